Source: an optimization exercise on an open RTL-to-GDS flow (aim: small area). Production flows keep margins and buffers that such runs may drop. Where RTL was checked, it was by simulation tests only, not by an equivalence proof against the original. Runs are listed by start time; runs that overlapped did not see each other's results, and the first one shown may already differ from the original design. Not every run is shown, and edits may drop behaviour that the tests do not exercise. The RTL of runs 4 and 5 was laid out without a check of its function. Power and IR drop assume default switching activity.

## run.sh

```bash
#!/bin/bash
# synth_recipe.tcl (not shown) runs the flow's synth.tcl, then flattens the netlist and writes it again
# the make line also repeats each setting of config.mk as NAME=value (left out here)
make -C /OpenROAD-flow-scripts/flow DESIGN_CONFIG=/design/flow/config.mk WORK_HOME=/design/flow/orfs CLKGATE_MAP_FILE= SYNTH_SCRIPT=/design/flow/synth_recipe.tcl finish
```

## config.mk

```make
export PLATFORM = sky130hd
export DESIGN_NAME = koto_evt_ctrl
export DESIGN_NICKNAME = koto_evt_ctrl
export VERILOG_FILES = /design/flow/design.v
export SDC_FILE = /design/flow/constraint.sdc
export NUM_CORES = 4
export LEC_CHECK = 0
export CAP_MARGIN = 20
export CORE_MARGIN = 2
export CORE_UTILIZATION = 40
export SLEW_MARGIN = 20
```

## constraint.sdc

```tcl
create_clock -name core_clock -period 10.0 [get_ports {clk}]
set_input_delay 2.0000 -clock core_clock [delete_from_list [all_inputs] [get_ports {clk}]]
set_output_delay 2.0000 -clock core_clock [all_outputs]
set_load 0.01 [all_outputs]
```

## design.v

```verilog
module new_receive_manager(din,clk,reset,evt_tx,need_read,     
evt_rx_00, evt_rx_01, evt_rx_02, evt_rx_03,
evt_rx_04, evt_rx_05, evt_rx_06, evt_rx_07,
evt_rx_08, evt_rx_09, evt_rx_10, evt_rx_11,
evt_rx_12, evt_rx_13, evt_rx_14, evt_rx_15,
need_check);
input wire clk;
input wire[15:0] din;      
input wire reset;
input wire[15:0] evt_tx;            
output reg need_read;      
output reg[15:0] evt_rx_00;
output reg[15:0] evt_rx_01;
output reg[15:0] evt_rx_02;
output reg[15:0] evt_rx_03;
output reg[15:0] evt_rx_04;
output reg[15:0] evt_rx_05;
output reg[15:0] evt_rx_06;
output reg[15:0] evt_rx_07;
output reg[15:0] evt_rx_08;
output reg[15:0] evt_rx_09;
output reg[15:0] evt_rx_10;
output reg[15:0] evt_rx_11;
output reg[15:0] evt_rx_12;
output reg[15:0] evt_rx_13;
output reg[15:0] evt_rx_14;
output reg[15:0] evt_rx_15;
output reg need_check;
reg lock;
reg[15:0] evt_tx_pipe;
reg[15:0] evt_rx_00_v;    
reg[15:0] evt_rx_01_v;    
reg[15:0] evt_rx_02_v;    
reg[15:0] evt_rx_03_v;    
reg[15:0] evt_rx_04_v;    
reg[15:0] evt_rx_05_v;    
reg[15:0] evt_rx_06_v;    
reg[15:0] evt_rx_07_v;    
reg[15:0] evt_rx_08_v;    
reg[15:0] evt_rx_09_v;    
reg[15:0] evt_rx_10_v;    
reg[15:0] evt_rx_11_v;    
reg[15:0] evt_rx_12_v;    
reg[15:0] evt_rx_13_v;    
reg[15:0] evt_rx_14_v;    
reg[15:0] evt_rx_15_v;    
reg need_read_v;    
reg need_check_v;    
reg lock_v;    
reg[15:0] evt_tx_pipe_v;    
always @(posedge clk)
begin
  evt_rx_00_v = evt_rx_00;
  evt_rx_01_v = evt_rx_01;
  evt_rx_02_v = evt_rx_02;
  evt_rx_03_v = evt_rx_03;
  evt_rx_04_v = evt_rx_04;
  evt_rx_05_v = evt_rx_05;
  evt_rx_06_v = evt_rx_06;
  evt_rx_07_v = evt_rx_07;
  evt_rx_08_v = evt_rx_08;
  evt_rx_09_v = evt_rx_09;
  evt_rx_10_v = evt_rx_10;
  evt_rx_11_v = evt_rx_11;
  evt_rx_12_v = evt_rx_12;
  evt_rx_13_v = evt_rx_13;
  evt_rx_14_v = evt_rx_14;
  evt_rx_15_v = evt_rx_15;
  need_read_v = need_read;
  need_check_v = need_check;
  lock_v = lock;
  evt_tx_pipe_v = evt_tx_pipe;
  if(reset)
  begin
  evt_rx_00_v   = 16'b0;
  evt_rx_01_v   = 16'b0;
  evt_rx_02_v   = 16'b0;
  evt_rx_03_v   = 16'b0;  
  evt_rx_04_v   = 16'b0;
  evt_rx_05_v   = 16'b0;
  evt_rx_06_v   = 16'b0;
  evt_rx_07_v   = 16'b0;
  evt_rx_08_v   = 16'b0;
  evt_rx_09_v   = 16'b0;
  evt_rx_10_v   = 16'b0;
  evt_rx_11_v   = 16'b0; 
  evt_rx_12_v   = 16'b0;
  evt_rx_13_v   = 16'b0;
  evt_rx_14_v   = 16'b0;
  evt_rx_15_v   = 16'b0;   
  need_read_v   = 1'b0;
  need_check_v  = 1'b0;
  lock_v        = 1'b0;
  evt_tx_pipe_v = 16'b0;
  end  
  else
  begin    
  evt_rx_00_v  = din[0]   ? evt_rx_00_v  + 1'b1 : evt_rx_00_v;
  evt_rx_01_v  = din[1]   ? evt_rx_01_v  + 1'b1 : evt_rx_01_v;
  evt_rx_02_v  = din[2]   ? evt_rx_02_v  + 1'b1 : evt_rx_02_v;
  evt_rx_03_v  = din[3]   ? evt_rx_03_v  + 1'b1 : evt_rx_03_v;
  evt_rx_04_v  = din[4]   ? evt_rx_04_v  + 1'b1 : evt_rx_04_v;
  evt_rx_05_v  = din[5]   ? evt_rx_05_v  + 1'b1 : evt_rx_05_v;
  evt_rx_06_v  = din[6]   ? evt_rx_06_v  + 1'b1 : evt_rx_06_v;
  evt_rx_07_v  = din[7]   ? evt_rx_07_v  + 1'b1 : evt_rx_07_v;
  evt_rx_08_v  = din[8]   ? evt_rx_08_v  + 1'b1 : evt_rx_08_v;
  evt_rx_09_v  = din[9]   ? evt_rx_09_v  + 1'b1 : evt_rx_09_v;
  evt_rx_10_v  = din[10]  ? evt_rx_10_v  + 1'b1 : evt_rx_10_v;
  evt_rx_11_v  = din[11]  ? evt_rx_11_v  + 1'b1 : evt_rx_11_v;  
  evt_rx_12_v  = din[12]  ? evt_rx_12_v  + 1'b1 : evt_rx_12_v;
  evt_rx_13_v  = din[13]  ? evt_rx_13_v  + 1'b1 : evt_rx_13_v;
  evt_rx_14_v  = din[14]  ? evt_rx_14_v  + 1'b1 : evt_rx_14_v;
  evt_rx_15_v  = din[15]  ? evt_rx_15_v  + 1'b1 : evt_rx_15_v;  
  need_read_v = 1'b1;	 
  need_read_v = (evt_rx_00_v <= evt_tx) ? 1'b0 : need_read_v;      
  need_read_v = (evt_rx_01_v <= evt_tx) ? 1'b0 : need_read_v;
  need_read_v = (evt_rx_02_v <= evt_tx) ? 1'b0 : need_read_v;      
  need_read_v = (evt_rx_03_v <= evt_tx) ? 1'b0 : need_read_v;  
  need_read_v = (evt_rx_04_v <= evt_tx) ? 1'b0 : need_read_v;      
  need_read_v = (evt_rx_05_v <= evt_tx) ? 1'b0 : need_read_v;
  need_read_v = (evt_rx_06_v <= evt_tx) ? 1'b0 : need_read_v;      
  need_read_v = (evt_rx_07_v <= evt_tx) ? 1'b0 : need_read_v;  
  need_read_v = (evt_rx_08_v <= evt_tx) ? 1'b0 : need_read_v;      
  need_read_v = (evt_rx_09_v <= evt_tx) ? 1'b0 : need_read_v;
  need_read_v = (evt_rx_10_v <= evt_tx) ? 1'b0 : need_read_v;      
  need_read_v = (evt_rx_11_v <= evt_tx) ? 1'b0 : need_read_v;  
  need_read_v = (evt_rx_12_v <= evt_tx) ? 1'b0 : need_read_v;      
  need_read_v = (evt_rx_13_v <= evt_tx) ? 1'b0 : need_read_v;
  need_read_v = (evt_rx_14_v <= evt_tx) ? 1'b0 : need_read_v;      
  need_read_v = (evt_rx_15_v <= evt_tx) ? 1'b0 : need_read_v;  
  if((evt_tx-evt_tx_pipe_v)==1'b1)
  begin
    if(need_read_v)
    begin
      need_check_v = 1'b1;
      lock_v       = 1'b1;
    end
    else
    begin
      need_check_v = 1'b0;
      lock_v       = 1'b0;	 
    end
  end
  else
  begin
    if(need_read_v)
    begin
      if(lock_v==1'b0)
      begin
        need_check_v = 1'b1;
        lock_v       = 1'b1;
      end  
      else
      begin
        need_check_v = 1'b0;
        lock_v       = lock_v;
      end
    end	 
    else
    begin
      need_check_v = 1'b0;
      lock_v       = 1'b0;
    end	 
  end
  evt_tx_pipe_v = evt_tx;  
  end
  evt_rx_00 <= evt_rx_00_v;
  evt_rx_01 <= evt_rx_01_v;
  evt_rx_02 <= evt_rx_02_v;
  evt_rx_03 <= evt_rx_03_v;
  evt_rx_04 <= evt_rx_04_v;
  evt_rx_05 <= evt_rx_05_v;
  evt_rx_06 <= evt_rx_06_v;
  evt_rx_07 <= evt_rx_07_v;
  evt_rx_08 <= evt_rx_08_v;
  evt_rx_09 <= evt_rx_09_v;
  evt_rx_10 <= evt_rx_10_v;
  evt_rx_11 <= evt_rx_11_v;
  evt_rx_12 <= evt_rx_12_v;
  evt_rx_13 <= evt_rx_13_v;
  evt_rx_14 <= evt_rx_14_v;
  evt_rx_15 <= evt_rx_15_v;
  need_read <= need_read_v;
  need_check <= need_check_v;
  lock <= lock_v;
  evt_tx_pipe <= evt_tx_pipe_v;
end
endmodule
module L1A_checker_part1(reset,need_check,clk,one_adc_finish_check,start_check,error,check_in_progress);
input wire reset;
input wire need_check;
input wire clk;
input wire one_adc_finish_check;
output reg[15:0] start_check;
output reg[1:0] error;
output reg check_in_progress;
reg[15:0] start_check_v;    
reg[1:0] error_v;    
reg check_in_progress_v;    
always @(posedge clk)
begin
  start_check_v = start_check;
  error_v = error;
  check_in_progress_v = check_in_progress;
  if(reset)
  begin
    error_v             = 2'b0;
    start_check_v       = 16'b0;
    check_in_progress_v = 1'b0;
  end
  else
  begin    
  if(need_check)
  begin
    if(start_check_v==16'b0)
      start_check_v = start_check_v + 1'b1;
    else  
      error_v[0] = 1'b1;                      
  end
  if(one_adc_finish_check)
    start_check_v = start_check_v << 1'b1;
  check_in_progress_v = start_check_v==16'b0 ? 1'b0 : 1'b1;	 
  end
  start_check <= start_check_v;
  error <= error_v;
  check_in_progress <= check_in_progress_v;
end
endmodule
module L1A_checker_part3(L1A_00,L1A_01,L1A_02,L1A_03,
L1A_04,L1A_05,L1A_06,L1A_07,
L1A_08,L1A_09,L1A_10,L1A_11,
L1A_12,L1A_13,L1A_14,L1A_15,
clk,reset,check_in_progress,start_check,L1A_align,error,one_adc_finish_check,trig_in);
input wire[13:0] L1A_00;
input wire[13:0] L1A_01;
input wire[13:0] L1A_02;
input wire[13:0] L1A_03;
input wire[13:0] L1A_04;
input wire[13:0] L1A_05;
input wire[13:0] L1A_06;
input wire[13:0] L1A_07;
input wire[13:0] L1A_08;
input wire[13:0] L1A_09;
input wire[13:0] L1A_10;
input wire[13:0] L1A_11;
input wire[13:0] L1A_12;
input wire[13:0] L1A_13;
input wire[13:0] L1A_14;
input wire[13:0] L1A_15;
input wire[15:0] start_check;           
input wire clk;
input wire reset;
input wire check_in_progress;
input wire[15:0] trig_in;
output reg L1A_align;
output reg[15:0] error;
output reg one_adc_finish_check; 
reg[3:0] mode;
reg[3:0] mode_v;    
reg L1A_align_v;    
reg[15:0] error_v;    
reg one_adc_finish_check_v;    
always @(posedge clk)
begin
  mode_v = mode;
  L1A_align_v = L1A_align;
  error_v = error;
  one_adc_finish_check_v = one_adc_finish_check;
  if(reset)
  begin
    mode_v                   = 4'b0;
    L1A_align_v              = 1'b0;
    error_v                  = 16'b0;
    one_adc_finish_check_v   = 1'b0;
  end
  else
  begin    
  one_adc_finish_check_v = 1'b0;
  L1A_align_v = 1'b0;
  case(mode_v)
  2'b00:  
  begin
    if(trig_in[0] && start_check[0])  
      begin
        if(check_in_progress)
        begin
          mode_v = mode_v +1'b1;
          error_v[0] = 1'b0;
          one_adc_finish_check_v = 1'b1;
        end	
        else
        begin
          mode_v = mode_v;
          error_v[0] = 1'b1;
        end
      end	
    else
        one_adc_finish_check_v = 1'b0;
  end
  2'b01:  
  begin
    if(trig_in[1] && start_check[1]) 
      begin
        if(L1A_01==L1A_00)  
        begin
          error_v[1] = 1'b0;
          mode_v = mode_v + 1'b1;
          one_adc_finish_check_v = 1'b1;
        end
        else
        begin
          error_v[1] = 1'b1;
          mode_v = mode_v;
        end
      end	
    else
      one_adc_finish_check_v = 1'b0;
  end
  2'b10:  
  begin
    if(trig_in[2] && start_check[2]) 
      begin
        if(L1A_02==L1A_01)      
        begin
          error_v[2] = 1'b0;
          mode_v = mode_v + 1'b1;
          one_adc_finish_check_v = 1'b1;
        end
        else
        begin
          error_v[2] = 1'b1;
          mode_v = mode_v;
        end
      end
    else
      one_adc_finish_check_v = 1'b0;
  end
  2'b11:  
  begin
    if(trig_in[3] && start_check[3])
      begin
        if(L1A_03==L1A_02)      
        begin
          error_v[3] = 1'b0;
          mode_v = mode_v + 1'b1;
          one_adc_finish_check_v = 1'b1;
        end
        else
        begin
          error_v[3] = 1'b1;
          mode_v = mode_v;
        end
      end
    else
      one_adc_finish_check_v = 1'b0;
  end
  3'b100:  
  begin
    if(trig_in[4] && start_check[4])
      begin
        if(L1A_04==L1A_03)      
        begin
          error_v[4] = 1'b0;
          mode_v = mode_v + 1'b1;
          one_adc_finish_check_v = 1'b1;
        end
        else
        begin
          error_v[4] = 1'b1;
          mode_v = mode_v;
        end
      end
    else
      one_adc_finish_check_v = 1'b0;
  end
  3'b101:  
  begin
    if(trig_in[5] && start_check[5])
      begin
        if(L1A_05==L1A_04)      
        begin
          error_v[5] = 1'b0;
          mode_v = mode_v + 1'b1;
          one_adc_finish_check_v = 1'b1;
        end
        else
        begin
          error_v[5] = 1'b1;
          mode_v = mode_v;
        end
      end
    else
      one_adc_finish_check_v = 1'b0;
  end
  3'b110:  
  begin
    if(trig_in[6] && start_check[6])
      begin
        if(L1A_06==L1A_05)      
        begin
          error_v[6] = 1'b0;
          mode_v = mode_v + 1'b1;
          one_adc_finish_check_v = 1'b1;
        end
        else
        begin
          error_v[6] = 1'b1;
          mode_v = mode_v;
        end
      end
    else
      one_adc_finish_check_v = 1'b0;
  end
  3'b111:  
  begin
    if(trig_in[7] && start_check[7])
      begin
        if(L1A_07==L1A_06)      
        begin
          error_v[7] = 1'b0;
          mode_v = mode_v + 1'b1;
          one_adc_finish_check_v = 1'b1;
        end
        else
        begin
          error_v[7] = 1'b1;
          mode_v = mode_v;
        end
      end
    else
      one_adc_finish_check_v = 1'b0;
  end
  4'b1000:  
  begin
    if(trig_in[8] && start_check[8])
      begin
        if(L1A_08==L1A_07)      
        begin
          error_v[8] = 1'b0;
          mode_v = mode_v + 1'b1;
          one_adc_finish_check_v = 1'b1;
        end
        else
        begin
          error_v[8] = 1'b1;
          mode_v = mode_v;
        end
      end
    else
      one_adc_finish_check_v = 1'b0;
  end
  4'b1001:  
  begin
    if(trig_in[9] && start_check[9])
      begin
        if(L1A_09==L1A_08)      
        begin
          error_v[9] = 1'b0;
          mode_v = mode_v + 1'b1;
          one_adc_finish_check_v = 1'b1;
        end
        else
        begin
          error_v[9] = 1'b1;
          mode_v = mode_v;
        end
      end
    else
      one_adc_finish_check_v = 1'b0;
  end
  4'b1010:  
  begin
    if(trig_in[10] && start_check[10])
      begin
        if(L1A_10==L1A_09)      
        begin
          error_v[10] = 1'b0;
          mode_v = mode_v + 1'b1;
          one_adc_finish_check_v = 1'b1;
        end
        else
        begin
          error_v[10] = 1'b1;
          mode_v = mode_v;
        end
      end
    else
      one_adc_finish_check_v = 1'b0;
  end
  4'b1011:  
  begin
    if(trig_in[11] && start_check[11])
      begin
        if(L1A_11==L1A_10)      
        begin
          error_v[11] = 1'b0;
          mode_v = mode_v + 1'b1;
          one_adc_finish_check_v = 1'b1;
        end
        else
        begin
          error_v[11] = 1'b1;
          mode_v = mode_v;
        end
      end
    else
      one_adc_finish_check_v = 1'b0;
  end
  4'b1100:  
  begin
    if(trig_in[12] && start_check[12])
      begin
        if(L1A_12==L1A_11)      
        begin
          error_v[12] = 1'b0;
          mode_v = mode_v + 1'b1;
          one_adc_finish_check_v = 1'b1;
        end
        else
        begin
          error_v[12] = 1'b1;
          mode_v = mode_v;
        end
      end
    else
      one_adc_finish_check_v = 1'b0;
  end
  4'b1101:  
  begin
    if(trig_in[13] && start_check[13])
      begin
        if(L1A_13==L1A_12)      
        begin
          error_v[13] = 1'b0;
          mode_v = mode_v + 1'b1;
          one_adc_finish_check_v = 1'b1;
        end
        else
        begin
          error_v[13] = 1'b1;
          mode_v = mode_v;
        end
      end
    else
      one_adc_finish_check_v = 1'b0;
  end
  4'b1110:  
  begin
    if(trig_in[14] && start_check[14])
      begin
        if(L1A_14==L1A_13)      
        begin
          error_v[14] = 1'b0;
          mode_v = mode_v + 1'b1;
          one_adc_finish_check_v = 1'b1;
        end
        else
        begin
          error_v[14] = 1'b1;
          mode_v = mode_v;
        end
      end
    else
      one_adc_finish_check_v = 1'b0;
  end
  4'b1111:  
  begin
    if(trig_in[15] && start_check[15])
      begin
        if(L1A_15==L1A_14)      
        begin
          error_v[15] = 1'b0;
          mode_v = mode_v + 1'b1;
          one_adc_finish_check_v = 1'b1;
          L1A_align_v = error_v==16'b0 ? 1'b1:1'b0;
        end
        else
        begin
          error_v[15] = 1'b1;
          mode_v = mode_v;
        end
      end
    else
    begin
      one_adc_finish_check_v = 1'b0;
      L1A_align_v = 1'b0;	
    end	
  end  
  endcase
  end
  mode <= mode_v;
  L1A_align <= L1A_align_v;
  error <= error_v;
  one_adc_finish_check <= one_adc_finish_check_v;
end
endmodule
module tx_manager(clk,reset,L1A_Align,need_read,one_adc_finish_read,start_read,error,evt_tx);
input wire clk;
input wire reset;
input wire L1A_Align;
input wire need_read;
input wire one_adc_finish_read;
output reg[15:0] start_read;
output reg[1:0] error;     
output reg[15:0] evt_tx;
reg[15:0] start_read_v;    
reg[1:0] error_v;    
reg[15:0] evt_tx_v;    
always @(posedge clk)
begin
  start_read_v = start_read;
  error_v = error;
  evt_tx_v = evt_tx;
  if(reset)
  begin
    start_read_v = 16'b0;
	 error_v = 2'b0;
	 evt_tx_v = 16'b0;  
  end
  else
  begin    
  if(L1A_Align)     
  begin
    if(start_read_v==16'b0)
	 begin
	   if(need_read)
	     start_read_v = start_read_v + 1'b1;
		else
		  error_v[0] = 1'b1;  
    end
	 else
	   error_v[1] = 1'b1;     
  end
  if(one_adc_finish_read)
  begin
    if(start_read_v[15]==1'b1)
	   evt_tx_v = evt_tx_v + 1'b1;
    start_read_v = start_read_v << 1'b1;
  end
  end
  start_read <= start_read_v;
  error <= error_v;
  evt_tx <= evt_tx_v;
end
endmodule
module koto_evt_ctrl(
  input  wire        clk,
  input  wire        reset,
  input  wire [15:0] din,
  input  wire [15:0] trig_in,
  input  wire [13:0] L1A_00, L1A_01, L1A_02, L1A_03,
  input  wire [13:0] L1A_04, L1A_05, L1A_06, L1A_07,
  input  wire [13:0] L1A_08, L1A_09, L1A_10, L1A_11,
  input  wire [13:0] L1A_12, L1A_13, L1A_14, L1A_15,
  input  wire        one_adc_finish_read,
  output wire [15:0] evt_rx_00, evt_rx_01, evt_rx_02, evt_rx_03,
  output wire [15:0] evt_rx_04, evt_rx_05, evt_rx_06, evt_rx_07,
  output wire [15:0] evt_rx_08, evt_rx_09, evt_rx_10, evt_rx_11,
  output wire [15:0] evt_rx_12, evt_rx_13, evt_rx_14, evt_rx_15,
  output wire        need_read,
  output wire        need_check,
  output wire [15:0] start_check,
  output wire        check_in_progress,
  output wire [1:0]  check_error,
  output wire [15:0] L1A_error,
  output wire        L1A_align,
  output wire        one_adc_finish_check,
  output wire [15:0] start_read,
  output wire [1:0]  tx_error,
  output wire [15:0] evt_tx
);
new_receive_manager u_rx(
  .din(din), .clk(clk), .reset(reset), .evt_tx(evt_tx), .need_read(need_read),
  .evt_rx_00(evt_rx_00), .evt_rx_01(evt_rx_01), .evt_rx_02(evt_rx_02), .evt_rx_03(evt_rx_03),
  .evt_rx_04(evt_rx_04), .evt_rx_05(evt_rx_05), .evt_rx_06(evt_rx_06), .evt_rx_07(evt_rx_07),
  .evt_rx_08(evt_rx_08), .evt_rx_09(evt_rx_09), .evt_rx_10(evt_rx_10), .evt_rx_11(evt_rx_11),
  .evt_rx_12(evt_rx_12), .evt_rx_13(evt_rx_13), .evt_rx_14(evt_rx_14), .evt_rx_15(evt_rx_15),
  .need_check(need_check));
L1A_checker_part1 u_chk1(
  .reset(reset), .need_check(need_check), .clk(clk),
  .one_adc_finish_check(one_adc_finish_check), .start_check(start_check),
  .error(check_error), .check_in_progress(check_in_progress));
L1A_checker_part3 u_chk3(
  .L1A_00(L1A_00), .L1A_01(L1A_01), .L1A_02(L1A_02), .L1A_03(L1A_03),
  .L1A_04(L1A_04), .L1A_05(L1A_05), .L1A_06(L1A_06), .L1A_07(L1A_07),
  .L1A_08(L1A_08), .L1A_09(L1A_09), .L1A_10(L1A_10), .L1A_11(L1A_11),
  .L1A_12(L1A_12), .L1A_13(L1A_13), .L1A_14(L1A_14), .L1A_15(L1A_15),
  .clk(clk), .reset(reset), .check_in_progress(check_in_progress),
  .start_check(start_check), .L1A_align(L1A_align), .error(L1A_error),
  .one_adc_finish_check(one_adc_finish_check), .trig_in(trig_in));
tx_manager u_tx(
  .clk(clk), .reset(reset), .L1A_Align(L1A_align), .need_read(need_read),
  .one_adc_finish_read(one_adc_finish_read), .start_read(start_read),
  .error(tx_error), .evt_tx(evt_tx));
endmodule
```

==> results.json, run 1 <==
{
  "status": "no timing/DRC/antenna violations",
  "synth_edf_count": 0,
  "path_cells": "clkdlybuf4s50_1 -> and3_1 -> and3_1 -> nand4_1 -> or3_1 -> nor3_1 -> xor2_1 -> ha_1 -> nand4_1 -> nor4_1 -> a31oi_1 -> o41ai_1 -> or3_1 -> nor4_1 -> and4_1 -> a21boi_1",
  "synth-xor-area-share_pct": 17.50,
  "multi_input_area_sq_um": 16150,
  "drive_gt1_share_pct": 3.346,
  "dr.pass1.iters": 5,
  "ys_ff_latch": 348,
  "tightest_slew_ps": 1007,
  "rows": 89,
  "die-area_sq_um": 61030,
  "p_comb_share_pct": 16.7,
  "clk_latency_ps": 580,
  "period_share_pct": 58.47,
  "power_density_nw_per_um2": 116.4,
  "slew_headroom_pct": 32.87,
  "pwr-share-clk_pct": 43.7,
  "hpwlAfterDp_um": 71700,
  "grt_max_degree": 208,
  "yosys_warnings": 4,
  "grt_pass1_vias": 22030,
  "avgSynthCellArea_sq_um": 8.777,
  "p_leak_nw": 12.93,
  "ys.flop_type": "dfxtp_1",
  "grt_pass1_wl_um": 135400,
  "antenna_found_initial": 2,
  "cts_sinks": 348,
  "clk_pin_slew_worst_paths_ps": 60,
  "report.final.slew_viol_count": 0,
  "seq_power_share_pct": 39.6,
  "die_w_um": 247.0,
  "io_pins": 588,
  "final-setup-viol-count": 0,
  "maxCapViolCount": 0,
  "final_common_cell": "clkdlybuf4s50_1",
  "drt_iter0_drc": 1346,
  "crit_path_start_kind": "input port",
  "synth-compound-area-share_pct": 7.816,
  "slowest_stage": "clkdlybuf4s50_1",
  "synth_fa_ha_area_share_pct": 15.76,
  "peakVddDrop_mv": 0.1064,
  "core_sq_um": 58690,
  "post_cts_buffers": 0,
  "muxShareOfSynthArea_pct": 2.627,
  "synth-simple-area-share_pct": 24.66,
  "start_util_pct": 40.26,
  "crit_type": "input port to flop",
  "gr-usage-all-layers_pct": 29.17,
  "ctsHtreeMaxLevel": 2,
  "cts_max_path_buffers": 3,
  "final_antenna_net_count": 0,
  "slowest_delay_ps": 570,
  "cts_tree": "built",
  "overflow": 0,
  "post-place-ws_ps": 3681,
  "end_kind": "flop",
  "final_cell_mix": "clkdlybuf4s50_1, dfxtp_1, ha_1, nor2b_1, xor2_1",
  "place.gp.congestion": 1.049,
  "switching_share_pct": 27.15,
  "hold_class": "flop to flop",
  "seq_area_frac_synth_pct": 29.49,
  "syn_inst": 2692,
  "synth_top_family_by_area": "simple AND/OR/NAND/NOR gates",
  "rsz0062_at_grt": "no",
  "setup_ws_ps": 4153,
  "num-nets-final": 3842,
  "total_power_mw": 3.704,
  "intPower_mw": 2.698,
  "wirelength_um": 91210,
  "cts_hold_buf": 0,
  "power_switching_mw": 1.006,
  "areaGrowthSynthToFinish_pct": 34.66,
  "synth_area_sq_um": 23630,
  "layout_min_cycle_time_ps": 5847,
  "final.setup.tns_ps": 0,
  "hold_viol": 0,
  "synth_cell_type_count": 59,
  "cts_buffers": 42,
  "numPortBuffers": 586,
  "via_per_inst": 5.392,
  "max_freq_mhz": 171.0,
  "critical_path.max_fanout": 5,
  "seq_area_sq_um": 6968,
  "async_flop_share_pct": 0,
  "cp_data_required_time_ps": 10500,
  "routedWlPerCell_um": 22.29,
  "clock-root-buffer": "clkbuf_16",
  "clock_skew_ps": 14.14,
  "cts-resized-gates": 0,
  "fill_cells": 5375,
  "drc": 0,
  "dieHeight_um": 247.0,
  "num_vias": 22060,
  "worstPathArrival_ps": 6350
}
-- area by class of cell --
cell class              count  area share (%)
multi-input cells        2219           50.77
flip-flops and latches    348           21.90
repair buffers            604           18.92
clock buffers              56           3.756
well taps                 773           3.040
inverters                  71          0.8376
clock inverters            19          0.7629
diodes                      2         0.01573
-- power by group through the flow --
stage | logic, mW | registers, mW | clock network (mW)
2_1_floorplan | 0.282 | 1.50 | 0
3_3_place_gp | 0.604 | 1.50 | 0
3_5_place_dp | 0.611 | 1.50 | 0
4_1_cts | 0.615 | 1.47 | 1.65
5_1_grt | 0.663 | 1.47 | 1.71
6_report | 0.617 | 1.47 | 1.62
-- layer usage --
| metal | global-route usage [%] | wire, um | share of wire [%] |
|---|---|---|---|
| met2 | 46.33 | 40780 | 45 |
| met5 | 0 | 0 | 0 |
| met4 | 7.406 | 1984 | 2.2 |
| met3 | 5.654 | 6162 | 6.8 |
| met1 | 40.32 | 42280 | 46 |
-- cells in the mapped netlist (3+ instances only) --
cell / count / share of area (%)
and4_1: 17 / 0.63
a211oi_1: 24 / 0.76
or3_1: 15 / 0.40
nor2_1: 220 / 3.5
clkbuf_8: 3 / 0.17
inv_1: 71 / 1.1
o21a_1: 7 / 0.22
a21o_1: 31 / 0.98
ha_1: 296 / 16
nand2b_1: 8 / 0.21
mux2i_1: 44 / 1.9
nand2_1: 145 / 2.3
nand4_1: 135 / 3.6
nand3_1: 89 / 1.9
a221oi_1: 4 / 0.15
o21bai_1: 3 / 0.095
o21ai_0: 49 / 1.0
a31oi_1: 4 / 0.11
o31ai_1: 6 / 0.19
a2111oi_0: 14 / 0.52
clkbuf_1: 46 / 0.73
a21oi_1: 112 / 2.4
or4_1: 5 / 0.16
xnor2_1: 218 / 8.1
nor4_1: 63 / 1.7
o22ai_1: 3 / 0.079
nor2b_1: 268 / 7.1
nor3_1: 54 / 1.1
and3_1: 61 / 1.6
mux2_2: 16 / 0.76
and2_1: 11 / 0.29
xor2_1: 254 / 9.4
buf_1: 3 / 0.048
o211ai_1: 14 / 0.44
dfxtp_1: 348 / 29
-- stage by stage --
stage / hold WS [ps] / cells / utilization, % / cell area, sq um
floorplan: 486.3 / 2692 / - / 23630
global placement: 450.6 / 4015 / 51.76 / 30370
detailed placement: 463.8 / 4015 / 51.76 / 30370
CTS: 479.9 / 4090 / 54.21 / 31810
global route: 500.2 / 4092 / 54.22 / 31820
finish: 479.1 / 4092 / 54.22 / 31820
-- critical path: cells and delay by family --
kind | cells | cell delay (ps)
buffers and inverters | 1 | 570
AOI/OAI and AO/OA | 3 | 790
and+or+nand+nor | 10 | 2480
xor gates and xnor gates | 1 | 220
adders and majority gates | 1 | 280
-- worst paths after layout --
path	end	from	slack (ps)	depth (start not counted)
setup / recovery	u_rx.need_check	din[12]	4150	16
hold / removal	u_tx.error[1]	u_tx.error[1]	480	2
hold reg to reg	u_tx.error[1]	u_tx.error[1]	480	2
setup reg to reg	u_rx.need_check	u_rx.evt_rx_12[3]	5760	15
-- kinds of logic (layout without fill, tap and decap cells) --
logic type	Yosys count	in the layout
DFF	348	348
adders and majority gates	297	297
other	1	3
buffers and inverters	125	750
and+or+nand+nor	1097	1097
muxes	60	60
AOI/OAI and AO/OA	292	292
xor gates and xnor gates	472	472
==> run 2, diff against run 1 <==
==> design.v (replaced) <==
module koto_evt_ctrl(
  input  wire        clk,
  input  wire        reset,
  input  wire [15:0] din,
  input  wire [15:0] trig_in,
  input  wire [13:0] L1A_00, L1A_01, L1A_02, L1A_03,
  input  wire [13:0] L1A_04, L1A_05, L1A_06, L1A_07,
  input  wire [13:0] L1A_08, L1A_09, L1A_10, L1A_11,
  input  wire [13:0] L1A_12, L1A_13, L1A_14, L1A_15,
  input  wire        one_adc_finish_read,
  output wire [15:0] evt_rx_00, evt_rx_01, evt_rx_02, evt_rx_03,
  output wire [15:0] evt_rx_04, evt_rx_05, evt_rx_06, evt_rx_07,
  output wire [15:0] evt_rx_08, evt_rx_09, evt_rx_10, evt_rx_11,
  output wire [15:0] evt_rx_12, evt_rx_13, evt_rx_14, evt_rx_15,
  output wire        need_read,
  output wire        need_check,
  output wire [15:0] start_check,
  output wire        check_in_progress,
  output wire [1:0]  check_error,
  output wire [15:0] L1A_error,
  output wire        L1A_align,
  output wire        one_adc_finish_check,
  output wire [15:0] start_read,
  output wire [1:0]  tx_error,
  output wire [15:0] evt_tx
);
reg [15:0] rx [0:15];
reg        nr_q;           
reg        nc_q;           
reg        tx_up_q;        
reg        rd_act_q;       
reg [3:0]  rd_idx_q;       
reg [15:0] tx_q;           
reg [1:0]  tx_err_q;
reg        ck_act_q;       
reg [3:0]  ck_idx_q;       
reg        ofc_q;          
reg        ck_err_q;       
reg        align_q;        
reg        chk_err_q;      
wire [15:0] gt;
genvar gi, gb;
generate
  for (gi = 0; gi < 16; gi = gi + 1) begin : g_rx
    wire [16:0] cc;        
    wire [16:0] ic;        
    assign cc[0] = din[gi];
    assign ic[0] = din[gi];
    for (gb = 0; gb < 16; gb = gb + 1) begin : g_b
      assign cc[gb+1] = (rx[gi][gb] & ~tx_q[gb]) | ((rx[gi][gb] | ~tx_q[gb]) & cc[gb]);
      assign ic[gb+1] = rx[gi][gb] & ic[gb];
    end
    assign gt[gi] = cc[16] & ~ic[16];
    always @(posedge clk)
      if (reset) rx[gi] <= 16'd0;
      else       rx[gi] <= rx[gi] ^ ic[15:0];
  end
endgenerate
wire nr_d = &gt;
always @(posedge clk)
  if (reset) begin
    nr_q <= 1'b0;
    nc_q <= 1'b0;
  end else begin
    nr_q <= nr_d;
    nc_q <= nr_d & (tx_up_q | ~nr_q);
  end
wire rd_start = align_q & ~rd_act_q & nr_q;
wire rd_on    = rd_act_q | rd_start;
wire rd_adv   = one_adc_finish_read & rd_on;
wire rd_wrap  = rd_adv & (&rd_idx_q);
always @(posedge clk)
  if (reset) begin
    rd_act_q <= 1'b0;
    rd_idx_q <= 4'd0;
    tx_q     <= 16'd0;
    tx_err_q <= 2'b00;
    tx_up_q  <= 1'b0;
  end else begin
    rd_act_q <= rd_on & ~rd_wrap;
    rd_idx_q <= rd_idx_q + rd_adv;
    tx_q     <= tx_q + rd_wrap;
    tx_err_q <= tx_err_q | {align_q & rd_act_q, align_q & ~rd_act_q & ~nr_q};
    tx_up_q  <= rd_wrap;
  end
wire [13:0] l1a [0:15];
assign l1a[0]  = L1A_00; assign l1a[1]  = L1A_01; assign l1a[2]  = L1A_02; assign l1a[3]  = L1A_03;
assign l1a[4]  = L1A_04; assign l1a[5]  = L1A_05; assign l1a[6]  = L1A_06; assign l1a[7]  = L1A_07;
assign l1a[8]  = L1A_08; assign l1a[9]  = L1A_09; assign l1a[10] = L1A_10; assign l1a[11] = L1A_11;
assign l1a[12] = L1A_12; assign l1a[13] = L1A_13; assign l1a[14] = L1A_14; assign l1a[15] = L1A_15;
wire [2:0]  ev_sel = ck_idx_q[3:1];                       
wire [2:0]  od_sel = ck_idx_q[3:1] - {2'b00, ~ck_idx_q[0]};  
wire [13:0] ev_l1a = l1a[{ev_sel, 1'b0}];
wire [13:0] od_l1a = l1a[{od_sel, 1'b1}];
wire        l1a_ok = (ev_l1a == od_l1a) | (ck_idx_q == 4'd0);
wire        ck_try = ck_act_q & ~ofc_q & trig_in[ck_idx_q];
wire        ck_pass = ck_try & l1a_ok;
wire        ck_fail = ck_try & ~l1a_ok;
always @(posedge clk)
  if (reset) begin
    ck_act_q  <= 1'b0;
    ck_idx_q  <= 4'd0;
    ofc_q     <= 1'b0;
    ck_err_q  <= 1'b0;
    align_q   <= 1'b0;
    chk_err_q <= 1'b0;
  end else begin
    ck_act_q  <= ck_act_q ? ~(ofc_q & (&ck_idx_q)) : nc_q;
    ck_idx_q  <= ck_idx_q + ofc_q;
    ofc_q     <= ck_pass;
    ck_err_q  <= ck_fail | (ck_err_q & ~ck_pass);
    align_q   <= ck_pass & (&ck_idx_q);
    chk_err_q <= chk_err_q | (nc_q & ck_act_q);
  end
wire [15:0] ck_dec = 16'd1 << ck_idx_q;
wire [15:0] rd_dec = 16'd1 << rd_idx_q;
assign evt_rx_00 = rx[0];  assign evt_rx_01 = rx[1];  assign evt_rx_02 = rx[2];  assign evt_rx_03 = rx[3];
assign evt_rx_04 = rx[4];  assign evt_rx_05 = rx[5];  assign evt_rx_06 = rx[6];  assign evt_rx_07 = rx[7];
assign evt_rx_08 = rx[8];  assign evt_rx_09 = rx[9];  assign evt_rx_10 = rx[10]; assign evt_rx_11 = rx[11];
assign evt_rx_12 = rx[12]; assign evt_rx_13 = rx[13]; assign evt_rx_14 = rx[14]; assign evt_rx_15 = rx[15];
assign need_read            = nr_q;
assign need_check           = nc_q;
assign start_check          = {ck_dec[15:1], ck_dec[0] & ck_act_q};
assign check_in_progress    = ck_act_q;
assign check_error          = {1'b0, chk_err_q};
assign L1A_error            = {ck_dec[15:1] & {15{ck_err_q}}, 1'b0};
assign L1A_align            = align_q;
assign one_adc_finish_check = ofc_q;
assign start_read           = {rd_dec[15:1], rd_dec[0] & rd_act_q};
assign tx_error             = tx_err_q;
assign evt_tx               = tx_q;
endmodule
--- a/config.mk
+++ b/config.mk
@@ -7,5 +7,6 @@
 export LEC_CHECK = 0
 export CAP_MARGIN = 20
 export CORE_MARGIN = 2
-export CORE_UTILIZATION = 40
+export CORE_UTILIZATION = 60
+export CTS_BUF_LIST = sky130_fd_sc_hd__clkbuf_4
 export SLEW_MARGIN = 20
==> results.json, run 2 <==
{
  "status": "no timing/DRC/antenna violations",
  "avgSynthCellArea_sq_um": 9.598,
  "synth_commonest_cells": "nor2b_1, dfxtp_1, ha_1",
  "dieHeight_um": 178.9,
  "grt_max_degree": 123,
  "clock-root-buffer": "clkbuf_4",
  "p_leak_nw": 10.95,
  "whs_ps": 473.9,
  "hold_path.startpoint": "tx_err_q[0]",
  "largest_reg_flops": 256,
  "core_sq_um": 30350,
  "numPortBuffers": 585,
  "netlist.top_cell.by_area": "dfxtp_1",
  "p_comb_share_pct": 10.7,
  "maxCapViolCount": 0,
  "synth_area_sq_um": 18350,
  "pwr-share-clk_pct": 42.9,
  "synth_cell_type_count": 86,
  "final_common_cell": "clkdlybuf4s50_1",
  "die_w_um": 178.9,
  "via_per_inst": 6.143,
  "rsz0062_at_grt": "no",
  "report.final.slew_viol_count": 0,
  "gr-usage-all-layers_pct": 45.09,
  "syn_inst": 1912,
  "peakVddDrop_mv": 0.1040,
  "areaGrowthSynthToFinish_pct": 38.11,
  "min_to": "tx_err_q[0]",
  "final.setup.tns_ps": 0,
  "max_freq_mhz": 135.3,
  "yosys_warnings": 2,
  "slew_headroom_pct": 33.47,
  "cts_sinks": 291,
  "cts_tree": "built",
  "num-nets-final": 3017,
  "post-place-ws_ps": 1970,
  "ctsHtreeMaxLevel": 3,
  "top_register": "rx",
  "synth_area_leaders": "dfxtp_1, ha_1, nor2b_1, mux4_2, maj3_1",
  "clk_latency_ps": 730,
  "final_antenna_net_count": 0,
  "power_density_nw_per_um2": 101.0,
  "power_switching_mw": 0.6451,
  "post_cts_buffers": 0,
  "hold_viol": 0,
  "synth.top_cell.area_share_pct": 31.74,
  "rows": 64,
  "drt_iter0_drc": 1785,
  "top_regs": "rx x256, tx_q x16",
  "setup_ws_ps": 2611,
  "clock_skew_ps": 70.99,
  "intPower_mw": 1.914,
  "cts_hold_buf": 0,
  "routedWlPerCell_um": 25.37,
  "fill_cells": 1897,
  "slowest_delay_ps": 520,
  "cts_max_path_buffers": 3,
  "rr_worst_depth": 25,
  "yosysMostFrequentCell": "nor2b_1",
  "overflow": 0,
  "switching_share_pct": 25.21,
  "worstHoldPathCells": 2,
  "rrSetupSlack_ps": 4030,
  "period_share_pct": 73.89,
  "critical_path.max_fanout": 3,
  "r2r-end": "nr_q",
  "cpMostUsedCell": "ha_1",
  "grt_pass1_vias": 17690,
  "wirelength_um": 74900,
  "crit_type": "input port to flop",
  "place.gp.congestion": 0.9738,
  "die-area_sq_um": 32000,
  "final_cell_mix": "clkdlybuf4s50_1, nor2b_1, dfxtp_1, ha_1, clkbuf_4",
  "seq_power_share_pct": 46.4,
  "drive_gt1_share_pct": 9.227,
  "worstPathArrival_ps": 8000,
  "ys.flop_type": "dfxtp_1",
  "clk_pin_slew_worst_paths_ps": 70,
  "cp_data_required_time_ps": 10610,
  "reg2reg_from": "rx[12][0]",
  "io_pins": 588,
  "total_power_mw": 2.559,
  "cts_buffers": 77,
  "slowest_stage": "nor4_1",
  "layout_min_cycle_time_ps": 7389,
  "dr.pass1.iters": 6,
  "synth_edf_count": 0,
  "hold_class": "flop to flop",
  "seq_area_frac_synth_pct": 31.74,
  "cts-resized-gates": 0,
  "hpwlAfterDp_um": 56770,
  "end_kind": "flop",
  "start_util_pct": 60.47,
  "num_vias": 18130,
  "ys_ff_latch": 291,
  "drc": 0,
  "async_flop_share_pct": 0,
  "grt_pass1_wl_um": 106900,
  "antenna_found_initial": 19,
  "tightest_slew_ps": 972.8,
  "crit_path_start_kind": "input port",
  "final-setup-viol-count": 0
}
==> run 2: changes by cell type in the layout (fill, tap and decap cells not counted), sizes merged, moves of 68 or more <==
cell | before | now
xor2 | 254 | 12
nand2 | 146 | 61
nand4 | 135 | 8
nor2 | 220 | 70
nand2b | 8 | 76
xnor2 | 218 | 19
==> run 2: cell families after synthesis <==
family | after synthesis | synth area share [%]
compound gates | 318 | 12.91
xor+xnor | 31 | 1.520
fa+ha+maj | 334 | 21.99
buf+inv | 187 | 4.718
flops | 291 | 31.74
mux | 63 | 5.352
other cells | 1 | 0.02043
simple gates | 687 | 21.74
==> run 2: how the worst max path moves through the flow <==
| stage | start | to | slack, ps | depth (start not counted) |
|---|---|---|---|---|
| after floorplan | din[7] | nc_q | 3390 | 25 |
| after global placement | din[12] | nc_q | 2240 | 26 |
| after detailed placement | din[12] | nr_q | 1970 | 26 |
| after CTS | din[12] | nr_q | 2670 | 26 |
| after global routing | din[12] | nr_q | 2400 | 26 |
| final | din[12] | nr_q | 2610 | 26 |
==> run 2: metal layers <==
layer,global-route usage (%),share of wire (%)
met5,0,0.20
met4,33.94,8.4
met3,19.08,13
met2,66.41,42
met1,51.83,36
==> run 2: per-stage QoR <==
step / utilization, % / cell area [sq um] / std cells
floorplan: - / 18360 / 1913
global placement: 80.13 / 24320 / 2806
detailed placement: 80.13 / 24320 / 2806
CTS: 83.44 / 25320 / 2943
global route: 83.48 / 25330 / 2948
finish: 83.51 / 25340 / 2952
==> run 2: final cells by class <==
type | count | area, sq um | area share [%]
Antenna cell | 9 | 22.52 | 0.08886
Clock buffer | 114 | 855.8 | 3.377
Clock inverter | 23 | 147.6 | 0.5825
Inverter | 76 | 289.0 | 1.140
Multi-Input combinational cell | 1435 | 11670 | 46.06
Sequential cell | 291 | 5828 | 23.00
Tap cell | 396 | 495.5 | 1.955
Timing Repair Buffer | 608 | 6032 | 23.80
==> run 2: worst max-delay path: cells and delay by family <==
kind	cells	cell delay [ps]
buf+inv	1	450
simple gates	5	1530
compound gates	4	900
fa+ha+maj	16	3100
==> run 2: power groups by stage <==
stage	combinational, mW	clock [mW]	sequential, mW
floorplan	0.0970	0	1.22
global placement	0.261	0	1.21
detailed placement	0.267	0	1.21
CTS	0.270	1.10	1.19
global route	0.292	1.16	1.19
finish	0.275	1.10	1.19
==> run 3, diff against run 2 <==
==> flow/run.sh (new file) <==
#!/bin/bash
# Standard layout, with the port buffers made from the smallest buffer cell.
set -o pipefail
export BUFFER_PORTS_ARGS="-buffer_cell sky130_fd_sc_hd__buf_1"
bash standard.sh > standard.log 2>&1
==> standard.sh (new file) <==
#!/bin/bash
# synth_recipe.tcl (not shown) runs the flow's synth.tcl, then flattens the netlist and writes it again
# the make line also repeats each setting of config.mk as NAME=value (left out here)
make -C /OpenROAD-flow-scripts/flow DESIGN_CONFIG=/design/flow/config.mk WORK_HOME=/design/flow/orfs CLKGATE_MAP_FILE= SYNTH_SCRIPT=/design/flow/synth_recipe.tcl "${@:-finish}"
removed: run.sh
==> results.json, run 3 <==
{
  "critical_path.max_fanout": 3,
  "drt_iter0_drc": 1719,
  "overflow": 0,
  "synth-simple-area-share_pct": 21.74,
  "syn_inst": 1912,
  "cts_hold_buf": 0,
  "num_vias": 17710,
  "multi_input_area_sq_um": 11670,
  "hold_path.startpoint": "tx_err_q[1]",
  "rr_worst_depth": 25,
  "total_power_mw": 2.500,
  "cts_buffers": 81,
  "hpwlAfterDp_um": 54220,
  "cts-resized-gates": 0,
  "die-area_sq_um": 32000,
  "min_to": "tx_err_q[1]",
  "tightest_slew_ps": 1171,
  "end_kind": "flop",
  "muxShareOfSynthArea_pct": 5.352,
  "cts_sinks": 291,
  "period_share_pct": 68.68,
  "yosys_warnings": 2,
  "crit_type": "input port to flop",
  "via_per_inst": 5.994,
  "io_pins": 588,
  "cp_data_required_time_ps": 10640,
  "areaGrowthSynthToFinish_pct": 18.28,
  "worstPathArrival_ps": 7510,
  "die_w_um": 178.9,
  "final_antenna_net_count": 0,
  "synth_area_sq_um": 18350,
  "numPortBuffers": 585,
  "rsz0062_at_grt": "no",
  "report.final.slew_viol_count": 0,
  "netlist.top_cell.by_area": "dfxtp_1",
  "ys.flop_type": "dfxtp_1",
  "post-place-ws_ps": 2464,
  "r2r-end": "nr_q",
  "crit_path_start_kind": "input port",
  "antenna_found_initial": 18,
  "ctsHtreeMaxLevel": 3,
  "async_flop_share_pct": 0,
  "core_sq_um": 30350,
  "synth-xor-area-share_pct": 1.520,
  "final-setup-viol-count": 0,
  "maxCapViolCount": 0,
  "peakVddDrop_mv": 0.1110,
  "grt_max_degree": 90,
  "rows": 64,
  "status": "no timing/DRC/antenna violations",
  "synth_area_leaders": "dfxtp_1, ha_1, nor2b_1, mux4_2, maj3_1",
  "dieHeight_um": 178.9,
  "hold_class": "flop to flop",
  "ys_ff_latch": 291,
  "whs_ps": 483.5,
  "max_freq_mhz": 145.6,
  "final_common_cell": "buf_1",
  "top_register": "rx",
  "dr.pass1.iters": 8,
  "synth_top_family_by_area": "adder cells",
  "start_util_pct": 60.47,
  "grt_pass1_vias": 16300,
  "seq_area_sq_um": 5828,
  "clk_latency_ps": 750,
  "wirelength_um": 70950,
  "p_leak_nw": 9.533,
  "synth_fa_ha_area_share_pct": 21.99,
  "stdcell_area_sq_um": 21710,
  "reg2reg_from": "rx[11][0]",
  "drive_gt1_share_pct": 9.384,
  "synth_edf_count": 0,
  "clock_skew_ps": 65.88,
  "top_regs": "rx x256, tx_q x16",
  "synth_cell_type_count": 86,
  "cts_max_path_buffers": 3,
  "hold_viol": 0,
  "avgSynthCellArea_sq_um": 9.598,
  "place.gp.congestion": 0.9701,
  "post_cts_buffers": 0,
  "cts_tree": "built",
  "final.setup.tns_ps": 0,
  "gr-usage-all-layers_pct": 42.71,
  "seq_area_frac_synth_pct": 31.74,
  "place_area_sq_um": 20660,
  "fill_cells": 2545,
  "final_cell_mix": "buf_1, nor2b_1, dfxtp_1, ha_1, clkbuf_4",
  "setup_ws_ps": 3132,
  "largest_reg_flops": 256,
  "synth-compound-area-share_pct": 12.91,
  "routedWlPerCell_um": 24.02,
  "power_density_nw_per_um2": 115.2,
  "rrSetupSlack_ps": 4190,
  "worstHoldPathCells": 2,
  "synth.top_cell.area_share_pct": 31.74,
  "clock-root-buffer": "clkbuf_4",
  "num-nets-final": 3021,
  "synth_commonest_cells": "nor2b_1, dfxtp_1, ha_1",
  "yosysMostFrequentCell": "nor2b_1",
  "grt_pass1_wl_um": 100600,
  "slew_headroom_pct": 19.94,
  "clk_pin_slew_worst_paths_ps": 60,
  "drc": 0,
  "layout_min_cycle_time_ps": 6868
}
run 3: cell count changes in the layout (fill, tap and decap cells not counted):
cell	change
clkbuf_4	+4
clkbuf_8	-1
clkdlybuf4s50_1	-584
clkinv_4	+1
buf_1	+584
clkinv_1	-4
diode_2	+2
run 3: layout make-up:
type,instances,area share [%]
multi-input combinational,1435,53.78
inverter,76,1.332
antenna,11,0.1268
sequential,291,26.85
clock inverter,20,0.6514
tap,396,2.283
timing repair buffer,608,10.93
clock buffer,117,4.047
run 3: worst max path at each step:
stage	end	slack (ps)	start	cells after the start
finish	nr_q	3130	din[11]	26
floorplan	nc_q	3390	din[7]	25
global placement	nc_q	2530	din[12]	26
global route	nc_q	2870	din[12]	26
CTS	nr_q	3170	din[11]	26
detailed placement	nc_q	2460	din[11]	26
run 3: layer usage:
layer	global-route usage [%]	vias up	part of all wire, %
met2	61.68	1017	42
met4	29.71	12	7.1
met3	16.67	249	12
met5	2.404	-	0.12
li1	-	8112	-
met1	51.74	8316	39
run 3: cells by family after synthesis:
| group | Yosys count |
|---|---|
| AOI/OAI and AO/OA | 318 |
| xor gates and xnor gates | 31 |
| adders and majority gates | 334 |
| buffers and inverters | 187 |
| DFF | 291 |
| muxes | 63 |
| other | 1 |
| and+or+nand+nor | 687 |
run 3: through the flow:
stage	instances	utilization, %
final	2954	71.52
after global routing	2953	71.51
after CTS	2943	71.43
after detailed placement	2806	68.07
after global placement	2806	68.07
after floorplan	1913	-
run 3: critical path, cell delays in order:
cell	delay [ps]
buf_1	110
ha_1	210
ha_1	180
ha_1	180
ha_1	190
ha_1	180
ha_1	180
ha_1	180
ha_1	180
ha_1	200
ha_1	250
ha_1	200
ha_1	170
ha_1	180
ha_1	180
ha_1	190
ha_1	180
nor4_1	440
o2111ai_1	170
nand4b_1	220
a2111oi_2	250
nand4_1	160
a2111oi_2	290
o2111ai_1	160
nor4_1	430
and4_1	250
run 3: where the power goes:
group | switching (mW) | internal, mW
clock network | 0.533 | 0.586
registers | 0.0140 | 1.17
logic | 0.107 | 0.0862
total | 0.654 | 1.85
==> run 4, diff against run 3 <==
--- a/design.v
+++ b/design.v
@@ -45,11 +45,15 @@
     wire [16:0] cc;        
     wire [16:0] ic;        
     assign cc[0] = din[gi];
-    assign ic[0] = din[gi];
     for (gb = 0; gb < 16; gb = gb + 1) begin : g_b
       assign cc[gb+1] = (rx[gi][gb] & ~tx_q[gb]) | ((rx[gi][gb] | ~tx_q[gb]) & cc[gb]);
-      assign ic[gb+1] = rx[gi][gb] & ic[gb];
+      if (gb == 0) begin : g_c0
+        assign ic[gb] = din[gi];
+      end else begin : g_cn
+        assign ic[gb] = din[gi] & (&rx[gi][gb-1:0]);
+      end
     end
+    assign ic[16] = din[gi] & (&rx[gi]);
     assign gt[gi] = cc[16] & ~ic[16];
     always @(posedge clk)
       if (reset) rx[gi] <= 16'd0;
==> flow/run.sh (replaced) <==
#!/bin/bash
# Standard ORFS layout (standard.sh) with two changes:
#  * synthesis maps the logic with an area-oriented ABC script (flow/area.abc),
#    through flow/synth_area.tcl, which otherwise runs synth_recipe.tcl as is;
#  * the port buffers use the smallest buffer cell.
# Each tool's output goes to standard.log; ORFS's own logs stay under orfs/logs.
set -euo pipefail
W=$(pwd)
export AREA_ABC_SCRIPT=$W/flow/area.abc
export FLOW_SYNTH_TCL=$W/synth_recipe.tcl
export BUFFER_PORTS_ARGS="-buffer_cell sky130_fd_sc_hd__buf_1"
sed "s|SYNTH_SCRIPT=[^ ]*|SYNTH_SCRIPT=$W/flow/synth_area.tcl|" standard.sh > standard_area.sh
grep -q "SYNTH_SCRIPT=$W/flow/synth_area.tcl" standard_area.sh
bash standard_area.sh > standard.log 2>&1
==> flow/area.abc (new file) <==
strash
&get -n
&fraig -x
&put
dc2
strash
&get -n
&dch -f
&nf -R 1000
&st
&syn2
&dch -f
&nf -R 1000
&st
&dch -f
&nf -R 1000
&put
==> flow/synth_area.tcl (new file) <==
# The standard flow's synthesis (synth_recipe.tcl, unchanged) with one difference: the
# combinational logic is mapped by ABC with an area-oriented script
# (area.abc) in place of ORFS's speed script. Registers are not touched.
set ::area_abc_script $::env(AREA_ABC_SCRIPT)
proc abc {args} {
  set i [lsearch -exact $args -script]
  if { $i >= 0 } {
    lset args [expr { $i + 1 }] $::area_abc_script
  }
  yosys abc {*}$args
}
source $::env(FLOW_SYNTH_TCL)
==> results.json, run 4 <==
{
  "ys_ff_latch": 291,
  "synth_cell_type_count": 46,
  "yosysMostFrequentCell": "dfxtp_1",
  "netlist.top_cell.by_area": "dfxtp_1",
  "rows": 57,
  "synth_commonest_cells": "dfxtp_1, a21oi_1, nor3_1",
  "yosys_warnings": 2,
  "seq_area_frac_synth_pct": 39.50,
  "start_util_pct": 60.82,
  "synth_edf_count": 0,
  "ys.flop_type": "dfxtp_1",
  "error": "[ERROR PPL-0024] Number of IO pins (588) exceeds maximum number of available positions (574). Increase the die perimeter from 643.12um to 799.68um.",
  "haltStage": "I/O pin placement (3_2_place_iop)",
  "avgSynthCellArea_sq_um": 8.399,
  "synth_area_sq_um": 14750,
  "synth.top_cell.area_share_pct": 39.50,
  "dieHeight_um": 160.8,
  "synth_area_leaders": "dfxtp_1, a21oi_1, nor3_1, o21a_1, a22oi_1",
  "async_flop_share_pct": 0,
  "die_w_um": 160.8,
  "syn_inst": 1756,
  "status": "stopped before the end"
}
==> run 4: cell types whose count changed after synthesis, sizes merged, moves of 55 or more <==
cell and change:
o22ai +55, buf -62, a21oi +191, nor2b -302, o21a +91, ha -240
nand2b -65, maj3 -63, inv -75, a22oi +78, and3 +80, nor3 +149
==> run 4: kinds of logic after synthesis <==
family	synth area share, %
buffers and inverters	1.273
and+or+nand+nor	21.83
DFF	39.50
adders and majority gates	2.596
AOI/OAI and AO/OA	32.88
xor gates and xnor gates	1.900
other	0.02543
==> run 5, diff against run 4 <==
--- a/config.mk
+++ b/config.mk
@@ -6,7 +6,7 @@
 export NUM_CORES = 4
 export LEC_CHECK = 0
 export CAP_MARGIN = 20
-export CORE_MARGIN = 2
-export CORE_UTILIZATION = 60
+export CORE_AREA = 4 4 198 198
 export CTS_BUF_LIST = sky130_fd_sc_hd__clkbuf_4
+export DIE_AREA = 0 0 202 202
 export SLEW_MARGIN = 20
==> results.json, run 5 <==
{
  "grt_util_met1_pct": 40.22,
  "worstHoldPathCells": 2,
  "ys.flop_type": "dfxtp_1",
  "io_pins": 588,
  "cts_sinks": 291,
  "die_w_um": 202,
  "clock-root-buffer": "clkbuf_4",
  "via_per_inst": 5.832,
  "maxCapViolCount": 0,
  "critical_path.max_fanout": 5,
  "stdcell_area_sq_um": 18740,
  "clk_pin_slew_worst_paths_ps": 60,
  "areaGrowthSynthToFinish_pct": 27.08,
  "max_freq_mhz": 188.1,
  "rsz0062_at_grt": "no",
  "final_antenna_net_count": 0,
  "antenna_found_initial": 3,
  "final-setup-viol-count": 0,
  "grt_max_degree": 94,
  "top_regs": "rx x256, tx_q x16",
  "numPortBuffers": 585,
  "cts_max_path_buffers": 3,
  "worstPathArrival_ps": 5920,
  "clock_skew_ps": 36.49,
  "peakVddDrop_mv": 0.09357,
  "hold_viol": 0,
  "synth_area_sq_um": 14750,
  "dieHeight_um": 202,
  "synth.top_cell.area_share_pct": 39.50,
  "place_area_sq_um": 17800,
  "drc": 0,
  "cts_hold_buf": 0,
  "rr_worst_depth": 15,
  "num-nets-final": 2738,
  "grt_pass1_wl_um": 97540,
  "total_power_mw": 2.438,
  "core_sq_um": 36870,
  "grt_util_met3_pct": 12.85,
  "post_cts_buffers": 0,
  "met2_usage_pct": 45.63,
  "synth_area_leaders": "dfxtp_1, a21oi_1, nor3_1, o21a_1, a22oi_1",
  "top_usage_layer": "met2",
  "rows": 70,
  "grt_pass1_vias": 15890,
  "end_kind": "flop",
  "cts-resized-gates": 0,
  "final_cell_mix": "buf_1, dfxtp_1, a21oi_1, nor3_1, clkbuf_4",
  "power_density_nw_per_um2": 130.1,
  "synth_cell_type_count": 46,
  "start_util_pct": 40.00,
  "drt_iter0_drc": 1516,
  "status": "no timing/DRC/antenna violations",
  "report.final.slew_viol_count": 0,
  "hold_class": "flop to flop",
  "seq_area_frac_synth_pct": 39.50,
  "setup_ws_ps": 4685,
  "crit_path_start_kind": "input port",
  "layout_min_cycle_time_ps": 5315,
  "top_register": "rx",
  "cpMostUsedCell": "and3_1",
  "ctsHtreeMaxLevel": 3,
  "overflow": 0,
  "clk_latency_ps": 710,
  "synth_edf_count": 0,
  "place.gp.congestion": 0.9666,
  "slowest_stage": "a2111oi_0",
  "yosys_warnings": 2,
  "largest_reg_flops": 256,
  "die-area_sq_um": 40800,
  "cts_tree": "built",
  "slew_headroom_pct": 30.25,
  "crit_type": "input port to flop",
  "final_common_cell": "buf_1",
  "wirelength_um": 66770,
  "num_vias": 17540,
  "dp_cells": 2875,
  "period_share_pct": 53.15,
  "gr-usage-all-layers_pct": 30.43,
  "fin_cells": 3008,
  "post-place-ws_ps": 3948,
  "async_flop_share_pct": 0,
  "yosysMostFrequentCell": "dfxtp_1",
  "avgSynthCellArea_sq_um": 8.399,
  "final.setup.tns_ps": 0,
  "synth_commonest_cells": "dfxtp_1, a21oi_1, nor3_1",
  "hpwlAfterDp_um": 52080,
  "drive_gt1_share_pct": 6.073,
  "syn_inst": 1756,
  "cts_buffers": 77,
  "cp_data_required_time_ps": 10600,
  "ys_ff_latch": 291,
  "path_cells": "buf_1 -> and4_1 -> and3_1 -> and3_1 -> and2_0 -> and3_1 -> and2_0 -> and3_1 -> and3_1 -> and2_0 -> a2111oi_0 -> nand4_1 -> a211oi_1 -> o2111ai_1 -> nor3_1 -> a21boi_0",
  "netlist.top_cell.by_area": "dfxtp_1",
  "slowest_delay_ps": 630,
  "p_leak_nw": 6.739,
  "tightest_slew_ps": 1046,
  "dr.pass1.iters": 8,
  "routedWlPerCell_um": 22.20
}
-- run 5: cell counts after synthesis --
Identical to the previous run, type by type.
-- run 5: path summary, 6_finish.rpt --
kind,from,end,slack (ps)
max,din[15],nc_q,4680
min,tx_up_q,nc_q,450
max reg2reg,ck_idx_q[1],align_q,5530
min reg2reg,tx_up_q,nc_q,450
-- run 5: kinds of logic (layout without fill, tap and decap cells) --
| family | after synthesis | after routing | synth area share [%] |
|---|---|---|---|
| xor gates and xnor gates | 32 | 32 | 1.900 |
| and+or+nand+nor | 621 | 621 | 21.83 |
| DFF | 291 | 291 | 39.50 |
| other | 1 | 3 | 0.02543 |
| AOI/OAI and AO/OA | 733 | 733 | 32.88 |
| buffers and inverters | 47 | 793 | 1.273 |
| adders and majority gates | 31 | 31 | 2.596 |
-- run 5: per-layer routing --
layer,share of wire [%],wire length (um),vias to the layer above
met1,42,28080,8269
met3,12,8136,109
met5,0.019,13,-
met4,2.8,1847,2
li1,-,-,8389
met2,43,28690,775
-- run 5: worst max-delay path, delay by kind of cell --
family	cells	cell delay, ps
buf+inv	1	120
compound gates	4	1240
simple gates	11	2550
-- run 5: final cells by class --
type,instances,area (sq um)
antenna,1,2.502
inverter,44,165.2
clock buffer,118,885.9
clock inverter,14,53.80
multi-input combinational,1419,8738
timing repair buffer,617,2440
sequential,291,5826
tap,504,630.6
fill,3815,18130
-- run 5: power by group --
group | internal, mW | switching (mW)
clock network | 0.533 | 0.498
registers | 1.17 | 0.0199
logic | 0.0969 | 0.117
-- run 5: per-stage QoR --
stage	util, %	hold slack (ps)
floorplan	-	420.3
global placement	48.27	431.7
detailed placement	48.27	449.1
CTS	50.82	459.4
global route	50.83	472.6
finish	50.83	454.2
==> run 6, diff against run 5 <==
--- a/design.v
+++ b/design.v
@@ -73,6 +73,16 @@
 wire rd_on    = rd_act_q | rd_start;
 wire rd_adv   = one_adc_finish_read & rd_on;
 wire rd_wrap  = rd_adv & (&rd_idx_q);
+wire [15:0] tx_inc;
+generate
+  for (gb = 0; gb < 16; gb = gb + 1) begin : g_tx
+    if (gb == 0) begin : g_c0
+      assign tx_inc[gb] = rd_wrap;
+    end else begin : g_cn
+      assign tx_inc[gb] = rd_wrap & (&tx_q[gb-1:0]);
+    end
+  end
+endgenerate
 always @(posedge clk)
   if (reset) begin
     rd_act_q <= 1'b0;
@@ -83,7 +93,7 @@
   end else begin
     rd_act_q <= rd_on & ~rd_wrap;
     rd_idx_q <= rd_idx_q + rd_adv;
-    tx_q     <= tx_q + rd_wrap;
+    tx_q     <= tx_q ^ tx_inc;
     tx_err_q <= tx_err_q | {align_q & rd_act_q, align_q & ~rd_act_q & ~nr_q};
     tx_up_q  <= rd_wrap;
   end
--- a/flow/run.sh
+++ b/flow/run.sh
@@ -9,6 +9,7 @@
 export AREA_ABC_SCRIPT=$W/flow/area.abc
 export FLOW_SYNTH_TCL=$W/synth_recipe.tcl
 export BUFFER_PORTS_ARGS="-buffer_cell sky130_fd_sc_hd__buf_1"
+export CTS_ARGS="-sink_clustering_enable -repair_clock_nets -dont_use_dummy_load -buf_list sky130_fd_sc_hd__clkbuf_4 -sink_clustering_size 10 -sink_clustering_max_diameter 50"
 sed "s|SYNTH_SCRIPT=[^ ]*|SYNTH_SCRIPT=$W/flow/synth_area.tcl|" standard.sh > standard_area.sh
 grep -q "SYNTH_SCRIPT=$W/flow/synth_area.tcl" standard_area.sh
 bash standard_area.sh > standard.log 2>&1
==> results.json, run 6 <==
{
  "dr.pass1.iters": 8,
  "layout_min_cycle_time_ps": 5143,
  "period_share_pct": 51.43,
  "die-area_sq_um": 40800,
  "clock_skew_ps": 47.14,
  "maxCapViolCount": 0,
  "cts_sinks": 291,
  "grt_util_met1_pct": 34.27,
  "worstPathArrival_ps": 5720,
  "synth_area_leaders": "dfxtp_1, a21oi_1, nor3_1, and3_1, o21a_1",
  "synth_edf_count": 0,
  "synth_cell_type_count": 48,
  "post_cts_buffers": 0,
  "final_antenna_net_count": 0,
  "gr-usage-all-layers_pct": 31.63,
  "synth.top_cell.area_share_pct": 39.41,
  "numPortBuffers": 585,
  "peakVddDrop_mv": 0.09744,
  "power_density_nw_per_um2": 109.3,
  "cts_hold_buf": 0,
  "num_vias": 17410,
  "hpwlAfterDp_um": 54770,
  "max_freq_mhz": 194.4,
  "top_regs": "rx x256, tx_q x16",
  "grt_max_degree": 94,
  "hold_class": "flop to flop",
  "cts-resized-gates": 0,
  "num-nets-final": 2695,
  "tightest_slew_ps": 1012,
  "rsz0062_at_grt": "no",
  "status": "no timing/DRC/antenna violations",
  "clk_pin_slew_worst_paths_ps": 120,
  "crit_type": "input port to flop",
  "ys.flop_type": "dfxtp_1",
  "drt_iter0_drc": 1569,
  "ctsHtreeMaxLevel": 2,
  "grt_pass1_wl_um": 100600,
  "cts_buffers": 38,
  "areaGrowthSynthToFinish_pct": 22.64,
  "crit_path_start_kind": "input port",
  "dieHeight_um": 202,
  "drc": 0,
  "synth_area_sq_um": 14780,
  "yosys_warnings": 2,
  "rows": 70,
  "top_usage_layer": "met2",
  "avgSynthCellArea_sq_um": 8.409,
  "die_w_um": 202,
  "cts_tree": "built",
  "place.gp.congestion": 0.9820,
  "via_per_inst": 5.961,
  "synth_commonest_cells": "dfxtp_1, a21oi_1, nor3_1",
  "critical_path.max_fanout": 5,
  "seq_area_frac_synth_pct": 39.41,
  "syn_inst": 1758,
  "hold_viol": 0,
  "end_kind": "flop",
  "async_flop_share_pct": 0,
  "final_common_cell": "buf_1",
  "ys_ff_latch": 291,
  "met2_usage_pct": 58.41,
  "io_pins": 588,
  "report.final.slew_viol_count": 0,
  "overflow": 0,
  "yosysMostFrequentCell": "dfxtp_1",
  "p_leak_nw": 6.436,
  "clk_latency_ps": 670,
  "final_cell_mix": "buf_1, dfxtp_1, a21oi_1, nor3_1, nor2_1",
  "wirelength_um": 69920,
  "post-place-ws_ps": 4209,
  "grt_util_met3_pct": 7.845,
  "antenna_found_initial": 19,
  "core_sq_um": 36870,
  "clock-root-buffer": "clkbuf_4",
  "fill_cells": 3801,
  "netlist.top_cell.by_area": "dfxtp_1",
  "cts_max_path_buffers": 3,
  "slew_headroom_pct": 32.11,
  "largest_reg_flops": 256,
  "final-setup-viol-count": 0,
  "routedWlPerCell_um": 23.94,
  "grt_pass1_vias": 16120,
  "setup_ws_ps": 4857,
  "final.setup.tns_ps": 0,
  "start_util_pct": 40.09,
  "top_register": "rx",
  "cp_data_required_time_ps": 10570,
  "drive_gt1_share_pct": 2.743
}
run 6: power breakdown:
group          internal, mW  switching, mW  total [mW]
registers              1.17         0.0203        1.19
logic                0.0971          0.120       0.217
clock network         0.176          0.396       0.572
total                  1.44          0.537        1.98
run 6: logic make-up after synthesis:
| logic type | count (synthesis) | synth area share, % |
|---|---|---|
| buffers and inverters | 43 | 1.168 |
| and+or+nand+nor | 624 | 21.86 |
| other | 1 | 0.02537 |
| DFF | 291 | 39.41 |
| adders and majority gates | 28 | 2.370 |
| xor gates and xnor gates | 25 | 1.481 |
| AOI/OAI and AO/OA | 746 | 33.69 |
run 6: final timing paths:
kind / startpoint / slack, ps / depth (start not counted) / endpoint
min: tx_err_q[0] / 490 / 2 / tx_err_q[0]
max reg2reg: ck_idx_q[1] / 5360 / 16 / align_q
min reg2reg: tx_err_q[0] / 490 / 2 / tx_err_q[0]
max: din[7] / 4860 / 16 / nc_q
run 6: metrics by stage:
stage	cells	total power [mW]	instance area (sq um)	hold slack (ps)	utilization, %
2_1_floorplan	1759	1.326	14790	420.3	-
3_3_place_gp	2871	1.432	17790	451.5	48.25
3_5_place_dp	2871	1.435	17790	459.4	48.25
4_1_cts	2909	1.995	18070	486.8	49.02
5_1_grt	2918	2.068	18120	520.1	49.15
6_report	2921	1.981	18130	492.1	49.17
run 6: final cells by class:
type | count | area (sq um) | area share (%)
Antenna cell | 11 | 27.53 | 0.1518
Clock buffer | 38 | 285.3 | 1.574
Inverter | 40 | 150.1 | 0.8282
Multi-Input combinational cell | 1425 | 8788 | 48.47
Sequential cell | 291 | 5826 | 32.13
Tap cell | 504 | 630.6 | 3.478
Timing Repair Buffer | 612 | 2422 | 13.36
run 6: layer usage:
| layer | vias to the layer above | part of all wire, % |
|---|---|---|
| li1 | 8267 | - |
| met1 | 8336 | 36 |
| met2 | 673 | 51 |
| met3 | 133 | 8.0 |
| met4 | 4 | 4.8 |
| met5 | - | 0.047 |
run 6: worst max-delay path: stages:
cell and delay (ps):
buf_1 120, and4_1 210, and3_1 240, and3_1 210, and2_0 240, and3_1 240
and2_0 220, and3_1 230, and2_0 220, and3_1 230, a2111oi_0 390, nand4_1 150
nor4_1 260, nor4b_1 360, and3_1 230, a21boi_0 160
==> run 7, diff against run 6 <==
--- a/flow/run.sh
+++ b/flow/run.sh
@@ -9,7 +9,7 @@
 export AREA_ABC_SCRIPT=$W/flow/area.abc
 export FLOW_SYNTH_TCL=$W/synth_recipe.tcl
 export BUFFER_PORTS_ARGS="-buffer_cell sky130_fd_sc_hd__buf_1"
-export CTS_ARGS="-sink_clustering_enable -repair_clock_nets -dont_use_dummy_load -buf_list sky130_fd_sc_hd__clkbuf_4 -sink_clustering_size 10 -sink_clustering_max_diameter 50"
+export CTS_ARGS="-sink_clustering_enable -repair_clock_nets -dont_use_dummy_load -buf_list sky130_fd_sc_hd__clkbuf_8 -sink_clustering_size 20 -sink_clustering_max_diameter 60"
 sed "s|SYNTH_SCRIPT=[^ ]*|SYNTH_SCRIPT=$W/flow/synth_area.tcl|" standard.sh > standard_area.sh
 grep -q "SYNTH_SCRIPT=$W/flow/synth_area.tcl" standard_area.sh
 bash standard_area.sh > standard.log 2>&1
==> results.json, run 7 <==
{
  "cts_max_path_buffers": 3,
  "report.final.slew_viol_count": 0,
  "r2r-end": "align_q",
  "hpwlAfterDp_um": 54770,
  "place_area_sq_um": 17790,
  "top_regs": "rx x256, tx_q x16",
  "areaGrowthSynthToFinish_pct": 23.25,
  "seq_area_sq_um": 5826,
  "period_share_pct": 52.50,
  "reg2reg_from": "ck_idx_q[1]",
  "cpMostUsedCell": "and3_1",
  "power_density_nw_per_um2": 112.2,
  "intPower_mw": 1.517,
  "cts-resized-gates": 0,
  "maxCapViolCount": 0,
  "path_cells": "buf_1 -> and4_1 -> and3_1 -> and3_1 -> and2_0 -> and3_1 -> and2_0 -> and3_1 -> and2_0 -> and3_1 -> a2111oi_0 -> nand4_1 -> nor4_1 -> nor4b_1 -> and3_1 -> a21boi_0",
  "antenna_found_initial": 17,
  "synth_fa_ha_area_share_pct": 2.370,
  "syn_inst": 1758,
  "synth-simple-area-share_pct": 21.86,
  "die-area_sq_um": 40800,
  "core_sq_um": 36870,
  "min_to": "tx_err_q[0]",
  "end_kind": "flop",
  "netlist.top_cell.by_area": "dfxtp_1",
  "final.setup.tns_ps": 0,
  "slowest_delay_ps": 390,
  "top_register": "rx",
  "io_pins": 588,
  "rows": 70,
  "switching_share_pct": 25.78,
  "overflow": 0,
  "stdcell_area_sq_um": 18220,
  "p_leak_nw": 6.462,
  "max_freq_mhz": 190.5,
  "crit_start": "din[7]",
  "synth_area_leaders": "dfxtp_1, a21oi_1, nor3_1, and3_1, o21a_1",
  "numPortBuffers": 585,
  "grt_pass1_vias": 16000,
  "peakVddDrop_mv": 0.1220,
  "crit_type": "input port to flop",
  "wirelength_um": 69310,
  "clock_skew_ps": 83.16,
  "ys.flop_type": "dfxtp_1",
  "clock-root-buffer": "clkbuf_8",
  "largest_reg_flops": 256,
  "rsz0062_at_grt": "no",
  "tightest_slew_ps": 1004,
  "clk_pin_slew_worst_paths_ps": 110,
  "synth_edf_count": 0,
  "dr.pass1.iters": 7,
  "start_util_pct": 40.09,
  "num_vias": 17320,
  "synth_area_sq_um": 14780,
  "dieHeight_um": 202,
  "async_flop_share_pct": 0,
  "die_w_um": 202,
  "pwr-share-clk_pct": 31.1,
  "rr_worst_depth": 16,
  "rrSetupSlack_ps": 5420,
  "cts_buffers": 28,
  "synth_cell_type_count": 48,
  "hold_viol": 0,
  "seq_power_share_pct": 58.3,
  "place.gp.congestion": 0.9820,
  "yosys_warnings": 2,
  "slowest_stage": "a2111oi_0",
  "final_common_cell": "buf_1",
  "crit_path_start_kind": "input port",
  "grt_max_degree": 94,
  "worstPathArrival_ps": 5710,
  "synth_top_family_by_area": "compound AO/OA/AOI/OAI gates",
  "drc": 0,
  "cts_tree": "built",
  "avgSynthCellArea_sq_um": 8.409,
  "critPathTopFamily": "simple AND/OR/NAND/NOR gates",
  "p_comb_share_pct": 10.6,
  "power_switching_mw": 0.5271,
  "fill_cells": 3780,
  "worstHoldPathCells": 2,
  "grt_pass1_wl_um": 99660,
  "routedWlPerCell_um": 23.84,
  "path_buf_inv": 1,
  "ys_ff_latch": 291,
  "cts_hold_buf": 0,
  "slew_headroom_pct": 32.62,
  "seq_area_frac_synth_pct": 39.41,
  "synth-xor-area-share_pct": 1.481,
  "final-setup-viol-count": 0,
  "hold_path.startpoint": "tx_err_q[0]",
  "status": "no timing/DRC/antenna violations",
  "cts_sinks": 291,
  "yosysMostFrequentCell": "dfxtp_1",
  "gr-usage-all-layers_pct": 31.37,
  "ctsHtreeMaxLevel": 1,
  "layout_min_cycle_time_ps": 5250,
  "synth_commonest_cells": "dfxtp_1, a21oi_1, nor3_1",
  "multi_input_area_sq_um": 8788,
  "synth-compound-area-share_pct": 33.69,
  "cp_data_required_time_ps": 10460,
  "num-nets-final": 2685,
  "final_antenna_net_count": 0,
  "synth.top_cell.area_share_pct": 39.41,
  "final_cell_mix": "buf_1, dfxtp_1, a21oi_1, nor3_1, nor2_1",
  "critical_path.max_fanout": 5,
  "drt_iter0_drc": 1452,
  "clk_latency_ps": 620,
  "muxShareOfSynthArea_pct": 0,
  "drive_gt1_share_pct": 2.337,
  "post_cts_buffers": 0,
  "via_per_inst": 5.957,
  "hold_class": "flop to flop"
}
run 7: changes by cell type in the layout (fill, tap and decap cells not counted), sizes merged:
cell and delta:
clkbuf -10, diode -4
run 7: worst min-delay path, cell delays in order, from the launching register on:
cell and delay [ps]:
dfxtp_1 350, a21oi_1 40, nor2_1 70
run 7: area by class of cell:
| type | count | area share, % |
|---|---|---|
| timing repair buffer | 612 | 13.29 |
| antenna | 7 | 0.09614 |
| sequential | 291 | 31.97 |
| clock buffer | 28 | 2.115 |
| multi-input combinational | 1425 | 48.24 |
| tap | 504 | 3.461 |
| inverter | 40 | 0.8241 |
run 7: logic make-up (layout without fill, tap and decap cells):
group           after synthesis  in the layout
buf+inv                      43            680
fa+ha+maj                    28             28
other cells                   1              9
simple gates                624            624
xor+xnor                     25             25
compound gates              746            746
flops                       291            291
run 7: power groups by stage:
stage               Sequential [mW]  Combinational [mW]  Clock [mW]
floorplan                      1.22               0.105           0
global placement               1.22               0.215           0
detailed placement             1.22               0.216           0
CTS                            1.19               0.218       0.655
global route                   1.20               0.240       0.696
finish                         1.19               0.217       0.636
run 7: how the worst max path moves through the flow:
stage | depth (start not counted) | to | slack (ps)
final | 16 | nc_q | 4750
after global routing | 16 | nc_q | 4440
after CTS | 16 | nc_q | 4770
after detailed placement | 16 | nc_q | 4210
after global placement | 16 | nc_q | 4230
after floorplan | 15 | nc_q | 4880
run 7: per-stage QoR:
step / util [%] / setup slack [ps] / power, mW / cells / hold WS [ps]
after floorplan: - / 4880 / 1.326 / 1759 / 420.3
after global placement: 48.25 / 4231 / 1.432 / 2871 / 451.5
after detailed placement: 48.25 / 4209 / 1.435 / 2871 / 459.4
after CTS: 49.29 / 4773 / 2.065 / 2899 / 485.3
after global routing: 49.41 / 4438 / 2.131 / 2906 / 517.0
final: 49.41 / 4750 / 2.045 / 2907 / 487.7
run 7: routing by layer:
metal	wire length [um]	vias to the layer above	GRT usage, %	part of all wire (%)
met5	76	-	0	0.11
met4	4374	10	17.19	6.3
met3	5852	149	8.070	8.4
met2	34250	692	56.08	49
met1	24750	8226	33.78	36
li1	-	8239	-	-
==> run 8, diff against run 7 <==
--- a/design.v
+++ b/design.v
@@ -25,8 +25,8 @@
   output wire [15:0] evt_tx
 );
 reg [15:0] rx [0:15];
-reg        nr_q;           
-reg        nc_q;           
+reg        nr_prev_q;      
+reg        up_prev_q;      
 reg        tx_up_q;        
 reg        rd_act_q;       
 reg [3:0]  rd_idx_q;       
@@ -36,15 +36,14 @@
 reg [3:0]  ck_idx_q;       
 reg        ofc_q;          
 reg        ck_err_q;       
-reg        align_q;        
 reg        chk_err_q;      
 wire [15:0] gt;
 genvar gi, gb;
 generate
   for (gi = 0; gi < 16; gi = gi + 1) begin : g_rx
     wire [16:0] cc;        
-    wire [16:0] ic;        
-    assign cc[0] = din[gi];
+    wire [15:0] ic;        
+    assign cc[0] = tx_up_q;
     for (gb = 0; gb < 16; gb = gb + 1) begin : g_b
       assign cc[gb+1] = (rx[gi][gb] & ~tx_q[gb]) | ((rx[gi][gb] | ~tx_q[gb]) & cc[gb]);
       if (gb == 0) begin : g_c0
@@ -53,22 +52,23 @@
         assign ic[gb] = din[gi] & (&rx[gi][gb-1:0]);
       end
     end
-    assign ic[16] = din[gi] & (&rx[gi]);
-    assign gt[gi] = cc[16] & ~ic[16];
+    assign gt[gi] = cc[16];
     always @(posedge clk)
       if (reset) rx[gi] <= 16'd0;
       else       rx[gi] <= rx[gi] ^ ic[15:0];
   end
 endgenerate
-wire nr_d = &gt;
+wire nr_q = (&gt) & ~(tx_up_q & ~(|tx_q));
+wire nc_q = nr_q & (up_prev_q | ~nr_prev_q);
 always @(posedge clk)
   if (reset) begin
-    nr_q <= 1'b0;
-    nc_q <= 1'b0;
+    nr_prev_q <= 1'b0;
+    up_prev_q <= 1'b0;
   end else begin
-    nr_q <= nr_d;
-    nc_q <= nr_d & (tx_up_q | ~nr_q);
+    nr_prev_q <= nr_q;
+    up_prev_q <= tx_up_q;
   end
+wire align_q = ofc_q & (&ck_idx_q);
 wire rd_start = align_q & ~rd_act_q & nr_q;
 wire rd_on    = rd_act_q | rd_start;
 wire rd_adv   = one_adc_finish_read & rd_on;
@@ -116,14 +116,12 @@
     ck_idx_q  <= 4'd0;
     ofc_q     <= 1'b0;
     ck_err_q  <= 1'b0;
-    align_q   <= 1'b0;
     chk_err_q <= 1'b0;
   end else begin
     ck_act_q  <= ck_act_q ? ~(ofc_q & (&ck_idx_q)) : nc_q;
     ck_idx_q  <= ck_idx_q + ofc_q;
     ofc_q     <= ck_pass;
-    ck_err_q  <= ck_fail | (ck_err_q & ~ck_pass);
-    align_q   <= ck_pass & (&ck_idx_q);
+    ck_err_q  <= ck_try ? ~l1a_ok : ck_err_q;
     chk_err_q <= chk_err_q | (nc_q & ck_act_q);
   end
 wire [15:0] ck_dec = 16'd1 << ck_idx_q;
==> flow/run.sh (replaced) <==
#!/bin/bash
# Standard ORFS layout (standard.sh) with three changes:
#  * synthesis maps the logic with an area-oriented ABC script (flow/area.abc),
#    through flow/synth_area.tcl, which otherwise runs synth_recipe.tcl as is;
#  * the port buffers use the smallest buffer cell;
#  * clock tree: clkbuf_8 buffers over clusters of up to 14 flip-flops,
#    without dummy loads.
# Each tool's output goes to standard.log; ORFS's own logs stay under orfs/logs.
set -euo pipefail
W=$(pwd)
export AREA_ABC_SCRIPT=$W/flow/area.abc
export FLOW_SYNTH_TCL=$W/synth_recipe.tcl
export BUFFER_PORTS_ARGS="-buffer_cell sky130_fd_sc_hd__buf_1"
export CTS_ARGS="-sink_clustering_enable -repair_clock_nets -dont_use_dummy_load -buf_list sky130_fd_sc_hd__clkbuf_8 -sink_clustering_size 14 -sink_clustering_max_diameter 45"
sed "s|SYNTH_SCRIPT=[^ ]*|SYNTH_SCRIPT=$W/flow/synth_area.tcl|" standard.sh > standard_area.sh
grep -q "SYNTH_SCRIPT=$W/flow/synth_area.tcl" standard_area.sh
bash standard_area.sh > standard.log 2>&1
--- a/flow/area.abc
+++ b/flow/area.abc
@@ -13,5 +13,5 @@
 &nf -R 1000
 &st
 &dch -f
-&nf -R 1000
+&nf -R 1000 -C 32
 &put
==> config.mk (replaced) <==
export PLATFORM = sky130hd
export DESIGN_NAME = koto_evt_ctrl
export DESIGN_NICKNAME = koto_evt_ctrl
export VERILOG_FILES = /design/flow/design.v
export SDC_FILE = /design/flow/constraint.sdc
export NUM_CORES = 4
export LEC_CHECK = 0
export CAP_MARGIN = 0
export CORE_AREA = 4 4 198 198
export DIE_AREA = 0 0 202 202
export GPL_TIMING_DRIVEN = 0
export SLEW_MARGIN = 0
==> results.json, run 8 <==
{
  "status": "no timing/DRC/antenna violations",
  "fin_cells": 2843,
  "async_flop_share_pct": 0,
  "dr.pass1.iters": 9,
  "final.setup.tns_ps": 0,
  "yosys_warnings": 2,
  "hold_class": "flop to flop",
  "whs_ps": 467.4,
  "ys.flop_type": "dfxtp_1",
  "slew_headroom_pct": 9.610,
  "final_cell_mix": "buf_1, dfxtp_1, a21oi_1, nor3_1, nor2_1",
  "grt_util_met1_pct": 41.10,
  "cts_sinks": 290,
  "grt_util_met3_pct": 10.91,
  "synth_area_leaders": "dfxtp_1, a21oi_1, nor3_1, a22oi_1, o21a_1",
  "die-area_sq_um": 40800,
  "clock_skew_ps": 58.90,
  "min_to": "tx_err_q[1]",
  "max_freq_mhz": 125.6,
  "fill_cells": 3772,
  "antenna_found_initial": 6,
  "clk_pin_slew_worst_paths_ps": 80,
  "wirelength_um": 68590,
  "maxCapViolCount": 0,
  "report.final.slew_viol_count": 0,
  "peakVddDrop_mv": 0.1038,
  "start_util_pct": 39.44,
  "critical_path.max_fanout": 16,
  "dp_cells": 2801,
  "drive_gt1_share_pct": 2.740,
  "power_density_nw_per_um2": 118.0,
  "via_per_inst": 5.943,
  "rr_worst_depth": 32,
  "cts_max_path_buffers": 3,
  "cts-resized-gates": 0,
  "final_antenna_net_count": 0,
  "synth_area_sq_um": 14540,
  "netlist.top_cell.by_area": "dfxtp_1",
  "end_kind": "flop",
  "place_area_sq_um": 17620,
  "post_cts_buffers": 0,
  "tightest_slew_ps": 1351,
  "hpwlAfterDp_um": 53020,
  "final-setup-viol-count": 0,
  "synth.top_cell.area_share_pct": 39.92,
  "crit_path_start_kind": "flop",
  "top_register": "rx",
  "num_vias": 16900,
  "p_leak_nw": 6.430,
  "reg2reg_from": "tx_up_q",
  "core_sq_um": 36870,
  "hold_path.startpoint": "tx_err_q[1]",
  "rsz0062_at_grt": "no",
  "top_regs": "rx x256, tx_q x16",
  "post-place-ws_ps": 2223,
  "hold_viol": 0,
  "cts_buffers": 35,
  "clock-root-buffer": "clkbuf_8",
  "critPathTopFamily": "simple AND/OR/NAND/NOR gates",
  "seq_area_frac_synth_pct": 39.92,
  "cts_hold_buf": 0,
  "overflow": 0,
  "path_buf_inv": 0,
  "synth_cell_type_count": 42,
  "worstPathArrival_ps": 8410,
  "grt_pass1_wl_um": 99840,
  "clk_latency_ps": 570,
  "stdcell_area_sq_um": 18200,
  "io_pins": 588,
  "numPortBuffers": 585,
  "total_power_mw": 2.149,
  "worstHoldPathCells": 2,
  "final_common_cell": "buf_1",
  "rrSetupSlack_ps": 2040,
  "fin_util_pct": 49.37,
  "num-nets-final": 2625,
  "areaGrowthSynthToFinish_pct": 25.17,
  "drc": 0,
  "avgSynthCellArea_sq_um": 8.565,
  "slowest_stage": "nand2b_1",
  "met2_usage_pct": 49.43,
  "dieHeight_um": 202,
  "rows": 70,
  "die_w_um": 202,
  "synth_commonest_cells": "dfxtp_1, a21oi_1, nor3_1",
  "largest_reg_flops": 256,
  "crit_type": "flop to flop",
  "syn_inst": 1698,
  "gr-usage-all-layers_pct": 31.59,
  "ctsHtreeMaxLevel": 2,
  "drt_iter0_drc": 1461,
  "r2r-end": "tx_q[15]",
  "period_share_pct": 79.63,
  "top_usage_layer": "met2",
  "place.gp.congestion": 0.9743,
  "yosysMostFrequentCell": "dfxtp_1",
  "slowest_delay_ps": 960,
  "cts_tree": "built",
  "grt_max_degree": 52,
  "cp_data_required_time_ps": 10440,
  "layout_min_cycle_time_ps": 7963,
  "routedWlPerCell_um": 24.12,
  "synth_edf_count": 0,
  "grt_pass1_vias": 15340,
  "setup_ws_ps": 2037,
  "ys_ff_latch": 290
}
==> run 8: changes by cell type in the layout (fill, tap and decap cells not counted), sizes merged, moves of 15 or more <==
cell    delta
a22oi     +17
o22ai     -24
a221oi    -15
nand2     -33
a22o      -21
a21oi     -21
==> run 8: kinds of logic after synthesis <==
| logic type | Yosys count | share of synthesized area [%] |
|---|---|---|
| compound gates | 705 | 32.63 |
| xor+xnor | 36 | 2.168 |
| fa+ha+maj | 31 | 2.616 |
| buf+inv | 38 | 1.058 |
| flops | 290 | 39.92 |
| other cells | 1 | 0.02579 |
| simple gates | 597 | 21.59 |
==> run 8: worst reg2reg max path: cells and delay by family (launching register included) <==
kind,cells,cell delay (ps)
and+or+nand+nor,16,4830
AOI/OAI and AO/OA,13,2060
adders and majority gates,2,440
DFF,1,340
xor gates and xnor gates,1,170
==> run 8: cell type report <==
type	instances	area, sq um	share of cell area [%]
repair buffers	602	2502	13.75
plain buffers	3	22.52	0.1237
inverters	35	131.4	0.7217
well taps	504	630.6	3.464
flip-flops and latches	290	5806	31.89
diodes	3	7.507	0.04124
multi-input cells	1371	8622	47.36
clock buffers	35	481.7	2.646
==> run 8: power breakdown <==
group	internal, mW	leakage, nW	switching, mW	total (mW)
sequential	1.17	2.34	0.0198	1.19
clock	0.312	0.252	0.410	0.722
combinational	0.113	3.84	0.126	0.239
total	1.59	6.43	0.556	2.15
==> run 8: per-layer routing <==
metal	part of all wire, %	vias to the layer above
met5	0.015	-
met4	3.7	2
met3	10	113
met2	44	704
met1	42	8044
li1	-	8033
==> run 8: worst max-delay path by stage <==
stage	endpoint	slack [ps]	startpoint	cells after the start
CTS	tx_q[15]	2150	tx_up_q	31
detailed placement	tx_q[15]	2220	tx_up_q	31
finish	tx_q[15]	2040	tx_up_q	32
global placement	tx_up_q	-2340	reset	2
floorplan	tx_q[15]	4000	tx_q[0]	31
global route	tx_q[15]	1300	tx_up_q	32
==> run 9, diff against run 8 <==
--- a/flow/run.sh
+++ b/flow/run.sh
@@ -11,7 +11,7 @@
 export AREA_ABC_SCRIPT=$W/flow/area.abc
 export FLOW_SYNTH_TCL=$W/synth_recipe.tcl
 export BUFFER_PORTS_ARGS="-buffer_cell sky130_fd_sc_hd__buf_1"
-export CTS_ARGS="-sink_clustering_enable -repair_clock_nets -dont_use_dummy_load -buf_list sky130_fd_sc_hd__clkbuf_8 -sink_clustering_size 14 -sink_clustering_max_diameter 45"
+export CTS_ARGS="-sink_clustering_enable -repair_clock_nets -dont_use_dummy_load -buf_list sky130_fd_sc_hd__clkbuf_4 -sink_clustering_size 10 -sink_clustering_max_diameter 35"
 sed "s|SYNTH_SCRIPT=[^ ]*|SYNTH_SCRIPT=$W/flow/synth_area.tcl|" standard.sh > standard_area.sh
 grep -q "SYNTH_SCRIPT=$W/flow/synth_area.tcl" standard_area.sh
 bash standard_area.sh > standard.log 2>&1
==> results.json, run 9 <==
{
  "place_area_sq_um": 17620,
  "clock-root-buffer": "clkbuf_4",
  "num_vias": 16930,
  "wl_met3_um": 7433,
  "ys_ff_latch": 290,
  "hold_viol": 0,
  "dieHeight_um": 202,
  "switching_share_pct": 26.88,
  "drc": 0,
  "p_leak_nw": 6.423,
  "drive_gt1_share_pct": 3.524,
  "max_freq_mhz": 122.3,
  "seq_area_frac_synth_pct": 39.92,
  "rsz0062_at_grt": "no",
  "clock_skew_ps": 89.13,
  "synth_area_sq_um": 14540,
  "yosysMostFrequentCell": "dfxtp_1",
  "layout_min_cycle_time_ps": 8178,
  "tightest_slew_ps": 1356,
  "final-setup-viol-count": 0,
  "num-nets-final": 2644,
  "peakVddDrop_mv": 0.08202,
  "top_register": "rx",
  "period_share_pct": 81.78,
  "numPortBuffers": 585,
  "cts_sinks": 290,
  "cts-resized-gates": 0,
  "final_common_cell": "buf_1",
  "worstPathArrival_ps": 6180,
  "power_density_nw_per_um2": 115.2,
  "via_per_inst": 5.916,
  "crit_path_start_kind": "flop",
  "place.gp.congestion": 0.9743,
  "rr_worst_depth": 32,
  "cts_tree": "built",
  "slew_headroom_pct": 9.248,
  "synth_commonest_cells": "dfxtp_1, a21oi_1, nor3_1",
  "ctsHtreeMaxLevel": 2,
  "cp_data_required_time_ps": 8000,
  "rows": 70,
  "synth_cell_type_count": 42,
  "drt_iter0_drc": 1368,
  "status": "no timing/DRC/antenna violations",
  "synth_area_leaders": "dfxtp_1, a21oi_1, nor3_1, a22oi_1, o21a_1",
  "yosys_warnings": 2,
  "gr-usage-all-layers_pct": 31.61,
  "final_antenna_net_count": 0,
  "routedWlPerCell_um": 24.00,
  "maxCapViolCount": 0,
  "wl_met1_um": 28620,
  "syn_inst": 1698,
  "synth_edf_count": 0,
  "cts_max_path_buffers": 3,
  "overflow": 0,
  "areaGrowthSynthToFinish_pct": 24.60,
  "cts_hold_buf": 0,
  "report.final.slew_viol_count": 0,
  "largest_reg_flops": 256,
  "post-place-ws_ps": 2223,
  "wirelength_um": 68680,
  "io_pins": 588,
  "crit_type": "flop to primary output",
  "p_comb_share_pct": 11.4,
  "power_switching_mw": 0.5610,
  "end_kind": "primary output",
  "hpwlAfterDp_um": 53020,
  "worstHoldPathCells": 2,
  "top_regs": "rx x256, tx_q x16",
  "wl_met2_um": 30030,
  "post_cts_buffers": 0,
  "grt_pass1_vias": 15440,
  "grt_max_degree": 52,
  "critical_path.max_fanout": 16,
  "final_cell_mix": "buf_1, dfxtp_1, a21oi_1, nor3_1, nor2_1",
  "antenna_found_initial": 7,
  "seq_power_share_pct": 56.9,
  "clk_pin_slew_worst_paths_ps": 80,
  "stdcell_area_sq_um": 18120,
  "setup_ws_ps": 1822,
  "avgSynthCellArea_sq_um": 8.565,
  "grt_pass1_wl_um": 99870,
  "dr.pass1.iters": 7,
  "pwr-share-clk_pct": 31.6,
  "hold_class": "flop to flop",
  "total_power_mw": 2.087,
  "intPower_mw": 1.526,
  "netlist.top_cell.by_area": "dfxtp_1",
  "ys.flop_type": "dfxtp_1",
  "async_flop_share_pct": 0,
  "synth.top_cell.area_share_pct": 39.92,
  "cts_buffers": 54,
  "topRoutingLayerUsed": "met5",
  "die-area_sq_um": 40800,
  "die_w_um": 202,
  "start_util_pct": 39.44,
  "core_sq_um": 36870,
  "clk_latency_ps": 750,
  "final.setup.tns_ps": 0
}
run 9: power by group through the flow:
stage          registers, mW  clock network [mW]  logic, mW
6_report                1.19               0.660      0.239
5_1_grt                 1.19               0.725      0.265
4_1_cts                 1.19               0.679      0.237
3_5_place_dp            1.21                   0      0.235
3_3_place_gp            1.21                   0      0.242
2_1_floorplan           1.22                   0      0.120
run 9: layout make-up:
| type | count | area, sq um |
|---|---|---|
| buffer | 3 | 22.52 |
| fill | 3787 | 18750 |
| sequential | 290 | 5806 |
| clock buffer | 54 | 405.4 |
| tap | 504 | 630.6 |
| multi-input combinational | 1371 | 8622 |
| inverter | 35 | 131.4 |
| timing repair buffer | 602 | 2495 |
| antenna | 3 | 7.507 |
run 9: logic make-up (layout without fill, tap and decap cells):
logic type / after synthesis / after routing / synth area share [%]
adder cells (fa/ha/maj): 31 / 31 / 2.616
buffers and inverters: 38 / 694 / 1.058
AO/OA/AOI/OAI: 705 / 705 / 32.63
flip-flops: 290 / 290 / 39.92
AND/OR/NAND/NOR: 597 / 597 / 21.59
XOR/XNOR: 36 / 36 / 2.168
other: 1 / 5 / 0.02579
run 9: routing by layer:
layer,GRT usage [%],up-vias
li1,-,8089
met1,40.80,8000
met2,49.12,726
met3,11.49,114
met4,10.69,2
met5,0,-
run 9: path summary, 6_finish.rpt:
path	slack [ps]	from	endpoint
max	1820	tx_up_q	need_check
min	470	tx_err_q[1]	tx_err_q[1]
max reg2reg	1970	tx_up_q	tx_q[15]
min reg2reg	470	tx_err_q[1]	tx_err_q[1]
run 9: per-stage QoR:
step	instances	util (%)	hold slack, ps
final	2862	49.14	468.2
after global routing	2862	49.14	497.7
after CTS	2855	48.89	472.9
after detailed placement	2801	47.79	460.2
after global placement	2788	47.12	455.5
after floorplan	1699	-	438.0
run 9: critical path: stages (launching register included):
cell and delay, ps:
dfxtp_1 340, nand2b_1 1020, a221oi_1 190, o21ai_0 250
o21a_1 150, maj3_1 250, o21ai_0 110, a2bb2oi_1 260
maj3_1 210, o21ai_0 70, o2bb2ai_1 180, a21oi_1 190
a221oi_1 60, o2bb2ai_1 190, o21ai_0 100, nand2_1 190
o2111ai_1 160, nor4b_1 530, nand4_1 370, a21oi_1 360
buf_1 280
==> run 10, diff against run 9 <==
--- a/flow/run.sh
+++ b/flow/run.sh
@@ -11,7 +11,7 @@
 export AREA_ABC_SCRIPT=$W/flow/area.abc
 export FLOW_SYNTH_TCL=$W/synth_recipe.tcl
 export BUFFER_PORTS_ARGS="-buffer_cell sky130_fd_sc_hd__buf_1"
-export CTS_ARGS="-sink_clustering_enable -repair_clock_nets -dont_use_dummy_load -buf_list sky130_fd_sc_hd__clkbuf_4 -sink_clustering_size 10 -sink_clustering_max_diameter 35"
+export CTS_ARGS='-sink_clustering_enable -repair_clock_nets -dont_use_dummy_load -buf_list {sky130_fd_sc_hd__clkbuf_4 sky130_fd_sc_hd__clkbuf_8} -sink_clustering_size 10 -sink_clustering_max_diameter 40'
 sed "s|SYNTH_SCRIPT=[^ ]*|SYNTH_SCRIPT=$W/flow/synth_area.tcl|" standard.sh > standard_area.sh
 grep -q "SYNTH_SCRIPT=$W/flow/synth_area.tcl" standard_area.sh
 bash standard_area.sh > standard.log 2>&1
==> results.json, run 10 <==
{
  "clk_latency_ps": 580,
  "pwr-share-clk_pct": 36.1,
  "async_flop_share_pct": 0,
  "p_leak_nw": 6.487,
  "cts_tree": "built",
  "num_vias": 16760,
  "synth_area_leaders": "dfxtp_1, a21oi_1, nor3_1, a22oi_1, o21a_1",
  "report.final.slew_viol_count": 0,
  "dieHeight_um": 202,
  "hpwlAfterDp_um": 53020,
  "num-nets-final": 2633,
  "cp_data_required_time_ps": 10460,
  "wirelength_um": 68630,
  "cts-resized-gates": 0,
  "final_antenna_net_count": 0,
  "cts_max_path_buffers": 3,
  "final_cell_mix": "buf_1, dfxtp_1, a21oi_1, nor3_1, nor2_1",
  "cp.depth": 32,
  "period_share_pct": 79.67,
  "fin_cells": 2851,
  "avgSynthCellArea_sq_um": 8.565,
  "maxCapViolCount": 0,
  "core_sq_um": 36870,
  "power_density_nw_per_um2": 122.1,
  "io_pins": 588,
  "gr-usage-all-layers_pct": 31.58,
  "setup_ws_ps": 2033,
  "top_register": "rx",
  "slowest_delay_ps": 970,
  "critical_path.max_fanout": 16,
  "peakVddDrop_mv": 0.09281,
  "start_util_pct": 39.44,
  "seq_area_sq_um": 5806,
  "netlist.top_cell.by_area": "dfxtp_1",
  "layout_min_cycle_time_ps": 7967,
  "tightest_slew_ps": 1372,
  "final.setup.tns_ps": 0,
  "final_common_cell": "buf_1",
  "critPathTopFamily": "simple AND/OR/NAND/NOR gates",
  "yosys_warnings": 2,
  "seq_power_share_pct": 53.2,
  "overflow": 0,
  "status": "no timing/DRC/antenna violations",
  "yosysMostFrequentCell": "dfxtp_1",
  "multi_input_area_sq_um": 8622,
  "grt_max_degree": 52,
  "ys_ff_latch": 290,
  "ctsHtreeMaxLevel": 2,
  "numPortBuffers": 585,
  "worstPathArrival_ps": 8430,
  "slew_headroom_pct": 8.227,
  "post-place-ws_ps": 2223,
  "worstHoldPathCells": 2,
  "end_kind": "flop",
  "syn_inst": 1698,
  "cts_sinks": 290,
  "intPower_mw": 1.662,
  "dr.pass1.iters": 9,
  "rsz0062_at_grt": "no",
  "hold_class": "flop to flop",
  "place_area_sq_um": 17620,
  "clock_skew_ps": 67.85,
  "hold_viol": 0,
  "antenna_found_initial": 6,
  "path_buf_inv": 0,
  "cts_hold_buf": 0,
  "synth.top_cell.area_share_pct": 39.92,
  "final-setup-viol-count": 0,
  "top_regs": "rx x256, tx_q x16",
  "p_comb_share_pct": 10.7,
  "post_cts_buffers": 0,
  "cts_buffers": 43,
  "crit_type": "flop to flop",
  "rows": 70,
  "switching_share_pct": 25.65,
  "rr_worst_depth": 32,
  "max_freq_mhz": 125.5,
  "areaGrowthSynthToFinish_pct": 25.93,
  "power_switching_mw": 0.5735,
  "drt_iter0_drc": 1522,
  "seq_area_frac_synth_pct": 39.92,
  "synth_area_sq_um": 14540,
  "dp_cells": 2801,
  "slowest_stage": "nand2b_1",
  "synth_cell_type_count": 42,
  "drc": 0,
  "fill_cells": 3757,
  "stdcell_area_sq_um": 18310,
  "ys.flop_type": "dfxtp_1",
  "clock-root-buffer": "clkbuf_8",
  "routedWlPerCell_um": 24.07,
  "clk_pin_slew_worst_paths_ps": 70,
  "largest_reg_flops": 256,
  "grt_pass1_vias": 15380,
  "die_w_um": 202,
  "synth_commonest_cells": "dfxtp_1, a21oi_1, nor3_1",
  "crit_path_start_kind": "flop",
  "place.gp.congestion": 0.9743,
  "die-area_sq_um": 40800,
  "grt_pass1_wl_um": 99810,
  "via_per_inst": 5.880,
  "synth_edf_count": 0,
  "drive_gt1_share_pct": 3.072
}
## run 10: cell counts after synthesis
Identical to the previous run, type by type.
## run 10: cell type report
type / count / share of cell area, %
Inverter: 35 / 0.7174
Clock buffer: 43 / 3.232
Buffer: 3 / 0.1230
Antenna cell: 3 / 0.04099
Sequential cell: 290 / 31.70
Timing Repair Buffer: 602 / 13.66
Tap cell: 504 / 3.443
Multi-Input combinational cell: 1371 / 47.08
## run 10: routing by layer
metal  up-vias  part of all wire [%]  global-route usage (%)
met5         -                     0                       0
met4         0                   3.6                   10.08
li1       8035                     -                       -
met2       660                    44                   49.03
met3       108                    11                   11.20
met1      7960                    42                   41.19
## run 10: cell families (layout without fill, tap and decap cells)
logic type | after synthesis | in the layout | share of synthesized area [%]
and+or+nand+nor | 597 | 597 | 21.59
adders and majority gates | 31 | 31 | 2.616
buffers and inverters | 38 | 683 | 1.058
AOI/OAI and AO/OA | 705 | 705 | 32.63
other | 1 | 5 | 0.02579
xor gates and xnor gates | 36 | 36 | 2.168
DFF | 290 | 290 | 39.92
## run 10: final timing paths
path                       to  slack (ps)         from
hold reg to reg   tx_err_q[1]         470  tx_err_q[1]
setup / recovery     tx_q[15]        2030      tx_up_q
hold / removal    tx_err_q[1]         470  tx_err_q[1]
setup reg to reg     tx_q[15]        2030      tx_up_q
## run 10: power by group through the flow
stage	logic, mW	clock network, mW	registers (mW)
2_1_floorplan	0.120	0	1.22
3_3_place_gp	0.242	0	1.21
3_5_place_dp	0.235	0	1.21
4_1_cts	0.237	0.831	1.19
5_1_grt	0.265	0.873	1.19
6_report	0.239	0.807	1.19
## run 10: per-stage QoR
step / power [mW] / util, % / hold WS, ps
4_1_cts: 2.257 / 49.40 / 470.0
2_1_floorplan: 1.336 / - / 438.0
3_5_place_dp: 1.449 / 47.79 / 460.2
3_3_place_gp: 1.455 / 47.12 / 455.5
6_report: 2.235 / 49.67 / 467.1
5_1_grt: 2.329 / 49.67 / 494.8
## run 10: tightest hold or removal path, stage by stage (launching register included)
cell and delay [ps]:
dfxtp_1 320, a21oi_1 40, nor2_1 70
==> run 11, diff against run 10 <==
--- a/flow/run.sh
+++ b/flow/run.sh
@@ -11,7 +11,8 @@
 export AREA_ABC_SCRIPT=$W/flow/area.abc
 export FLOW_SYNTH_TCL=$W/synth_recipe.tcl
 export BUFFER_PORTS_ARGS="-buffer_cell sky130_fd_sc_hd__buf_1"
-export CTS_ARGS='-sink_clustering_enable -repair_clock_nets -dont_use_dummy_load -buf_list {sky130_fd_sc_hd__clkbuf_4 sky130_fd_sc_hd__clkbuf_8} -sink_clustering_size 10 -sink_clustering_max_diameter 40'
+export DONT_USE_CELLS="sky130_fd_sc_hd__buf_6 sky130_fd_sc_hd__buf_8 sky130_fd_sc_hd__buf_12 sky130_fd_sc_hd__buf_16 sky130_fd_sc_hd__bufbuf_8 sky130_fd_sc_hd__bufbuf_16"
+export CTS_ARGS="-sink_clustering_enable -repair_clock_nets -dont_use_dummy_load -buf_list sky130_fd_sc_hd__clkbuf_8 -sink_clustering_size 14 -sink_clustering_max_diameter 45"
 sed "s|SYNTH_SCRIPT=[^ ]*|SYNTH_SCRIPT=$W/flow/synth_area.tcl|" standard.sh > standard_area.sh
 grep -q "SYNTH_SCRIPT=$W/flow/synth_area.tcl" standard_area.sh
 bash standard_area.sh > standard.log 2>&1
==> results.json, run 11 <==
{
  "pwr-share-clk_pct": 33.6,
  "grt_pass1_wl_um": 99840,
  "top_register": "rx",
  "clk_pin_slew_worst_paths_ps": 80,
  "cts_hold_buf": 0,
  "numPortBuffers": 585,
  "num-nets-final": 2625,
  "end_kind": "flop",
  "yosysMostFrequentCell": "dfxtp_1",
  "p_comb_share_pct": 11.1,
  "via_per_inst": 5.943,
  "crit_path_start_kind": "flop",
  "max_freq_mhz": 125.6,
  "cts-resized-gates": 0,
  "routedWlPerCell_um": 24.12,
  "clk_latency_ps": 570,
  "grt_pass1_vias": 15340,
  "seq_power_share_pct": 55.3,
  "drive_gt1_share_pct": 2.740,
  "rows": 70,
  "io_pins": 588,
  "avgSynthCellArea_sq_um": 8.565,
  "synth_commonest_cells": "dfxtp_1, a21oi_1, nor3_1",
  "largest_reg_flops": 256,
  "place.gp.congestion": 0.9743,
  "drc": 0,
  "hold_class": "flop to flop",
  "synth_cell_type_count": 42,
  "final_cell_mix": "buf_1, dfxtp_1, a21oi_1, nor3_1, nor2_1",
  "critical_path.max_fanout": 16,
  "power_density_nw_per_um2": 118.0,
  "final_common_cell": "buf_1",
  "power_switching_mw": 0.5555,
  "post-place-ws_ps": 2223,
  "dr.pass1.iters": 9,
  "rsz0062_at_grt": "no",
  "maxCapViolCount": 0,
  "top_regs": "rx x256, tx_q x16",
  "netlist.top_cell.by_area": "dfxtp_1",
  "ctsHtreeMaxLevel": 2,
  "final-setup-viol-count": 0,
  "gr-usage-all-layers_pct": 31.59,
  "cts_tree": "built",
  "synth_edf_count": 0,
  "die_w_um": 202,
  "clock_skew_ps": 58.90,
  "cts_max_path_buffers": 3,
  "areaGrowthSynthToFinish_pct": 25.17,
  "dieHeight_um": 202,
  "wirelength_um": 68590,
  "die-area_sq_um": 40800,
  "antenna_found_initial": 6,
  "async_flop_share_pct": 0,
  "ys_ff_latch": 290,
  "switching_share_pct": 25.85,
  "slew_headroom_pct": 9.610,
  "drt_iter0_drc": 1461,
  "hold_viol": 0,
  "core_sq_um": 36870,
  "clock-root-buffer": "clkbuf_8",
  "synth.top_cell.area_share_pct": 39.92,
  "overflow": 0,
  "peakVddDrop_mv": 0.1038,
  "status": "no timing/DRC/antenna violations",
  "ys.flop_type": "dfxtp_1",
  "crit_type": "flop to flop",
  "grt_max_degree": 52,
  "slowest_stage": "nand2b_1",
  "cts_buffers": 35,
  "cp_data_required_time_ps": 10440,
  "syn_inst": 1698,
  "synth_area_sq_um": 14540,
  "num_vias": 16900,
  "worstPathArrival_ps": 8410,
  "hpwlAfterDp_um": 53020,
  "cts_sinks": 290,
  "report.final.slew_viol_count": 0,
  "total_power_mw": 2.149,
  "synth_area_leaders": "dfxtp_1, a21oi_1, nor3_1, a22oi_1, o21a_1",
  "post_cts_buffers": 0,
  "layout_min_cycle_time_ps": 7963,
  "tightest_slew_ps": 1351,
  "period_share_pct": 79.63,
  "p_leak_nw": 6.430,
  "slowest_delay_ps": 960,
  "seq_area_frac_synth_pct": 39.92,
  "setup_ws_ps": 2037,
  "final_antenna_net_count": 0,
  "yosys_warnings": 2,
  "intPower_mw": 1.593,
  "start_util_pct": 39.44
}
run 11: cell types whose count changed in the layout (fill, tap and decap cells not counted), sizes merged:
| cell | before | now |
|---|---|---|
| clkbuf | 43 | 35 |
run 11: area by class of cell:
| cell class | instances | area (sq um) |
|---|---|---|
| Inverter | 35 | 131.4 |
| Clock buffer | 35 | 481.7 |
| Sequential cell | 290 | 5806 |
| Timing Repair Buffer | 602 | 2502 |
| Tap cell | 504 | 630.6 |
| Antenna cell | 3 | 7.507 |
| Buffer | 3 | 22.52 |
| Fill cell | 3772 | 18670 |
| Multi-Input combinational cell | 1371 | 8622 |
run 11: kinds of logic after synthesis:
group	after synthesis	share of synthesized area (%)
AOI/OAI and AO/OA	705	32.63
DFF	290	39.92
other	1	0.02579
xor gates and xnor gates	36	2.168
and+or+nand+nor	597	21.59
adders and majority gates	31	2.616
buffers and inverters	38	1.058
run 11: through the flow:
step	hold slack [ps]	cells	area [sq um]	setup TNS (ps)	utilization [%]
after floorplan	438.0	1699	14550	0	-
after global placement	455.5	2788	17370	-497600	47.12
after detailed placement	460.2	2801	17620	0	47.79
after CTS	473.4	2836	18100	0	49.10
after global routing	498.7	2842	18200	0	49.36
final	467.4	2843	18200	0	49.37
run 11: power groups by stage:
stage	sequential, mW	clock, mW	combinational [mW]
floorplan	1.22	0	0.120
global placement	1.21	0	0.242
detailed placement	1.21	0	0.235
CTS	1.19	0.741	0.237
global route	1.19	0.783	0.265
finish	1.19	0.722	0.239
run 11: per-layer routing:
metal	wire (um)	track usage, %	vias up
met4	2559	10.03	2
met5	10	0	-
li1	-	-	8033
met2	30060	49.43	704
met3	7101	10.91	113
met1	28850	41.10	8044
run 11: path summary, 6_finish.rpt:
kind | cells after the start | slack (ps) | endpoint | start
worst min-delay path | 2 | 470 | tx_err_q[1] | tx_err_q[1]
worst max register to register | 32 | 2040 | tx_q[15] | tx_up_q
worst max-delay path | 32 | 2040 | tx_q[15] | tx_up_q
worst min register to register | 2 | 470 | tx_err_q[1] | tx_err_q[1]
run 11: worst max-delay path: cells and delay by family (launching register included):
kind | cells | cell delay, ps
AND/OR/NAND/NOR | 16 | 4820
adder cells (fa/ha/maj) | 2 | 440
XOR/XNOR | 1 | 170
AO/OA/AOI/OAI | 13 | 2030
flip-flops | 1 | 340
==> run 12, diff against run 11 <==
--- a/design.v
+++ b/design.v
@@ -53,9 +53,9 @@
       end
     end
     assign gt[gi] = cc[16];
+    wire [16:0] icx = {din[gi] & (&rx[gi]), ic};
     always @(posedge clk)
-      if (reset) rx[gi] <= 16'd0;
-      else       rx[gi] <= rx[gi] ^ ic[15:0];
+      rx[gi] <= (rx[gi] | icx[15:0]) & ~({16{reset}} | icx[16:1]);
   end
 endgenerate
 wire nr_q = (&gt) & ~(tx_up_q & ~(|tx_q));
@@ -73,7 +73,7 @@
 wire rd_on    = rd_act_q | rd_start;
 wire rd_adv   = one_adc_finish_read & rd_on;
 wire rd_wrap  = rd_adv & (&rd_idx_q);
-wire [15:0] tx_inc;
+wire [16:0] tx_inc;
 generate
   for (gb = 0; gb < 16; gb = gb + 1) begin : g_tx
     if (gb == 0) begin : g_c0
@@ -83,17 +83,18 @@
     end
   end
 endgenerate
+assign tx_inc[16] = rd_wrap & (&tx_q);
+always @(posedge clk)
+  tx_q <= (tx_q | tx_inc[15:0]) & ~({16{reset}} | tx_inc[16:1]);
 always @(posedge clk)
   if (reset) begin
     rd_act_q <= 1'b0;
     rd_idx_q <= 4'd0;
-    tx_q     <= 16'd0;
     tx_err_q <= 2'b00;
     tx_up_q  <= 1'b0;
   end else begin
     rd_act_q <= rd_on & ~rd_wrap;
     rd_idx_q <= rd_idx_q + rd_adv;
-    tx_q     <= tx_q ^ tx_inc;
     tx_err_q <= tx_err_q | {align_q & rd_act_q, align_q & ~rd_act_q & ~nr_q};
     tx_up_q  <= rd_wrap;
   end
==> flow/run.sh (replaced) <==
#!/bin/bash
# Standard ORFS layout (standard.sh) with these changes:
#  * synthesis maps the logic with an area-oriented ABC script (flow/area.abc)
#    and without ha/fa extraction, through flow/synth_area.tcl, which otherwise
#    runs synth_recipe.tcl as is;
#  * the port buffers use the smallest buffer cell;
#  * the large buffers (buf_6 and up) are added to the platform's don't-use
#    list, so high-fanout nets get trees of small buffers;
#  * clock tree: clkbuf_8 buffers over clusters of up to 14 flip-flops,
#    without dummy loads.
# Each tool's output goes to standard.log; ORFS's own logs stay under orfs/logs.
set -euo pipefail
W=$(pwd)
export AREA_ABC_SCRIPT=$W/flow/area.abc
export FLOW_SYNTH_TCL=$W/synth_recipe.tcl
export BUFFER_PORTS_ARGS="-buffer_cell sky130_fd_sc_hd__buf_1"
export CTS_ARGS="-sink_clustering_enable -repair_clock_nets -dont_use_dummy_load -buf_list sky130_fd_sc_hd__clkbuf_8 -sink_clustering_size 14 -sink_clustering_max_diameter 45"
# the platform's don't-use cells, then the large buffers
DU="sky130_fd_sc_hd__probe_p_8 sky130_fd_sc_hd__probec_p_8 sky130_fd_sc_hd__lpflow_bleeder_1 sky130_fd_sc_hd__lpflow_clkbufkapwr_1 sky130_fd_sc_hd__lpflow_clkbufkapwr_16 sky130_fd_sc_hd__lpflow_clkbufkapwr_2 sky130_fd_sc_hd__lpflow_clkbufkapwr_4 sky130_fd_sc_hd__lpflow_clkbufkapwr_8 sky130_fd_sc_hd__lpflow_clkinvkapwr_1 sky130_fd_sc_hd__lpflow_clkinvkapwr_16 sky130_fd_sc_hd__lpflow_clkinvkapwr_2 sky130_fd_sc_hd__lpflow_clkinvkapwr_4 sky130_fd_sc_hd__lpflow_clkinvkapwr_8 sky130_fd_sc_hd__lpflow_decapkapwr_12 sky130_fd_sc_hd__lpflow_decapkapwr_3 sky130_fd_sc_hd__lpflow_decapkapwr_4 sky130_fd_sc_hd__lpflow_decapkapwr_6 sky130_fd_sc_hd__lpflow_decapkapwr_8 sky130_fd_sc_hd__lpflow_inputiso0n_1 sky130_fd_sc_hd__lpflow_inputiso0p_1 sky130_fd_sc_hd__lpflow_inputiso1n_1 sky130_fd_sc_hd__lpflow_inputiso1p_1 sky130_fd_sc_hd__lpflow_inputisolatch_1 sky130_fd_sc_hd__lpflow_isobufsrc_1 sky130_fd_sc_hd__lpflow_isobufsrc_16 sky130_fd_sc_hd__lpflow_isobufsrc_2 sky130_fd_sc_hd__lpflow_isobufsrc_4 sky130_fd_sc_hd__lpflow_isobufsrc_8 sky130_fd_sc_hd__lpflow_isobufsrckapwr_16 sky130_fd_sc_hd__lpflow_lsbuf_lh_hl_isowell_tap_1 sky130_fd_sc_hd__lpflow_lsbuf_lh_hl_isowell_tap_2 sky130_fd_sc_hd__lpflow_lsbuf_lh_hl_isowell_tap_4 sky130_fd_sc_hd__lpflow_lsbuf_lh_isowell_4 sky130_fd_sc_hd__lpflow_lsbuf_lh_isowell_tap_1 sky130_fd_sc_hd__lpflow_lsbuf_lh_isowell_tap_2 sky130_fd_sc_hd__lpflow_lsbuf_lh_isowell_tap_4 sky130_fd_sc_hd__buf_6 sky130_fd_sc_hd__buf_8 sky130_fd_sc_hd__buf_12 sky130_fd_sc_hd__buf_16 sky130_fd_sc_hd__bufbuf_8 sky130_fd_sc_hd__bufbuf_16"
sed "s|SYNTH_SCRIPT=[^ ]*|SYNTH_SCRIPT=$W/flow/synth_area.tcl|; s|\"\${@:-finish}\"|DONT_USE_CELLS=\"$DU\" \"\${@:-finish}\"|" standard.sh > standard_area.sh
grep -q "DONT_USE_CELLS=" standard_area.sh
grep -q "SYNTH_SCRIPT=$W/flow/synth_area.tcl" standard_area.sh
bash standard_area.sh > standard.log 2>&1
==> flow/synth_area.tcl (replaced) <==
# The standard flow's synthesis (synth_recipe.tcl, unchanged) with two differences in how
# the combinational logic is mapped; registers are not touched:
#  * ABC runs an area-oriented script (area.abc) in place of ORFS's speed script;
#  * half/full adders are not extracted into ha/fa cells first, so ABC maps
#    the adder logic with the rest.
set ::area_abc_script $::env(AREA_ABC_SCRIPT)
proc abc {args} {
  set i [lsearch -exact $args -script]
  if { $i >= 0 } {
    lset args [expr { $i + 1 }] $::area_abc_script
  }
  yosys abc {*}$args
}
proc extract_fa {args} {
  puts "extract_fa skipped"
}
source $::env(FLOW_SYNTH_TCL)
==> results.json, run 12 <==
{
  "report.final.slew_viol_count": 0,
  "ys.flop_type": "dfxtp_1",
  "netlist.top_cell.by_area": "dfxtp_1",
  "top_regs": "rx x256, tx_q x16",
  "synth_area_sq_um": 14230,
  "cts_max_path_buffers": 3,
  "crit_path_start_kind": "flop",
  "synth_area_leaders": "dfxtp_1, a21oi_1, nor3_1, o21a_1, a22oi_1",
  "p_comb_share_pct": 9.7,
  "largest_reg_flops": 256,
  "layout_min_cycle_time_ps": 8104,
  "rsz0062_at_grt": "no",
  "power_density_nw_per_um2": 120.3,
  "pwr-share-clk_pct": 34.9,
  "io_pins": 588,
  "path_cells": "nand2b_1 -> o221ai_1 -> a2bb2oi_1 -> a21oi_1 -> o21a_1 -> o2bb2ai_1 -> o21ai_0 -> a21oi_1 -> a221oi_1 -> o21ai_0 -> a222oi_1 -> o2bb2ai_1 -> o21ai_0 -> or4b_1 -> nor4_1 -> nand3_1 -> a21oi_1 -> buf_1",
  "dieHeight_um": 202,
  "async_flop_share_pct": 0,
  "grt_pass1_vias": 15520,
  "synth_cell_type_count": 38,
  "gr-usage-all-layers_pct": 31.73,
  "final_antenna_net_count": 0,
  "clock_skew_ps": 80.56,
  "ys_ff_latch": 290,
  "numPortBuffers": 585,
  "clk_latency_ps": 580,
  "hold_class": "flop to flop",
  "multi_input_area_sq_um": 8343,
  "cts_buffers": 38,
  "total_power_mw": 2.130,
  "die-area_sq_um": 40800,
  "seq_area_sq_um": 5806,
  "place.gp.congestion": 1.033,
  "clock-root-buffer": "clkbuf_8",
  "synth_edf_count": 0,
  "top_register": "rx",
  "power_switching_mw": 0.5397,
  "critical_path.max_fanout": 16,
  "rows": 70,
  "hold_viol": 0,
  "areaGrowthSynthToFinish_pct": 24.51,
  "worstPathArrival_ps": 6100,
  "yosys_warnings": 2,
  "period_share_pct": 81.04,
  "max_freq_mhz": 123.4,
  "critPathTopFamily": "compound AO/OA/AOI/OAI gates",
  "peakVddDrop_mv": 0.09543,
  "seq_area_frac_synth_pct": 40.81,
  "antenna_found_initial": 5,
  "grt_pass1_wl_um": 99370,
  "post_cts_buffers": 0,
  "cts_hold_buf": 0,
  "hpwlAfterDp_um": 54360,
  "cts_tree": "built",
  "num_vias": 17000,
  "p_leak_nw": 6.220,
  "start_util_pct": 38.58,
  "cp_data_required_time_ps": 8000,
  "path_buf_inv": 1,
  "tightest_slew_ps": 1386,
  "drc": 0,
  "wirelength_um": 69230,
  "final_cell_mix": "buf_1, dfxtp_1, a21oi_1, nor3_1, nor2_1",
  "place_area_sq_um": 17180,
  "die_w_um": 202,
  "crit_type": "flop to primary output",
  "slowest_delay_ps": 780,
  "cts-resized-gates": 0,
  "drive_gt1_share_pct": 2.743,
  "synth_commonest_cells": "dfxtp_1, a21oi_1, nor3_1",
  "core_sq_um": 36870,
  "switching_share_pct": 25.34,
  "cts_sinks": 290,
  "fill_cells": 3862,
  "grt_max_degree": 46,
  "final.setup.tns_ps": 0,
  "clk_pin_slew_worst_paths_ps": 70,
  "seq_power_share_pct": 55.4,
  "end_kind": "primary output",
  "final_common_cell": "buf_1",
  "synth.top_cell.area_share_pct": 40.81,
  "dr.pass1.iters": 9,
  "num-nets-final": 2594,
  "overflow": 0,
  "ctsHtreeMaxLevel": 2,
  "avgSynthCellArea_sq_um": 8.378,
  "drt_iter0_drc": 1509,
  "slowest_stage": "nand2b_1",
  "yosysMostFrequentCell": "dfxtp_1",
  "final-setup-viol-count": 0,
  "syn_inst": 1698,
  "routedWlPerCell_um": 24.36,
  "intPower_mw": 1.590,
  "via_per_inst": 5.981,
  "status": "no timing/DRC/antenna violations",
  "maxCapViolCount": 0,
  "stdcell_area_sq_um": 17710,
  "slew_headroom_pct": 7.287
}
-- run 12: layout make-up --
class / instances / share of cell area (%)
plain buffers: 3 / 0.1271
inverters: 27 / 0.5722
multi-input cells: 1379 / 47.10
repair buffers: 596 / 12.84
well taps: 504 / 3.560
diodes: 5 / 0.07064
flip-flops and latches: 290 / 32.78
clock buffers: 38 / 2.953
-- run 12: final timing paths --
check | startpoint | end | slack [ps] | cells past startpoint
worst max-delay path | tx_up_q | need_check | 1900 | 18
worst min-delay path | tx_err_q[1] | tx_err_q[1] | 470 | 2
worst max register to register | tx_up_q | tx_q[15] | 2000 | 29
worst min register to register | tx_err_q[1] | tx_err_q[1] | 470 | 2
-- run 12: layer usage --
| metal | vias up | GRT usage (%) | share of wire [%] | wire length (um) |
|---|---|---|---|---|
| li1 | 8052 | - | - | - |
| met1 | 8141 | 36.87 | 38 | 26490 |
| met2 | 669 | 54.74 | 49 | 33640 |
| met3 | 135 | 8.295 | 7.9 | 5488 |
| met4 | 2 | 14.62 | 5.2 | 3608 |
| met5 | - | 0 | 0.010 | 7 |
-- run 12: logic make-up (layout without fill, tap and decap cells) --
| family | count (synthesis) | after routing | synth area share, % |
|---|---|---|---|
| compound gates | 752 | 752 | 35.34 |
| flops | 290 | 290 | 40.81 |
| simple gates | 613 | 613 | 22.22 |
| buf+inv | 30 | 664 | 0.8707 |
| other cells | 1 | 7 | 0.02636 |
| xor+xnor | 12 | 12 | 0.7389 |
-- run 12: per-stage QoR --
stage	hold WS [ps]	util [%]	setup slack (ps)	instances
2_1_floorplan	438.0	-	4283	1699
3_3_place_gp	449.9	46.26	-1989	2788
3_5_place_dp	454.5	46.59	2204	2799
4_1_cts	465.2	48.00	1993	2837
5_1_grt	488.6	48.03	1525	2840
6_report	468.3	48.04	1896	2842
-- run 12: tightest hold or removal path: cells and delay by family, from the launching register on --
family          cells  cell delay [ps]
compound gates      1               40
flops               1              320
simple gates        1               70
-- run 12: power groups by stage --
| stage | clock [mW] | combinational (mW) | sequential (mW) |
|---|---|---|---|
| 2_1_floorplan | 0 | 0.0903 | 1.21 |
| 4_1_cts | 0.770 | 0.205 | 1.18 |
| 6_report | 0.744 | 0.206 | 1.18 |
| 3_3_place_gp | 0 | 0.214 | 1.20 |
| 5_1_grt | 0.816 | 0.225 | 1.18 |
| 3_5_place_dp | 0 | 0.203 | 1.21 |
==> run 13, diff against run 12 <==
==> flow/run.sh (replaced) <==
#!/bin/bash
# Standard ORFS layout (standard.sh) with these changes:
#  * synthesis maps the logic with an area-oriented ABC script (flow/area.abc)
#    and without ha/fa extraction, through flow/synth_area.tcl, which otherwise
#    runs synth_recipe.tcl as is;
#  * the port buffers use the smallest buffer cell;
#  * clock tree: clkbuf_8 buffers over clusters of up to 14 flip-flops,
#    without dummy loads.
# Each tool's output goes to standard.log; ORFS's own logs stay under orfs/logs.
set -euo pipefail
W=$(pwd)
export AREA_ABC_SCRIPT=$W/flow/area.abc
export FLOW_SYNTH_TCL=$W/synth_recipe.tcl
export BUFFER_PORTS_ARGS="-buffer_cell sky130_fd_sc_hd__buf_1"
export CTS_ARGS="-sink_clustering_enable -repair_clock_nets -dont_use_dummy_load -buf_list sky130_fd_sc_hd__clkbuf_8 -sink_clustering_size 14 -sink_clustering_max_diameter 45"
sed "s|SYNTH_SCRIPT=[^ ]*|SYNTH_SCRIPT=$W/flow/synth_area.tcl|" standard.sh > standard_area.sh
grep -q "SYNTH_SCRIPT=$W/flow/synth_area.tcl" standard_area.sh
bash standard_area.sh > standard.log 2>&1
==> results.json, run 13 <==
{
  "clock_skew_ps": 77.04,
  "final_common_cell": "buf_1",
  "seq_power_share_pct": 55.1,
  "fin_cells": 2842,
  "cts_buffers": 38,
  "clock-root-buffer": "clkbuf_8",
  "clk_pin_slew_worst_paths_ps": 60,
  "period_share_pct": 79.92,
  "drc": 0,
  "crit_type": "flop to primary output",
  "grt_pass1_wl_um": 99310,
  "synth.top_cell.area_share_pct": 40.81,
  "p_comb_share_pct": 9.8,
  "dr.pass1.iters": 8,
  "cts_tree": "built",
  "dieHeight_um": 202,
  "hold_class": "flop to flop",
  "fill_cells": 3788,
  "ys_ff_latch": 290,
  "ctsHtreeMaxLevel": 2,
  "largest_reg_flops": 256,
  "overflow": 0,
  "cts_sinks": 290,
  "power_switching_mw": 0.5482,
  "synth_area_sq_um": 14230,
  "status": "no timing/DRC/antenna violations",
  "seq_area_sq_um": 5806,
  "stdcell_area_sq_um": 17850,
  "io_pins": 588,
  "end_kind": "primary output",
  "core_sq_um": 36870,
  "switching_share_pct": 25.58,
  "num_vias": 16990,
  "rows": 70,
  "rsz0062_at_grt": "no",
  "drive_gt1_share_pct": 2.743,
  "top_regs": "rx x256, tx_q x16",
  "post-place-ws_ps": 2288,
  "final_antenna_net_count": 0,
  "p_leak_nw": 6.266,
  "synth_edf_count": 0,
  "cts_max_path_buffers": 3,
  "antenna_found_initial": 7,
  "synth_cell_type_count": 38,
  "place_area_sq_um": 17310,
  "worstPathArrival_ps": 5990,
  "ys.flop_type": "dfxtp_1",
  "final-setup-viol-count": 0,
  "tightest_slew_ps": 1350,
  "synth_commonest_cells": "dfxtp_1, a21oi_1, nor3_1",
  "dp_cells": 2799,
  "crit_path_start_kind": "flop",
  "power_density_nw_per_um2": 120.1,
  "start_util_pct": 38.58,
  "avgSynthCellArea_sq_um": 8.378,
  "grt_pass1_vias": 15570,
  "max_freq_mhz": 125.1,
  "synth_area_leaders": "dfxtp_1, a21oi_1, nor3_1, o21a_1, a22oi_1",
  "die_w_um": 202,
  "numPortBuffers": 585,
  "hpwlAfterDp_um": 54350,
  "areaGrowthSynthToFinish_pct": 25.46,
  "place.gp.congestion": 1.033,
  "report.final.slew_viol_count": 0,
  "syn_inst": 1698,
  "pwr-share-clk_pct": 35.1,
  "multi_input_area_sq_um": 8343,
  "peakVddDrop_mv": 0.09596,
  "async_flop_share_pct": 0,
  "wirelength_um": 69200,
  "via_per_inst": 5.980,
  "die-area_sq_um": 40800,
  "num-nets-final": 2594,
  "routedWlPerCell_um": 24.35,
  "yosys_warnings": 2,
  "critical_path.max_fanout": 16,
  "cp_data_required_time_ps": 8000,
  "intPower_mw": 1.595,
  "final_cell_mix": "buf_1, dfxtp_1, a21oi_1, nor3_1, nor2_1",
  "slew_headroom_pct": 9.686,
  "hold_viol": 0,
  "netlist.top_cell.by_area": "dfxtp_1",
  "top_register": "rx",
  "setup_ws_ps": 2008,
  "cts-resized-gates": 0,
  "post_cts_buffers": 0,
  "seq_area_frac_synth_pct": 40.81,
  "clk_latency_ps": 600,
  "yosysMostFrequentCell": "dfxtp_1",
  "grt_max_degree": 46,
  "layout_min_cycle_time_ps": 7992,
  "gr-usage-all-layers_pct": 31.76,
  "maxCapViolCount": 0,
  "cts_hold_buf": 0,
  "drt_iter0_drc": 1618
}
==> run 13: final timing paths <==
kind,from,slack (ps),cells past startpoint,to
worst min-delay path,tx_err_q[1],470,2,tx_err_q[1]
worst max register to register,tx_up_q,2180,29,tx_q[15]
worst min register to register,tx_err_q[1],470,2,tx_err_q[1]
worst max-delay path,tx_up_q,2010,18,need_check
==> run 13: power groups by stage <==
stage | clock network, mW | logic [mW] | registers [mW]
global route | 0.826 | 0.230 | 1.18
detailed placement | 0 | 0.208 | 1.21
CTS | 0.773 | 0.210 | 1.18
floorplan | 0 | 0.0903 | 1.21
finish | 0.752 | 0.211 | 1.18
global placement | 0 | 0.214 | 1.20
==> run 13: logic make-up (layout without fill, tap and decap cells) <==
group / Yosys count / in the layout / share of synthesized area [%]
AO/OA/AOI/OAI: 752 / 752 / 35.34
flip-flops: 290 / 290 / 40.81
buffers and inverters: 30 / 664 / 0.8707
AND/OR/NAND/NOR: 613 / 613 / 22.22
other: 1 / 7 / 0.02636
XOR/XNOR: 12 / 12 / 0.7389
==> run 13: worst max-delay path, cell delays in order (launching register included) <==
cell and delay, ps:
dfxtp_1 340, nand2b_1 720, o221ai_1 260, a2bb2oi_1 210, a21oi_1 60, o21a_1 230
o2bb2ai_1 280, o21ai_0 150, a21oi_1 180, a221oi_1 70, o21ai_0 240, a222oi_1 110
o2bb2ai_1 490, o21ai_0 150, or4b_1 620, nor4_1 310, nand3_1 380, a21oi_1 360
buf_1 240
==> run 13: final cells by class <==
cell class                      count  share of cell area (%)
Antenna cell                        5                 0.07010
Clock buffer                       38                   2.930
Timing Repair Buffer              596                   13.50
Sequential cell                   290                   32.53
Inverter                           27                  0.5678
Tap cell                          504                   3.533
Buffer                              3                  0.1262
Multi-Input combinational cell   1379                   46.74
==> run 13: stage by stage <==
stage | TNS (ps) | hold slack [ps] | utilization (%) | total power [mW]
floorplan | 0 | 438.0 | - | 1.298
global placement | -485740 | 449.9 | 46.26 | 1.418
detailed placement | 0 | 454.5 | 46.95 | 1.414
CTS | 0 | 466.3 | 48.37 | 2.162
global route | 0 | 489.8 | 48.40 | 2.238
finish | 0 | 465.3 | 48.41 | 2.143
==> run 13: layer usage <==
metal,GRT usage (%),up-vias,wire length [um]
met2,54.30,737,33230
met3,10.20,140,6518
met1,35.64,8060,25650
met5,0,-,7
met4,15.84,2,3796
li1,-,8055,-
==> run 14, diff against run 13 <==
==> flow/run.sh (replaced) <==
#!/bin/bash
# Standard ORFS layout (standard.sh) with these changes:
#  * synthesis maps the logic with an area-oriented ABC script (flow/area.abc)
#    and without ha/fa extraction, through flow/synth_area.tcl, which otherwise
#    runs synth_recipe.tcl as is;
#  * the port buffers use the smallest buffer cell;
#  * the large buffers (buf_6 and up) are added to the platform's don't-use
#    list, so high-fanout nets get trees of small buffers;
#  * clock tree: clkbuf_8 buffers over clusters of up to 14 flip-flops,
#    without dummy loads.
# Each tool's output goes to standard.log; ORFS's own logs stay under orfs/logs.
set -euo pipefail
W=$(pwd)
export AREA_ABC_SCRIPT=$W/flow/area.abc
export FLOW_SYNTH_TCL=$W/synth_recipe.tcl
export BUFFER_PORTS_ARGS="-buffer_cell sky130_fd_sc_hd__buf_1"
export CTS_ARGS="-sink_clustering_enable -repair_clock_nets -dont_use_dummy_load -buf_list sky130_fd_sc_hd__clkbuf_4 -sink_clustering_size 9 -sink_clustering_max_diameter 50"
# the platform's don't-use cells, then the large buffers
DU="sky130_fd_sc_hd__probe_p_8 sky130_fd_sc_hd__probec_p_8 sky130_fd_sc_hd__lpflow_bleeder_1 sky130_fd_sc_hd__lpflow_clkbufkapwr_1 sky130_fd_sc_hd__lpflow_clkbufkapwr_16 sky130_fd_sc_hd__lpflow_clkbufkapwr_2 sky130_fd_sc_hd__lpflow_clkbufkapwr_4 sky130_fd_sc_hd__lpflow_clkbufkapwr_8 sky130_fd_sc_hd__lpflow_clkinvkapwr_1 sky130_fd_sc_hd__lpflow_clkinvkapwr_16 sky130_fd_sc_hd__lpflow_clkinvkapwr_2 sky130_fd_sc_hd__lpflow_clkinvkapwr_4 sky130_fd_sc_hd__lpflow_clkinvkapwr_8 sky130_fd_sc_hd__lpflow_decapkapwr_12 sky130_fd_sc_hd__lpflow_decapkapwr_3 sky130_fd_sc_hd__lpflow_decapkapwr_4 sky130_fd_sc_hd__lpflow_decapkapwr_6 sky130_fd_sc_hd__lpflow_decapkapwr_8 sky130_fd_sc_hd__lpflow_inputiso0n_1 sky130_fd_sc_hd__lpflow_inputiso0p_1 sky130_fd_sc_hd__lpflow_inputiso1n_1 sky130_fd_sc_hd__lpflow_inputiso1p_1 sky130_fd_sc_hd__lpflow_inputisolatch_1 sky130_fd_sc_hd__lpflow_isobufsrc_1 sky130_fd_sc_hd__lpflow_isobufsrc_16 sky130_fd_sc_hd__lpflow_isobufsrc_2 sky130_fd_sc_hd__lpflow_isobufsrc_4 sky130_fd_sc_hd__lpflow_isobufsrc_8 sky130_fd_sc_hd__lpflow_isobufsrckapwr_16 sky130_fd_sc_hd__lpflow_lsbuf_lh_hl_isowell_tap_1 sky130_fd_sc_hd__lpflow_lsbuf_lh_hl_isowell_tap_2 sky130_fd_sc_hd__lpflow_lsbuf_lh_hl_isowell_tap_4 sky130_fd_sc_hd__lpflow_lsbuf_lh_isowell_4 sky130_fd_sc_hd__lpflow_lsbuf_lh_isowell_tap_1 sky130_fd_sc_hd__lpflow_lsbuf_lh_isowell_tap_2 sky130_fd_sc_hd__lpflow_lsbuf_lh_isowell_tap_4 sky130_fd_sc_hd__buf_6 sky130_fd_sc_hd__buf_8 sky130_fd_sc_hd__buf_12 sky130_fd_sc_hd__buf_16 sky130_fd_sc_hd__bufbuf_8 sky130_fd_sc_hd__bufbuf_16"
sed "s|SYNTH_SCRIPT=[^ ]*|SYNTH_SCRIPT=$W/flow/synth_area.tcl|; s|\"\${@:-finish}\"|DONT_USE_CELLS=\"$DU\" \"\${@:-finish}\"|" standard.sh > standard_area.sh
grep -q "DONT_USE_CELLS=" standard_area.sh
grep -q "SYNTH_SCRIPT=$W/flow/synth_area.tcl" standard_area.sh
bash standard_area.sh > standard.log 2>&1
==> results.json, run 14 <==
{
  "numPortBuffers": 585,
  "drc": 0,
  "syn_inst": 1698,
  "start_util_pct": 38.58,
  "stdcell_area_sq_um": 17500,
  "cts_buffers": 41,
  "drt_iter0_drc": 1517,
  "end_kind": "primary output",
  "yosys_warnings": 2,
  "die_w_um": 202,
  "final_antenna_net_count": 0,
  "seq_power_share_pct": 59.9,
  "io_pins": 588,
  "ys_ff_latch": 290,
  "clk_latency_ps": 710,
  "post_cts_buffers": 0,
  "clk_pin_slew_worst_paths_ps": 100,
  "place_area_sq_um": 17180,
  "synth_area_leaders": "dfxtp_1, a21oi_1, nor3_1, o21a_1, a22oi_1",
  "crit_type": "flop to primary output",
  "crit_path_start_kind": "flop",
  "r2r-end": "tx_q[15]",
  "rsz0062_at_grt": "no",
  "synth_commonest_cells": "dfxtp_1, a21oi_1, nor3_1",
  "cts-resized-gates": 0,
  "layout_min_cycle_time_ps": 8260,
  "dr.pass1.iters": 8,
  "ys.flop_type": "dfxtp_1",
  "power_density_nw_per_um2": 112.5,
  "via_per_inst": 6.004,
  "rr_worst_depth": 29,
  "hold_viol": 0,
  "cts_tree": "built",
  "num-nets-final": 2597,
  "antenna_found_initial": 7,
  "setup_ws_ps": 1740,
  "worstPathArrival_ps": 6260,
  "status": "no timing/DRC/antenna violations",
  "synth.top_cell.area_share_pct": 40.81,
  "clock-root-buffer": "clkbuf_4",
  "routedWlPerCell_um": 24.33,
  "report.final.slew_viol_count": 0,
  "synth_area_sq_um": 14230,
  "period_share_pct": 82.60,
  "hold_class": "flop to flop",
  "async_flop_share_pct": 0,
  "p_comb_share_pct": 10.4,
  "power_switching_mw": 0.5285,
  "grt_pass1_wl_um": 99530,
  "switching_share_pct": 26.84,
  "synth_cell_type_count": 38,
  "hpwlAfterDp_um": 54360,
  "core_sq_um": 36870,
  "final-setup-viol-count": 0,
  "grt_pass1_vias": 15560,
  "dieHeight_um": 202,
  "crit_start": "tx_up_q",
  "top_regs": "rx x256, tx_q x16",
  "die-area_sq_um": 40800,
  "tightest_slew_ps": 1393,
  "cts_max_path_buffers": 3,
  "whs_ps": 466.0,
  "max_freq_mhz": 121.1,
  "post-place-ws_ps": 2204,
  "reg2reg_from": "tx_up_q",
  "ctsHtreeMaxLevel": 2,
  "place.gp.congestion": 1.033,
  "pwr-share-clk_pct": 29.7,
  "critPathCapture": "need_check",
  "intPower_mw": 1.441,
  "wirelength_um": 69250,
  "seq_area_frac_synth_pct": 40.81,
  "final_common_cell": "buf_1",
  "cp_data_required_time_ps": 8000,
  "rows": 70,
  "gr-usage-all-layers_pct": 31.79,
  "cts_hold_buf": 0,
  "overflow": 0,
  "final_cell_mix": "buf_1, dfxtp_1, a21oi_1, nor3_1, nor2_1",
  "netlist.top_cell.by_area": "dfxtp_1",
  "largest_reg_flops": 256,
  "grt_max_degree": 46,
  "num_vias": 17090,
  "cts_sinks": 290,
  "peakVddDrop_mv": 0.09720,
  "synth_edf_count": 0,
  "slew_headroom_pct": 6.801,
  "yosysMostFrequentCell": "dfxtp_1",
  "clock_skew_ps": 135.1,
  "avgSynthCellArea_sq_um": 8.378,
  "p_leak_nw": 6.136,
  "maxCapViolCount": 0,
  "rrSetupSlack_ps": 2020,
  "top_register": "rx",
  "drive_gt1_share_pct": 2.868,
  "areaGrowthSynthToFinish_pct": 23.02,
  "final.setup.tns_ps": 0,
  "critical_path.max_fanout": 16
}
==> run 14: cell counts after synthesis <==
No cell type changed its count.
==> run 14: through the flow <==
step / instances / total power, mW / utilization [%]
finish: 2846 / 1.969 / 47.46
global route: 2844 / 2.060 / 47.45
CTS: 2840 / 1.991 / 47.42
detailed placement: 2799 / 1.409 / 46.59
global placement: 2788 / 1.418 / 46.26
floorplan: 1699 / 1.298 / -
==> run 14: worst min path at each step <==
stage	from	to	slack, ps	depth (start not counted)
3_5_place_dp	tx_err_q[1]	tx_err_q[1]	450	2
2_1_floorplan	chk_err_q	chk_err_q	440	2
3_3_place_gp	tx_err_q[0]	tx_err_q[0]	450	2
6_report	tx_err_q[1]	tx_err_q[1]	470	2
4_1_cts	tx_err_q[1]	tx_err_q[1]	470	2
5_1_grt	tx_err_q[1]	tx_err_q[1]	490	2
==> run 14: critical path, stage by stage, from the launching register on <==
cell and delay (ps):
dfxtp_1 370, nand2b_1 800, o221ai_1 260, a2bb2oi_1 210, a21oi_1 70, o21a_1 230
o2bb2ai_1 260, o21ai_0 140, a21oi_1 170, a221oi_1 70, o21ai_0 270, a222oi_1 120
o2bb2ai_1 470, o21ai_0 160, or4b_1 610, nor4_1 330, nand3_1 370, a21oi_1 360
buf_1 250
==> run 14: layer usage <==
layer	track usage (%)	routed length (um)
met4	14.11	3684
met5	0	7
met2	54.90	33460
met1	37.03	26450
met3	8.455	5651
==> run 14: cells by family (layout without fill, tap and decap cells) <==
kind of cell              count (synthesis)  in the layout  synth area share, %
xor gates and xnor gates                 12             12               0.7389
other                                     1              8              0.02636
DFF                                     290            290                40.81
AOI/OAI and AO/OA                       752            752                35.34
buffers and inverters                    30            667               0.8707
and+or+nand+nor                         613            613                22.22
==> run 14: power groups by stage <==
stage | Clock (mW) | Combinational (mW) | Sequential, mW
CTS | 0.607 | 0.205 | 1.18
global placement | 0 | 0.214 | 1.20
floorplan | 0 | 0.0903 | 1.21
global route | 0.653 | 0.225 | 1.18
finish | 0.584 | 0.206 | 1.18
detailed placement | 0 | 0.203 | 1.21
==> run 14: final cells by class <==
cell class,count,area (sq um)
Clock buffer,41,307.8
Timing Repair Buffer,596,2275
Multi-Input combinational cell,1379,8343
Sequential cell,290,5806
Tap cell,504,630.6
Buffer,3,22.52
Fill cell,3897,19370
Inverter,27,101.3
Antenna cell,6,15.01
==> run 15, diff against run 14 <==
--- a/flow/run.sh
+++ b/flow/run.sh
@@ -14,7 +14,7 @@
 export AREA_ABC_SCRIPT=$W/flow/area.abc
 export FLOW_SYNTH_TCL=$W/synth_recipe.tcl
 export BUFFER_PORTS_ARGS="-buffer_cell sky130_fd_sc_hd__buf_1"
-export CTS_ARGS="-sink_clustering_enable -repair_clock_nets -dont_use_dummy_load -buf_list sky130_fd_sc_hd__clkbuf_4 -sink_clustering_size 9 -sink_clustering_max_diameter 50"
+export CTS_ARGS="-sink_clustering_enable -repair_clock_nets -dont_use_dummy_load -buf_list sky130_fd_sc_hd__clkbuf_2 -sink_clustering_size 6 -sink_clustering_max_diameter 30"
 # the platform's don't-use cells, then the large buffers
 DU="sky130_fd_sc_hd__probe_p_8 sky130_fd_sc_hd__probec_p_8 sky130_fd_sc_hd__lpflow_bleeder_1 sky130_fd_sc_hd__lpflow_clkbufkapwr_1 sky130_fd_sc_hd__lpflow_clkbufkapwr_16 sky130_fd_sc_hd__lpflow_clkbufkapwr_2 sky130_fd_sc_hd__lpflow_clkbufkapwr_4 sky130_fd_sc_hd__lpflow_clkbufkapwr_8 sky130_fd_sc_hd__lpflow_clkinvkapwr_1 sky130_fd_sc_hd__lpflow_clkinvkapwr_16 sky130_fd_sc_hd__lpflow_clkinvkapwr_2 sky130_fd_sc_hd__lpflow_clkinvkapwr_4 sky130_fd_sc_hd__lpflow_clkinvkapwr_8 sky130_fd_sc_hd__lpflow_decapkapwr_12 sky130_fd_sc_hd__lpflow_decapkapwr_3 sky130_fd_sc_hd__lpflow_decapkapwr_4 sky130_fd_sc_hd__lpflow_decapkapwr_6 sky130_fd_sc_hd__lpflow_decapkapwr_8 sky130_fd_sc_hd__lpflow_inputiso0n_1 sky130_fd_sc_hd__lpflow_inputiso0p_1 sky130_fd_sc_hd__lpflow_inputiso1n_1 sky130_fd_sc_hd__lpflow_inputiso1p_1 sky130_fd_sc_hd__lpflow_inputisolatch_1 sky130_fd_sc_hd__lpflow_isobufsrc_1 sky130_fd_sc_hd__lpflow_isobufsrc_16 sky130_fd_sc_hd__lpflow_isobufsrc_2 sky130_fd_sc_hd__lpflow_isobufsrc_4 sky130_fd_sc_hd__lpflow_isobufsrc_8 sky130_fd_sc_hd__lpflow_isobufsrckapwr_16 sky130_fd_sc_hd__lpflow_lsbuf_lh_hl_isowell_tap_1 sky130_fd_sc_hd__lpflow_lsbuf_lh_hl_isowell_tap_2 sky130_fd_sc_hd__lpflow_lsbuf_lh_hl_isowell_tap_4 sky130_fd_sc_hd__lpflow_lsbuf_lh_isowell_4 sky130_fd_sc_hd__lpflow_lsbuf_lh_isowell_tap_1 sky130_fd_sc_hd__lpflow_lsbuf_lh_isowell_tap_2 sky130_fd_sc_hd__lpflow_lsbuf_lh_isowell_tap_4 sky130_fd_sc_hd__buf_6 sky130_fd_sc_hd__buf_8 sky130_fd_sc_hd__buf_12 sky130_fd_sc_hd__buf_16 sky130_fd_sc_hd__bufbuf_8 sky130_fd_sc_hd__bufbuf_16"
 sed "s|SYNTH_SCRIPT=[^ ]*|SYNTH_SCRIPT=$W/flow/synth_area.tcl|; s|\"\${@:-finish}\"|DONT_USE_CELLS=\"$DU\" \"\${@:-finish}\"|" standard.sh > standard_area.sh
==> results.json, run 15 <==
{
  "top_regs": "rx x256, tx_q x16",
  "rows": 70,
  "largest_reg_flops": 256,
  "report.final.slew_viol_count": 0,
  "reg2reg_from": "tx_up_q",
  "start_util_pct": 38.58,
  "slew_headroom_pct": 6.621,
  "final_cell_mix": "buf_1, dfxtp_1, a21oi_1, nor3_1, nor2_1",
  "cts_sinks": 290,
  "synth.top_cell.area_share_pct": 40.81,
  "netlist.top_cell.by_area": "dfxtp_1",
  "routedWlPerCell_um": 24.10,
  "tightest_slew_ps": 1396,
  "r2r-end": "tx_q[15]",
  "post-place-ws_ps": 2204,
  "cts-resized-gates": 0,
  "cts_hold_buf": 0,
  "hold_class": "flop to flop",
  "die-area_sq_um": 40800,
  "maxCapViolCount": 0,
  "crit_type": "flop to primary output",
  "cp_data_required_time_ps": 8000,
  "post_cts_buffers": 0,
  "synth_area_leaders": "dfxtp_1, a21oi_1, nor3_1, o21a_1, a22oi_1",
  "setup_ws_ps": 1717,
  "yosysMostFrequentCell": "dfxtp_1",
  "synth_area_sq_um": 14230,
  "drt_iter0_drc": 1404,
  "hpwlAfterDp_um": 54360,
  "rr_worst_depth": 29,
  "hold_viol": 0,
  "worstHoldPathCells": 2,
  "ctsHtreeMaxLevel": 3,
  "core_sq_um": 36870,
  "synth_edf_count": 0,
  "seq_area_frac_synth_pct": 40.81,
  "num_vias": 17180,
  "yosys_warnings": 2,
  "place.gp.congestion": 1.033,
  "rsz0062_at_grt": "no",
  "drive_gt1_share_pct": 4.262,
  "grt_max_degree": 46,
  "drc": 0,
  "peakVddDrop_mv": 0.07054,
  "antenna_found_initial": 5,
  "layout_min_cycle_time_ps": 8283,
  "rrSetupSlack_ps": 2140,
  "crit_path_start_kind": "flop",
  "end_kind": "primary output",
  "final_antenna_net_count": 0,
  "areaGrowthSynthToFinish_pct": 23.53,
  "grt_pass1_vias": 15880,
  "synth_commonest_cells": "dfxtp_1, a21oi_1, nor3_1",
  "status": "no timing/DRC/antenna violations",
  "num-nets-final": 2631,
  "numPortBuffers": 585,
  "cts_max_path_buffers": 3,
  "clock_skew_ps": 148.1,
  "clk_pin_slew_worst_paths_ps": 70,
  "final-setup-viol-count": 0,
  "cts_buffers": 75,
  "async_flop_share_pct": 0,
  "via_per_inst": 5.960,
  "power_density_nw_per_um2": 114.5,
  "p_leak_nw": 6.259,
  "syn_inst": 1698,
  "io_pins": 588,
  "dr.pass1.iters": 14,
  "avgSynthCellArea_sq_um": 8.378,
  "die_w_um": 202,
  "hold_path.startpoint": "tx_err_q[1]",
  "worstPathArrival_ps": 6280,
  "total_power_mw": 2.012,
  "max_freq_mhz": 120.7,
  "final_common_cell": "buf_1",
  "top_register": "rx",
  "dieHeight_um": 202,
  "wirelength_um": 69470,
  "grt_pass1_wl_um": 99930,
  "gr-usage-all-layers_pct": 31.94,
  "synth_cell_type_count": 38,
  "clock-root-buffer": "clkbuf_2",
  "overflow": 0,
  "period_share_pct": 82.83,
  "critical_path.max_fanout": 16,
  "ys_ff_latch": 290,
  "ys.flop_type": "dfxtp_1",
  "clk_latency_ps": 900,
  "min_to": "tx_err_q[1]",
  "cts_tree": "built"
}
[run 15: cell counts after synthesis]
No cell type changed its count.
[run 15: cell families (layout without fill, tap and decap cells)]
logic type	count (synthesis)	after routing	synth area share, %
AO/OA/AOI/OAI	752	752	35.34
buffers and inverters	30	701	0.8707
XOR/XNOR	12	12	0.7389
flip-flops	290	290	40.81
AND/OR/NAND/NOR	613	613	22.22
other	1	10	0.02636
[run 15: cell type report]
cell class | count | area, sq um
Fill cell | 3893 | 19300
Multi-Input combinational cell | 1379 | 8343
Sequential cell | 290 | 5806
Timing Repair Buffer | 596 | 2275
Tap cell | 504 | 630.6
Clock buffer | 75 | 375.4
Inverter | 27 | 101.3
Buffer | 3 | 22.52
Antenna cell | 8 | 20.02
[run 15: metrics by stage]
step | cell area (sq um) | utilization [%] | cells | hold WS (ps) | setup TNS (ps)
floorplan | 14230 | - | 1699 | 438.0 | 0
global placement | 17060 | 46.26 | 2788 | 449.9 | -485740
detailed placement | 17180 | 46.59 | 2799 | 454.5 | 0
CTS | 17550 | 47.60 | 2874 | 467.3 | 0
global route | 17560 | 47.63 | 2878 | 484.6 | 0
finish | 17570 | 47.66 | 2882 | 466.2 | 0
[run 15: per-layer routing]
| layer | vias to the layer above | GRT usage [%] | routed length [um] |
|---|---|---|---|
| met2 | 728 | 54.54 | 33510 |
| met5 | - | 0 | 0 |
| li1 | 8135 | - | - |
| met1 | 8155 | 36.76 | 26340 |
| met3 | 159 | 8.872 | 5785 |
| met4 | 0 | 15.92 | 3833 |
[run 15: report_power, final]
part | switching, mW | internal (mW)
registers | 0.0145 | 1.17
logic | 0.118 | 0.0876
clock network | 0.432 | 0.194
total | 0.565 | 1.45
[run 15: worst max-delay path: stages, from the launching register on]
cell,delay (ps)
dfxtp_1,350
nand2b_1,770
o221ai_1,260
a2bb2oi_1,200
a21oi_1,70
o21a_1,240
o2bb2ai_1,280
o21ai_0,150
a21oi_1,170
a221oi_1,70
o21ai_0,270
a222oi_1,120
o2bb2ai_1,460
o21ai_0,140
or4b_1,600
nor4_1,320
nand3_1,360
a21oi_1,360
buf_1,250
[run 15: worst max path at each step]
| stage | endpoint | cells past startpoint | startpoint |
|---|---|---|---|
| floorplan | tx_q[15] | 29 | tx_q[0] |
| global placement | rx[13][14] | 3 | reset |
| detailed placement | tx_q[15] | 29 | tx_up_q |
| CTS | need_check | 18 | tx_up_q |
| global route | need_check | 18 | tx_up_q |
| finish | need_check | 18 | tx_up_q |
==> run 16, diff against run 15 <==
--- a/flow/run.sh
+++ b/flow/run.sh
@@ -14,7 +14,7 @@
 export AREA_ABC_SCRIPT=$W/flow/area.abc
 export FLOW_SYNTH_TCL=$W/synth_recipe.tcl
 export BUFFER_PORTS_ARGS="-buffer_cell sky130_fd_sc_hd__buf_1"
-export CTS_ARGS="-sink_clustering_enable -repair_clock_nets -dont_use_dummy_load -buf_list sky130_fd_sc_hd__clkbuf_2 -sink_clustering_size 6 -sink_clustering_max_diameter 30"
+export CTS_ARGS="-sink_clustering_enable -repair_clock_nets -dont_use_dummy_load -buf_list sky130_fd_sc_hd__clkbuf_4 -sink_clustering_size 10 -sink_clustering_max_diameter 60"
 # the platform's don't-use cells, then the large buffers
 DU="sky130_fd_sc_hd__probe_p_8 sky130_fd_sc_hd__probec_p_8 sky130_fd_sc_hd__lpflow_bleeder_1 sky130_fd_sc_hd__lpflow_clkbufkapwr_1 sky130_fd_sc_hd__lpflow_clkbufkapwr_16 sky130_fd_sc_hd__lpflow_clkbufkapwr_2 sky130_fd_sc_hd__lpflow_clkbufkapwr_4 sky130_fd_sc_hd__lpflow_clkbufkapwr_8 sky130_fd_sc_hd__lpflow_clkinvkapwr_1 sky130_fd_sc_hd__lpflow_clkinvkapwr_16 sky130_fd_sc_hd__lpflow_clkinvkapwr_2 sky130_fd_sc_hd__lpflow_clkinvkapwr_4 sky130_fd_sc_hd__lpflow_clkinvkapwr_8 sky130_fd_sc_hd__lpflow_decapkapwr_12 sky130_fd_sc_hd__lpflow_decapkapwr_3 sky130_fd_sc_hd__lpflow_decapkapwr_4 sky130_fd_sc_hd__lpflow_decapkapwr_6 sky130_fd_sc_hd__lpflow_decapkapwr_8 sky130_fd_sc_hd__lpflow_inputiso0n_1 sky130_fd_sc_hd__lpflow_inputiso0p_1 sky130_fd_sc_hd__lpflow_inputiso1n_1 sky130_fd_sc_hd__lpflow_inputiso1p_1 sky130_fd_sc_hd__lpflow_inputisolatch_1 sky130_fd_sc_hd__lpflow_isobufsrc_1 sky130_fd_sc_hd__lpflow_isobufsrc_16 sky130_fd_sc_hd__lpflow_isobufsrc_2 sky130_fd_sc_hd__lpflow_isobufsrc_4 sky130_fd_sc_hd__lpflow_isobufsrc_8 sky130_fd_sc_hd__lpflow_isobufsrckapwr_16 sky130_fd_sc_hd__lpflow_lsbuf_lh_hl_isowell_tap_1 sky130_fd_sc_hd__lpflow_lsbuf_lh_hl_isowell_tap_2 sky130_fd_sc_hd__lpflow_lsbuf_lh_hl_isowell_tap_4 sky130_fd_sc_hd__lpflow_lsbuf_lh_isowell_4 sky130_fd_sc_hd__lpflow_lsbuf_lh_isowell_tap_1 sky130_fd_sc_hd__lpflow_lsbuf_lh_isowell_tap_2 sky130_fd_sc_hd__lpflow_lsbuf_lh_isowell_tap_4 sky130_fd_sc_hd__buf_6 sky130_fd_sc_hd__buf_8 sky130_fd_sc_hd__buf_12 sky130_fd_sc_hd__buf_16 sky130_fd_sc_hd__bufbuf_8 sky130_fd_sc_hd__bufbuf_16"
 sed "s|SYNTH_SCRIPT=[^ ]*|SYNTH_SCRIPT=$W/flow/synth_area.tcl|; s|\"\${@:-finish}\"|DONT_USE_CELLS=\"$DU\" \"\${@:-finish}\"|" standard.sh > standard_area.sh
==> results.json, run 16 <==
{
  "clock_skew_ps": 73.87,
  "ys_ff_latch": 290,
  "clock-root-buffer": "clkbuf_4",
  "final_common_cell": "buf_1",
  "crit_start": "tx_up_q",
  "rrSetupSlack_ps": 2010,
  "yosys_warnings": 2,
  "top_register": "rx",
  "final-setup-viol-count": 0,
  "final_antenna_net_count": 0,
  "grt_pass1_wl_um": 99470,
  "via_per_inst": 6.027,
  "top_regs": "rx x256, tx_q x16",
  "cts_sinks": 290,
  "reg2reg_from": "tx_up_q",
  "synth-xor-area-share_pct": 0.7388,
  "clk_latency_ps": 700,
  "avgSynthCellArea_sq_um": 8.378,
  "netlist.top_cell.by_area": "dfxtp_1",
  "final.setup.tns_ps": 0,
  "hpwlAfterDp_um": 54360,
  "synth_top_family_by_area": "compound AO/OA/AOI/OAI gates",
  "seq_area_frac_synth_pct": 40.81,
  "synth_area_leaders": "dfxtp_1, a21oi_1, nor3_1, o21a_1, a22oi_1",
  "min_to": "up_prev_q",
  "hold_viol": 0,
  "die_w_um": 202,
  "cts_max_path_buffers": 3,
  "antenna_found_initial": 6,
  "cts_tree": "built",
  "rsz0062_at_grt": "no",
  "synth.top_cell.area_share_pct": 40.81,
  "core_sq_um": 36870,
  "post_cts_buffers": 0,
  "syn_inst": 1698,
  "stdcell_area_sq_um": 17460,
  "cp_data_required_time_ps": 8000,
  "report.final.slew_viol_count": 0,
  "worstHoldPathCells": 1,
  "drc": 0,
  "crit_path_start_kind": "flop",
  "synth_cell_type_count": 38,
  "p_leak_nw": 6.113,
  "numPortBuffers": 585,
  "synth_commonest_cells": "dfxtp_1, a21oi_1, nor3_1",
  "grt_pass1_vias": 15540,
  "cts-resized-gates": 0,
  "max_freq_mhz": 121.5,
  "start_util_pct": 38.58,
  "end_kind": "primary output",
  "muxShareOfSynthArea_pct": 0,
  "total_power_mw": 1.941,
  "synth_area_sq_um": 14230,
  "ctsHtreeMaxLevel": 2,
  "overflow": 0,
  "synth_fa_ha_area_share_pct": 0,
  "routedWlPerCell_um": 24.41,
  "dieHeight_um": 202,
  "slowest_stage": "nand2b_1",
  "layout_min_cycle_time_ps": 8233,
  "synth-compound-area-share_pct": 35.34,
  "clk_pin_slew_worst_paths_ps": 120,
  "tightest_slew_ps": 1390,
  "largest_reg_flops": 256,
  "slew_headroom_pct": 6.972,
  "num-nets-final": 2592,
  "status": "no timing/DRC/antenna violations",
  "cts_hold_buf": 0,
  "fin_util_pct": 47.35,
  "gr-usage-all-layers_pct": 31.76,
  "place.gp.congestion": 1.033,
  "yosysMostFrequentCell": "dfxtp_1",
  "crit_type": "flop to primary output",
  "ys.flop_type": "dfxtp_1",
  "wirelength_um": 69300,
  "rows": 70,
  "synth-simple-area-share_pct": 22.22,
  "dr.pass1.iters": 9,
  "grt_max_degree": 46,
  "worstPathArrival_ps": 6230,
  "num_vias": 17110,
  "period_share_pct": 82.33,
  "io_pins": 588,
  "synth_edf_count": 0,
  "slowest_delay_ps": 800,
  "peakVddDrop_mv": 0.09162,
  "critical_path.max_fanout": 16,
  "path_cells": "nand2b_1 -> o221ai_1 -> a2bb2oi_1 -> a21oi_1 -> o21a_1 -> o2bb2ai_1 -> o21ai_0 -> a21oi_1 -> a221oi_1 -> o21ai_0 -> a222oi_1 -> o2bb2ai_1 -> o21ai_0 -> or4b_1 -> nor4_1 -> nand3_1 -> a21oi_1 -> buf_1",
  "place_area_sq_um": 17180,
  "r2r-end": "tx_q[15]",
  "async_flop_share_pct": 0,
  "die-area_sq_um": 40800,
  "drive_gt1_share_pct": 2.660,
  "hold_path.startpoint": "tx_up_q",
  "drt_iter0_drc": 1495,
  "final_cell_mix": "buf_1, dfxtp_1, a21oi_1, nor3_1, nor2_1",
  "hold_class": "flop to flop",
  "power_density_nw_per_um2": 111.2,
  "areaGrowthSynthToFinish_pct": 22.72,
  "maxCapViolCount": 0,
  "cts_buffers": 36,
  "rr_worst_depth": 29
}
==> run 16: cell counts after synthesis <==
No cell type changed its count.
==> run 16: cell type report <==
| type | instances | area [sq um] |
|---|---|---|
| Clock buffer | 36 | 270.3 |
| Timing Repair Buffer | 596 | 2275 |
| Sequential cell | 290 | 5806 |
| Inverter | 27 | 101.3 |
| Tap cell | 504 | 630.6 |
| Buffer | 3 | 22.52 |
| Fill cell | 3897 | 19410 |
| Antenna cell | 4 | 10.01 |
| Multi-Input combinational cell | 1379 | 8343 |
==> run 16: stage by stage <==
step                      std cells  setup slack, ps  hold WS [ps]
after floorplan                1699             4283         438.0
after global placement         2788            -1989         449.9
after detailed placement       2799             2204         454.5
after CTS                      2835             1833         484.1
after global routing           2838             1452         496.3
final                          2839             1767         483.3
==> run 16: cells by family after synthesis <==
family | after synthesis
AND/OR/NAND/NOR | 613
buffers and inverters | 30
other | 1
flip-flops | 290
AO/OA/AOI/OAI | 752
XOR/XNOR | 12
==> run 16: how the worst max path moves through the flow <==
stage / slack (ps) / endpoint
after global placement: -1990 / rx[13][14]
after CTS: 1830 / need_check
final: 1770 / need_check
after global routing: 1450 / need_check
after floorplan: 4280 / tx_q[15]
after detailed placement: 2200 / tx_q[15]
==> run 16: critical path: cells and delay by family (launching register included) <==
kind,cells,cell delay (ps)
AO/OA/AOI/OAI,13,2780
buffers and inverters,1,250
flip-flops,1,370
AND/OR/NAND/NOR,4,2120
==> run 16: metal layers <==
metal / track usage, % / vias up / share of wire [%]
met3: 8.327 / 136 / 8.3
li1: - / 8049 / -
met5: 0 / - / 0.030
met4: 14.53 / 4 / 5.2
met2: 54.82 / 740 / 48
met1: 36.92 / 8183 / 38
==> run 16: report_power, final <==
| part | internal [mW] | switching [mW] | leakage, nW |
|---|---|---|---|
| clock network | 0.166 | 0.389 | 0.166 |
| logic | 0.0876 | 0.118 | 3.61 |
| registers | 1.17 | 0.0146 | 2.34 |
==> run 17, diff against run 16 <==
--- a/flow/run.sh
+++ b/flow/run.sh
@@ -6,15 +6,15 @@
 #  * the port buffers use the smallest buffer cell;
 #  * the large buffers (buf_6 and up) are added to the platform's don't-use
 #    list, so high-fanout nets get trees of small buffers;
-#  * clock tree: clkbuf_8 buffers over clusters of up to 14 flip-flops,
-#    without dummy loads.
+#  * clock tree: clkbuf_4 buffers over clusters of up to 9 flip-flops
+#    (at most 50 um across), without dummy loads.
 # Each tool's output goes to standard.log; ORFS's own logs stay under orfs/logs.
 set -euo pipefail
 W=$(pwd)
 export AREA_ABC_SCRIPT=$W/flow/area.abc
 export FLOW_SYNTH_TCL=$W/synth_recipe.tcl
 export BUFFER_PORTS_ARGS="-buffer_cell sky130_fd_sc_hd__buf_1"
-export CTS_ARGS="-sink_clustering_enable -repair_clock_nets -dont_use_dummy_load -buf_list sky130_fd_sc_hd__clkbuf_4 -sink_clustering_size 10 -sink_clustering_max_diameter 60"
+export CTS_ARGS="-sink_clustering_enable -repair_clock_nets -dont_use_dummy_load -buf_list sky130_fd_sc_hd__clkbuf_4 -sink_clustering_size 9 -sink_clustering_max_diameter 50"
 # the platform's don't-use cells, then the large buffers
 DU="sky130_fd_sc_hd__probe_p_8 sky130_fd_sc_hd__probec_p_8 sky130_fd_sc_hd__lpflow_bleeder_1 sky130_fd_sc_hd__lpflow_clkbufkapwr_1 sky130_fd_sc_hd__lpflow_clkbufkapwr_16 sky130_fd_sc_hd__lpflow_clkbufkapwr_2 sky130_fd_sc_hd__lpflow_clkbufkapwr_4 sky130_fd_sc_hd__lpflow_clkbufkapwr_8 sky130_fd_sc_hd__lpflow_clkinvkapwr_1 sky130_fd_sc_hd__lpflow_clkinvkapwr_16 sky130_fd_sc_hd__lpflow_clkinvkapwr_2 sky130_fd_sc_hd__lpflow_clkinvkapwr_4 sky130_fd_sc_hd__lpflow_clkinvkapwr_8 sky130_fd_sc_hd__lpflow_decapkapwr_12 sky130_fd_sc_hd__lpflow_decapkapwr_3 sky130_fd_sc_hd__lpflow_decapkapwr_4 sky130_fd_sc_hd__lpflow_decapkapwr_6 sky130_fd_sc_hd__lpflow_decapkapwr_8 sky130_fd_sc_hd__lpflow_inputiso0n_1 sky130_fd_sc_hd__lpflow_inputiso0p_1 sky130_fd_sc_hd__lpflow_inputiso1n_1 sky130_fd_sc_hd__lpflow_inputiso1p_1 sky130_fd_sc_hd__lpflow_inputisolatch_1 sky130_fd_sc_hd__lpflow_isobufsrc_1 sky130_fd_sc_hd__lpflow_isobufsrc_16 sky130_fd_sc_hd__lpflow_isobufsrc_2 sky130_fd_sc_hd__lpflow_isobufsrc_4 sky130_fd_sc_hd__lpflow_isobufsrc_8 sky130_fd_sc_hd__lpflow_isobufsrckapwr_16 sky130_fd_sc_hd__lpflow_lsbuf_lh_hl_isowell_tap_1 sky130_fd_sc_hd__lpflow_lsbuf_lh_hl_isowell_tap_2 sky130_fd_sc_hd__lpflow_lsbuf_lh_hl_isowell_tap_4 sky130_fd_sc_hd__lpflow_lsbuf_lh_isowell_4 sky130_fd_sc_hd__lpflow_lsbuf_lh_isowell_tap_1 sky130_fd_sc_hd__lpflow_lsbuf_lh_isowell_tap_2 sky130_fd_sc_hd__lpflow_lsbuf_lh_isowell_tap_4 sky130_fd_sc_hd__buf_6 sky130_fd_sc_hd__buf_8 sky130_fd_sc_hd__buf_12 sky130_fd_sc_hd__buf_16 sky130_fd_sc_hd__bufbuf_8 sky130_fd_sc_hd__bufbuf_16"
 sed "s|SYNTH_SCRIPT=[^ ]*|SYNTH_SCRIPT=$W/flow/synth_area.tcl|; s|\"\${@:-finish}\"|DONT_USE_CELLS=\"$DU\" \"\${@:-finish}\"|" standard.sh > standard_area.sh
==> results.json, run 17 <==
{
  "final_common_cell": "buf_1",
  "fin_util_pct": 47.46,
  "report.final.slew_viol_count": 0,
  "yosys_warnings": 2,
  "seq_power_share_pct": 59.9,
  "synth_cell_type_count": 38,
  "critical_path.max_fanout": 16,
  "hpwlAfterDp_um": 54360,
  "ys.flop_type": "dfxtp_1",
  "p_leak_nw": 6.136,
  "grt_max_degree": 46,
  "rr_worst_depth": 29,
  "start_util_pct": 38.58,
  "drive_gt1_share_pct": 2.868,
  "crit_path_start_kind": "flop",
  "status": "no timing/DRC/antenna violations",
  "num_vias": 17090,
  "rsz0062_at_grt": "no",
  "final_cell_mix": "buf_1, dfxtp_1, a21oi_1, nor3_1, nor2_1",
  "wirelength_um": 69250,
  "gr-usage-all-layers_pct": 31.79,
  "ys_ff_latch": 290,
  "routedWlPerCell_um": 24.33,
  "clk_pin_slew_worst_paths_ps": 100,
  "intPower_mw": 1.441,
  "grt_pass1_vias": 15560,
  "rows": 70,
  "critPathTopFamily": "compound AO/OA/AOI/OAI gates",
  "worstHoldPathCells": 2,
  "drt_iter0_drc": 1517,
  "die-area_sq_um": 40800,
  "avgSynthCellArea_sq_um": 8.378,
  "cts_sinks": 290,
  "final-setup-viol-count": 0,
  "slowest_stage": "nand2b_1",
  "dieHeight_um": 202,
  "ctsHtreeMaxLevel": 2,
  "synth_area_leaders": "dfxtp_1, a21oi_1, nor3_1, o21a_1, a22oi_1",
  "clk_latency_ps": 710,
  "maxCapViolCount": 0,
  "fin_cells": 2846,
  "syn_inst": 1698,
  "antenna_found_initial": 7,
  "power_switching_mw": 0.5285,
  "hold_class": "flop to flop",
  "layout_min_cycle_time_ps": 8260,
  "io_pins": 588,
  "path_cells": "nand2b_1 -> o221ai_1 -> a2bb2oi_1 -> a21oi_1 -> o21a_1 -> o2bb2ai_1 -> o21ai_0 -> a21oi_1 -> a221oi_1 -> o21ai_0 -> a222oi_1 -> o2bb2ai_1 -> o21ai_0 -> or4b_1 -> nor4_1 -> nand3_1 -> a21oi_1 -> buf_1",
  "clock_skew_ps": 135.1,
  "via_per_inst": 6.004,
  "overflow": 0,
  "end_kind": "primary output",
  "place.gp.congestion": 1.033,
  "cts_tree": "built",
  "cts_max_path_buffers": 3,
  "synth.top_cell.area_share_pct": 40.81,
  "synth_edf_count": 0,
  "die_w_um": 202,
  "fill_cells": 3897,
  "cts-resized-gates": 0,
  "total_power_mw": 1.969,
  "dp_cells": 2799,
  "pwr-share-clk_pct": 29.7,
  "tightest_slew_ps": 1393,
  "cp_data_required_time_ps": 8000,
  "async_flop_share_pct": 0,
  "synth_area_sq_um": 14230,
  "rrSetupSlack_ps": 2020,
  "synth_commonest_cells": "dfxtp_1, a21oi_1, nor3_1",
  "worstPathArrival_ps": 6260,
  "switching_share_pct": 26.84,
  "largest_reg_flops": 256,
  "crit_type": "flop to primary output",
  "numPortBuffers": 585,
  "drc": 0,
  "hold_viol": 0,
  "num-nets-final": 2597,
  "period_share_pct": 82.60,
  "post_cts_buffers": 0,
  "slew_headroom_pct": 6.801,
  "setup_ws_ps": 1740,
  "seq_area_sq_um": 5806,
  "yosysMostFrequentCell": "dfxtp_1",
  "grt_pass1_wl_um": 99530,
  "r2r-end": "tx_q[15]",
  "final_antenna_net_count": 0,
  "min_to": "tx_err_q[1]",
  "whs_ps": 466.0,
  "top_regs": "rx x256, tx_q x16",
  "p_comb_share_pct": 10.4,
  "dr.pass1.iters": 8,
  "reg2reg_from": "tx_up_q",
  "cts_buffers": 41,
  "cts_hold_buf": 0,
  "clock-root-buffer": "clkbuf_4",
  "max_freq_mhz": 121.1,
  "path_buf_inv": 1,
  "peakVddDrop_mv": 0.09720,
  "cp.depth": 18,
  "netlist.top_cell.by_area": "dfxtp_1",
  "hold_path.startpoint": "tx_err_q[1]",
  "seq_area_frac_synth_pct": 40.81,
  "core_sq_um": 36870,
  "slowest_delay_ps": 800,
  "top_register": "rx",
  "power_density_nw_per_um2": 112.5,
  "areaGrowthSynthToFinish_pct": 23.02,
  "multi_input_area_sq_um": 8343,
  "post-place-ws_ps": 2204
}
==> run 17: changes by cell type in the layout (fill, tap and decap cells not counted) <==
cell | before | now
clkbuf_4 | 36 | 41
diode_2 | 4 | 6
==> run 17: routing by layer <==
metal | up-vias | track usage [%] | wire length [um]
met3 | 154 | 8.455 | 5651
met2 | 728 | 54.90 | 33460
met5 | - | 0 | 7
li1 | 8058 | - | -
met1 | 8144 | 37.03 | 26450
met4 | 2 | 14.11 | 3684
==> run 17: final cells by class <==
class / instances / area share (%)
repair buffers: 596 / 13.00
plain buffers: 3 / 0.1287
flip-flops and latches: 290 / 33.17
inverters: 27 / 0.5791
diodes: 6 / 0.08579
well taps: 504 / 3.603
clock buffers: 41 / 1.759
multi-input cells: 1379 / 47.67
==> run 17: cell families after synthesis <==
| kind of cell | synth area share (%) |
|---|---|
| AO/OA/AOI/OAI | 35.34 |
| AND/OR/NAND/NOR | 22.22 |
| flip-flops | 40.81 |
| buffers and inverters | 0.8707 |
| XOR/XNOR | 0.7389 |
| other | 0.02636 |
==> run 17: power by group through the flow <==
stage          combinational, mW  clock (mW)  sequential [mW]
2_1_floorplan             0.0903           0             1.21
3_3_place_gp               0.214           0             1.20
3_5_place_dp               0.203           0             1.21
4_1_cts                    0.205       0.607             1.18
5_1_grt                    0.225       0.653             1.18
6_report                   0.206       0.584             1.18
==> run 17: how the worst max path moves through the flow <==
stage | startpoint | end | slack, ps
6_report | tx_up_q | need_check | 1740
5_1_grt | tx_up_q | need_check | 1410
4_1_cts | tx_up_q | need_check | 1780
3_5_place_dp | tx_up_q | tx_q[15] | 2200
3_3_place_gp | reset | rx[13][14] | -1990
2_1_floorplan | tx_q[0] | tx_q[15] | 4280
==> run 17: stage by stage <==
stage | setup TNS (ps) | area (sq um)
3_3_place_gp | -485740 | 17060
2_1_floorplan | 0 | 14230
4_1_cts | 0 | 17490
5_1_grt | 0 | 17500
6_report | 0 | 17500
3_5_place_dp | 0 | 17180
==> run 17: worst register-to-register path: cells and delay by family (launching register included) <==
| kind | cells | cell delay (ps) |
|---|---|---|
| buffers and inverters | 1 | 140 |
| AO/OA/AOI/OAI | 13 | 2550 |
| AND/OR/NAND/NOR | 15 | 4790 |
| flip-flops | 1 | 370 |
==> run 18, diff against run 17 <==
--- a/config.mk
+++ b/config.mk
@@ -6,7 +6,7 @@
 export NUM_CORES = 4
 export LEC_CHECK = 0
 export CAP_MARGIN = 0
-export CORE_AREA = 4 4 198 198
-export DIE_AREA = 0 0 202 202
+export CORE_AREA = 4 4 236 126
+export DIE_AREA = 0 0 240 130
 export GPL_TIMING_DRIVEN = 0
 export SLEW_MARGIN = 0
==> results.json, run 18 <==
{
  "status": "complete, but fails checks",
  "violations": "capacitance limit, slew limit",
  "synth.top_cell.area_share_pct": 40.81,
  "start_util_pct": 51.27,
  "async_flop_share_pct": 0,
  "numPortBuffers": 585,
  "worstPathArrival_ps": 6340,
  "die-area_sq_um": 31200,
  "cpMostUsedCell": "a21oi_1",
  "power_switching_mw": 0.5214,
  "cts-resized-gates": 0,
  "ys.flop_type": "dfxtp_1",
  "peakVddDrop_mv": 0.08979,
  "crit_type": "flop to primary output",
  "slowest_stage": "a2111oi_0",
  "final_cell_mix": "buf_1, dfxtp_1, a21oi_1, nor3_1, nor2_1",
  "die_w_um": 240,
  "slew_headroom_pct": -3.944,
  "final_common_cell": "buf_1",
  "seq_area_frac_synth_pct": 40.81,
  "synth_area_sq_um": 14230,
  "syn_inst": 1698,
  "drt_iter0_drc": 2780,
  "rr_worst_depth": 29,
  "layout_min_cycle_time_ps": 8338,
  "ctsHtreeMaxLevel": 2,
  "ys_ff_latch": 290,
  "num_vias": 17790,
  "dieHeight_um": 130,
  "via_per_inst": 6.587,
  "p_comb_share_pct": 10.0,
  "yosysMostFrequentCell": "dfxtp_1",
  "largest_reg_flops": 256,
  "areaGrowthSynthToFinish_pct": 21.25,
  "clk_latency_ps": 700,
  "hpwlAfterDp_um": 49220,
  "top_register": "rx",
  "post_cts_buffers": 0,
  "clock-root-buffer": "clkbuf_4",
  "drc": 0,
  "cp.depth": 18,
  "path_cells": "nand2b_1 -> o221ai_1 -> a21oi_1 -> o22ai_1 -> a21oi_1 -> a221o_1 -> o21ai_0 -> a21oi_1 -> a221o_1 -> o21ai_0 -> a21oi_1 -> a221oi_1 -> o21ai_0 -> o21ai_0 -> a2111oi_0 -> nand3_1 -> a21oi_1 -> buf_1",
  "p_leak_nw": 6.101,
  "dr.pass1.iters": 10,
  "report.final.slew_viol_count": 30,
  "cts_sinks": 290,
  "grt_max_degree": 56,
  "final_antenna_net_count": 0,
  "antenna_found_initial": 2,
  "crit_path_start_kind": "flop",
  "place.gp.congestion": 0.9861,
  "final-setup-viol-count": 0,
  "fill_cells": 2562,
  "netlist.top_cell.by_area": "dfxtp_1",
  "seq_power_share_pct": 60.5,
  "slowest_delay_ps": 1130,
  "synth_area_leaders": "dfxtp_1, a21oi_1, nor3_1, o21a_1, a22oi_1",
  "wirelength_um": 63270,
  "drive_gt1_share_pct": 2.275,
  "grt_pass1_wl_um": 92600,
  "end_kind": "primary output",
  "cts_buffers": 38,
  "gr-usage-all-layers_pct": 37.88,
  "num-nets-final": 2591,
  "rows": 44,
  "worstHoldPathCells": 1,
  "cp_data_required_time_ps": 8000,
  "max_freq_mhz": 119.9,
  "synth_cell_type_count": 38,
  "clk_pin_slew_worst_paths_ps": 110,
  "core_sq_um": 27750,
  "synth_edf_count": 0,
  "power_density_nw_per_um2": 113.0,
  "period_share_pct": 83.38,
  "top_regs": "rx x256, tx_q x16",
  "path_buf_inv": 1,
  "maxCapViolCount": 4,
  "hold_class": "flop to flop",
  "overflow": 0,
  "clock_skew_ps": 95.58,
  "yosys_warnings": 2,
  "tightest_slew_ps": 1553,
  "switching_share_pct": 26.75,
  "cts_max_path_buffers": 3,
  "io_pins": 588,
  "synth_commonest_cells": "dfxtp_1, a21oi_1, nor3_1",
  "intPower_mw": 1.428,
  "fin_util_pct": 62.17,
  "cts_tree": "built",
  "hold_viol": 0,
  "final.setup.tns_ps": 0,
  "critical_path.max_fanout": 16,
  "routedWlPerCell_um": 23.43,
  "cts_hold_buf": 0,
  "rsz0062_at_grt": "no",
  "pwr-share-clk_pct": 29.4,
  "avgSynthCellArea_sq_um": 8.378,
  "grt_pass1_vias": 15570,
  "critPathTopFamily": "compound AO/OA/AOI/OAI gates"
}
==> run 18: cell counts after synthesis <==
Identical to the previous run, type by type.
==> run 18: logic make-up after synthesis <==
| family | share of synthesized area, % |
|---|---|
| xor gates and xnor gates | 0.7389 |
| other | 0.02636 |
| AOI/OAI and AO/OA | 35.34 |
| buffers and inverters | 0.8707 |
| DFF | 40.81 |
| and+or+nand+nor | 22.22 |
==> run 18: area by class of cell <==
class / count / area, sq um / share of cell area, %
antenna: 3 / 7.507 / 0.04352
buffer: 3 / 22.52 / 0.1306
clock buffer: 38 / 285.3 / 1.654
inverter: 27 / 101.3 / 0.5876
multi-input combinational: 1379 / 8312 / 48.19
sequential: 290 / 5806 / 33.66
tap: 368 / 460.4 / 2.669
timing repair buffer: 593 / 2255 / 13.07
==> run 18: worst paths after layout <==
check | from | endpoint | slack (ps)
setup / recovery | tx_up_q | need_check | 1660
hold / removal | tx_up_q | up_prev_q | 480
setup reg to reg | tx_up_q | tx_q[15] | 1860
hold reg to reg | tx_up_q | up_prev_q | 480
==> run 18: per-layer routing <==
metal / up-vias / GRT usage (%) / part of all wire (%) / wire length (um)
li1: 8047 / - / - / -
met1: 8471 / 51.49 / 40 / 25490
met2: 1101 / 58.84 / 44 / 27570
met3: 170 / 10.45 / 12 / 7650
met4: 2 / 12.64 / 4.0 / 2557
met5: - / 0 / 0.011 / 7
==> run 18: worst reg2reg max path, delay by kind of cell (launching register included) <==
family | cells | cell delay [ps]
simple gates | 13 | 4010
compound gates | 15 | 3480
flops | 1 | 360
buf+inv | 1 | 160
==> run 18: power groups by stage <==
stage	clock, mW	combinational [mW]	sequential, mW
final	0.574	0.196	1.18
after global routing	0.626	0.213	1.18
after CTS	0.576	0.192	1.18
after detailed placement	0	0.190	1.21
after global placement	0	0.198	1.20
after floorplan	0	0.0903	1.21
==> run 18: stage by stage <==
stage	total power, mW	instances	cell area, sq um	setup slack, ps	hold slack, ps
after floorplan	1.298	1699	14230	4283	438.0
after global placement	1.403	2652	16890	-1356	455.2
after detailed placement	1.396	2660	16960	2396	463.4
after CTS	1.947	2698	17240	2082	476.1
after global routing	2.021	2699	17240	1334	482.7
final	1.949	2701	17250	1662	482.8
==> run 19, diff against run 18 <==
--- a/flow/run.sh
+++ b/flow/run.sh
@@ -3,7 +3,8 @@
 #  * synthesis maps the logic with an area-oriented ABC script (flow/area.abc)
 #    and without ha/fa extraction, through flow/synth_area.tcl, which otherwise
 #    runs synth_recipe.tcl as is;
-#  * the port buffers use the smallest buffer cell;
+#  * the port buffers, and the buffers synthesis puts on outputs driven by a
+#    constant, use the smallest buffer cell;
 #  * the large buffers (buf_6 and up) are added to the platform's don't-use
 #    list, so high-fanout nets get trees of small buffers;
 #  * clock tree: clkbuf_4 buffers over clusters of up to 9 flip-flops
@@ -17,7 +18,8 @@
 export CTS_ARGS="-sink_clustering_enable -repair_clock_nets -dont_use_dummy_load -buf_list sky130_fd_sc_hd__clkbuf_4 -sink_clustering_size 9 -sink_clustering_max_diameter 50"
 # the platform's don't-use cells, then the large buffers
 DU="sky130_fd_sc_hd__probe_p_8 sky130_fd_sc_hd__probec_p_8 sky130_fd_sc_hd__lpflow_bleeder_1 sky130_fd_sc_hd__lpflow_clkbufkapwr_1 sky130_fd_sc_hd__lpflow_clkbufkapwr_16 sky130_fd_sc_hd__lpflow_clkbufkapwr_2 sky130_fd_sc_hd__lpflow_clkbufkapwr_4 sky130_fd_sc_hd__lpflow_clkbufkapwr_8 sky130_fd_sc_hd__lpflow_clkinvkapwr_1 sky130_fd_sc_hd__lpflow_clkinvkapwr_16 sky130_fd_sc_hd__lpflow_clkinvkapwr_2 sky130_fd_sc_hd__lpflow_clkinvkapwr_4 sky130_fd_sc_hd__lpflow_clkinvkapwr_8 sky130_fd_sc_hd__lpflow_decapkapwr_12 sky130_fd_sc_hd__lpflow_decapkapwr_3 sky130_fd_sc_hd__lpflow_decapkapwr_4 sky130_fd_sc_hd__lpflow_decapkapwr_6 sky130_fd_sc_hd__lpflow_decapkapwr_8 sky130_fd_sc_hd__lpflow_inputiso0n_1 sky130_fd_sc_hd__lpflow_inputiso0p_1 sky130_fd_sc_hd__lpflow_inputiso1n_1 sky130_fd_sc_hd__lpflow_inputiso1p_1 sky130_fd_sc_hd__lpflow_inputisolatch_1 sky130_fd_sc_hd__lpflow_isobufsrc_1 sky130_fd_sc_hd__lpflow_isobufsrc_16 sky130_fd_sc_hd__lpflow_isobufsrc_2 sky130_fd_sc_hd__lpflow_isobufsrc_4 sky130_fd_sc_hd__lpflow_isobufsrc_8 sky130_fd_sc_hd__lpflow_isobufsrckapwr_16 sky130_fd_sc_hd__lpflow_lsbuf_lh_hl_isowell_tap_1 sky130_fd_sc_hd__lpflow_lsbuf_lh_hl_isowell_tap_2 sky130_fd_sc_hd__lpflow_lsbuf_lh_hl_isowell_tap_4 sky130_fd_sc_hd__lpflow_lsbuf_lh_isowell_4 sky130_fd_sc_hd__lpflow_lsbuf_lh_isowell_tap_1 sky130_fd_sc_hd__lpflow_lsbuf_lh_isowell_tap_2 sky130_fd_sc_hd__lpflow_lsbuf_lh_isowell_tap_4 sky130_fd_sc_hd__buf_6 sky130_fd_sc_hd__buf_8 sky130_fd_sc_hd__buf_12 sky130_fd_sc_hd__buf_16 sky130_fd_sc_hd__bufbuf_8 sky130_fd_sc_hd__bufbuf_16"
-sed "s|SYNTH_SCRIPT=[^ ]*|SYNTH_SCRIPT=$W/flow/synth_area.tcl|; s|\"\${@:-finish}\"|DONT_USE_CELLS=\"$DU\" \"\${@:-finish}\"|" standard.sh > standard_area.sh
+sed "s|SYNTH_SCRIPT=[^ ]*|SYNTH_SCRIPT=$W/flow/synth_area.tcl|; s|\"\${@:-finish}\"|DONT_USE_CELLS=\"$DU\" \"MIN_BUF_CELL_AND_PORTS=sky130_fd_sc_hd__buf_1 A X\" \"\${@:-finish}\"|" standard.sh > standard_area.sh
 grep -q "DONT_USE_CELLS=" standard_area.sh
+grep -q "MIN_BUF_CELL_AND_PORTS=" standard_area.sh
 grep -q "SYNTH_SCRIPT=$W/flow/synth_area.tcl" standard_area.sh
 bash standard_area.sh > standard.log 2>&1
--- a/config.mk
+++ b/config.mk
@@ -6,7 +6,7 @@
 export NUM_CORES = 4
 export LEC_CHECK = 0
 export CAP_MARGIN = 0
-export CORE_AREA = 4 4 236 126
-export DIE_AREA = 0 0 240 130
+export CORE_AREA = 4 4 198 198
+export DIE_AREA = 0 0 202 202
 export GPL_TIMING_DRIVEN = 0
 export SLEW_MARGIN = 0
==> results.json, run 19 <==
{
  "via_per_inst": 6.019,
  "crit_path_start_kind": "flop",
  "rsz0062_at_grt": "no",
  "ys_ff_latch": 290,
  "fill_cells": 3867,
  "syn_inst": 1698,
  "io_pins": 588,
  "p_leak_nw": 6.119,
  "final-setup-viol-count": 0,
  "cts_sinks": 290,
  "seq_area_frac_synth_pct": 40.84,
  "ctsHtreeMaxLevel": 2,
  "yosysMostFrequentCell": "dfxtp_1",
  "report.final.slew_viol_count": 46,
  "rows": 70,
  "final_common_cell": "buf_1",
  "grt_max_degree": 54,
  "place.gp.congestion": 1.048,
  "period_share_pct": 80.72,
  "drc": 0,
  "grt_pass1_vias": 15950,
  "synth_area_sq_um": 14210,
  "async_flop_share_pct": 0,
  "top_register": "rx",
  "synth_area_leaders": "dfxtp_1, a21oi_1, nor3_1, o21a_1, a22oi_1",
  "drt_iter0_drc": 1451,
  "layout_min_cycle_time_ps": 8072,
  "top_regs": "rx x256, tx_q x16",
  "cp_data_required_time_ps": 8000,
  "dieHeight_um": 202,
  "violations": "capacitance limit, slew limit",
  "gr-usage-all-layers_pct": 31.93,
  "max_freq_mhz": 123.9,
  "cts_tree": "built",
  "avgSynthCellArea_sq_um": 8.372,
  "num-nets-final": 2596,
  "wirelength_um": 69490,
  "peakVddDrop_mv": 0.09263,
  "synth_commonest_cells": "dfxtp_1, a21oi_1, nor3_1",
  "slew_headroom_pct": -4.806,
  "maxCapViolCount": 4,
  "dr.pass1.iters": 9,
  "synth_edf_count": 0,
  "final_cell_mix": "buf_1, dfxtp_1, a21oi_1, nor3_1, nor2_1",
  "yosys_warnings": 2,
  "num_vias": 17150,
  "cts_hold_buf": 0,
  "cts_max_path_buffers": 3,
  "clk_latency_ps": 770,
  "numPortBuffers": 585,
  "antenna_found_initial": 12,
  "cts-resized-gates": 0,
  "end_kind": "primary output",
  "cts_buffers": 42,
  "worstPathArrival_ps": 6070,
  "post_cts_buffers": 0,
  "power_density_nw_per_um2": 113.5,
  "clock-root-buffer": "clkbuf_4",
  "post-place-ws_ps": 2327,
  "routedWlPerCell_um": 24.39,
  "status": "complete, but fails checks",
  "hpwlAfterDp_um": 54020,
  "grt_pass1_wl_um": 100300,
  "core_sq_um": 36870,
  "drive_gt1_share_pct": 2.570,
  "final_antenna_net_count": 0,
  "crit_type": "flop to primary output",
  "clk_pin_slew_worst_paths_ps": 100,
  "tightest_slew_ps": 1566,
  "ys.flop_type": "dfxtp_1",
  "largest_reg_flops": 256,
  "critical_path.max_fanout": 16,
  "hold_viol": 0,
  "netlist.top_cell.by_area": "dfxtp_1",
  "synth_cell_type_count": 38,
  "die_w_um": 202,
  "overflow": 0,
  "setup_ws_ps": 1928,
  "synth.top_cell.area_share_pct": 40.84,
  "clock_skew_ps": 131.6,
  "die-area_sq_um": 40800,
  "start_util_pct": 38.55,
  "hold_class": "flop to flop",
  "areaGrowthSynthToFinish_pct": 23.04,
  "total_power_mw": 1.985
}
[run 19: cell count changes after synthesis]
cell | before | now
buf_4 | 3 | 0
buf_1 | 0 | 3
[run 19: cell families (layout without fill, tap and decap cells)]
group                  count (synthesis)  in the layout  synth area share, %
AO/OA/AOI/OAI                        752            752                35.37
AND/OR/NAND/NOR                      613            613                22.23
flip-flops                           290            290                40.84
buffers and inverters                 30            666               0.7922
XOR/XNOR                              12             12               0.7394
other                                  1             12              0.02638
[run 19: metal layers]
layer	GRT usage, %	vias up	wire (um)
met5	0	-	13
met4	18.77	2	4682
met3	9.995	175	6283
met2	53.16	744	32580
met1	36.02	8159	25930
li1	-	8067	-
[run 19: stage by stage]
stage	setup TNS [ps]	util, %	std cells	hold WS, ps	area (sq um)
floorplan	0	-	1699	434.9	14220
detailed placement	0	46.45	2795	464.3	17130
global placement	-500030	46.23	2788	450.2	17050
CTS	0	47.31	2837	482.1	17440
global route	0	47.41	2846	537.6	17480
finish	0	47.43	2849	482.7	17490
[run 19: path summary, 6_finish.rpt]
kind | start | endpoint | slack, ps | cells after the start
worst max-delay path | tx_up_q | need_check | 1930 | 18
worst min-delay path | tx_err_q[0] | tx_err_q[0] | 480 | 2
worst max register to register | tx_up_q | tx_q[15] | 2240 | 29
worst min register to register | tx_err_q[0] | tx_err_q[0] | 480 | 2
[run 19: layout make-up]
class | instances | area, sq um | share of cell area [%]
Tap cell | 504 | 630.6 | 3.606
Inverter | 27 | 101.3 | 0.5795
Timing Repair Buffer | 594 | 2265 | 12.95
Clock buffer | 42 | 315.3 | 1.803
Antenna cell | 10 | 25.02 | 0.1431
Sequential cell | 290 | 5806 | 33.19
Buffer | 3 | 11.26 | 0.06439
Multi-Input combinational cell | 1379 | 8335 | 47.66
[run 19: power breakdown]
| group | switching (mW) | internal, mW | total [mW] |
|---|---|---|---|
| Clock | 0.409 | 0.193 | 0.602 |
| Combinational | 0.116 | 0.0868 | 0.203 |
| Sequential | 0.0154 | 1.16 | 1.18 |
| Total | 0.540 | 1.44 | 1.98 |
[run 19: worst max-delay path: stages, from the launching register on]
cell and delay [ps]:
dfxtp_1 340, nand2b_1 760, o221ai_1 290, a2bb2oi_1 210, a21oi_1 60, o21a_1 230, o2bb2ai_1 260, o21ai_0 150
a21oi_1 180, a221oi_1 70, o21ai_0 270, a222oi_1 120, o2bb2ai_1 480, o21ai_0 150, or4b_1 600, nor4_1 260
nand3_1 330, a21oi_1 330, buf_1 220
==> run 20, diff against run 19 <==
--- a/flow/run.sh
+++ b/flow/run.sh
@@ -7,7 +7,7 @@
 #    constant, use the smallest buffer cell;
 #  * the large buffers (buf_6 and up) are added to the platform's don't-use
 #    list, so high-fanout nets get trees of small buffers;
-#  * clock tree: clkbuf_4 buffers over clusters of up to 9 flip-flops
+#  * clock tree: clkbuf_8 buffers over clusters of up to 12 flip-flops
 #    (at most 50 um across), without dummy loads.
 # Each tool's output goes to standard.log; ORFS's own logs stay under orfs/logs.
 set -euo pipefail
@@ -15,7 +15,7 @@
 export AREA_ABC_SCRIPT=$W/flow/area.abc
 export FLOW_SYNTH_TCL=$W/synth_recipe.tcl
 export BUFFER_PORTS_ARGS="-buffer_cell sky130_fd_sc_hd__buf_1"
-export CTS_ARGS="-sink_clustering_enable -repair_clock_nets -dont_use_dummy_load -buf_list sky130_fd_sc_hd__clkbuf_4 -sink_clustering_size 9 -sink_clustering_max_diameter 50"
+export CTS_ARGS="-sink_clustering_enable -repair_clock_nets -dont_use_dummy_load -buf_list sky130_fd_sc_hd__clkbuf_8 -sink_clustering_size 12 -sink_clustering_max_diameter 50"
 # the platform's don't-use cells, then the large buffers
 DU="sky130_fd_sc_hd__probe_p_8 sky130_fd_sc_hd__probec_p_8 sky130_fd_sc_hd__lpflow_bleeder_1 sky130_fd_sc_hd__lpflow_clkbufkapwr_1 sky130_fd_sc_hd__lpflow_clkbufkapwr_16 sky130_fd_sc_hd__lpflow_clkbufkapwr_2 sky130_fd_sc_hd__lpflow_clkbufkapwr_4 sky130_fd_sc_hd__lpflow_clkbufkapwr_8 sky130_fd_sc_hd__lpflow_clkinvkapwr_1 sky130_fd_sc_hd__lpflow_clkinvkapwr_16 sky130_fd_sc_hd__lpflow_clkinvkapwr_2 sky130_fd_sc_hd__lpflow_clkinvkapwr_4 sky130_fd_sc_hd__lpflow_clkinvkapwr_8 sky130_fd_sc_hd__lpflow_decapkapwr_12 sky130_fd_sc_hd__lpflow_decapkapwr_3 sky130_fd_sc_hd__lpflow_decapkapwr_4 sky130_fd_sc_hd__lpflow_decapkapwr_6 sky130_fd_sc_hd__lpflow_decapkapwr_8 sky130_fd_sc_hd__lpflow_inputiso0n_1 sky130_fd_sc_hd__lpflow_inputiso0p_1 sky130_fd_sc_hd__lpflow_inputiso1n_1 sky130_fd_sc_hd__lpflow_inputiso1p_1 sky130_fd_sc_hd__lpflow_inputisolatch_1 sky130_fd_sc_hd__lpflow_isobufsrc_1 sky130_fd_sc_hd__lpflow_isobufsrc_16 sky130_fd_sc_hd__lpflow_isobufsrc_2 sky130_fd_sc_hd__lpflow_isobufsrc_4 sky130_fd_sc_hd__lpflow_isobufsrc_8 sky130_fd_sc_hd__lpflow_isobufsrckapwr_16 sky130_fd_sc_hd__lpflow_lsbuf_lh_hl_isowell_tap_1 sky130_fd_sc_hd__lpflow_lsbuf_lh_hl_isowell_tap_2 sky130_fd_sc_hd__lpflow_lsbuf_lh_hl_isowell_tap_4 sky130_fd_sc_hd__lpflow_lsbuf_lh_isowell_4 sky130_fd_sc_hd__lpflow_lsbuf_lh_isowell_tap_1 sky130_fd_sc_hd__lpflow_lsbuf_lh_isowell_tap_2 sky130_fd_sc_hd__lpflow_lsbuf_lh_isowell_tap_4 sky130_fd_sc_hd__buf_6 sky130_fd_sc_hd__buf_8 sky130_fd_sc_hd__buf_12 sky130_fd_sc_hd__buf_16 sky130_fd_sc_hd__bufbuf_8 sky130_fd_sc_hd__bufbuf_16"
 sed "s|SYNTH_SCRIPT=[^ ]*|SYNTH_SCRIPT=$W/flow/synth_area.tcl|; s|\"\${@:-finish}\"|DONT_USE_CELLS=\"$DU\" \"MIN_BUF_CELL_AND_PORTS=sky130_fd_sc_hd__buf_1 A X\" \"\${@:-finish}\"|" standard.sh > standard_area.sh
==> results.json, run 20 <==
{
  "p_leak_nw": 6.199,
  "top_usage_layer": "met2",
  "maxCapViolCount": 2,
  "power_density_nw_per_um2": 120.9,
  "syn_inst": 1698,
  "slew_headroom_pct": -3.544,
  "num_vias": 17000,
  "rsz0062_at_grt": "no",
  "drc": 0,
  "report.final.slew_viol_count": 31,
  "hold_path.startpoint": "tx_err_q[0]",
  "critical_path.max_fanout": 16,
  "netlist.top_cell.by_area": "dfxtp_1",
  "synth_area_leaders": "dfxtp_1, a21oi_1, nor3_1, o21a_1, a22oi_1",
  "start_util_pct": 38.55,
  "met2_usage_pct": 53.69,
  "grt_util_met3_pct": 9.546,
  "final_common_cell": "buf_1",
  "final-setup-viol-count": 0,
  "cts_sinks": 290,
  "avgSynthCellArea_sq_um": 8.372,
  "crit_type": "flop to primary output",
  "stdcell_area_sq_um": 17690,
  "yosysMostFrequentCell": "dfxtp_1",
  "areaGrowthSynthToFinish_pct": 24.43,
  "dr.pass1.iters": 7,
  "final_antenna_net_count": 0,
  "rrSetupSlack_ps": 2160,
  "peakVddDrop_mv": 0.1021,
  "die_w_um": 202,
  "hold_viol": 0,
  "cts_buffers": 38,
  "period_share_pct": 79.47,
  "r2r-end": "tx_q[15]",
  "clk_latency_ps": 570,
  "overflow": 0,
  "yosys_warnings": 2,
  "ys.flop_type": "dfxtp_1",
  "cts_max_path_buffers": 3,
  "fill_cells": 3839,
  "top_register": "rx",
  "total_power_mw": 2.139,
  "async_flop_share_pct": 0,
  "crit_path_start_kind": "flop",
  "ctsHtreeMaxLevel": 2,
  "num-nets-final": 2592,
  "final.setup.tns_ps": 0,
  "drt_iter0_drc": 1506,
  "ys_ff_latch": 290,
  "antenna_found_initial": 8,
  "core_sq_um": 36870,
  "dieHeight_um": 202,
  "place.gp.congestion": 1.048,
  "status": "complete, but fails checks",
  "layout_min_cycle_time_ps": 7947,
  "routedWlPerCell_um": 24.43,
  "rr_worst_depth": 29,
  "grt_pass1_wl_um": 100200,
  "grt_max_degree": 54,
  "via_per_inst": 5.982,
  "rows": 70,
  "post_cts_buffers": 0,
  "gr-usage-all-layers_pct": 31.75,
  "wirelength_um": 69410,
  "hold_class": "flop to flop",
  "slowest_delay_ps": 770,
  "slowest_stage": "nand2b_1",
  "io_pins": 588,
  "hpwlAfterDp_um": 54020,
  "worstPathArrival_ps": 5950,
  "reg2reg_from": "tx_up_q",
  "max_freq_mhz": 125.8,
  "synth.top_cell.area_share_pct": 40.84,
  "clk_pin_slew_worst_paths_ps": 80,
  "cts-resized-gates": 0,
  "clock-root-buffer": "clkbuf_8",
  "worstHoldPathCells": 2,
  "path_cells": "nand2b_1 -> o221ai_1 -> a2bb2oi_1 -> a21oi_1 -> o21a_1 -> o2bb2ai_1 -> o21ai_0 -> a21oi_1 -> a221oi_1 -> o21ai_0 -> a222oi_1 -> o2bb2ai_1 -> o21ai_0 -> or4b_1 -> nor4_1 -> nand3_1 -> a21oi_1 -> buf_1",
  "synth_area_sq_um": 14210,
  "drive_gt1_share_pct": 2.402,
  "final_cell_mix": "buf_1, dfxtp_1, a21oi_1, nor3_1, nor2_1",
  "clock_skew_ps": 73.42,
  "die-area_sq_um": 40800,
  "fin_cells": 2841,
  "grt_pass1_vias": 15950,
  "dp_cells": 2795,
  "synth_cell_type_count": 38,
  "top_regs": "rx x256, tx_q x16",
  "cts_tree": "built",
  "end_kind": "primary output",
  "largest_reg_flops": 256,
  "min_to": "tx_err_q[0]",
  "cp_data_required_time_ps": 8000,
  "cts_hold_buf": 0,
  "place_area_sq_um": 17130,
  "violations": "capacitance limit, slew limit",
  "seq_area_frac_synth_pct": 40.84,
  "numPortBuffers": 585,
  "synth_edf_count": 0,
  "grt_util_met1_pct": 35.68,
  "tightest_slew_ps": 1547,
  "synth_commonest_cells": "dfxtp_1, a21oi_1, nor3_1"
}
-- run 20: layout make-up --
type | count | area [sq um] | area share [%]
antenna | 6 | 15.01 | 0.08489
inverter | 27 | 101.3 | 0.5730
clock buffer | 38 | 523.0 | 2.957
buffer | 3 | 11.26 | 0.06367
multi-input combinational | 1379 | 8335 | 47.13
timing repair buffer | 594 | 2265 | 12.80
sequential | 290 | 5806 | 32.82
tap | 504 | 630.6 | 3.565
-- run 20: report_power, final --
| part | total, mW | internal (mW) | switching [mW] |
|---|---|---|---|
| sequential | 1.18 | 1.17 | 0.0153 |
| clock | 0.756 | 0.337 | 0.419 |
| combinational | 0.202 | 0.0868 | 0.115 |
| total | 2.14 | 1.59 | 0.549 |
-- run 20: cells by family (layout without fill, tap and decap cells) --
family | Yosys count | in the layout | synth area share [%]
xor+xnor | 12 | 12 | 0.7394
buf+inv | 30 | 662 | 0.7922
flops | 290 | 290 | 40.84
compound gates | 752 | 752 | 35.37
other cells | 1 | 8 | 0.02638
simple gates | 613 | 613 | 22.23
-- run 20: critical path: cells and delay by family (launching register included) --
kind	cells	cell delay [ps]
AND/OR/NAND/NOR	4	1950
AO/OA/AOI/OAI	13	2840
buffers and inverters	1	240
flip-flops	1	340
-- run 20: routing by layer --
metal | routed length (um) | vias to the layer above
li1 | - | 8048
met1 | 26110 | 8075
met2 | 32780 | 719
met3 | 6165 | 153
met4 | 4355 | 0
met5 | 0 | -
-- run 20: worst max-delay path by stage --
stage                  from          to  slack (ps)
CTS                 tx_up_q  need_check        2110
global route        tx_up_q    tx_q[15]        1750
finish              tx_up_q  need_check        2050
detailed placement  tx_up_q    tx_q[15]        2330
floorplan           tx_q[0]    tx_q[15]        4280
global placement      reset    tx_q[14]       -2030
-- run 20: metrics by stage --
step | hold slack (ps) | util (%) | setup WS (ps)
detailed placement | 464.3 | 46.45 | 2327
finish | 472.9 | 47.97 | 2054
global route | 529.7 | 47.95 | 1754
floorplan | 434.9 | - | 4283
global placement | 450.2 | 46.23 | -2033
CTS | 475.1 | 47.87 | 2110
==> run 21, diff against run 20 <==
==> flow/run.sh: back to that of run 17 <==
--- a/config.mk
+++ b/config.mk
@@ -5,8 +5,8 @@
 export SDC_FILE = /design/flow/constraint.sdc
 export NUM_CORES = 4
 export LEC_CHECK = 0
-export CAP_MARGIN = 0
+export CAP_MARGIN = 10
 export CORE_AREA = 4 4 198 198
 export DIE_AREA = 0 0 202 202
 export GPL_TIMING_DRIVEN = 0
-export SLEW_MARGIN = 0
+export SLEW_MARGIN = 10
==> results.json, run 21 <==
{
  "routedWlPerCell_um": 24.42,
  "clock_skew_ps": 96.97,
  "p_leak_nw": 6.152,
  "wirelength_um": 69660,
  "clock-root-buffer": "clkbuf_4",
  "cts-resized-gates": 0,
  "setup_ws_ps": 1799,
  "stdcell_area_sq_um": 17550,
  "ctsHtreeMaxLevel": 2,
  "critical_path.max_fanout": 16,
  "antenna_found_initial": 7,
  "io_pins": 588,
  "num_vias": 17110,
  "max_freq_mhz": 121.9,
  "maxCapViolCount": 0,
  "final_antenna_net_count": 0,
  "tightest_slew_ps": 1109,
  "final.setup.tns_ps": 0,
  "synth.top_cell.area_share_pct": 40.81,
  "ys_ff_latch": 290,
  "final_cell_mix": "buf_1, dfxtp_1, a21oi_1, nor3_1, nor2_1",
  "drc": 0,
  "die-area_sq_um": 40800,
  "report.final.slew_viol_count": 0,
  "power_density_nw_per_um2": 112.0,
  "layout_min_cycle_time_ps": 8201,
  "dieHeight_um": 202,
  "place_area_sq_um": 17220,
  "hold_viol": 0,
  "top_regs": "rx x256, tx_q x16",
  "whs_ps": 475.5,
  "post-place-ws_ps": 2239,
  "drive_gt1_share_pct": 3.249,
  "end_kind": "primary output",
  "grt_max_degree": 46,
  "dp_cells": 2803,
  "core_sq_um": 36870,
  "start_util_pct": 38.58,
  "wl_met2_um": 33520,
  "cts_buffers": 40,
  "hold_class": "flop to flop",
  "die_w_um": 202,
  "hpwlAfterDp_um": 54510,
  "syn_inst": 1698,
  "wl_met1_um": 25760,
  "cts_max_path_buffers": 3,
  "dr.pass1.iters": 9,
  "cts_tree": "built",
  "topRoutingLayerUsed": "met4",
  "grt_pass1_wl_um": 100300,
  "yosysMostFrequentCell": "dfxtp_1",
  "rsz0062_at_grt": "no",
  "rows": 70,
  "cts_hold_buf": 0,
  "cp_data_required_time_ps": 8000,
  "avgSynthCellArea_sq_um": 8.378,
  "crit_path_start_kind": "flop",
  "final-setup-viol-count": 0,
  "drt_iter0_drc": 1652,
  "num-nets-final": 2600,
  "worstPathArrival_ps": 6200,
  "async_flop_share_pct": 0,
  "synth_commonest_cells": "dfxtp_1, a21oi_1, nor3_1",
  "slew_headroom_pct": 25.60,
  "synth_area_sq_um": 14230,
  "seq_area_frac_synth_pct": 40.81,
  "largest_reg_flops": 256,
  "peakVddDrop_mv": 0.08246,
  "grt_pass1_vias": 15720,
  "synth_cell_type_count": 38,
  "wl_met3_um": 6517,
  "yosys_warnings": 2,
  "gr-usage-all-layers_pct": 32.00,
  "clk_pin_slew_worst_paths_ps": 100,
  "place.gp.congestion": 1.033,
  "netlist.top_cell.by_area": "dfxtp_1",
  "clk_latency_ps": 730,
  "status": "no timing/DRC/antenna violations",
  "overflow": 0,
  "post_cts_buffers": 0,
  "final_common_cell": "buf_1",
  "areaGrowthSynthToFinish_pct": 23.37,
  "period_share_pct": 82.01,
  "numPortBuffers": 585,
  "ys.flop_type": "dfxtp_1",
  "cts_sinks": 290,
  "top_register": "rx",
  "synth_area_leaders": "dfxtp_1, a21oi_1, nor3_1, o21a_1, a22oi_1",
  "crit_type": "flop to primary output",
  "synth_edf_count": 0,
  "fin_cells": 2853,
  "via_per_inst": 5.996
}
## run 21: cell types whose count changed after synthesis
cell,delta
buf_1,-3
buf_4,+3
## run 21: per-stage QoR
step	power (mW)	util, %
CTS	1.985	47.52
finish	1.966	47.60
global placement	1.418	46.26
floorplan	1.298	-
global route	2.050	47.56
detailed placement	1.409	46.70
## run 21: path summary, 6_finish.rpt
| path | from | cells after the start | endpoint | slack, ps |
|---|---|---|---|---|
| worst max-delay path | tx_up_q | 18 | need_check | 1800 |
| worst min-delay path | tx_err_q[1] | 2 | tx_err_q[1] | 480 |
| worst max register to register | tx_up_q | 29 | tx_q[15] | 2050 |
| worst min register to register | tx_err_q[1] | 2 | tx_err_q[1] | 480 |
## run 21: per-layer routing
metal | global-route usage [%] | vias up
met1 | 36.36 | 8124
met4 | 14.75 | 0
met5 | 0 | -
met3 | 9.883 | 153
met2 | 55.07 | 754
li1 | - | 8077
## run 21: layout make-up
type                       instances  area (sq um)
timing repair buffer             600          2307
antenna                           10         25.02
fill                            3826         19320
clock buffer                      40         300.3
inverter                          27         101.3
multi-input combinational       1379          8358
buffer                             3         22.52
tap                              504         630.6
sequential                       290          5806
## run 21: worst max-delay path: stages (launching register included)
cell	delay [ps]
dfxtp_1	360
nand2b_1	750
o221ai_1	270
a2bb2oi_1	200
a21oi_1	60
o21a_1	230
o2bb2ai_1	250
o21ai_0	140
a21oi_1	170
a221oi_1	70
o21ai_0	240
a222oi_1	110
o2bb2ai_1	480
o21ai_0	150
or4b_1	610
nor4_1	370
nand3_1	390
a21oi_1	360
buf_1	240
## run 21: cells by family after synthesis
family                    count (synthesis)  share of synthesized area (%)
AOI/OAI and AO/OA                       752                          35.34
xor gates and xnor gates                 12                         0.7389
buffers and inverters                    30                         0.8707
DFF                                     290                          40.81
other                                     1                        0.02636
and+or+nand+nor                         613                          22.22
## run 21: report_power, final
group,switching [mW],internal [mW]
logic,0.118,0.0876
clock network,0.397,0.184
registers,0.0143,1.16
total,0.530,1.44
==> run 22, diff against run 21 <==
==> flow/run.sh: back to that of run 19 <==
==> results.json, run 22 <==
{
  "slowest_delay_ps": 740,
  "seq_area_frac_synth_pct": 40.84,
  "dr.pass1.iters": 7,
  "report.final.slew_viol_count": 0,
  "die-area_sq_um": 40800,
  "overflow": 0,
  "dp_cells": 2798,
  "post_cts_buffers": 0,
  "total_power_mw": 1.978,
  "yosysMostFrequentCell": "dfxtp_1",
  "dieHeight_um": 202,
  "worstPathArrival_ps": 6080,
  "ys_ff_latch": 290,
  "grt_pass1_wl_um": 101100,
  "post-place-ws_ps": 2253,
  "final_antenna_net_count": 0,
  "multi_input_area_sq_um": 8358,
  "setup_ws_ps": 1917,
  "largest_reg_flops": 256,
  "place.gp.congestion": 1.048,
  "peakVddDrop_mv": 0.07724,
  "clock_skew_ps": 91.08,
  "die_w_um": 202,
  "top_regs": "rx x256, tx_q x16",
  "cts_buffers": 41,
  "rsz0062_at_grt": "no",
  "layout_min_cycle_time_ps": 8083,
  "areaGrowthSynthToFinish_pct": 23.24,
  "cts_tree": "built",
  "hpwlAfterDp_um": 54160,
  "netlist.top_cell.by_area": "dfxtp_1",
  "clk_latency_ps": 720,
  "path_cells": "nand2b_1 -> o221ai_1 -> a2bb2oi_1 -> a21oi_1 -> o21a_1 -> o2bb2ai_1 -> o21ai_0 -> a21oi_1 -> a221oi_1 -> o21ai_0 -> a222oi_1 -> o2bb2ai_1 -> o21ai_0 -> or4b_1 -> nor4_1 -> nand3_1 -> a21oi_1 -> buf_1",
  "seq_area_sq_um": 5806,
  "maxCapViolCount": 0,
  "clk_pin_slew_worst_paths_ps": 100,
  "synth_area_sq_um": 14210,
  "synth_edf_count": 0,
  "cts_hold_buf": 0,
  "ctsHtreeMaxLevel": 2,
  "synth_area_leaders": "dfxtp_1, a21oi_1, nor3_1, o21a_1, a22oi_1",
  "synth.top_cell.area_share_pct": 40.84,
  "core_sq_um": 36870,
  "final_common_cell": "buf_1",
  "final_cell_mix": "buf_1, dfxtp_1, a21oi_1, nor3_1, nor2_1",
  "max_freq_mhz": 123.7,
  "crit_type": "flop to primary output",
  "synth_commonest_cells": "dfxtp_1, a21oi_1, nor3_1",
  "rows": 70,
  "gr-usage-all-layers_pct": 32.12,
  "start_util_pct": 38.55,
  "via_per_inst": 5.997,
  "period_share_pct": 80.83,
  "hold_class": "flop to flop",
  "wirelength_um": 69730,
  "grt_max_degree": 48,
  "stdcell_area_sq_um": 17520,
  "syn_inst": 1698,
  "final-setup-viol-count": 0,
  "num_vias": 17080,
  "drc": 0,
  "clock-root-buffer": "clkbuf_4",
  "end_kind": "primary output",
  "routedWlPerCell_um": 24.48,
  "avgSynthCellArea_sq_um": 8.372,
  "power_density_nw_per_um2": 112.9,
  "io_pins": 588,
  "tightest_slew_ps": 1130,
  "status": "no timing/DRC/antenna violations",
  "synth_cell_type_count": 38,
  "slew_headroom_pct": 24.23,
  "cp_data_required_time_ps": 8000,
  "cts_sinks": 290,
  "crit_path_start_kind": "flop",
  "num-nets-final": 2597,
  "hold_viol": 0,
  "cts_max_path_buffers": 3,
  "yosys_warnings": 2,
  "drive_gt1_share_pct": 2.997,
  "async_flop_share_pct": 0,
  "slowest_stage": "nand2b_1",
  "top_register": "rx",
  "fill_cells": 3818,
  "cts-resized-gates": 0,
  "fin_cells": 2848,
  "numPortBuffers": 585,
  "p_leak_nw": 6.126,
  "drt_iter0_drc": 1426,
  "antenna_found_initial": 10,
  "ys.flop_type": "dfxtp_1",
  "place_area_sq_um": 17170,
  "grt_pass1_vias": 15910,
  "critical_path.max_fanout": 16
}
[run 22: metrics by stage]
stage,TNS (ps),hold slack [ps],util (%)
floorplan,0,434.9,-
global placement,-500030,450.2,46.23
detailed placement,0,460.9,46.58
CTS,0,489.7,47.41
global route,0,541.6,47.50
finish,0,490.2,47.51
[run 22: critical path: cells and delay by family, from the launching register on]
kind            cells  cell delay (ps)
compound gates     13             2850
simple gates        4             1950
buf+inv             1              240
flops               1              330
[run 22: area by class of cell]
| class | count | share of cell area [%] |
|---|---|---|
| Multi-Input combinational cell | 1379 | 47.71 |
| Sequential cell | 290 | 33.14 |
| Timing Repair Buffer | 596 | 13.03 |
| Tap cell | 504 | 3.600 |
| Clock buffer | 41 | 1.757 |
| Inverter | 27 | 0.5785 |
| Antenna cell | 8 | 0.1143 |
| Buffer | 3 | 0.06428 |
[run 22: final timing paths]
check                           cells past startpoint   startpoint           to  slack [ps]
worst max register to register                     29      tx_up_q     tx_q[15]        2180
worst min register to register                      2  tx_err_q[0]  tx_err_q[0]         490
worst max-delay path                               18      tx_up_q   need_check        1920
worst min-delay path                                2  tx_err_q[0]  tx_err_q[0]         490
[run 22: kinds of logic after synthesis]
logic type                after synthesis  share of synthesized area (%)
and+or+nand+nor                       613                          22.23
AOI/OAI and AO/OA                     752                          35.37
buffers and inverters                  30                         0.7922
other                                   1                        0.02638
DFF                                   290                          40.84
xor gates and xnor gates               12                         0.7394
[run 22: layer usage]
metal,GRT usage (%),vias to the layer above,share of wire [%]
met5,0,-,0
met4,17.63,0,6.4
met3,9.177,139,8.4
met2,54.62,679,47
met1,36.33,8200,38
li1,-,8061,-
[run 22: power by group]
group	internal, mW	leakage, nW	total [mW]	switching (mW)
logic	0.0871	3.60	0.203	0.116
registers	1.16	2.34	1.18	0.0154
clock network	0.188	0.189	0.595	0.406

-- what the ideal ports hide --
Ports are ideal in the flow. The routed layouts listed here were re-timed in OpenROAD. Step 1, drivers: a clkbuf_16 drives clk and a buf_2 each remaining input, both assumed. Step 2 moves the port delays by t, midway between the first and last clock arrival at a register: inputs arrive t later, outputs are due t later. That takes back most of the time a late clock gives input paths. Slacks: ideal / step 1 / step 2; pairs: ideal / step 1.
run | shift t [ns] | slack for setup (ns) | worst setup path at the end | latest minus earliest clock arrival (ns) | pins driven straight from the clock port
run 1 | 0.631 | 4.153 / 4.154 / 3.522 | input to register | 0.015 / 0.015 | 1
run 2 | 0.746 | 2.611 / 2.633 / 1.887 | input to register | 0.076 / 0.076 | 1
run 3 | 0.769 | 3.132 / 3.146 / 2.377 | input to register | 0.067 / 0.066 | 1
run 5 | 0.742 | 4.685 / 4.714 / 3.972 | input to register | 0.036 / 0.036 | 1
run 6 | 0.689 | 4.857 / 4.885 / 4.196 | input to register | 0.050 / 0.051 | 1
run 7 | 0.621 | 4.750 / 4.775 / 4.154 | input to register | 0.083 / 0.083 | 1
run 8 | 0.588 | 2.037 / 1.996 / 2.037 | register to register | 0.059 / 0.059 | 1
run 9 | 0.754 | 1.822 / 1.774 / 1.973 | register to register | 0.089 / 0.089 | 1
run 10 | 0.589 | 2.033 / 2.011 / 2.033 | register to register | 0.068 / 0.068 | 1
run 11 | 0.588 | 2.037 / 1.996 / 2.037 | register to register | 0.059 / 0.059 | 1
run 12 | 0.596 | 1.896 / 1.845 / 1.998 | register to register | 0.081 / 0.080 | 1
run 13 | 0.611 | 2.008 / 1.957 / 2.176 | register to register | 0.077 / 0.077 | 1
run 14 | 0.700 | 1.740 / 1.691 / 2.021 | register to register | 0.142 / 0.142 | 1
run 15 | 0.869 | 1.717 / 1.669 / 2.142 | register to register | 0.162 / 0.161 | 1
run 16 | 0.714 | 1.767 / 1.716 / 2.006 | register to register | 0.074 / 0.074 | 1
run 17 | 0.700 | 1.740 / 1.691 / 2.021 | register to register | 0.142 / 0.142 | 1
run 18 | 0.699 | 1.662 / 1.615 / 1.862 | register to register | 0.096 / 0.096 | 1
run 19 | 0.756 | 1.928 / 1.876 / 2.243 | register to register | 0.137 / 0.137 | 1
run 20 | 0.583 | 2.054 / 2.002 / 2.155 | register to register | 0.073 / 0.073 | 1
run 21 | 0.733 | 1.799 / 1.749 / 2.055 | register to register | 0.098 / 0.097 | 1
run 22 | 0.723 | 1.917 / 1.868 / 2.180 | register to register | 0.091 / 0.091 | 1
The setup slack of run 3, which loses most, moves by +0.014 ns with the drivers and by -0.755 ns with both steps.
